Source: an optimization exercise on an open RTL-to-GDS flow (aim: small area). Production flows keep margins and buffers that such runs may drop. Where RTL was checked, it was by simulation tests only, not by an equivalence proof against the original. Runs are listed by start time; runs that overlapped did not see each other's results, and the first one shown may already differ from the original design. The series may have gaps, and a smaller design here may also do less where the tests do not look. Only the layout flow was run in runs 7 to 9 and 17; the RTL was not checked for function there. The clock port is modelled as an ideal driver, which makes a skipped or thinned clock tree look cheaper than it is; a real chip needs a root buffer or a tree.

--- flow/config.mk ---
export PLATFORM = sky130hd
export DESIGN_NAME = main
export DESIGN_NICKNAME = main
export VERILOG_FILES = /design/flow/design.v
export SDC_FILE = /design/flow/constraint.sdc
export NUM_CORES = 4
export LEC_CHECK = 0
export CAP_MARGIN = 20
export CORE_MARGIN = 2
export CORE_UTILIZATION = 40
export SLEW_MARGIN = 20
--- flow/constraint.sdc ---
create_clock -name core_clock -period 20.0 [get_ports {clk}]
set_input_delay 4.0000 -clock core_clock [delete_from_list [all_inputs] [get_ports {clk}]]
set_output_delay 4.0000 -clock core_clock [all_outputs]
set_load 0.01 [all_outputs]
--- flow/design.v ---
module ADC128S022_DRIVER (input clk_in, start_convert, reset, ADC_SDAT,
								  output reg ADC_SCLK, ADC_CS_N, ADC_SADDR,
								  output reg [15:0] data_out,
								  output reg process_flg
								  );
parameter divider_clk = 16;						 
parameter quantity_clk = 16;
reg [7:0] state;	
reg [7:0] next_state;
localparam IDLE 							= 8'd0;
localparam START							= 8'd1;
localparam START_GENERATE				= 8'd2;
localparam REVERSE_CLK              = 8'd3;
localparam STOP							= 8'd4;
reg [7:0] cnt;
reg [7:0] cnt_quantity_clk;
always @* 	
		case (state)
			IDLE:
				if (start_convert == 1'b1) begin
					next_state <= START;
				end
				else begin
					next_state <= IDLE;
				end
			START:	
				if (cnt == divider_clk) begin
					next_state <= START_GENERATE;
				end
				else begin
					next_state <= START;
				end
			START_GENERATE:
				if (cnt == divider_clk) begin
					next_state <= REVERSE_CLK;
				end
				else begin
					next_state <= START_GENERATE;
				end
			REVERSE_CLK:
				if (cnt == divider_clk && cnt_quantity_clk < quantity_clk) begin
					next_state <= START_GENERATE;
				end
				else if (cnt == divider_clk && cnt_quantity_clk == quantity_clk) begin
					next_state <= STOP;
				end
				else begin
					next_state <= REVERSE_CLK;
				end
			STOP:
				if (state == STOP) begin
					next_state <= IDLE;
				end
				else begin
					next_state <= STOP;
				end
			default:
				next_state <= IDLE;
		endcase
always @(posedge clk_in or negedge reset) begin
	if (!reset) begin
		ADC_SCLK <= 1'b1;
		ADC_CS_N <= 1'b1;
		ADC_SADDR <= 1'b0; 
		process_flg <= 1'b0;
		cnt <= 1'b0;
	end
	else begin
	if (start_convert == 1'b1) begin
		process_flg <= 1'b1;
	end
	if (state == START) begin
		ADC_CS_N <= 1'b0;
		ADC_SADDR <= 1'b0;		
	end
	if (process_flg == 1'b1) begin			
		cnt <= cnt + 1'b1;
	end
	if (cnt == divider_clk) begin
		cnt <= 1'b0;
	end
	if (state == START_GENERATE) begin
		ADC_SCLK <= 1'b0;
	end
	if (state == REVERSE_CLK) begin
		ADC_SCLK <= 1'b1;
	end
	if (state == STOP) begin
		process_flg <= 1'b0;				
		ADC_CS_N <= 1'b1;	
		cnt <= 1'b0;
	end
	end
end	
always @(posedge clk_in or negedge reset) begin		
	if (!reset) begin
		cnt_quantity_clk <= 1'b0;
		data_out <= 1'b0;
	end
	else if (!process_flg) begin														
		cnt_quantity_clk <= 1'b0;
	end
	else if (state == REVERSE_CLK && ADC_SCLK == 1'b0) begin
		cnt_quantity_clk <= cnt_quantity_clk + 1'b1;
		data_out <=  {data_out[14:0], ADC_SDAT};
	end
end
always @(posedge clk_in or negedge reset) begin 
	if(!reset) begin
		state <= IDLE;
	end
	else begin
		state <= next_state;
	end
end		
endmodule
module UART_Tx (input clk_Tx, TX_LAUNCH, reset,							 
					 input [7:0] data_in,
					 output wire UART_clk,		
					 output reg	Tx_out,
					 output reg transmit_flg					 
					 );
parameter Fclk = 50 * 1000000;			
parameter Fuart = 921600;		 
parameter divider	= Fclk / Fuart; 
reg [7:0] state;	
reg [7:0] next_state;
reg [7:0] state_cnt;
assign UART_clk = 1'b0;
localparam IDLE 							= 8'd0;
localparam START_BIT						= 8'd1;
localparam SET_DATA_BIT					= 8'd2;
localparam DEC_BIT_CNT					= 8'd3;
localparam STOP_TRANSMIT				= 8'd4;
reg [24:0] cnt;
reg [7:0] bit_cnt;
always @* 	
		case (state)
			IDLE:
				if (TX_LAUNCH == 1'b0 && transmit_flg == 1'b0) begin
					next_state <= START_BIT;
				end
				else begin
					next_state <= IDLE;
				end
			START_BIT:	
				if (cnt == divider) begin
					next_state <= SET_DATA_BIT;
				end
				else begin
					next_state <= START_BIT;
				end
			SET_DATA_BIT:	
				if (cnt == divider) begin
					next_state <= DEC_BIT_CNT;
				end
				else begin
					next_state <= SET_DATA_BIT;
				end				
			DEC_BIT_CNT:
				if (bit_cnt == 8'd7) begin
					next_state <= STOP_TRANSMIT;
				end
				else begin
					next_state <= SET_DATA_BIT;
				end
			STOP_TRANSMIT:
				if (cnt == divider) begin
					next_state <= IDLE;
				end
				else begin
					next_state <= STOP_TRANSMIT;
				end
			default:
				next_state <= IDLE;
		endcase
always @(posedge clk_Tx or negedge reset) begin
	if (!reset) begin
		transmit_flg <= 1'b0;
		cnt <= 1'b0;
		bit_cnt <= 8'd0;
		Tx_out <= 1'b1;
	end
	else begin
	if (TX_LAUNCH == 1'b0) begin
		transmit_flg <= 1'b1;
	end
	if (transmit_flg == 1'b1) begin
		cnt <= cnt + 1'b1;
	end
	if (cnt == divider) begin
		cnt <= 1'b0;
	end
	if (state == IDLE) begin
		cnt <= 1'b0;
		transmit_flg <= 1'b0;
		bit_cnt <= 1'b0;
		Tx_out <= 1'b1;
	end
	if (state == START_BIT) begin
		Tx_out <= 1'b0;
	end
	if (state == SET_DATA_BIT) begin
		Tx_out <= data_in[bit_cnt];
	end
	if (state == DEC_BIT_CNT) begin
		bit_cnt <= bit_cnt + 1'b1;
	end
	if (state == STOP_TRANSMIT) begin
		Tx_out <= 1'b1;
	end
	end
end	
always @(posedge clk_Tx or negedge reset) begin 
	if(!reset) begin
		state <= IDLE;
	end
	else begin
		state <= next_state;
	end
end		
endmodule
module main
				#(
				  parameter gate_width = 10,
				  parameter MMa_width = 5
				 )
				 (
				  input logic clk, start_read, reset, ADC_SDAT,
				  output logic iv_hold, iv_reset,
				  output logic [gate_width:0] gate, 
				  output logic [MMa_width - 1:0] M, Ma,
				  output logic ADC_SCLK, ADC_CS_N, ADC_SADDR, Tx_out,
				  output logic [7:0] LED
				 );				 
parameter delay_launch_module	= 5;											 
parameter reset_time 			= 100;
parameter accumulation_time 	= 100;
parameter iv_hold_time 			= 10;
parameter iv_reset_time			= 10;
logic [15:0] data_from_ADC;	
logic start_convert; 
logic ADC_process;	
logic TX_LAUNCH;
logic UART_TX_process;
logic [7:0] state;	
logic [7:0] next_state;
localparam IDLE 							= 8'd0;
localparam START_READ					= 8'd1;
localparam ACCUMULATION					= 8'd2;
localparam SELECT_PIXEL					= 8'd3;
localparam IV_HOLD						= 8'd4;
localparam ADC								= 8'd5;
localparam UART_TRANSMIT				= 8'd6;
localparam IV_RESET						= 8'd7;
localparam RESET_SENSOR					= 8'd8;
logic process_flg;
logic [12:0] reset_cnt;
logic [12:0] accum_cnt;
logic [12:0] row_cnt;
logic [12:0] column_cnt;
logic [12:0] iv_hold_cnt;
logic [12:0] iv_reset_cnt;
logic [7:0]  adc_cnt;
logic [7:0]	 uart_cnt;
assign LED[0] = process_flg;
assign LED[1] = ~Tx_out;
assign LED[7:2] = 6'b000000;
always @* 	
		case (state)
			IDLE:	
				if (process_flg == 1'b1) begin
					next_state <= START_READ;
				end
				else begin
					next_state <= IDLE;
				end
			START_READ:
				if (state == START_READ) begin
					next_state <= ACCUMULATION;
				end
				else begin
					next_state <= START_READ;
				end	
			ACCUMULATION:	
				if (state == ACCUMULATION && accum_cnt == accumulation_time) begin
					next_state <= SELECT_PIXEL;
				end
				else begin
					next_state <= ACCUMULATION;
				end
			SELECT_PIXEL:	
				if (state == SELECT_PIXEL) begin
					next_state <= IV_HOLD;
				end
				else begin
					next_state <= SELECT_PIXEL;
				end
			IV_HOLD:
				if (iv_hold_cnt == iv_hold_time) begin
					next_state <= ADC;
				end
				else if (gate == {1'b1, {gate_width{1'b0}}}) begin
					next_state <= RESET_SENSOR;
				end
				else begin
					next_state <= IV_HOLD;
				end				
			ADC:	
				if (adc_cnt >= 7'd5 && ADC_process == 1'b0) begin
					next_state <= UART_TRANSMIT;
				end
				else begin
					next_state <= ADC;
				end
			UART_TRANSMIT:	
				if (uart_cnt >= 7'd5 && UART_TX_process == 1'b0) begin
					next_state <= IV_RESET;
				end
				else begin
					next_state <= UART_TRANSMIT;
				end
			IV_RESET:
				if (iv_reset_cnt == iv_reset_time) begin
					next_state <= SELECT_PIXEL;
				end
				else begin
					next_state <= IV_RESET;
				end	
			RESET_SENSOR:
				if (state == RESET_SENSOR && reset_cnt == reset_time) begin
					next_state <= IDLE;
				end
				else begin
					next_state <= RESET_SENSOR;
				end
			default:
				next_state <= IDLE;
		endcase
always @(posedge clk or negedge reset) begin
	if (!reset) begin
		process_flg <= 1'b0;
		gate <= {gate_width + 1{1'b1}};
		M 	  <= {MMa_width {1'b1}};
		Ma   <= {MMa_width {1'b1}};
		iv_reset 	<= 1'b0;
		iv_hold		<= 1'b1;
		iv_hold_cnt 	<= 1'b0;
		iv_reset_cnt 	<= 1'b0;
		reset_cnt	<= 1'b0;
		accum_cnt 	<= 1'b0;
		row_cnt 		<= 1'b0;
		column_cnt 	<= 1'b0;
		start_convert <= 1'b0;
		TX_LAUNCH	  <= 1'b1;
		adc_cnt 	<= 1'b0;
		uart_cnt 	<= 1'b0;
	end
	else begin
	if (state == IDLE) begin
		start_convert <= 1'b0;
		TX_LAUNCH	  <= 1'b1;
		gate <= {gate_width + 1{1'b1}};		 
		M 	  <= {MMa_width {1'b1}};			 
		Ma   <= {MMa_width {1'b1}};
		iv_reset 	<= 1'b0;
		iv_hold		<= 1'b1;
		iv_hold_cnt 	<= 1'b0;
		iv_reset_cnt 	<= 1'b0;
		accum_cnt 	<= 1'b0;
		reset_cnt 	<= 1'b0;
		row_cnt 		<= 1'b0;
		column_cnt 	<= 1'b0;
	end
	if (start_read == 1'b0) begin
		process_flg <= 1'b1;
	end
	if (state == START_READ) begin
		iv_reset <= 1'b1;
	end
	if (state == ACCUMULATION) begin
		accum_cnt <= accum_cnt + 1'b1;
		gate <= {gate_width + 1{1'b0}};			 
		M 	  <= {MMa_width {1'b0}};				 
		Ma   <= {MMa_width {1'b0}};
	end
	if (accum_cnt == accumulation_time) begin
		accum_cnt <= 1'b0;
	end
	if (state == SELECT_PIXEL) begin
		iv_reset 	<= 1'b1;
		iv_hold		<= 1'b0;
		if (Ma == 1'b0) begin
			Ma <= Ma + 1'b1;
			M <= M + 1'b1;
			gate <= gate + 1'b1;
		end
		if (Ma != 1'b0) begin
			Ma <= Ma << 1;
		end
		if (Ma == {1'b1, {MMa_width - 1{1'b0}}}) begin			
			Ma   <= {{MMa_width - 1{1'b0}}, {1'b1}};														
			M 		<= M 	<< 1;
		end
		if (M == {1'b1, {MMa_width - 1{1'b0}}} && Ma == {1'b1, {MMa_width - 1{1'b0}}}) begin
			M 	  <= {{MMa_width - 1{1'b0}}, {1'b1}};
			gate <= gate << 1;
		end
	end
	if (state == IV_HOLD) begin
		iv_reset 	<= 1'b1;
		iv_hold		<= 1'b0;
		iv_hold_cnt <= iv_hold_cnt + 1'b1;
	end
	if (iv_hold_cnt == iv_hold_time) begin
		iv_hold_cnt <= 1'b0;
	end
	if (state == ADC && adc_cnt < delay_launch_module) begin
		start_convert <= 1'b1;
		adc_cnt <= adc_cnt + 1'b1;
	end
	if (adc_cnt == delay_launch_module) begin
		start_convert <= 1'b0;
	end
	if (state != ADC) begin
		adc_cnt <= 1'b0;
	end
	if (state == UART_TRANSMIT && uart_cnt < delay_launch_module) begin
		iv_reset 	<= 1'b0;
		iv_hold		<= 1'b1;
		uart_cnt <= uart_cnt + 1'b1;
		TX_LAUNCH 	<= 1'b0;
	end	
	if (uart_cnt == delay_launch_module) begin
		TX_LAUNCH 	<= 1'b1;
	end
	if (state != UART_TRANSMIT) begin
		uart_cnt <= 1'b0;
	end
	if (state == IV_RESET) begin
		iv_reset 	<= 1'b0;
		iv_hold		<= 1'b1;
		iv_reset_cnt <= iv_reset_cnt + 1'b1;
	end
	if (iv_reset_cnt == iv_reset_time) begin
		iv_reset_cnt <= 1'b0;
	end
	if (state == RESET_SENSOR) begin
		gate <= {gate_width + 1{1'b1}};			 
		M 	  <= {MMa_width {1'b1}};				 
		Ma   <= {MMa_width {1'b1}};
		iv_reset 	<= 1'b0;
		iv_hold		<= 1'b1;
		reset_cnt <= reset_cnt + 1'b1;
	end
	if (reset_cnt == reset_time) begin
		reset_cnt <= 1'b0;
		process_flg <= 1'b0;
	end
	end
end	
always @(posedge clk or negedge reset) begin 
	if(!reset) begin
		state <= IDLE;
	end
	else begin
		state <= next_state;
	end
end		
ADC128S022_DRIVER ADC1 		(.clk_in(clk), .start_convert(start_convert), .reset(reset), .process_flg(ADC_process),
									 .ADC_SDAT(ADC_SDAT), .ADC_SCLK(ADC_SCLK), .ADC_CS_N(ADC_CS_N), 
									 .ADC_SADDR(ADC_SADDR), .data_out(data_from_ADC));
UART_Tx UART_Tx  				(.clk_Tx(clk), .TX_LAUNCH(TX_LAUNCH), .reset(reset), .data_in(data_from_ADC[11:4]), 
									 .Tx_out(Tx_out), .transmit_flg(UART_TX_process));
endmodule
--- flow/run.sh ---
#!/bin/bash
# synth_recipe.tcl (not shown) runs the flow's synth.tcl, then flattens the netlist and writes it again
# the make line also repeats each setting of config.mk as NAME=value (left out here)
make -C /OpenROAD-flow-scripts/flow DESIGN_CONFIG=/design/flow/config.mk WORK_HOME=/design/flow/orfs CLKGATE_MAP_FILE= SYNTH_SCRIPT=/design/flow/synth_recipe.tcl finish
==> results of run 1 <==
## through the flow
step / cells / util
after global placement: 1358 / 0.429
after detailed placement: 1358 / 0.429
after global routing: 1390 / 0.455
after floorplan: 1054 / -
after CTS: 1390 / 0.455
final: 1390 / 0.455
## placed cells by master (no fill, tap or decap), types with 5 or more instances in the layout
| cell | Yosys | final |
|---|---|---|
| sky130_fd_sc_hd__o21ai_0 | 74 | 74 |
| sky130_fd_sc_hd__o221ai_1 | 6 | 6 |
| sky130_fd_sc_hd__conb_1 | 1 | 7 |
| sky130_fd_sc_hd__inv_1 | 38 | 38 |
| sky130_fd_sc_hd__or3_1 | 11 | 11 |
| sky130_fd_sc_hd__o21ai_1 | 12 | 12 |
| sky130_fd_sc_hd__clkbuf_16 | 0 | 17 |
| sky130_fd_sc_hd__nor2_1 | 124 | 124 |
| sky130_fd_sc_hd__o31ai_1 | 7 | 7 |
| sky130_fd_sc_hd__mux2_2 | 12 | 12 |
| sky130_fd_sc_hd__dfstp_2 | 26 | 26 |
| sky130_fd_sc_hd__a221o_1 | 5 | 5 |
| sky130_fd_sc_hd__a211o_1 | 6 | 6 |
| sky130_fd_sc_hd__a22o_1 | 5 | 5 |
| sky130_fd_sc_hd__or2_2 | 7 | 7 |
| sky130_fd_sc_hd__nor4_1 | 10 | 9 |
| sky130_fd_sc_hd__xnor2_1 | 26 | 26 |
| sky130_fd_sc_hd__dfrtp_1 | 144 | 144 |
| sky130_fd_sc_hd__nor2b_1 | 7 | 7 |
| sky130_fd_sc_hd__or4_1 | 10 | 10 |
| sky130_fd_sc_hd__nor3_1 | 28 | 28 |
| sky130_fd_sc_hd__ha_1 | 27 | 27 |
| sky130_fd_sc_hd__a21oi_1 | 41 | 41 |
| sky130_fd_sc_hd__mux2i_1 | 10 | 10 |
| sky130_fd_sc_hd__nor4b_1 | 5 | 5 |
| sky130_fd_sc_hd__and3_1 | 24 | 24 |
| sky130_fd_sc_hd__clkdlybuf4s50_1 | 0 | 30 |
| sky130_fd_sc_hd__nand3_1 | 44 | 44 |
| sky130_fd_sc_hd__nand4_1 | 33 | 33 |
| sky130_fd_sc_hd__a31oi_1 | 22 | 22 |
| sky130_fd_sc_hd__a211oi_1 | 5 | 5 |
| sky130_fd_sc_hd__xor2_1 | 27 | 27 |
| sky130_fd_sc_hd__buf_4 | 8 | 10 |
| sky130_fd_sc_hd__inv_8 | 0 | 6 |
| sky130_fd_sc_hd__nand2_1 | 113 | 113 |
| sky130_fd_sc_hd__and2_1 | 15 | 15 |
## cells by family after synthesis
family | after synthesis | share of synthesized area
flip-flops | 170 | 0.452
buffers and inverters | 94 | 0.0448
AND/OR/NAND/NOR | 464 | 0.248
AO/OA/AOI/OAI | 215 | 0.140
XOR/XNOR | 53 | 0.0490
other | 1 | 0.000396
multiplexers | 24 | 0.0296
adder cells (fa/ha/maj) | 27 | 0.0357
## worst max-delay path by stage
stage / start / endpoint / slack (ns) / depth (start not counted)
6_report: Ma[4] / Ma[4] / 14.17 / 1
5_1_grt: Ma[4] / Ma[4] / 14.12 / 1
2_1_floorplan: UART_Tx.Tx_out / LED[1] / 15.39 / 1
3_5_place_dp: reset / UART_Tx.cnt[1] / 14.25 / 2
3_3_place_gp: reset / UART_Tx.cnt[3] / 14.24 / 2
4_1_cts: Ma[4] / Ma[4] / 14.15 / 1
## cell type report
cell class | instances | area [um2]
multi-input combinational | 790 | 4790
inverter | 38 | 143
tap | 319 | 399
clock buffer | 17 | 425
sequential | 170 | 4290
clock inverter | 15 | 180
fill | 2264 | 12700
timing repair buffer | 41 | 387
## flip-flops by register name, summed over array words and instances, names as in the netlist, 4 cells and up
| signal | flops |
|---|---|
| UART_Tx.cnt | 25 |
| iv_reset_cnt | 13 |
| ADC1.cnt_quantity_clk | 8 |
| uart_cnt | 8 |
| adc_cnt | 8 |
| accum_cnt | 13 |
| iv_hold_cnt | 13 |
| gate | 11 |
| state | 4 |
| reset_cnt | 13 |
| UART_Tx.bit_cnt | 8 |
| ADC1.data_out | 12 |
| ADC1.cnt | 8 |
| Ma | 5 |
| M | 5 |
## Yosys cell counts, types with 11 or more instances
library cell	number
sky130_fd_sc_hd__and2_1	15
sky130_fd_sc_hd__or3_1	11
sky130_fd_sc_hd__nand2_1	113
sky130_fd_sc_hd__ha_1	27
sky130_fd_sc_hd__xor2_1	27
sky130_fd_sc_hd__a21oi_1	41
sky130_fd_sc_hd__inv_1	38
sky130_fd_sc_hd__nor2_1	124
sky130_fd_sc_hd__nor3_1	28
sky130_fd_sc_hd__xnor2_1	26
sky130_fd_sc_hd__nand3_1	44
sky130_fd_sc_hd__a31oi_1	22
sky130_fd_sc_hd__clkbuf_1	33
sky130_fd_sc_hd__dfrtp_1	144
sky130_fd_sc_hd__mux2_2	12
sky130_fd_sc_hd__nand4_1	33
sky130_fd_sc_hd__and3_1	24
sky130_fd_sc_hd__o21ai_1	12
sky130_fd_sc_hd__dfstp_2	26
sky130_fd_sc_hd__o21ai_0	74
## layer usage
layer | track usage | routed length (um) | vias up
li1 | - | - | 3756
met1 | 0.251 | 10500 | 3674
met2 | 0.278 | 9610 | 137
met3 | 0.0282 | 691 | 17
met4 | 0.0494 | 196 | 0
met5 | 0 | 0 | -
==> results.toml, run 1 <==
[route]
vias = 7584
drc = 0
route.detailed.wl_per_inst_um = 15.1
detail_route.wirelength_um = 21000
drt_first_pass_iters = 5
routed_via_density = 5.46
detail-route-antenna-nets = 0
drtIter0Drc = 499

[setup_path]
critical_path.top_delay_family = "flip-flops"
critical_setup_path_class = "reg -> out"
worstReg2RegStart = "state[0]"
worst-endpoint-arrival_ns = 1.83
cp_data_required_time_ns = 16.00
worstPathCellList = "clkdlybuf4s50_1"
critPathCaptureType = "output port"
timing.critical_path.slowest_stage_cell = "sky130_fd_sc_hd__dfstp_2"
critPathMaxFanout = 21
r2r_cells = 6
cp_num_buf_inv = 1
reg2reg_slack_ns = 17.12
worst_r2r_endpoint = "reset_cnt[4]"
slowest_stage_delay_cp_ns = 0.77
startpoint_type = "register"

[synthesis]
synth_top_flop_cell = "sky130_fd_sc_hd__dfrtp_1"
synth-async-reset-ratio = 1.00
synth_top_area_frac = 0.380
synth-seq-area-share = 0.452
syn-instance-count = 1048
syn-mean-instance-area_um2 = 9.04
yosys_register_bits = 170
synth-edff-count = 0
synth.cell_area_um2 = 9470
warnings_synthesis = 3
cell_types_occupying_the_most_area_after_synthesis = "sky130_fd_sc_hd__dfrtp_1 38%, sky130_fd_sc_hd__dfstp_2 7.2%, sky130_fd_sc_hd__nor2_1 4.9%"
synth_area_leader_cell = "sky130_fd_sc_hd__dfrtp_1"
yosysUniqueCellTypes = 75

[sta]
clock.fmax_mhz = 172
finalSetupViolations = 0
hold-worst-slack_ns = 0.472
timing.final.crit_share = 0.291
final.setup_skew_ns = 0.00931
fin_setup_tns_ns = 0
drv_slew = 0
setup_slack_ns = 14.17
timing.max_slew.rel_slack = 0.368
post-route-min-period_ns = 5.83
timing.final.hold_violations = 0
rsz_0062_raised_after_global_routing = "false"
worstMarginPinSlew_ns = 0.940

[cells_and_area]
design_area_um2 = 10600
finish.net_count = 1089
area_growth_pct = 12.0
antenna-diode-count = 0
layout-drive-gt1-share = 0.0990

[clocking]
clock_tree.buffer_depth = 2
post_cts_hold_buffer_count = 0
ctsResizeCount = 0
htree_levels = 4
clkSinkCount = 170
numCtsBuffers = 17
cts_tree = "built"
post-cts-setup-buffers = 0
cts.reportedPaths.clkPinSlew_ns = 0.07
ctsRootBufferMaster = "sky130_fd_sc_hd__clkbuf_16"
clkLatencyLatePin_ns = 0.43

[floorplanning]
core.rowCount = 56
fp.dieW_um = 158
io_pins = 39
die-area_um2 = 24900
floorplan.initialDensity = 0.406
die_y_um = 158
core_area_um2 = 23300

[placement]
port-buffer-count = 31
gp_congestion = 0.837
dpl_worst_slack_ns = 14.25
postPlaceCellArea_um2 = 10000
post-dp-hpwl_um = 13800

[global_routing]
grt_antenna_before_repair = 0
vias_in_the_first_global_route = 7168
grt_start_max_net_pins = 98
grt_first_pass_wirelength_um = 35900
grt_overflow_total = 0
globalRouteTotalUtil = 0.176

[hold_path]
timing.hold.worst_endpoint = "TX_LAUNCH"
hold_removal_path_class = "reg -> reg"
worst_hold_path.num_cells = 1
worst_hold_startpoint = "uart_cnt[3]"

[job]
drv.max_cap_violation_count = 0

[status]
status = "no timing/DRC/antenna violations"
Power of run 1 is not shown: the default activity estimate is doubtful for this run.
==> inputs of run 2 (changes only) <==
==> flow/design.v (replaced) <==
module main
  #(
    parameter gate_width = 10,
    parameter MMa_width = 5
   )
   (
    input  logic clk, start_read, reset, ADC_SDAT,
    output logic iv_hold, iv_reset,
    output logic [gate_width:0] gate,
    output logic [MMa_width - 1:0] M, Ma,
    output logic ADC_SCLK, ADC_CS_N, ADC_SADDR, Tx_out,
    output logic [7:0] LED
   );
  localparam [5:0] S_G1    = 6'd37;   
  localparam [5:0] S_G2    = 6'd38;   
  localparam [5:0] S_SB    = 6'd39;   
  localparam [5:0] S_POST1 = 6'd48;   
  localparam [5:0] S_POST2 = 6'd49;
  localparam [5:0] S_END1  = 6'd55;   
  localparam [5:0] S_END2  = 6'd56;
  localparam [5:0] S_IDLE  = 6'd57;
  localparam [5:0] S_START = 6'd58;
  localparam [5:0] S_ACC1  = 6'd59;   
  localparam [5:0] S_ACCA  = 6'd60;   
  localparam [5:0] S_ACCB  = 6'd61;
  localparam [5:0] S_PRE   = 6'd62;   
  localparam [5:0] S_ADC0  = 6'd63;   
  logic       busy;
  logic [5:0] seg;
  logic [5:0] cnt;
  logic [3:0] gi;
  logic [2:0] mi, mai;
  logic [7:0] data;
  logic adc_seg;
  assign adc_seg = ~seg[5] | (seg == S_ADC0);
  logic term;
  always_comb begin
    case (seg)
      S_G1, S_G2:                  term = (cnt == 6'd1);
      S_START, S_ACC1:             term = (cnt == 6'd0);
      S_SB, 6'd40:                 term = (cnt == 6'd55);
      6'd41, 6'd42, 6'd43, 6'd44, 6'd45, 6'd46, 6'd47, S_POST1:
                                   term = (cnt == 6'd54);
      S_POST2:                     term = (cnt == 6'd11);
      S_END1, S_END2, S_ACCA:      term = (cnt == 6'd49);
      S_ACCB:                      term = (cnt == 6'd50);
      S_IDLE:                      term = busy;
      S_PRE:                       term = (gi == 4'd10) ? (cnt == 6'd1) : (cnt == 6'd13);
      default:                     term = adc_seg ? (cnt == 6'd16) : 1'b1;
    endcase
  end
  logic [5:0] seg_next;
  always_comb begin
    case (seg)
      6'd31:   seg_next = S_G1;
      S_POST2: seg_next = S_PRE;
      S_PRE:   seg_next = (gi == 4'd10) ? S_END1 : S_ADC0;
      default: seg_next = (adc_seg | seg >= S_G1 && seg <= S_POST2 || seg >= S_END1) ? seg + 6'd1 : S_IDLE;
    endcase
  end
  always_ff @(posedge clk or negedge reset)
    if (!reset) begin
      busy <= 1'b0;
      seg  <= S_IDLE;
    end else begin
      busy <= (busy | ~start_read) & ~(seg == S_END2 && term);
      if (term) seg <= seg_next;
    end
  always_ff @(posedge clk) begin
    cnt <= term ? 6'd0 : cnt + 6'd1;
    if (seg == S_IDLE) begin
      gi <= 4'd0; mi <= 3'd0; mai <= 3'd0;
    end else if (seg == S_POST2 && term) begin
      if (mai == 3'd4) begin
        mai <= 3'd0;
        if (mi == 3'd4) begin
          mi <= 3'd0;
          gi <= gi + 4'd1;
        end else
          mi <= mi + 3'd1;
      end else
        mai <= mai + 3'd1;
    end
    if (~seg[5] && ~seg[0] && (seg[4] ^ seg[3]) && cnt == 6'd16)
      data <= {data[6:0], ADC_SDAT};
  end
  logic ones, zeros;
  assign ones  = (seg >= S_END1 && seg <= S_ACC1);
  assign zeros = (seg == S_ACCA || seg == S_ACCB);
  always_comb begin
    gate = '0; M = '0; Ma = '0;
    if (ones) begin
      gate = '1; M = '1; Ma = '1;
    end else if (!zeros) begin
      gate[gi] = 1'b1; M[mi] = 1'b1; Ma[mai] = 1'b1;
    end
  end
  assign iv_hold   = ~(adc_seg | seg == S_PRE | seg == S_G1);
  assign iv_reset  = adc_seg | seg == S_PRE | seg == S_G1 | seg == S_ACC1 | zeros;
  assign ADC_CS_N  = ~adc_seg;
  assign ADC_SCLK  = seg[5] | seg[0];
  assign ADC_SADDR = 1'b0;
  assign Tx_out    = (seg == S_SB) ? 1'b0 : (seg[5:3] == 3'b101) ? data[seg[2:0]] : 1'b1;
  assign LED       = {6'b000000, ~Tx_out, busy};
endmodule
==> results.toml, run 2 <==
[status]
status = "no timing/DRC/antenna violations"

[clocking]
numCtsBuffers = 5
ctsResizeCount = 0
cts_tree = "built"
post-cts-setup-buffers = 0
clock_tree.buffer_depth = 2
ctsRootBufferMaster = "sky130_fd_sc_hd__clkbuf_8"
cts.reportedPaths.clkPinSlew_ns = 0.07
htree_levels = 2
post_cts_hold_buffer_count = 0
clkLatencyLatePin_ns = 0.28
clkSinkCount = 31

[global_routing]
vias_in_the_first_global_route = 2153
grt_start_max_net_pins = 25
grt_antenna_before_repair = 0
grt_first_pass_wirelength_um = 10400
grt_overflow_total = 0
globalRouteTotalUtil = 0.174

[setup_path]
critPathCaptureType = "output port"
startpoint_type = "register"
critical_path.top_delay_family = "simple AND/OR/NAND/NOR gates"
timing.critical_path.slowest_stage_cell = "sky130_fd_sc_hd__dfstp_2"
cp_num_buf_inv = 1
critical_setup_path_class = "reg -> out"
worst-endpoint-arrival_ns = 2.80
worstPathCellList = "ha_1, xnor2_1, nor2_1, or3_1, o31ai_1, clkdlybuf4s50_1"
cp_data_required_time_ns = 16.00
critPathMaxFanout = 19
slowest_stage_delay_cp_ns = 0.63

[cells_and_area]
area_growth_pct = 14.7
antenna-diode-count = 0
final_cell_mix = "42 x sky130_fd_sc_hd__nand2_1, 35 x sky130_fd_sc_hd__nor2_1, 31 x sky130_fd_sc_hd__clkdlybuf4s50_1"
regArea_um2 = 741
fill_cells = 634
largest_register_ffs = 8
finish.net_count = 379
multi_input_combinational_cell_area_um2 = 1770
layout-drive-gt1-share = 0.0603
largestRegisters = "data: 8 flops, cnt: 6 flops, seg: 6 flops"
leading_cell_type_in_the_layout_fill_and_taps_excluded = "sky130_fd_sc_hd__nand2_1"
max_flop_register = "data"

[sta]
rsz_0062_raised_after_global_routing = "false"
final.setup_skew_ns = 0.00460
finalSetupViolations = 0
timing.max_slew.rel_slack = 0.506
timing.final.crit_share = 0.340
worstMarginPinSlew_ns = 0.732
timing.final.hold_violations = 0
post-route-min-period_ns = 6.80
fin_setup_tns_ns = 0
clock.fmax_mhz = 147
drv_slew = 0
setup_slack_ns = 13.20

[floorplanning]
io_pins = 39
core_area_um2 = 6390
die-area_um2 = 7340
fp.dieW_um = 85.7
die_y_um = 85.7
floorplan.initialDensity = 0.418
core.rowCount = 29

[synthesis]
synth_top_flop_cell = "sky130_fd_sc_hd__dfxtp_1"
most_frequent_cell_after_synthesis = "sky130_fd_sc_hd__nand2_1"
yosys_register_bits = 31
synth_top_area_frac = 0.131
syn-mean-instance-area_um2 = 8.19
cell_types_occupying_the_most_area_after_synthesis = "sky130_fd_sc_hd__ha_1 13%, sky130_fd_sc_hd__dfxtp_1 12%, sky130_fd_sc_hd__edfxtp_1 9.0%"
syn-instance-count = 326
synth_area_leader_cell = "sky130_fd_sc_hd__ha_1"
synth-seq-area-share = 0.278
synth-edff-count = 8
yosysUniqueCellTypes = 60
warnings_synthesis = 1
synth.top_cells.by_count = "42 x sky130_fd_sc_hd__nand2_1, 35 x sky130_fd_sc_hd__nor2_1, 28 x sky130_fd_sc_hd__ha_1"
synth-async-reset-ratio = 0.226
synth.cell_area_um2 = 2670

[placement]
dpl_worst_slack_ns = 13.50
port-buffer-count = 31
gp_congestion = 0.888
post-dp-hpwl_um = 4630

[route]
drc = 0
routed_via_density = 5.54
vias = 2353
detail-route-antenna-nets = 0
drtIter0Drc = 103
drt_first_pass_iters = 4
route.detailed.wl_per_inst_um = 14.5
detail_route.wirelength_um = 6160

[hold_path]
hold_removal_path_class = "reg -> reg"

[job]
drv.max_cap_violation_count = 0
==> run 2: changes by cell type after synthesis, sizes merged, moves of 24 or more <==
cell / change
dfrtp: -141
nor2: -89
o21ai: -73
nand2: -71
nand3: -34
nand4: -30
a21oi: -27
xor2: -24
==> run 2: metal layers <==
metal / track usage / vias to the layer above / wire (um)
met5: 0 / - / 0
met4: 0.0476 / 0 / 70
met2: 0.286 / 84 / 2780
li1: - / 1183 / -
met3: 0.0279 / 8 / 388
met1: 0.238 / 1078 / 2920
==> run 2: cell families after synthesis <==
| kind of cell | after synthesis | share of synthesized area |
|---|---|---|
| AOI/OAI and AO/OA | 61 | 0.166 |
| xor gates and xnor gates | 10 | 0.0328 |
| adders and majority gates | 28 | 0.131 |
| buffers and inverters | 41 | 0.0713 |
| DFF | 31 | 0.278 |
| muxes | 8 | 0.0394 |
| other | 1 | 0.00141 |
| and+or+nand+nor | 146 | 0.280 |
==> run 2: worst paths after layout <==
path                       startpoint      end  slack (ns)  cells after the start
min                           data[4]  data[5]        0.45                      0
max reg2reg                    seg[1]   seg[2]       16.37                     10
max                            seg[0]     M[4]       13.20                      6
min reg2reg                   data[4]  data[5]        0.45                      0
max in group asynchronous       reset   seg[5]       15.73                      1
min in group asynchronous       reset     busy        3.97                      1
==> run 2: layout make-up <==
class                      count  share of cell area
clock inverter                 2             0.00245
clock buffer                   6              0.0237
inverter                      18              0.0221
multi-input combinational    260               0.577
tap                           77              0.0315
sequential                    31               0.242
timing repair buffer          31               0.101
==> run 2: metrics by stage <==
| step | utilization | cell area [um2] | std cells | hold slack, ns |
|---|---|---|---|---|
| floorplan | - | 2690 | 332 | 0.421 |
| global placement | 0.466 | 2980 | 417 | 0.434 |
| detailed placement | 0.466 | 2980 | 417 | 0.439 |
| CTS | 0.478 | 3060 | 425 | 0.460 |
| global route | 0.479 | 3060 | 425 | 0.469 |
| finish | 0.479 | 3060 | 425 | 0.451 |
Power of run 2 is not shown: the default activity estimate is doubtful for this run.
==> inputs of run 3 (changes only) <==
==> flow/design.v (replaced) <==
module main
  #(
    parameter gate_width = 10,
    parameter MMa_width = 5
   )
   (
    input  logic clk, start_read, reset, ADC_SDAT,
    output logic iv_hold, iv_reset,
    output logic [gate_width:0] gate,
    output logic [MMa_width - 1:0] M, Ma,
    output logic ADC_SCLK, ADC_CS_N, ADC_SADDR, Tx_out,
    output logic [7:0] LED
   );
  localparam [5:0] S_IDLE = 6'd25;
  logic       busy;
  logic [5:0] seg;
  logic [5:0] cnt;
  logic [3:0] gi;
  logic [2:0] mi, mai;
  logic [7:0] data;
  wire last  = gi[3] & gi[1];           
  wire pre   = ~seg[5] & seg[4] & seg[2] & seg[1] & ~seg[0];
  wire post2 = ~seg[5] & seg[4] & ~seg[3] & ~seg[2] & seg[0];
  wire idle  = ~seg[5] & seg[4] & seg[3] & ~seg[2] & ~seg[1] & seg[0];
  wire endl  = ~seg[5] & seg[4] & seg[3] & ~seg[2] & ~seg[1] & ~seg[0];
  wire adc   = (seg[4] & seg[3] & seg[2] & seg[1] & seg[0]) | seg[5];
  wire held  = (~seg[4] & ~seg[3] & ~seg[2] & ~seg[1]) | (seg[4] & seg[3] & seg[2] & seg[1]) | seg[5];
  wire ones  = (~seg[5] & seg[4] & seg[3] & ~seg[2] & ~seg[1]) | (~seg[5] & seg[4] & seg[3] & ~seg[2] & ~seg[0]) | (~seg[5] & seg[4] & ~seg[3] & seg[2]);
  wire zeros = (~seg[5] & seg[4] & ~seg[2] & seg[1] & seg[0]) | (~seg[5] & seg[4] & seg[2] & ~seg[1]);
  wire [5:0] k;
  assign k[5] = (~seg[5] & ~seg[4] & seg[3]) | (~seg[5] & ~seg[3] & seg[2] & seg[1] & seg[0]) | (~seg[5] & seg[4] & ~seg[1] & ~seg[0]) | (~seg[5] & seg[3] & seg[2] & ~seg[1]);
  assign k[4] = (seg[2] & seg[1] & seg[0]) | (~seg[4] & seg[3]) | (seg[4] & ~seg[3]) | seg[5] | (seg[4] & ~seg[1] & ~seg[0]) | (seg[3] & seg[1] & seg[0]);
  assign k[3] = 1'b0 | pre & ~last;
  assign k[2] = (~seg[5] & ~seg[4] & seg[2] & seg[1] & seg[0]) | (~seg[5] & ~seg[4] & seg[3]) | pre & ~last;
  assign k[1] = ~seg[5] & ~seg[4] & seg[3];
  assign k[0] = (~seg[5] & seg[3] & ~seg[2] & ~seg[1] & ~seg[0]) | (~seg[5] & seg[4] & ~seg[3] & seg[0]) | (~seg[5] & seg[4] & seg[3] & ~seg[1]) | pre;
  wire term = &(cnt | ~k);
  wire [5:0] inc = seg + {5'd0, term};
  wire [5:0] seg_next = {inc[5:4], inc[3] & ~(pre & last & term) | post2 & term, inc[2] | post2 & term, inc[1:0]};
  always_ff @(posedge clk or negedge reset)
    if (!reset) begin
      busy <= 1'b0;
      seg  <= S_IDLE;
      mi   <= 3'd0;
      mai  <= 3'd0;
    end else begin
      busy <= (busy | ~start_read) & ~(endl & term);
      seg  <= seg_next;
      mai  <= mai ^ {adv & (mai[2] | mai[1] & mai[0]), adv & mai[0], adv & ~mai[2]};
      mi   <= mi ^ {advm & (mi[2] | mi[1] & mi[0]), advm & mi[0], advm & ~mi[2]};
    end
  wire adv  = post2 & term;
  wire advm = adv & mai[2];
  wire advg = advm & mi[2];
  always_ff @(posedge clk) begin
    cnt <= (term | idle & ~busy) ? 6'd0 : cnt + 6'd1;
    gi  <= idle ? 4'd0 : gi + {3'd0, advg};
    if (((seg[5] & ~seg[4] & ~seg[0]) | (seg[5] & ~seg[3] & ~seg[0])) & term)
      data <= {data[6:0], ADC_SDAT};
  end
  wire loop = ~ones & ~zeros;
  genvar j;
  for (j = 0; j <= 10; j++) begin : g_gate
    assign gate[j] = ones | loop & (gi == j);
  end
  for (j = 0; j <= 4; j++) begin : g_m
    assign M[j]  = ones | loop & (mi == j);
    assign Ma[j] = ones | loop & (mai == j);
  end
  assign iv_hold   = ~held;
  assign iv_reset  = (~seg[4] & ~seg[3] & ~seg[2] & ~seg[1]) | seg[5] | (seg[4] & ~seg[2] & seg[1]) | (seg[4] & seg[3] & seg[2]);
  assign ADC_CS_N  = ~adc;
  assign ADC_SCLK  = ~seg[5] | seg[0];
  assign ADC_SADDR = 1'b0;
  assign Tx_out    = ~(~seg[5] & ~seg[4] & ~seg[3] & seg[2]) & (~(~seg[5] & ~seg[4] & seg[3]) | data[seg[2:0]]);
  assign LED       = {6'b000000, ~Tx_out, busy};
endmodule
==> results.toml, run 3 <==
[route]
vias = 1520
drc = 0
drt_first_pass_iters = 4
routed_via_density = 5.22
detail_route.wirelength_um = 3830
detail-route-antenna-nets = 0
route.detailed.wl_per_inst_um = 13.1
drtIter0Drc = 37

[placement]
dpl_worst_slack_ns = 13.51
port-buffer-count = 31
postPlaceCellArea_um2 = 2190
post-dp-hpwl_um = 2710
gp_congestion = 0.782

[global_routing]
grt_start_max_net_pins = 25
grt_first_pass_wirelength_um = 6670
vias_in_the_first_global_route = 1384
globalRouteTotalUtil = 0.163
grt_antenna_before_repair = 0
grt_overflow_total = 0

[cells_and_area]
max_flop_register = "data"
finish.net_count = 245
largest_register_ffs = 8
antenna-diode-count = 0
area_growth_pct = 21.2
design_area_um2 = 2290
layout-drive-gt1-share = 0.101
final_cell_mix = "31 x sky130_fd_sc_hd__clkdlybuf4s50_1, 21 x sky130_fd_sc_hd__nand2_1, 20 x sky130_fd_sc_hd__o21ai_0"
leading_cell_type_in_the_layout_fill_and_taps_excluded = "sky130_fd_sc_hd__clkdlybuf4s50_1"
largestRegisters = "data: 8 flops, cnt: 6 flops, seg: 6 flops"

[clocking]
clkSinkCount = 31
htree_levels = 2
numCtsBuffers = 5
clkLatencyLatePin_ns = 0.29
cts_tree = "built"
post_cts_hold_buffer_count = 0
clock_tree.buffer_depth = 2
cts.reportedPaths.clkPinSlew_ns = 0.07
ctsRootBufferMaster = "sky130_fd_sc_hd__clkbuf_8"
ctsResizeCount = 0
post-cts-setup-buffers = 0

[setup_path]
slowest_stage_delay_cp_ns = 0.81
worstReg2RegStart = "seg[0]"
timing.critical_path.slowest_stage_cell = "sky130_fd_sc_hd__dfrtp_1"
critical_path.top_delay_family = "flip-flops"
cp_data_required_time_ns = 16.00
r2r_cells = 10
startpoint_type = "register"
critPathCaptureType = "output port"
critical_setup_path_class = "reg -> out"
reg2reg_slack_ns = 16.95
worstPathCellList = "mux2_2, nor2_1, or3b_2, o21ai_0, clkdlybuf4s50_1"
worst_r2r_endpoint = "gi[2]"
worst-endpoint-arrival_ns = 2.79
cp_num_buf_inv = 1
critPathMaxFanout = 24

[synthesis]
synth.top_cells.by_count = "21 x sky130_fd_sc_hd__nand2_1, 20 x sky130_fd_sc_hd__o21ai_0, 18 x sky130_fd_sc_hd__nor2_1"
synth-edff-count = 8
synth-seq-area-share = 0.407
warnings_synthesis = 1
synth_top_flop_cell = "sky130_fd_sc_hd__dfxtp_1"
yosysUniqueCellTypes = 46
main_combinational_cell_family_by_area_after_synthesis = "simple AND/OR/NAND/NOR gates"
synth-async-reset-ratio = 0.419
cell_types_occupying_the_most_area_after_synthesis = "sky130_fd_sc_hd__dfrtp_1 13%, sky130_fd_sc_hd__edfxtp_1 13%, sky130_fd_sc_hd__dfxtp_1 11%"
synth_top_area_frac = 0.132
synth.cell_area_um2 = 1890
yosys.area_share.xor_xnor = 0.0595
syn-mean-instance-area_um2 = 8.92
synth_simple_gate_area_share = 0.237
yosys_register_bits = 31
synth_fa_ha_area_frac = 0.0331
synth_area_leader_cell = "sky130_fd_sc_hd__dfrtp_1"
share_of_cell_area_taken_by_muxes_after_synthesis = 0.0417
most_frequent_cell_after_synthesis = "sky130_fd_sc_hd__nand2_1"
syn-instance-count = 212
synth_compound_gate_area_share = 0.147

[sta]
setup_slack_ns = 13.21
final.setup_skew_ns = 0.00673
timing.final.crit_share = 0.339
finalSetupViolations = 0
worstMarginPinSlew_ns = 0.728
timing.final.hold_violations = 0
fin_setup_tns_ns = 0
rsz_0062_raised_after_global_routing = "false"
post-route-min-period_ns = 6.79
drv_slew = 0
clock.fmax_mhz = 147
timing.max_slew.rel_slack = 0.515

[hold_path]
hold_removal_path_class = "reg -> reg"
timing.hold.worst_endpoint = "data[4]"
worst_hold_startpoint = "data[3]"
worst_hold_path.num_cells = 0

[status]
status = "no timing/DRC/antenna violations"

[floorplanning]
core.rowCount = 25
die_y_um = 72.8
fp.dieW_um = 72.8
io_pins = 39
floorplan.initialDensity = 0.409
core_area_um2 = 4630
die-area_um2 = 5300

[job]
drv.max_cap_violation_count = 0
run 3: metrics by stage:
step / hold slack [ns] / utilization / cells
after floorplan: 0.421 / - / 218
after global placement: 0.436 / 0.472 / 283
after detailed placement: 0.433 / 0.472 / 283
after CTS: 0.450 / 0.495 / 291
after global routing: 0.474 / 0.495 / 291
final: 0.450 / 0.495 / 291
run 3: worst register-to-register path, cell delays in order, from the launching register on:
cell and delay (ns):
sky130_fd_sc_hd__dfstp_2 0.72, sky130_fd_sc_hd__inv_1 0.14, sky130_fd_sc_hd__a311oi_2 0.25, sky130_fd_sc_hd__nor4_1 0.08, sky130_fd_sc_hd__or4_1 0.75, sky130_fd_sc_hd__nor3_2 0.30
sky130_fd_sc_hd__and2_1 0.16, sky130_fd_sc_hd__ha_1 0.17, sky130_fd_sc_hd__ha_1 0.17, sky130_fd_sc_hd__xnor2_1 0.12, sky130_fd_sc_hd__a21oi_1 0.05
run 3: how the worst max path moves through the flow:
stage	startpoint	to	slack (ns)	cells after the start
floorplan	seg[0]	Tx_out	14.00	6
global placement	seg[2]	gate[0]	13.54	5
detailed placement	seg[2]	gate[7]	13.51	5
CTS	seg[2]	gate[7]	13.19	5
global route	seg[2]	gate[7]	12.96	5
finish	seg[2]	gate[7]	13.21	5
run 3: kinds of logic after synthesis:
family / after synthesis
flip-flops: 31
XOR/XNOR: 12
AO/OA/AOI/OAI: 47
multiplexers: 5
AND/OR/NAND/NOR: 84
adder cells (fa/ha/maj): 5
buffers and inverters: 27
other: 1
run 3: area by class of cell:
type	instances	area, um2
Clock inverter	3	38.8
Inverter	6	22.5
Sequential cell	31	769
Clock buffer	5	68.8
Multi-Input combinational cell	160	1010
Timing Repair Buffer	32	318
Fill cell	467	2340
Tap cell	54	67.6
run 3: routing by layer:
layer	global-route usage	wire length [um]	up-vias
met1	0.239	1850	688
met3	0.0359	213	10
met4	0.0782	110	0
met2	0.225	1650	43
li1	-	-	779
met5	0	0	-
Power of run 3 is not shown: the default activity estimate is doubtful for this run.
==> inputs of run 4 (changes only) <==
--- a/flow/config.mk
+++ b/flow/config.mk
@@ -8,4 +8,6 @@
 export CAP_MARGIN = 20
 export CORE_MARGIN = 2
 export CORE_UTILIZATION = 40
+export CTS_CLUSTER_DIAMETER = 500
+export CTS_CLUSTER_SIZE = 50
 export SLEW_MARGIN = 20
==> results.toml, run 4 <==
[route]
drt_first_pass_iters = 4
detail-route-antenna-nets = 0
route.detailed.wl_per_inst_um = 13.1
vias = 1520
drtIter0Drc = 37
routed_via_density = 5.22
drc = 0
detail_route.wirelength_um = 3830

[synthesis]
yosys_register_bits = 31
synth_top_area_frac = 0.132
most_frequent_cell_after_synthesis = "sky130_fd_sc_hd__nand2_1"
yosysUniqueCellTypes = 46
synth-edff-count = 8
warnings_synthesis = 1
synth-seq-area-share = 0.407
syn-instance-count = 212
cell_types_occupying_the_most_area_after_synthesis = "sky130_fd_sc_hd__dfrtp_1 13%, sky130_fd_sc_hd__edfxtp_1 13%, sky130_fd_sc_hd__dfxtp_1 11%"
synth.top_cells.by_count = "21 x sky130_fd_sc_hd__nand2_1, 20 x sky130_fd_sc_hd__o21ai_0, 18 x sky130_fd_sc_hd__nor2_1"
synth.cell_area_um2 = 1890
syn-mean-instance-area_um2 = 8.92
synth_top_flop_cell = "sky130_fd_sc_hd__dfxtp_1"
synth-async-reset-ratio = 0.419
synth_area_leader_cell = "sky130_fd_sc_hd__dfrtp_1"

[clocking]
numCtsBuffers = 5
clkLatencyLatePin_ns = 0.29
post-cts-setup-buffers = 0
clock_tree.buffer_depth = 2
clkSinkCount = 31
cts_tree = "built"
ctsResizeCount = 0
cts.reportedPaths.clkPinSlew_ns = 0.07
htree_levels = 2
ctsRootBufferMaster = "sky130_fd_sc_hd__clkbuf_8"
post_cts_hold_buffer_count = 0

[sta]
clock.fmax_mhz = 147
timing.final.crit_share = 0.339
drv_slew = 0
timing.max_slew.rel_slack = 0.515
finalSetupViolations = 0
post-route-min-period_ns = 6.79
timing.final.hold_violations = 0
rsz_0062_raised_after_global_routing = "false"
final.setup_skew_ns = 0.00673
worstMarginPinSlew_ns = 0.728
fin_setup_tns_ns = 0

[setup_path]
reg2reg_slack_ns = 16.95
worst-endpoint-arrival_ns = 2.79
worst_r2r_endpoint = "gi[2]"
cp_data_required_time_ns = 16.00
worstReg2RegStart = "seg[0]"
r2r_cells = 10
critical_setup_path_class = "reg -> out"
startpoint_type = "register"
critPathCaptureType = "output port"
critPathMaxFanout = 24

[placement]
gp_congestion = 0.782
post-dp-hpwl_um = 2710
port-buffer-count = 31

[global_routing]
grt_start_max_net_pins = 25
vias_in_the_first_global_route = 1384
globalRouteTotalUtil = 0.163
grt_antenna_before_repair = 0
grt_first_pass_wirelength_um = 6670
grt_overflow_total = 0

[hold_path]
worst_hold_startpoint = "data[3]"
hold_removal_path_class = "reg -> reg"
worst_hold_path.num_cells = 0
timing.hold.worst_endpoint = "data[4]"

[floorplanning]
core.rowCount = 25
fp.dieW_um = 72.8
floorplan.initialDensity = 0.409
die_y_um = 72.8
io_pins = 39
die-area_um2 = 5300
core_area_um2 = 4630

[cells_and_area]
max_flop_register = "data"
largestRegisters = "data: 8 flops, cnt: 6 flops, seg: 6 flops"
regArea_um2 = 769
area_growth_pct = 21.2
multi_input_combinational_cell_area_um2 = 1010
layout-drive-gt1-share = 0.101
fill_cells = 467
antenna-diode-count = 0
final_cell_mix = "31 x sky130_fd_sc_hd__clkdlybuf4s50_1, 21 x sky130_fd_sc_hd__nand2_1, 20 x sky130_fd_sc_hd__o21ai_0"
leading_cell_type_in_the_layout_fill_and_taps_excluded = "sky130_fd_sc_hd__clkdlybuf4s50_1"
finish.net_count = 245
largest_register_ffs = 8

[status]
status = "no timing/DRC/antenna violations"

[job]
drv.max_cap_violation_count = 0
==> run 4: cell counts in the layout (fill, tap and decap cells not counted) <==
No cell type changed its count.
==> run 4: cells by family after synthesis <==
family,synth area share
adders and majority gates,0.0331
DFF,0.407
and+or+nand+nor,0.237
other,0.00198
xor gates and xnor gates,0.0595
muxes,0.0417
AOI/OAI and AO/OA,0.147
buffers and inverters,0.0721
==> run 4: how the worst max path moves through the flow <==
stage            from      end  slack [ns]  cells after the start
3_5_place_dp   seg[2]  gate[7]       13.51                      5
6_report       seg[2]  gate[7]       13.21                      5
3_3_place_gp   seg[2]  gate[0]       13.54                      5
2_1_floorplan  seg[0]   Tx_out       14.00                      6
5_1_grt        seg[2]  gate[7]       12.96                      5
4_1_cts        seg[2]  gate[7]       13.19                      5
==> run 4: cell type report <==
cell class / instances / area share
multi-input cells: 160 / 0.440
flip-flops and latches: 31 / 0.336
repair buffers: 32 / 0.139
clock buffers: 5 / 0.0300
well taps: 54 / 0.0295
clock inverters: 3 / 0.0169
inverters: 6 / 0.00982
==> run 4: critical path, cell delays in order, from the launching register on <==
cell and delay (ns):
sky130_fd_sc_hd__dfrtp_1 0.81, sky130_fd_sc_hd__mux2_2 0.40, sky130_fd_sc_hd__nor2_1 0.45, sky130_fd_sc_hd__or3b_2 0.25, sky130_fd_sc_hd__o21ai_0 0.09, sky130_fd_sc_hd__clkdlybuf4s50_1 0.49
==> run 4: metrics by stage <==
stage | setup slack (ns) | utilization | cell area, um2 | hold WS, ns | instances
final | 13.21 | 0.495 | 2290 | 0.450 | 291
after global routing | 12.96 | 0.495 | 2290 | 0.474 | 291
after CTS | 13.19 | 0.495 | 2290 | 0.450 | 291
after detailed placement | 13.51 | 0.472 | 2190 | 0.433 | 283
after global placement | 13.54 | 0.472 | 2190 | 0.436 | 283
after floorplan | 14.00 | - | 1910 | 0.421 | 218
==> run 4: routing by layer <==
layer	GRT usage	wire, um	up-vias
met5	0	0	-
met4	0.0782	110	0
met3	0.0359	213	10
met2	0.225	1650	43
met1	0.239	1850	688
li1	-	-	779
Power of run 4 is not shown: the default activity estimate is doubtful for this run.
==> inputs of run 5 (changes only) <==
==> flow/flow/run.sh (new file) <==
#!/bin/bash
# Layout flow: the standard flow with smaller port buffers, a single
# clock buffer level and power recovery (downsizing) after global routing.
bash standard.sh \
  BUFFER_PORTS_ARGS="-buffer_cell sky130_fd_sc_hd__buf_1" \
  RECOVER_POWER=100 \
  CTS_ARGS="-sink_clustering_enable -repair_clock_nets -sink_clustering_size 50 -sink_clustering_max_diameter 500 -dont_use_dummy_load" \
  finish > standard.log 2>&1
==> flow/standard.sh (new file) <==
#!/bin/bash
# synth_recipe.tcl (not shown) runs the flow's synth.tcl, then flattens the netlist and writes it again
# the make line also repeats each setting of config.mk as NAME=value (left out here)
make -C /OpenROAD-flow-scripts/flow DESIGN_CONFIG=/design/flow/config.mk WORK_HOME=/design/flow/orfs CLKGATE_MAP_FILE= SYNTH_SCRIPT=/design/flow/synth_recipe.tcl "${@:-finish}"
--- a/flow/config.mk
+++ b/flow/config.mk
@@ -8,6 +8,4 @@
 export CAP_MARGIN = 20
 export CORE_MARGIN = 2
 export CORE_UTILIZATION = 40
-export CTS_CLUSTER_DIAMETER = 500
-export CTS_CLUSTER_SIZE = 50
 export SLEW_MARGIN = 20
removed: flow/run.sh
==> results.toml, run 5 <==
[clocking]
ctsResizeCount = 0
numCtsBuffers = 5
cts.reportedPaths.clkPinSlew_ns = 0.06
clkLatencyLatePin_ns = 0.28
clkSinkCount = 31
ctsRootBufferMaster = "sky130_fd_sc_hd__clkbuf_8"
post-cts-setup-buffers = 0
clock_tree.buffer_depth = 2
htree_levels = 2
post_cts_hold_buffer_count = 0
cts_tree = "built"

[setup_path]
timing.critical_path.slowest_stage_cell = "sky130_fd_sc_hd__dfstp_1"
critPathMaxFanout = 17
worst-endpoint-arrival_ns = 2.48
cp_data_required_time_ns = 16.00
worst_r2r_endpoint = "gi[2]"
worstReg2RegStart = "seg[0]"
startpoint_type = "register"
slowest_stage_delay_cp_ns = 0.89
reg2reg_slack_ns = 16.65
critPathCaptureType = "output port"
cp_num_buf_inv = 1
r2r_cells = 10
critical_setup_path_class = "reg -> out"
worstPathCellList = "nand2_1, mux2_2, nor2_1, or3b_2, o21ai_0, buf_1"
critical_path.top_delay_family = "flip-flops"

[synthesis]
most_frequent_cell_after_synthesis = "sky130_fd_sc_hd__nand2_1"
share_of_cell_area_taken_by_muxes_after_synthesis = 0.0417
synth.top_cells.by_count = "21 x sky130_fd_sc_hd__nand2_1, 20 x sky130_fd_sc_hd__o21ai_0, 18 x sky130_fd_sc_hd__nor2_1"
synth_simple_gate_area_share = 0.237
synth-edff-count = 8
synth-seq-area-share = 0.407
synth_top_area_frac = 0.132
synth_top_flop_cell = "sky130_fd_sc_hd__dfxtp_1"
synth.cell_area_um2 = 1890
synth_area_leader_cell = "sky130_fd_sc_hd__dfrtp_1"
synth_compound_gate_area_share = 0.147
yosys.area_share.xor_xnor = 0.0595
cell_types_occupying_the_most_area_after_synthesis = "sky130_fd_sc_hd__dfrtp_1 13%, sky130_fd_sc_hd__edfxtp_1 13%, sky130_fd_sc_hd__dfxtp_1 11%"
yosys_register_bits = 31
synth-async-reset-ratio = 0.419
syn-instance-count = 212
main_combinational_cell_family_by_area_after_synthesis = "simple AND/OR/NAND/NOR gates"
synth_fa_ha_area_frac = 0.0331
yosysUniqueCellTypes = 46
syn-mean-instance-area_um2 = 8.92
warnings_synthesis = 1

[hold_path]
timing.hold.worst_endpoint = "data[1]"
worst_hold_path.num_cells = 0
worst_hold_startpoint = "data[0]"
hold_removal_path_class = "reg -> reg"

[sta]
drv_slew = 0
post-route-min-period_ns = 6.48
finalSetupViolations = 0
timing.max_slew.rel_slack = 0.457
timing.final.crit_share = 0.324
final.setup_skew_ns = 0.0146
worstMarginPinSlew_ns = 0.815
rsz_0062_raised_after_global_routing = "false"
fin_setup_tns_ns = 0
hold-worst-slack_ns = 0.450
clock.fmax_mhz = 154
timing.final.hold_violations = 0

[placement]
post-place-cells = 283
postPlaceCellArea_um2 = 1990
port-buffer-count = 31
gp_congestion = 0.773
post-dp-hpwl_um = 2590

[route]
route.detailed.wl_per_inst_um = 12.6
drtIter0Drc = 58
drc = 0
vias = 1486
drt_first_pass_iters = 4
routed_via_density = 5.16
detail-route-antenna-nets = 0
detail_route.wirelength_um = 3630

[cells_and_area]
design_area_um2 = 2030
largestRegisters = "data: 8 flops, cnt: 6 flops, seg: 6 flops"
fill_cells = 504
leading_cell_type_in_the_layout_fill_and_taps_excluded = "sky130_fd_sc_hd__buf_1"
area_growth_pct = 7.14
final_cell_mix = "30 x sky130_fd_sc_hd__buf_1, 21 x sky130_fd_sc_hd__o21ai_0, 21 x sky130_fd_sc_hd__nand2_1"
max_flop_register = "data"
finish.cell_count_without_fillers = 288
antenna-diode-count = 0
layout-drive-gt1-share = 0.0641
finish.net_count = 245
largest_register_ffs = 8

[global_routing]
grt_antenna_before_repair = 0
grt_start_max_net_pins = 25
grt_overflow_total = 0
vias_in_the_first_global_route = 1414
grt_first_pass_wirelength_um = 6250
globalRouteTotalUtil = 0.153

[job]
drv.max_cap_violation_count = 0

[floorplanning]
fp.dieW_um = 72.8
core_area_um2 = 4630
die_y_um = 72.8
die-area_um2 = 5300
io_pins = 39
floorplan.initialDensity = 0.409
core.rowCount = 25

[status]
status = "no timing/DRC/antenna violations"
-- run 5: worst max-delay path by stage --
stage,from,to,slack [ns],depth (start not counted)
finish,seg[0],gate[6],13.52,6
global route,seg[0],gate[4],13.24,6
CTS,seg[2],gate[6],13.58,5
detailed placement,seg[2],gate[6],13.90,5
global placement,seg[2],gate[0],13.93,5
floorplan,seg[0],Tx_out,14.00,6
-- run 5: per-layer routing --
metal	GRT usage	wire length, um	vias to the layer above
met2	0.240	1540	42
met4	0.0638	63	0
met1	0.196	1820	665
li1	-	-	774
met5	0	0	-
met3	0.0483	201	5
-- run 5: area by class of cell --
cell class	instances	area (um2)	area share
clock buffers	5	68.8	0.0340
repair buffers	32	124	0.0611
inverters	6	22.5	0.0111
multi-input cells	160	975	0.481
well taps	54	67.6	0.0333
flip-flops and latches	31	769	0.380
-- run 5: cell families after synthesis --
| family | count (synthesis) |
|---|---|
| AOI/OAI and AO/OA | 47 |
| xor gates and xnor gates | 12 |
| adders and majority gates | 5 |
| buffers and inverters | 27 |
| DFF | 31 |
| muxes | 5 |
| other | 1 |
| and+or+nand+nor | 84 |
-- run 5: worst reg2reg max path: stages, from the launching register on --
cell,delay (ns)
sky130_fd_sc_hd__dfstp_1,0.89
sky130_fd_sc_hd__inv_1,0.17
sky130_fd_sc_hd__a311oi_1,0.31
sky130_fd_sc_hd__nor4_1,0.08
sky130_fd_sc_hd__or4_1,0.72
sky130_fd_sc_hd__nor3_1,0.34
sky130_fd_sc_hd__and2_0,0.19
sky130_fd_sc_hd__ha_1,0.18
sky130_fd_sc_hd__ha_1,0.16
sky130_fd_sc_hd__xnor2_1,0.12
sky130_fd_sc_hd__a21oi_1,0.05
-- run 5: per-stage QoR --
step           utilization  worst slack, ns
6_report             0.438            13.52
5_1_grt              0.438            13.24
4_1_cts              0.445            13.58
3_5_place_dp         0.430            13.90
3_3_place_gp         0.430            13.93
2_1_floorplan            -            14.00
Power of run 5 is not shown: the default activity estimate is doubtful for this run.
==> inputs of run 6 (changes only) <==
==> flow/flow/run.sh (replaced) <==
#!/bin/bash
# Layout flow: the standard flow (standard.sh, unchanged synthesis) with
#  - the smallest buffer (buf_1) on each input and output port,
#  - a clock tree of clkbuf_4 only and no dummy clock loads,
#  - power recovery (downsizing of gates with slack) after global routing.
# The make output goes to standard.log; each tool's log is under orfs/logs.
bash standard.sh \
  BUFFER_PORTS_ARGS="-buffer_cell sky130_fd_sc_hd__buf_1" \
  RECOVER_POWER=100 \
  CTS_ARGS="-sink_clustering_enable -repair_clock_nets -dont_use_dummy_load -buf_list sky130_fd_sc_hd__clkbuf_4" \
  finish > standard.log 2>&1
==> results.toml, run 6 <==
[synthesis]
main_combinational_cell_family_by_area_after_synthesis = "simple AND/OR/NAND/NOR gates"
yosys.area_share.xor_xnor = 0.0595
synth_top_flop_cell = "sky130_fd_sc_hd__dfxtp_1"
yosysUniqueCellTypes = 46
synth_compound_gate_area_share = 0.147
synth-edff-count = 8
synth_fa_ha_area_frac = 0.0331
synth-seq-area-share = 0.407
synth_area_leader_cell = "sky130_fd_sc_hd__dfrtp_1"
synth.top_cells.by_count = "21 x sky130_fd_sc_hd__nand2_1, 20 x sky130_fd_sc_hd__o21ai_0, 18 x sky130_fd_sc_hd__nor2_1"
most_frequent_cell_after_synthesis = "sky130_fd_sc_hd__nand2_1"
synth.cell_area_um2 = 1890
syn-mean-instance-area_um2 = 8.92
yosys_register_bits = 31
synth_simple_gate_area_share = 0.237
cell_types_occupying_the_most_area_after_synthesis = "sky130_fd_sc_hd__dfrtp_1 13%, sky130_fd_sc_hd__edfxtp_1 13%, sky130_fd_sc_hd__dfxtp_1 11%"
synth_top_area_frac = 0.132
warnings_synthesis = 1
synth-async-reset-ratio = 0.419
syn-instance-count = 212
share_of_cell_area_taken_by_muxes_after_synthesis = 0.0417

[cells_and_area]
max_flop_register = "data"
final_cell_mix = "30 x sky130_fd_sc_hd__buf_1, 21 x sky130_fd_sc_hd__o21ai_0, 21 x sky130_fd_sc_hd__nand2_1"
leading_cell_type_in_the_layout_fill_and_taps_excluded = "sky130_fd_sc_hd__buf_1"
largestRegisters = "data: 8 flops, cnt: 6 flops, seg: 6 flops"
finish.net_count = 245
layout-drive-gt1-share = 0.0641
area_growth_pct = 5.49
design_area_um2 = 2000
antenna-diode-count = 0
largest_register_ffs = 8

[route]
met3_wirelength_um = 237
drtIter0Drc = 70
route.detailed.wl_per_inst_um = 12.5
dr.max_layer_used = "met4"
vias = 1490
detail-route-antenna-nets = 0
routed_via_density = 5.17
drt_first_pass_iters = 4
drc = 0
detail_route.wirelength_um = 3610
route.met2.wl_um = 1540
route.layer.met1.wl_um = 1770

[setup_path]
critPathMaxFanout = 17
timing.critical_path.slowest_stage_cell = "sky130_fd_sc_hd__dfstp_1"
r2r_cells = 10
critical_setup_path_class = "reg -> out"
worst_r2r_endpoint = "gi[2]"
startpoint_type = "register"
slowest_stage_delay_cp_ns = 0.90
critPathCaptureType = "output port"
reg2reg_slack_ns = 16.64
cp_data_required_time_ns = 16.00
startpoint = "seg[0]"
worst-endpoint-arrival_ns = 2.54
worstPathCellList = "nand2_1, mux2_2, nor2_1, or3b_2, o21ai_0, buf_1"
worstReg2RegStart = "seg[0]"

[sta]
timing.final.crit_share = 0.327
worstMarginPinSlew_ns = 0.809
post-route-min-period_ns = 6.54
finalSetupViolations = 0
drv_slew = 0
rsz_0062_raised_after_global_routing = "false"
fin_setup_tns_ns = 0
hold-worst-slack_ns = 0.448
timing.final.hold_violations = 0
clock.fmax_mhz = 153
timing.max_slew.rel_slack = 0.460
final.setup_skew_ns = 0.0235

[hold_path]
hold_removal_path_class = "reg -> reg"
worst_hold_startpoint = "data[0]"
worst_hold_path.num_cells = 0
timing.hold.worst_endpoint = "data[1]"

[job]
drv.max_cap_violation_count = 0

[floorplanning]
die_y_um = 72.8
floorplan.initialDensity = 0.409
io_pins = 39
core_area_um2 = 4630
die-area_um2 = 5300
fp.dieW_um = 72.8
core.rowCount = 25

[global_routing]
vias_in_the_first_global_route = 1408
grt_first_pass_wirelength_um = 6240
grt_overflow_total = 0
globalRouteTotalUtil = 0.153
grt_antenna_before_repair = 0
grt_start_max_net_pins = 25

[clocking]
post_cts_hold_buffer_count = 0
ctsRootBufferMaster = "sky130_fd_sc_hd__clkbuf_4"
numCtsBuffers = 5
cts_tree = "built"
htree_levels = 2
cts.reportedPaths.clkPinSlew_ns = 0.09
ctsResizeCount = 0
clock_tree.buffer_depth = 2
clkLatencyLatePin_ns = 0.33
clkSinkCount = 31
post-cts-setup-buffers = 0

[placement]
post-dp-hpwl_um = 2590
port-buffer-count = 31
gp_congestion = 0.773
postPlaceCellArea_um2 = 1990

[status]
status = "no timing/DRC/antenna violations"
==> run 6: cell counts after synthesis <==
No cell type changed its count.
==> run 6: through the flow <==
stage               utilization  worst slack [ns]  cells
finish                    0.431             13.46    288
global route              0.431             13.17    288
CTS                       0.438             13.51    288
detailed placement        0.430             13.90    283
global placement          0.430             13.93    283
floorplan                     -             14.00    218
==> run 6: kinds of logic (layout without fill, tap and decap cells) <==
| logic type | after synthesis | in the layout |
|---|---|---|
| simple gates | 84 | 84 |
| compound gates | 47 | 47 |
| flops | 31 | 31 |
| buf+inv | 27 | 43 |
| xor+xnor | 12 | 12 |
| fa+ha+maj | 5 | 5 |
| mux | 5 | 5 |
| other cells | 1 | 7 |
==> run 6: metal layers <==
| layer | track usage | vias up |
|---|---|---|
| li1 | - | 776 |
| met1 | 0.197 | 658 |
| met2 | 0.240 | 51 |
| met3 | 0.0483 | 5 |
| met4 | 0.0576 | 0 |
| met5 | 0 | - |
==> run 6: critical path: cells and delay by family, from the launching register on <==
family / cells / cell delay [ns]
DFF: 1 / 0.90
AOI/OAI and AO/OA: 1 / 0.08
and+or+nand+nor: 3 / 0.81
buffers and inverters: 1 / 0.14
muxes: 1 / 0.28
==> run 6: layout make-up <==
type | instances | area, um2
Fill cell | 506 | 2630
Multi-Input combinational cell | 160 | 975
Sequential cell | 31 | 769
Timing Repair Buffer | 32 | 124
Tap cell | 54 | 67.6
Clock buffer | 5 | 37.5
Inverter | 6 | 22.5
==> run 6: worst max path at each step <==
stage / endpoint / slack, ns / depth (start not counted)
after CTS: gate[6] / 13.51 / 5
final: gate[6] / 13.46 / 6
after detailed placement: gate[6] / 13.90 / 5
after floorplan: Tx_out / 14.00 / 6
after global routing: gate[4] / 13.17 / 6
after global placement: gate[0] / 13.93 / 5
Power of run 6 is not shown: the default activity estimate is doubtful for this run.
==> inputs of run 7 (changes only) <==
==> flow/design.v (replaced) <==
module main
  #(
    parameter gate_width = 10,
    parameter MMa_width = 5
   )
   (
    input  logic clk, start_read, reset, ADC_SDAT,
    output logic iv_hold, iv_reset,
    output logic [gate_width:0] gate,
    output logic [MMa_width - 1:0] M, Ma,
    output logic ADC_SCLK, ADC_CS_N, ADC_SADDR, Tx_out,
    output logic [7:0] LED
   );
  logic       busy;
  logic [5:0] seg;
  logic [5:0] cnt;
  logic [3:0] gi;                       
  logic [2:0] mi, mai;                  
  logic [7:0] data;
  wire [5:0] s = seg;
  wire [5:0] c = cnt;
  wire term;
  seg_end u_term(.seg(seg), .cnt(cnt), .g3(gi[3]), .g1(gi[1]), .term(term));
  wire h_n, u, q, g1z, x27, ones, y, zeros, zn, idle_n, ib, e_n;
  c_nand2  u_hn  (.A(s[4]), .B(s[3]), .Y(h_n));
  c_nor2   u_u   (.A(s[5]), .B(s[4]), .Y(u));
  c_and4   u_q   (.A(s[4]), .B(s[3]), .C(s[2]), .D(s[1]), .X(q));
  c_nor4   u_g1z (.A(s[4]), .B(s[3]), .C(s[2]), .D(s[1]), .Y(g1z));
  c_nor3   u_hold(.A(s[5]), .B(q), .C(g1z), .Y(iv_hold));
  c_a21o   u_x27 (.A1(s[1]), .A2(s[0]), .B1(s[2]), .X(x27));
  c_a311o  u_rst (.A1(s[4]), .A2(s[3]), .A3(x27), .B1(s[5]), .C1(g1z), .X(iv_reset));
  c_a21oi  u_cs  (.A1(q), .A2(s[0]), .B1(s[5]), .Y(ADC_CS_N));
  c_nand2b u_sclk(.A_N(s[0]), .B(s[5]), .Y(ADC_SCLK));
  c_nor3   u_ones(.A(s[5]), .B(h_n), .C(s[2]), .Y(ones));
  c_nand2b u_y   (.A_N(s[1]), .B(s[2]), .Y(y));
  c_nor3   u_zero(.A(s[5]), .B(h_n), .C(y), .Y(zeros));
  c_inv    u_zn  (.A(zeros), .Y(zn));
  c_nand3b u_idle(.A_N(s[0]), .B(ones), .C(s[1]), .Y(idle_n));
  c_nor2   u_ib  (.A(idle_n), .B(busy), .Y(ib));
  c_nand4b u_en  (.A_N(s[1]), .B(ones), .C(s[0]), .D(term), .Y(e_n));
  wire pre3_n, pre, fin_n, p2a_n, p2;
  c_nand3  u_pr3 (.A(s[4]), .B(s[2]), .C(s[1]), .Y(pre3_n));
  c_nor3   u_pre (.A(s[5]), .B(s[0]), .C(pre3_n), .Y(pre));
  c_nand4  u_fin (.A(pre), .B(gi[3]), .C(gi[1]), .D(term), .Y(fin_n));
  c_nand3  u_p2a (.A(s[4]), .B(s[0]), .C(term), .Y(p2a_n));
  c_nor3   u_p2  (.A(s[5]), .B(s[3]), .C(p2a_n), .Y(p2));
  wire bq, busy_d;
  c_nand2b u_bq  (.A_N(busy), .B(start_read), .Y(bq));
  c_and2   u_bd  (.A(bq), .B(e_n), .X(busy_d));
  wire clr, t2n, t3n, t4n, t5n;
  wire [5:0] xn, cnt_d;
  c_or2    u_clr (.A(term), .B(ib), .X(clr));
  c_nor2   u_cd0 (.A(clr), .B(c[0]), .Y(cnt_d[0]));
  c_xnor2  u_cx1 (.A(c[1]), .B(c[0]), .Y(xn[1]));
  c_nand2  u_t2  (.A(c[1]), .B(c[0]), .Y(t2n));
  c_nand3  u_t3  (.A(c[2]), .B(c[1]), .C(c[0]), .Y(t3n));
  c_nand4  u_t4  (.A(c[3]), .B(c[2]), .C(c[1]), .D(c[0]), .Y(t4n));
  c_nand2b u_t5  (.A_N(t4n), .B(c[4]), .Y(t5n));
  c_xor2   u_cx2 (.A(c[2]), .B(t2n), .X(xn[2]));
  c_xor2   u_cx3 (.A(c[3]), .B(t3n), .X(xn[3]));
  c_xor2   u_cx4 (.A(c[4]), .B(t4n), .X(xn[4]));
  c_xor2   u_cx5 (.A(c[5]), .B(t5n), .X(xn[5]));
  genvar j;
  for (j = 1; j < 6; j++) begin : g_cd
    c_nor2 u_cd(.A(clr), .B(xn[j]), .Y(cnt_d[j]));
  end
  wire [5:0] sum, sc, seg_d;
  c_ha     u_s0  (.A(s[0]), .B(term),  .SUM(sum[0]), .COUT(sc[1]));
  c_ha     u_s1  (.A(s[1]), .B(sc[1]), .SUM(sum[1]), .COUT(sc[2]));
  c_ha     u_s2  (.A(s[2]), .B(sc[2]), .SUM(sum[2]), .COUT(sc[3]));
  c_ha     u_s3  (.A(s[3]), .B(sc[3]), .SUM(sum[3]), .COUT(sc[4]));
  c_ha     u_s4  (.A(s[4]), .B(sc[4]), .SUM(seg_d[4]), .COUT(sc[5]));
  c_xor2   u_s5  (.A(s[5]), .B(sc[5]), .X(seg_d[5]));
  c_and2   u_j0  (.A(sum[0]), .B(fin_n), .X(seg_d[0]));
  c_and2   u_j1  (.A(sum[1]), .B(fin_n), .X(seg_d[1]));
  c_a21o   u_j2  (.A1(sum[2]), .A2(fin_n), .B1(p2), .X(seg_d[2]));
  c_or2    u_j3  (.A(sum[3]), .B(p2), .X(seg_d[3]));
  wire advm, advg;
  wire [2:0] ma_d, m_d;
  wire [3:0] gx, gc, gi_d;
  c_and2   u_avm (.A(p2), .B(mai[2]), .X(advm));
  c_and2   u_avg (.A(advm), .B(mi[2]), .X(advg));
  idx5     u_ima (.q(mai), .adv(p2), .d(ma_d));
  idx5     u_im  (.q(mi), .adv(advm), .d(m_d));
  c_ha     u_g0  (.A(gi[0]), .B(advg),  .SUM(gx[0]), .COUT(gc[1]));
  c_ha     u_g1  (.A(gi[1]), .B(gc[1]), .SUM(gx[1]), .COUT(gc[2]));
  c_ha     u_g2  (.A(gi[2]), .B(gc[2]), .SUM(gx[2]), .COUT(gc[3]));
  c_xor2   u_g3  (.A(gi[3]), .B(gc[3]), .X(gx[3]));
  for (j = 0; j < 4; j++) begin : g_gd
    c_and2 u_gd(.A(gx[j]), .B(idle_n), .X(gi_d[j]));
  end
  wire de;
  c_and4b  u_de  (.A_N(s[0]), .B(s[5]), .C(h_n), .D(term), .X(de));
  always_ff @(posedge clk or negedge reset)
    if (!reset) begin
      busy <= 1'b0;
      seg  <= 6'd26;
      mi   <= 3'd0;
      mai  <= 3'd0;
    end else begin
      busy <= busy_d;
      seg  <= seg_d;
      mi   <= m_d;
      mai  <= ma_d;
    end
  always_ff @(posedge clk) begin
    cnt <= cnt_d;
    gi  <= gi_d;
    if (de) data <= {data[6:0], ADC_SDAT};
  end
  wire g0n, g1n, g2n, w;
  wire [3:0] gpn;
  wire [2:0] gqn;
  c_inv    u_g0n (.A(gi[0]), .Y(g0n));
  c_inv    u_g1n (.A(gi[1]), .Y(g1n));
  c_inv    u_g2n (.A(gi[2]), .Y(g2n));
  c_a21oi  u_gp0 (.A1(g1n), .A2(g0n), .B1(ones), .Y(gpn[0]));
  c_a21oi  u_gp1 (.A1(g1n), .A2(gi[0]), .B1(ones), .Y(gpn[1]));
  c_a21oi  u_gp2 (.A1(gi[1]), .A2(g0n), .B1(ones), .Y(gpn[2]));
  c_a21oi  u_gp3 (.A1(gi[1]), .A2(gi[0]), .B1(ones), .Y(gpn[3]));
  c_nor2   u_w   (.A(zeros), .B(gi[3]), .Y(w));
  c_a21oi  u_gq0 (.A1(w), .A2(g2n), .B1(ones), .Y(gqn[0]));
  c_a21oi  u_gq1 (.A1(w), .A2(gi[2]), .B1(ones), .Y(gqn[1]));
  c_a21oi  u_gq2 (.A1(zn), .A2(gi[3]), .B1(ones), .Y(gqn[2]));
  for (j = 0; j <= 10; j++) begin : g_gate
    c_nor2 u_o(.A(gpn[j % 4]), .B(gqn[j / 4]), .Y(gate[j]));
  end
  sel5 u_selm (.q(mi), .ones(ones), .zeros(zeros), .zn(zn), .o(M));
  sel5 u_selma(.q(mai), .ones(ones), .zeros(zeros), .zn(zn), .o(Ma));
  wire mlo, mhi, mn, inner;
  c_mux4   u_mlo (.A0(data[0]), .A1(data[1]), .A2(data[2]), .A3(data[3]), .S0(s[0]), .S1(s[1]), .X(mlo));
  c_mux4   u_mhi (.A0(data[4]), .A1(data[5]), .A2(data[6]), .A3(data[7]), .S0(s[0]), .S1(s[1]), .X(mhi));
  c_mux2i  u_mn  (.A0(mlo), .A1(mhi), .S(s[2]), .Y(mn));
  c_mux2   u_in  (.A0(s[2]), .A1(mn), .S(s[3]), .X(inner));
  c_nand2  u_tx  (.A(u), .B(inner), .Y(Tx_out));
  c_inv    u_led1(.A(Tx_out), .Y(LED[1]));
  assign ADC_SADDR = 1'b0;
  assign LED[0]    = busy;
  assign LED[7:2]  = 6'b000000;
endmodule
module seg_end(input logic [5:0] seg, input logic [5:0] cnt, input logic g3, g1,
               output logic term);
  wire [5:0] s = seg;
  wire pre = ~s[5] & s[4] & s[2] & s[1] & ~s[0];
  wire first = ~(g3 & g1);              
  wire [5:0] k;
  assign k[5] = (~s[5] & ~s[4] & s[3]) | (~s[5] & ~s[3] & s[2] & s[1] & s[0]) | (~s[5] & s[4] & ~s[1]);
  assign k[4] = (s[2] & s[1] & s[0]) | (~s[4] & s[3]) | (s[3] & ~s[1]) | s[5];
  assign k[3] = pre & first;
  assign k[2] = (~s[5] & ~s[4] & s[3]) | (~s[5] & ~s[3] & s[2] & s[1] & s[0]) | pre & first;
  assign k[1] = (~s[5] & ~s[4] & s[3]) | (~s[5] & s[4] & s[2] & ~s[1] & ~s[0]);
  assign k[0] = (~s[5] & s[3] & ~s[2] & ~s[1] & ~s[0]) | (~s[5] & s[4] & ~s[1] & s[0])
              | (~s[5] & s[4] & s[3] & ~s[2] & ~s[0]) | pre;
  assign term = &(cnt | ~k);
endmodule
module idx5(input logic [2:0] q, input logic adv, output logic [2:0] d);
  wire s0, c1, q10;
  c_ha     u_h  (.A(q[0]), .B(adv), .SUM(s0), .COUT(c1));
  c_nor2b  u_d0 (.A(q[2]), .B_N(s0), .Y(d[0]));
  c_xor2   u_d1 (.A(q[1]), .B(c1), .X(d[1]));
  c_and2   u_10 (.A(q[1]), .B(q[0]), .X(q10));
  c_mux2   u_d2 (.A0(q[2]), .A1(q10), .S(adv), .X(d[2]));
endmodule
module sel5(input logic [2:0] q, input logic ones, zeros, zn, output logic [4:0] o);
  wire q0n, q1n, z2, qn;
  wire [3:0] pn;
  c_inv    u_0n (.A(q[0]), .Y(q0n));
  c_inv    u_1n (.A(q[1]), .Y(q1n));
  c_a21oi  u_p0 (.A1(q1n), .A2(q0n), .B1(ones), .Y(pn[0]));
  c_a21oi  u_p1 (.A1(q1n), .A2(q[0]), .B1(ones), .Y(pn[1]));
  c_a21oi  u_p2 (.A1(q[1]), .A2(q0n), .B1(ones), .Y(pn[2]));
  c_a21oi  u_p3 (.A1(q[1]), .A2(q[0]), .B1(ones), .Y(pn[3]));
  c_nor2   u_z2 (.A(zeros), .B(q[2]), .Y(z2));
  c_nor2   u_qn (.A(ones), .B(z2), .Y(qn));
  genvar j;
  for (j = 0; j < 4; j++) begin : g_o
    c_nor2 u_o(.A(pn[j]), .B(qn), .Y(o[j]));
  end
  c_a21o   u_o4 (.A1(zn), .A2(q[2]), .B1(ones), .X(o[4]));
endmodule
module c_inv   (input logic A, output logic Y); assign Y = ~A; endmodule
module c_nand2 (input logic A, B, output logic Y); assign Y = ~(A & B); endmodule
module c_nor2  (input logic A, B, output logic Y); assign Y = ~(A | B); endmodule
module c_nand3 (input logic A, B, C, output logic Y); assign Y = ~(A & B & C); endmodule
module c_nor3  (input logic A, B, C, output logic Y); assign Y = ~(A | B | C); endmodule
module c_nand4 (input logic A, B, C, D, output logic Y); assign Y = ~(A & B & C & D); endmodule
module c_nor4  (input logic A, B, C, D, output logic Y); assign Y = ~(A | B | C | D); endmodule
module c_and2  (input logic A, B, output logic X); assign X = A & B; endmodule
module c_or2   (input logic A, B, output logic X); assign X = A | B; endmodule
module c_and4  (input logic A, B, C, D, output logic X); assign X = A & B & C & D; endmodule
module c_xor2  (input logic A, B, output logic X); assign X = A ^ B; endmodule
module c_xnor2 (input logic A, B, output logic Y); assign Y = ~(A ^ B); endmodule
module c_ha    (input logic A, B, output logic SUM, COUT); assign SUM = A ^ B; assign COUT = A & B; endmodule
module c_nand2b(input logic A_N, B, output logic Y); assign Y = ~(~A_N & B); endmodule
module c_nor2b (input logic A, B_N, output logic Y); assign Y = ~(A | ~B_N); endmodule
module c_nand3b(input logic A_N, B, C, output logic Y); assign Y = ~(~A_N & B & C); endmodule
module c_nand4b(input logic A_N, B, C, D, output logic Y); assign Y = ~(~A_N & B & C & D); endmodule
module c_and4b (input logic A_N, B, C, D, output logic X); assign X = ~A_N & B & C & D; endmodule
module c_a21o  (input logic A1, A2, B1, output logic X); assign X = (A1 & A2) | B1; endmodule
module c_a21oi (input logic A1, A2, B1, output logic Y); assign Y = ~((A1 & A2) | B1); endmodule
module c_a311o (input logic A1, A2, A3, B1, C1, output logic X); assign X = (A1 & A2 & A3) | B1 | C1; endmodule
module c_mux2  (input logic A0, A1, S, output logic X); assign X = S ? A1 : A0; endmodule
module c_mux2i (input logic A0, A1, S, output logic Y); assign Y = ~(S ? A1 : A0); endmodule
module c_mux4  (input logic A0, A1, A2, A3, S0, S1, output logic X);
  assign X = S1 ? (S0 ? A3 : A2) : (S0 ? A1 : A0);
endmodule
--- a/flow/config.mk
+++ b/flow/config.mk
@@ -9,3 +9,5 @@
 export CORE_MARGIN = 2
 export CORE_UTILIZATION = 40
 export SLEW_MARGIN = 20
+export SYNTH_HIERARCHICAL = 1
+export SYNTH_MINIMUM_KEEP_SIZE = 0
==> results.toml, run 7 <==
[placement]
gp_congestion = 0.688
post-dp-hpwl_um = 2470
port-buffer-count = 31
dpl_worst_slack_ns = 13.76

[synthesis]
most_frequent_cell_after_synthesis = "sky130_fd_sc_hd__nor2_1"
synth_top_area_frac = 0.130
synth-edff-count = 8
warnings_synthesis = 7
yosys_register_bits = 31
syn-instance-count = 189
yosysUniqueCellTypes = 40
synth_area_leader_cell = "sky130_fd_sc_hd__dfrtp_1"
synth.cell_area_um2 = 1920
synth_top_flop_cell = "sky130_fd_sc_hd__dfxtp_1"
synth-seq-area-share = 0.401
cell_types_occupying_the_most_area_after_synthesis = "sky130_fd_sc_hd__dfrtp_1 13%, sky130_fd_sc_hd__edfxtp_1 13%, sky130_fd_sc_hd__dfxtp_1 10%"
synth.top_cells.by_count = "33 x sky130_fd_sc_hd__nor2_1, 16 x sky130_fd_sc_hd__a21oi_2, 12 x sky130_fd_sc_hd__and2_1, 12 x sky130_fd_sc_hd__inv_1"
synth-async-reset-ratio = 0.419
syn-mean-instance-area_um2 = 10.1

[floorplanning]
floorplan.initialDensity = 0.412
fp.dieW_um = 73.2
die_y_um = 73.2
die-area_um2 = 5360
core_area_um2 = 4660
io_pins = 39
core.rowCount = 25

[setup_path]
startpoint = "seg[4]"
critPathMaxFanout = 21
critical_path.top_delay_family = "simple AND/OR/NAND/NOR gates"
cp_data_required_time_ns = 16.00
critical_setup_path_class = "reg -> out"
critPathCaptureType = "output port"
cp_num_buf_inv = 1
timing.critical_path.slowest_stage_cell = "sky130_fd_sc_hd__nor3_1"
slowest_stage_delay_cp_ns = 2.17
startpoint_type = "register"
worstPathCellList = "nand2_1, nor3_1, a21oi_1, nor2_1, buf_1"
worstReg2RegStart = "seg[4]"
worst-endpoint-arrival_ns = 4.20

[hold_path]
hold_removal_path_class = "reg -> reg"
worst_hold_startpoint = "data[3]"

[clocking]
ctsRootBufferMaster = "sky130_fd_sc_hd__clkbuf_4"
clock_tree.buffer_depth = 2
post-cts-setup-buffers = 0
cts_tree = "built"
post_cts_hold_buffer_count = 0
clkLatencyLatePin_ns = 0.34
clkSinkCount = 31
cts.reportedPaths.clkPinSlew_ns = 0.10
htree_levels = 2
ctsResizeCount = 0
numCtsBuffers = 5

[route]
detail-route-antenna-nets = 0
vias = 1389
route.detailed.wl_per_inst_um = 12.7
detail_route.wirelength_um = 3510
routed_via_density = 5.01
drt_first_pass_iters = 4
drtIter0Drc = 27
drc = 0

[sta]
timing.max_slew.rel_slack = -0.888
timing.final.hold_violations = 0
rsz_0062_raised_after_global_routing = "false"
final.setup_skew_ns = 0.0259
setup_slack_ns = 11.80
drv_slew = 22
fin_setup_tns_ns = 0
timing.final.crit_share = 0.410
worstMarginPinSlew_ns = 2.81
post-route-min-period_ns = 8.20
clock.fmax_mhz = 122
finalSetupViolations = 0

[global_routing]
grt_first_pass_wirelength_um = 5860
globalRouteTotalUtil = 0.143
grt_antenna_before_repair = 0
grt_start_max_net_pins = 22
grt_overflow_total = 0
vias_in_the_first_global_route = 1284

[cells_and_area]
leading_cell_type_in_the_layout_fill_and_taps_excluded = "sky130_fd_sc_hd__nor2_1"
layout-drive-gt1-share = 0.126
final_cell_mix = "33 x sky130_fd_sc_hd__nor2_1, 30 x sky130_fd_sc_hd__buf_1, 12 x sky130_fd_sc_hd__inv_1, 12 x sky130_fd_sc_hd__a21oi_2"
finish.net_count = 239
max_flop_register = "data"
area_growth_pct = 6.46
antenna-diode-count = 0
largest_register_ffs = 8
largestRegisters = "data: 8 flops, cnt: 6 flops, seg: 6 flops"
finalCoreUtilization = 0.438

[status]
layout.failed_checks = "capacitance limit, slew limit"
status = "finished with violations"

[job]
drv.max_cap_violation_count = 1
-- run 7: cell count changes in the layout (fill, tap and decap cells not counted), moves of 5 or more --
cell / previous run / this run
sky130_fd_sc_hd__a21oi_2: 0 / 12
sky130_fd_sc_hd__and2_1: 2 / 9
sky130_fd_sc_hd__ha_1: 5 / 10
sky130_fd_sc_hd__inv_1: 6 / 12
sky130_fd_sc_hd__nand2_1: 21 / 6
sky130_fd_sc_hd__nor2_1: 18 / 33
sky130_fd_sc_hd__nor2b_1: 6 / 1
sky130_fd_sc_hd__nor4_1: 6 / 1
sky130_fd_sc_hd__o21ai_0: 21 / 2
sky130_fd_sc_hd__xnor2_1: 6 / 1
-- run 7: final cells by class --
cell class                      count  area [um2]
Fill cell                         465        2620
Multi-Input combinational cell    144        1010
Sequential cell                    31         769
Timing Repair Buffer               31         116
Tap cell                           54        67.6
Inverter                           12        45.0
Clock buffer                        5        37.5
-- run 7: metrics by stage --
stage	hold WS, ns	area (um2)	instances
CTS	0.458	2110	277
finish	0.459	2040	277
global route	0.469	2040	277
floorplan	0.421	1940	195
global placement	0.432	2070	272
detailed placement	0.435	2070	272
-- run 7: routing by layer --
layer	track usage	vias up	share of wire
li1	-	711	-
met1	0.190	654	0.49
met2	0.221	19	0.46
met3	0.0290	5	0.029
met4	0.0679	0	0.014
met5	0	-	0
-- run 7: final timing paths --
check / endpoint / slack [ns] / depth (start not counted)
setup reg to reg: cnt[1] / 15.68 / 6
min in group asynchronous: mai[2] / 3.71 / 1
hold / removal: data[4] / 0.46 / 0
max in group asynchronous: busy / 15.77 / 1
setup / recovery: gate[5] / 11.80 / 5
hold reg to reg: data[4] / 0.46 / 0
-- run 7: worst reg2reg max path: stages (launching register included) --
cell and delay, ns:
sky130_fd_sc_hd__dfstp_1 0.79, sky130_fd_sc_hd__nand2_1 0.18, sky130_fd_sc_hd__nor3_1 2.17, sky130_fd_sc_hd__nand3b_1 0.46, sky130_fd_sc_hd__nor2_1 0.19, sky130_fd_sc_hd__or2_0 0.34
sky130_fd_sc_hd__nor2_1 0.07
-- run 7: cells by family (layout without fill, tap and decap cells) --
logic type,Yosys count,after routing,share of synthesized area
fa+ha+maj,10,10,0.0652
flops,31,31,0.401
xor+xnor,9,9,0.0411
simple gates,82,82,0.247
buf+inv,20,48,0.0548
compound gates,29,29,0.132
other cells,1,7,0.00196
mux,7,7,0.0574
-- run 7: Yosys stat by module (local to each module, per instance), a selection --
module   cell area [um2]  cells inside  flip-flops and latches  copies in the design
seg_end              176            25                       0                     1
c_mux4              22.5             1                       0                     2
c_mux2i             10.0             1                       0                     1
c_and4              8.76             1                       0                     1
c_and2              6.26             1                       0                    11
c_nand3             5.00             1                       0                     3
c_nand2             3.75             1                       0                     3
Power of run 7 is not shown: the default activity estimate is doubtful for this run.
==> inputs of run 8 (changes only) <==
--- a/flow/flow/run.sh
+++ b/flow/flow/run.sh
@@ -7,5 +7,6 @@
 bash standard.sh \
   BUFFER_PORTS_ARGS="-buffer_cell sky130_fd_sc_hd__buf_1" \
   RECOVER_POWER=100 \
+  SKIP_REPAIR_TIE_FANOUT=1 \
   CTS_ARGS="-sink_clustering_enable -repair_clock_nets -dont_use_dummy_load -buf_list sky130_fd_sc_hd__clkbuf_4" \
   finish > standard.log 2>&1
==> results.toml, run 8 <==
[synthesis]
cell_types_occupying_the_most_area_after_synthesis = "sky130_fd_sc_hd__dfrtp_1 13%, sky130_fd_sc_hd__edfxtp_1 13%, sky130_fd_sc_hd__dfxtp_1 10%"
synth_top_area_frac = 0.130
yosysUniqueCellTypes = 40
warnings_synthesis = 7
synth.top_cells.by_count = "33 x sky130_fd_sc_hd__nor2_1, 16 x sky130_fd_sc_hd__a21oi_2, 12 x sky130_fd_sc_hd__and2_1, 12 x sky130_fd_sc_hd__inv_1"
synth-edff-count = 8
synth-async-reset-ratio = 0.419
synth-seq-area-share = 0.401
synth_area_leader_cell = "sky130_fd_sc_hd__dfrtp_1"
syn-instance-count = 189
syn-mean-instance-area_um2 = 10.1
synth_top_flop_cell = "sky130_fd_sc_hd__dfxtp_1"
synth.cell_area_um2 = 1920
yosys_register_bits = 31
most_frequent_cell_after_synthesis = "sky130_fd_sc_hd__nor2_1"

[floorplanning]
floorplan.initialDensity = 0.412
die-area_um2 = 5360
io_pins = 39
core_area_um2 = 4660
die_y_um = 73.2
fp.dieW_um = 73.2
core.rowCount = 25

[sta]
clock.fmax_mhz = 124
post-route-min-period_ns = 8.06
drv_slew = 22
fin_setup_tns_ns = 0
final.setup_skew_ns = 0.0309
finalSetupViolations = 0
rsz_0062_raised_after_global_routing = "false"
timing.final.crit_share = 0.403
worstMarginPinSlew_ns = 2.76
timing.max_slew.rel_slack = -0.856
hold-worst-slack_ns = 0.459
timing.final.hold_violations = 0

[placement]
port-buffer-count = 31
post-dp-hpwl_um = 2500
gp_congestion = 0.705

[route]
detail-route-antenna-nets = 0
vias = 1400
drc = 0
detail_route.wirelength_um = 3500
drt_first_pass_iters = 4
routed_via_density = 5.17
drtIter0Drc = 54
route.detailed.wl_per_inst_um = 12.9

[clocking]
cts.reportedPaths.clkPinSlew_ns = 0.11
ctsResizeCount = 0
ctsRootBufferMaster = "sky130_fd_sc_hd__clkbuf_4"
clkSinkCount = 31
clkLatencyLatePin_ns = 0.33
post_cts_hold_buffer_count = 0
post-cts-setup-buffers = 0
htree_levels = 2
numCtsBuffers = 5
cts_tree = "built"
clock_tree.buffer_depth = 2

[cells_and_area]
layout-drive-gt1-share = 0.129
max_flop_register = "data"
area_growth_pct = 5.15
leading_cell_type_in_the_layout_fill_and_taps_excluded = "sky130_fd_sc_hd__nor2_1"
largestRegisters = "data: 8 flops, cnt: 6 flops, seg: 6 flops"
fill_cells = 478
multi_input_combinational_cell_area_um2 = 981
final_cell_mix = "33 x sky130_fd_sc_hd__nor2_1, 30 x sky130_fd_sc_hd__buf_1, 12 x sky130_fd_sc_hd__inv_1, 12 x sky130_fd_sc_hd__a21oi_2"
finalCoreUtilization = 0.433
finish.net_count = 233
largest_register_ffs = 8
regArea_um2 = 769
antenna-diode-count = 0

[hold_path]
hold_removal_path_class = "reg -> reg"

[status]
layout.failed_checks = "capacitance limit, slew limit"
status = "finished with violations"

[setup_path]
critPathMaxFanout = 21
critPathCaptureType = "output port"
cp_data_required_time_ns = 16.00
startpoint_type = "register"
critical_setup_path_class = "reg -> out"
worst-endpoint-arrival_ns = 4.06

[global_routing]
grt_first_pass_wirelength_um = 5900
grt_start_max_net_pins = 22
grt_overflow_total = 0
vias_in_the_first_global_route = 1281
globalRouteTotalUtil = 0.142
grt_antenna_before_repair = 0

[job]
drv.max_cap_violation_count = 1
## run 8: cell counts after synthesis
Identical to the previous run, type by type.
## run 8: path summary, 6_finish.rpt
kind | cells past startpoint | endpoint | slack (ns) | startpoint
worst max-delay path | 5 | gate[7] | 11.94 | seg[4]
worst min-delay path | 0 | data[4] | 0.46 | data[3]
worst max register to register | 6 | cnt[2] | 15.75 | seg[4]
worst min register to register | 0 | data[4] | 0.46 | data[3]
max in group asynchronous | 1 | seg[5] | 15.78 | reset
min in group asynchronous | 1 | mai[1] | 3.71 | reset
## run 8: logic make-up (layout without fill, tap and decap cells)
group           Yosys count  in the layout  share of synthesized area
simple gates             82             82                      0.247
mux                       7              7                     0.0574
compound gates           29             29                      0.132
flops                    31             31                      0.401
fa+ha+maj                10             10                     0.0652
xor+xnor                  9              9                     0.0411
buf+inv                  20             48                     0.0548
other cells               1              1                    0.00196
## run 8: area by class of cell
| cell class | instances | share of cell area |
|---|---|---|
| timing repair buffer | 31 | 0.0577 |
| tap | 54 | 0.0335 |
| clock buffer | 5 | 0.0186 |
| multi-input combinational | 138 | 0.486 |
| inverter | 12 | 0.0223 |
| sequential | 31 | 0.382 |
## run 8: worst max-delay path: stages (launching register included)
cell and delay [ns]:
sky130_fd_sc_hd__dfstp_1 0.78, sky130_fd_sc_hd__nand2_1 0.17, sky130_fd_sc_hd__nor3_1 2.13, sky130_fd_sc_hd__a21oi_1 0.29, sky130_fd_sc_hd__nor2_1 0.23, sky130_fd_sc_hd__buf_1 0.17
## run 8: per-layer routing
layer | global-route usage | part of all wire | up-vias
met3 | 0.0359 | 0.035 | 7
met4 | 0.0494 | 0.015 | 0
met1 | 0.193 | 0.49 | 663
li1 | - | - | 708
met5 | 0 | 0 | -
met2 | 0.219 | 0.46 | 22
## run 8: per-module statistics from Yosys (local to each module, per instance), a selection
module    times used  area (um2)  cells inside  flops+latches
c_a21o             4        7.51             1              0
c_a21oi           16        8.76             1              0
c_a311o            1        10.0             1              0
c_and2            11        6.26             1              0
c_and4b            1        10.0             1              0
c_ha              10        12.5             1              0
c_inv              9        3.75             1              0
c_mux2             3        15.0             1              0
c_mux4             2        22.5             1              0
c_nand3b           1        7.51             1              0
c_nor2            32        3.75             1              0
c_nor3             5        10.0             1              0
## run 8: metrics by stage
| step | worst slack [ns] | area [um2] | cells |
|---|---|---|---|
| after floorplan | 13.74 | 1920 | 189 |
| after global placement | 13.82 | 2050 | 266 |
| after detailed placement | 13.74 | 2050 | 266 |
| after CTS | 13.38 | 2090 | 271 |
| after global routing | 11.39 | 2020 | 271 |
| final | 11.94 | 2020 | 271 |
Power of run 8 is not shown: the default activity estimate is doubtful for this run.
==> inputs of run 9 (changes only) <==
--- a/flow/flow/run.sh
+++ b/flow/flow/run.sh
@@ -6,7 +6,5 @@
 # The make output goes to standard.log; each tool's log is under orfs/logs.
 bash standard.sh \
   BUFFER_PORTS_ARGS="-buffer_cell sky130_fd_sc_hd__buf_1" \
-  RECOVER_POWER=100 \
-  SKIP_REPAIR_TIE_FANOUT=1 \
   CTS_ARGS="-sink_clustering_enable -repair_clock_nets -dont_use_dummy_load -buf_list sky130_fd_sc_hd__clkbuf_4" \
   finish > standard.log 2>&1
==> results.toml, run 9 <==
[route]
drt_first_pass_iters = 4
drtIter0Drc = 51
drc = 0
routed_via_density = 4.98
vias = 1379
route.detailed.wl_per_inst_um = 12.6
detail-route-antenna-nets = 0
detail_route.wirelength_um = 3480

[global_routing]
grt_antenna_before_repair = 0
vias_in_the_first_global_route = 1284
globalRouteTotalUtil = 0.143
grt_start_max_net_pins = 22
grt_first_pass_wirelength_um = 5860
grt_overflow_total = 0

[synthesis]
synth.top_cells.by_count = "33 x sky130_fd_sc_hd__nor2_1, 16 x sky130_fd_sc_hd__a21oi_2, 12 x sky130_fd_sc_hd__and2_1, 12 x sky130_fd_sc_hd__inv_1"
syn-instance-count = 189
synth-edff-count = 8
synth.cell_area_um2 = 1920
synth_top_area_frac = 0.130
synth-async-reset-ratio = 0.419
warnings_synthesis = 7
syn-mean-instance-area_um2 = 10.1
synth-seq-area-share = 0.401
synth_area_leader_cell = "sky130_fd_sc_hd__dfrtp_1"
yosysUniqueCellTypes = 40
yosys_register_bits = 31
cell_types_occupying_the_most_area_after_synthesis = "sky130_fd_sc_hd__dfrtp_1 13%, sky130_fd_sc_hd__edfxtp_1 13%, sky130_fd_sc_hd__dfxtp_1 10%"
synth_top_flop_cell = "sky130_fd_sc_hd__dfxtp_1"
most_frequent_cell_after_synthesis = "sky130_fd_sc_hd__nor2_1"

[clocking]
cts.reportedPaths.clkPinSlew_ns = 0.10
ctsRootBufferMaster = "sky130_fd_sc_hd__clkbuf_4"
post_cts_hold_buffer_count = 0
post-cts-setup-buffers = 0
numCtsBuffers = 5
clkSinkCount = 31
clkLatencyLatePin_ns = 0.34
clock_tree.buffer_depth = 2
cts_tree = "built"
htree_levels = 2
ctsResizeCount = 0

[setup_path]
critPathCaptureType = "output port"
cp_data_required_time_ns = 16.00
worstPathCellList = "nand2_1, nor3_4, nor2_1, nor2_1, buf_1"
slowest_stage_delay_cp_ns = 0.89
worstReg2RegStart = "seg[1]"
timing.critical_path.slowest_stage_cell = "sky130_fd_sc_hd__nor3_4"
critPathMaxFanout = 21
startpoint = "seg[4]"
most_used_cell_along_the_critical_path = "sky130_fd_sc_hd__nor2_1"
worst-endpoint-arrival_ns = 2.62
critical_setup_path_class = "reg -> out"
startpoint_type = "register"

[hold_path]
hold_removal_path_class = "reg -> reg"
worst_hold_startpoint = "data[3]"

[floorplanning]
core_area_um2 = 4660
floorplan.initialDensity = 0.412
die-area_um2 = 5360
io_pins = 39
fp.dieW_um = 73.2
core.rowCount = 25
die_y_um = 73.2

[job]
drv.max_cap_violation_count = 0

[sta]
drv_slew = 0
timing.final.hold_violations = 0
rsz_0062_raised_after_global_routing = "false"
timing.max_slew.rel_slack = 0.297
final.setup_skew_ns = 0.0262
timing.final.crit_share = 0.331
finalSetupViolations = 0
fin_setup_tns_ns = 0
worstMarginPinSlew_ns = 1.05
post-route-min-period_ns = 6.62
clock.fmax_mhz = 151

[placement]
post-dp-hpwl_um = 2470
port-buffer-count = 31
gp_congestion = 0.688

[cells_and_area]
largest_register_ffs = 8
final_cell_mix = "33 x sky130_fd_sc_hd__nor2_1, 31 x sky130_fd_sc_hd__buf_1, 16 x sky130_fd_sc_hd__a21oi_2"
finish.net_count = 239
fill_cells = 455
largestRegisters = "data: 8 flops, cnt: 6 flops, seg: 6 flops"
multi_input_combinational_cell_area_um2 = 1070
max_flop_register = "data"
regArea_um2 = 769
layout-drive-gt1-share = 0.184
leading_cell_type_in_the_layout_fill_and_taps_excluded = "sky130_fd_sc_hd__nor2_1"
area_growth_pct = 9.92
antenna-diode-count = 0

[status]
status = "no timing/DRC/antenna violations"
-- run 9: cell counts after synthesis --
Identical to the previous run, type by type.
-- run 9: Yosys stat by module, one instance, submodules excluded, excerpt --
module	cells	flip-flops and latches	copies in the design	area [um2]
c_nor2	1	0	32	3.75
c_and2	1	0	11	6.26
c_nor4	1	0	1	12.5
seg_end	25	0	1	176
c_and4	1	0	1	8.76
c_nand2b	1	0	4	6.26
c_inv	1	0	9	3.75
-- run 9: cell type report --
class | instances | share of cell area
well taps | 54 | 0.0320
multi-input cells | 144 | 0.509
inverters | 12 | 0.0214
clock buffers | 5 | 0.0178
repair buffers | 31 | 0.0552
flip-flops and latches | 31 | 0.365
-- run 9: final timing paths --
check | endpoint | slack, ns | cells after the start
hold reg to reg | data[4] | 0.46 | 0
max in group asynchronous | busy | 15.79 | 1
min in group asynchronous | mai[2] | 3.70 | 1
hold / removal | data[4] | 0.46 | 0
setup reg to reg | gi[3] | 16.58 | 13
setup / recovery | M[1] | 13.38 | 5
-- run 9: per-stage QoR --
| step | worst slack, ns | util | hold WS (ns) | area (um2) | cells |
|---|---|---|---|---|---|
| 5_1_grt | 13.15 | 0.452 | 0.469 | 2110 | 277 |
| 4_1_cts | 13.36 | 0.452 | 0.458 | 2110 | 277 |
| 3_5_place_dp | 13.76 | 0.444 | 0.435 | 2070 | 272 |
| 2_1_floorplan | 13.74 | - | 0.421 | 1940 | 195 |
| 3_3_place_gp | 13.83 | 0.444 | 0.432 | 2070 | 272 |
| 6_report | 13.38 | 0.452 | 0.459 | 2110 | 277 |
-- run 9: cells by family (layout without fill, tap and decap cells) --
group                    after synthesis  in the layout  synth area share
adder cells (fa/ha/maj)               10             10            0.0652
other                                  1              7           0.00196
multiplexers                           7              7            0.0574
XOR/XNOR                               9              9            0.0411
buffers and inverters                 20             48            0.0548
AO/OA/AOI/OAI                         29             29             0.132
AND/OR/NAND/NOR                       82             82             0.247
flip-flops                            31             31             0.401
-- run 9: layer usage --
| metal | GRT usage | part of all wire |
|---|---|---|
| met1 | 0.190 | 0.48 |
| met2 | 0.221 | 0.47 |
| met3 | 0.0290 | 0.033 |
| met4 | 0.0679 | 0.021 |
| met5 | 0 | 0 |
-- run 9: critical path, delay by kind of cell (launching register included) --
family | cells | cell delay [ns]
buffers and inverters | 1 | 0.16
DFF | 1 | 0.69
and+or+nand+nor | 4 | 1.42
Power of run 9 is not shown: the default activity estimate is doubtful for this run.
==> inputs of run 10 (changes only) <==
--- a/flow/design.v
+++ b/flow/design.v
@@ -32,6 +32,9 @@
   c_a21oi  u_cs  (.A1(q), .A2(s[0]), .B1(s[5]), .Y(ADC_CS_N));
   c_nand2b u_sclk(.A_N(s[0]), .B(s[5]), .Y(ADC_SCLK));
   c_nor3   u_ones(.A(s[5]), .B(h_n), .C(s[2]), .Y(ones));
+  wire ones_m, ones_a;                  
+  c_nor3   u_onm (.A(s[5]), .B(h_n), .C(s[2]), .Y(ones_m));
+  c_nor3   u_ona (.A(s[5]), .B(h_n), .C(s[2]), .Y(ones_a));
   c_nand2b u_y   (.A_N(s[1]), .B(s[2]), .Y(y));
   c_nor3   u_zero(.A(s[5]), .B(h_n), .C(y), .Y(zeros));
   c_inv    u_zn  (.A(zeros), .Y(zn));
@@ -125,8 +128,8 @@
   for (j = 0; j <= 10; j++) begin : g_gate
     c_nor2 u_o(.A(gpn[j % 4]), .B(gqn[j / 4]), .Y(gate[j]));
   end
-  sel5 u_selm (.q(mi), .ones(ones), .zeros(zeros), .zn(zn), .o(M));
-  sel5 u_selma(.q(mai), .ones(ones), .zeros(zeros), .zn(zn), .o(Ma));
+  sel5 u_selm (.q(mi), .ones(ones_m), .zeros(zeros), .zn(zn), .o(M));
+  sel5 u_selma(.q(mai), .ones(ones_a), .zeros(zeros), .zn(zn), .o(Ma));
   wire mlo, mhi, mn, inner;
   c_mux4   u_mlo (.A0(data[0]), .A1(data[1]), .A2(data[2]), .A3(data[3]), .S0(s[0]), .S1(s[1]), .X(mlo));
   c_mux4   u_mhi (.A0(data[4]), .A1(data[5]), .A2(data[6]), .A3(data[7]), .S0(s[0]), .S1(s[1]), .X(mhi));
--- a/flow/flow/run.sh
+++ b/flow/flow/run.sh
@@ -6,5 +6,6 @@
 # The make output goes to standard.log; each tool's log is under orfs/logs.
 bash standard.sh \
   BUFFER_PORTS_ARGS="-buffer_cell sky130_fd_sc_hd__buf_1" \
+  RECOVER_POWER=100 \
   CTS_ARGS="-sink_clustering_enable -repair_clock_nets -dont_use_dummy_load -buf_list sky130_fd_sc_hd__clkbuf_4" \
   finish > standard.log 2>&1
==> results.toml, run 10 <==
[synthesis]
most_frequent_cell_after_synthesis = "sky130_fd_sc_hd__nor2_1"
yosysUniqueCellTypes = 40
yosys_register_bits = 31
synth_simple_gate_area_share = 0.254
syn-instance-count = 191
synth_top_area_frac = 0.129
main_combinational_cell_family_by_area_after_synthesis = "simple AND/OR/NAND/NOR gates"
synth-seq-area-share = 0.397
synth-async-reset-ratio = 0.419
synth-edff-count = 8
yosys.area_share.xor_xnor = 0.0407
warnings_synthesis = 7
synth_fa_ha_area_frac = 0.0646
synth_area_leader_cell = "sky130_fd_sc_hd__dfrtp_1"
synth_compound_gate_area_share = 0.130
synth_top_flop_cell = "sky130_fd_sc_hd__dfxtp_1"
synth.cell_area_um2 = 1940
synth.top_cells.by_count = "33 x sky130_fd_sc_hd__nor2_1, 16 x sky130_fd_sc_hd__a21oi_2, 12 x sky130_fd_sc_hd__and2_1, 12 x sky130_fd_sc_hd__inv_1"
share_of_cell_area_taken_by_muxes_after_synthesis = 0.0568
cell_types_occupying_the_most_area_after_synthesis = "sky130_fd_sc_hd__dfrtp_1 13%, sky130_fd_sc_hd__edfxtp_1 12%, sky130_fd_sc_hd__dfxtp_1 10%"
syn-mean-instance-area_um2 = 10.1

[clocking]
ctsRootBufferMaster = "sky130_fd_sc_hd__clkbuf_4"
clock_tree.buffer_depth = 2
clkSinkCount = 31
post-cts-setup-buffers = 0
post_cts_hold_buffer_count = 0
cts.reportedPaths.clkPinSlew_ns = 0.09
ctsResizeCount = 0
cts_tree = "built"
numCtsBuffers = 5
htree_levels = 2
clkLatencyLatePin_ns = 0.33

[floorplanning]
core_area_um2 = 4690
fp.dieW_um = 73.6
floorplan.initialDensity = 0.413
die_y_um = 73.6
die-area_um2 = 5420
io_pins = 39
core.rowCount = 25

[setup_path]
cp_data_required_time_ns = 16.00
critical_setup_path_class = "reg -> out"
critPathMaxFanout = 15
worst-endpoint-arrival_ns = 2.54
startpoint_type = "register"
critPathCaptureType = "output port"

[route]
drt_first_pass_iters = 4
detail_route.wirelength_um = 3480
route.detailed.wl_per_inst_um = 12.5
vias = 1410
detail-route-antenna-nets = 0
drtIter0Drc = 70
drc = 0
routed_via_density = 5.05

[global_routing]
grt_antenna_before_repair = 0
grt_first_pass_wirelength_um = 5820
vias_in_the_first_global_route = 1290
grt_start_max_net_pins = 18
grt_overflow_total = 0
globalRouteTotalUtil = 0.142

[cells_and_area]
antenna-diode-count = 0
leading_cell_type_in_the_layout_fill_and_taps_excluded = "sky130_fd_sc_hd__nor2_1"
multi_input_combinational_cell_area_um2 = 1020
largest_register_ffs = 8
finish.net_count = 241
max_flop_register = "data"
area_growth_pct = 6.13
regArea_um2 = 769
largestRegisters = "data: 8 flops, cnt: 6 flops, seg: 6 flops"
fill_cells = 488
layout-drive-gt1-share = 0.129
final_cell_mix = "33 x sky130_fd_sc_hd__nor2_1, 30 x sky130_fd_sc_hd__buf_1, 12 x sky130_fd_sc_hd__inv_1, 12 x sky130_fd_sc_hd__a21oi_2"

[sta]
finalSetupViolations = 0
drv_slew = 0
timing.max_slew.rel_slack = 0.499
clock.fmax_mhz = 153
post-route-min-period_ns = 6.54
rsz_0062_raised_after_global_routing = "false"
worstMarginPinSlew_ns = 0.752
final.setup_skew_ns = 0.0205
timing.final.crit_share = 0.327
timing.final.hold_violations = 0
fin_setup_tns_ns = 0

[placement]
port-buffer-count = 31
post-dp-hpwl_um = 2500
gp_congestion = 0.732

[status]
status = "no timing/DRC/antenna violations"

[job]
drv.max_cap_violation_count = 0

[hold_path]
hold_removal_path_class = "reg -> reg"
-- run 10: worst max-delay path: stages, from the launching register on --
cell                      delay (ns)
sky130_fd_sc_hd__dfstp_1        0.80
sky130_fd_sc_hd__nand2_1        0.25
sky130_fd_sc_hd__nor3_1         0.47
sky130_fd_sc_hd__nor2_1         0.12
sky130_fd_sc_hd__a21oi_1        0.32
sky130_fd_sc_hd__nor2_1         0.10
sky130_fd_sc_hd__buf_1          0.14
-- run 10: kinds of logic after synthesis --
kind of cell / count (synthesis)
AOI/OAI and AO/OA: 29
adders and majority gates: 10
muxes: 7
other: 1
and+or+nand+nor: 84
buffers and inverters: 20
DFF: 31
xor gates and xnor gates: 9
-- run 10: area by class of cell --
cell class              count  share of cell area
well taps                  54              0.0328
multi-input cells         146               0.496
clock buffers               5              0.0182
flip-flops and latches     31               0.374
inverters                  12              0.0219
repair buffers             31              0.0566
-- run 10: layer usage --
metal | GRT usage | vias up | share of wire
met4 | 0.0606 | 0 | 0.014
met2 | 0.227 | 28 | 0.46
met3 | 0.0453 | 5 | 0.039
met5 | 0 | - | 0
met1 | 0.174 | 660 | 0.49
li1 | - | 717 | -
-- run 10: final timing paths --
| path | start | endpoint | slack (ns) | cells after the start |
|---|---|---|---|---|
| setup / recovery | seg[4] | gate[4] | 13.46 | 6 |
| hold reg to reg | data[5] | data[6] | 0.46 | 0 |
| max in group asynchronous | reset | mai[1] | 15.80 | 1 |
| setup reg to reg | seg[1] | gi[3] | 16.03 | 13 |
| min in group asynchronous | reset | mi[0] | 3.71 | 1 |
| hold / removal | data[5] | data[6] | 0.46 | 0 |
-- run 10: stage by stage --
| step | instances | worst slack, ns | util | cell area, um2 | hold WS, ns |
|---|---|---|---|---|---|
| 4_1_cts | 279 | 13.66 | 0.452 | 2120 | 0.463 |
| 3_5_place_dp | 274 | 14.04 | 0.444 | 2080 | 0.444 |
| 2_1_floorplan | 197 | 14.34 | - | 1960 | 0.421 |
| 5_1_grt | 279 | 13.18 | 0.438 | 2060 | 0.474 |
| 6_report | 279 | 13.46 | 0.438 | 2060 | 0.458 |
| 3_3_place_gp | 274 | 14.06 | 0.444 | 2080 | 0.440 |
-- run 10: Yosys stat by module, one instance, submodules excluded, a selection --
module    cell area, um2  copies in the design  cells  flip-flops and latches
c_and4              8.76                     1      1                       0
c_nand4b            8.76                     1      1                       0
c_nor4              12.5                     1      1                       0
c_nand2             3.75                     3      1                       0
c_and2              6.26                    11      1                       0
c_or2               6.26                     2      1                       0
c_nand4             6.26                     2      1                       0
c_a21o              7.51                     4      1                       0
c_nand3             5.00                     3      1                       0
c_nand3b            7.51                     1      1                       0
main                 833                     1     40                      31
c_inv               3.75                     9      1                       0
c_nor3              10.0                     7      1                       0
c_mux2i             10.0                     1      1                       0
c_mux2              15.0                     3      1                       0
Power of run 10 is not shown: the default activity estimate is doubtful for this run.
==> inputs of run 11 (changes only) <==
==> flow/design.v: back to that of run 3 <==
==> flow/flow/run.sh (replaced) <==
#!/bin/bash
# Layout flow: the standard flow (standard.sh, its synthesis unchanged) with
#  - every logic gate swapped for the smallest cell of its footprint after the
#    floorplan (flow/downsize.tcl); placement's repair_design then fixes slew
#    and capacitance,
#  - the smallest buffer (buf_1) on each input and output port,
#  - a clock tree of clkbuf_4 only and no dummy clock loads,
#  - power recovery (downsizing of gates with slack) after global routing.
# Each step's output goes to a log of its own here; the tools' logs are under
# orfs/logs.
set -e
ARGS=(
  BUFFER_PORTS_ARGS="-buffer_cell sky130_fd_sc_hd__buf_1"
  RECOVER_POWER=100
  CTS_ARGS="-sink_clustering_enable -repair_clock_nets -dont_use_dummy_load -buf_list sky130_fd_sc_hd__clkbuf_4"
)
bash standard.sh "${ARGS[@]}" floorplan > standard_floorplan.log 2>&1
openroad -no_init -exit flow/downsize.tcl > downsize.log 2>&1
bash standard.sh "${ARGS[@]}" finish > standard.log 2>&1
==> flow/flow/downsize.tcl (new file) <==
# Swap each logic gate for the smallest cell of the same footprint (same
# function, lowest drive strength); the flow's repair_design fixes slew and
# capacitance afterwards. Flip-flops, buffers and clock cells are left alone.
set res orfs/results/sky130hd/main/base
read_liberty $::env(FLOW_HOME)/platforms/sky130hd/lib/sky130_fd_sc_hd__tt_025C_1v80.lib
read_db $res/2_floorplan.odb
set smaller [dict create \
  sky130_fd_sc_hd__a2111o_2 sky130_fd_sc_hd__a2111o_1 \
  sky130_fd_sc_hd__a2111o_4 sky130_fd_sc_hd__a2111o_1 \
  sky130_fd_sc_hd__a2111oi_1 sky130_fd_sc_hd__a2111oi_0 \
  sky130_fd_sc_hd__a2111oi_2 sky130_fd_sc_hd__a2111oi_0 \
  sky130_fd_sc_hd__a2111oi_4 sky130_fd_sc_hd__a2111oi_0 \
  sky130_fd_sc_hd__a211o_2 sky130_fd_sc_hd__a211o_1 \
  sky130_fd_sc_hd__a211o_4 sky130_fd_sc_hd__a211o_1 \
  sky130_fd_sc_hd__a211oi_2 sky130_fd_sc_hd__a211oi_1 \
  sky130_fd_sc_hd__a211oi_4 sky130_fd_sc_hd__a211oi_1 \
  sky130_fd_sc_hd__a21bo_4 sky130_fd_sc_hd__a21bo_1 \
  sky130_fd_sc_hd__a21boi_2 sky130_fd_sc_hd__a21boi_0 \
  sky130_fd_sc_hd__a21boi_4 sky130_fd_sc_hd__a21boi_0 \
  sky130_fd_sc_hd__a21o_2 sky130_fd_sc_hd__a21o_1 \
  sky130_fd_sc_hd__a21o_4 sky130_fd_sc_hd__a21o_1 \
  sky130_fd_sc_hd__a21oi_2 sky130_fd_sc_hd__a21oi_1 \
  sky130_fd_sc_hd__a21oi_4 sky130_fd_sc_hd__a21oi_1 \
  sky130_fd_sc_hd__a221o_2 sky130_fd_sc_hd__a221o_1 \
  sky130_fd_sc_hd__a221o_4 sky130_fd_sc_hd__a221o_1 \
  sky130_fd_sc_hd__a221oi_2 sky130_fd_sc_hd__a221oi_1 \
  sky130_fd_sc_hd__a221oi_4 sky130_fd_sc_hd__a221oi_1 \
  sky130_fd_sc_hd__a22o_2 sky130_fd_sc_hd__a22o_1 \
  sky130_fd_sc_hd__a22o_4 sky130_fd_sc_hd__a22o_1 \
  sky130_fd_sc_hd__a22oi_2 sky130_fd_sc_hd__a22oi_1 \
  sky130_fd_sc_hd__a22oi_4 sky130_fd_sc_hd__a22oi_1 \
  sky130_fd_sc_hd__a2bb2o_2 sky130_fd_sc_hd__a2bb2o_1 \
  sky130_fd_sc_hd__a2bb2o_4 sky130_fd_sc_hd__a2bb2o_1 \
  sky130_fd_sc_hd__a2bb2oi_2 sky130_fd_sc_hd__a2bb2oi_1 \
  sky130_fd_sc_hd__a2bb2oi_4 sky130_fd_sc_hd__a2bb2oi_1 \
  sky130_fd_sc_hd__a311o_2 sky130_fd_sc_hd__a311o_1 \
  sky130_fd_sc_hd__a311o_4 sky130_fd_sc_hd__a311o_1 \
  sky130_fd_sc_hd__a311oi_2 sky130_fd_sc_hd__a311oi_1 \
  sky130_fd_sc_hd__a311oi_4 sky130_fd_sc_hd__a311oi_1 \
  sky130_fd_sc_hd__a31o_4 sky130_fd_sc_hd__a31o_1 \
  sky130_fd_sc_hd__a31oi_2 sky130_fd_sc_hd__a31oi_1 \
  sky130_fd_sc_hd__a31oi_4 sky130_fd_sc_hd__a31oi_1 \
  sky130_fd_sc_hd__a32o_2 sky130_fd_sc_hd__a32o_1 \
  sky130_fd_sc_hd__a32o_4 sky130_fd_sc_hd__a32o_1 \
  sky130_fd_sc_hd__a32oi_2 sky130_fd_sc_hd__a32oi_1 \
  sky130_fd_sc_hd__a32oi_4 sky130_fd_sc_hd__a32oi_1 \
  sky130_fd_sc_hd__a41o_2 sky130_fd_sc_hd__a41o_1 \
  sky130_fd_sc_hd__a41o_4 sky130_fd_sc_hd__a41o_1 \
  sky130_fd_sc_hd__a41oi_2 sky130_fd_sc_hd__a41oi_1 \
  sky130_fd_sc_hd__a41oi_4 sky130_fd_sc_hd__a41oi_1 \
  sky130_fd_sc_hd__and2_2 sky130_fd_sc_hd__and2_0 \
  sky130_fd_sc_hd__and2_4 sky130_fd_sc_hd__and2_0 \
  sky130_fd_sc_hd__and2b_2 sky130_fd_sc_hd__and2b_1 \
  sky130_fd_sc_hd__and2b_4 sky130_fd_sc_hd__and2b_1 \
  sky130_fd_sc_hd__and3_2 sky130_fd_sc_hd__and3_1 \
  sky130_fd_sc_hd__and3_4 sky130_fd_sc_hd__and3_1 \
  sky130_fd_sc_hd__and3b_2 sky130_fd_sc_hd__and3b_1 \
  sky130_fd_sc_hd__and3b_4 sky130_fd_sc_hd__and3b_1 \
  sky130_fd_sc_hd__and4_2 sky130_fd_sc_hd__and4_1 \
  sky130_fd_sc_hd__and4_4 sky130_fd_sc_hd__and4_1 \
  sky130_fd_sc_hd__and4b_2 sky130_fd_sc_hd__and4b_1 \
  sky130_fd_sc_hd__and4b_4 sky130_fd_sc_hd__and4b_1 \
  sky130_fd_sc_hd__and4bb_4 sky130_fd_sc_hd__and4bb_1 \
  sky130_fd_sc_hd__fa_2 sky130_fd_sc_hd__fa_1 \
  sky130_fd_sc_hd__fa_4 sky130_fd_sc_hd__fa_1 \
  sky130_fd_sc_hd__ha_2 sky130_fd_sc_hd__ha_1 \
  sky130_fd_sc_hd__ha_4 sky130_fd_sc_hd__ha_1 \
  sky130_fd_sc_hd__maj3_2 sky130_fd_sc_hd__maj3_1 \
  sky130_fd_sc_hd__maj3_4 sky130_fd_sc_hd__maj3_1 \
  sky130_fd_sc_hd__mux2_4 sky130_fd_sc_hd__mux2_1 \
  sky130_fd_sc_hd__mux2_8 sky130_fd_sc_hd__mux2_1 \
  sky130_fd_sc_hd__mux2i_2 sky130_fd_sc_hd__mux2i_1 \
  sky130_fd_sc_hd__mux2i_4 sky130_fd_sc_hd__mux2i_1 \
  sky130_fd_sc_hd__mux4_4 sky130_fd_sc_hd__mux4_2 \
  sky130_fd_sc_hd__mux4_1 sky130_fd_sc_hd__mux4_2 \
  sky130_fd_sc_hd__nand2_2 sky130_fd_sc_hd__nand2_1 \
  sky130_fd_sc_hd__nand2_4 sky130_fd_sc_hd__nand2_1 \
  sky130_fd_sc_hd__nand2_8 sky130_fd_sc_hd__nand2_1 \
  sky130_fd_sc_hd__nand2b_2 sky130_fd_sc_hd__nand2b_1 \
  sky130_fd_sc_hd__nand2b_4 sky130_fd_sc_hd__nand2b_1 \
  sky130_fd_sc_hd__nand3_2 sky130_fd_sc_hd__nand3_1 \
  sky130_fd_sc_hd__nand3_4 sky130_fd_sc_hd__nand3_1 \
  sky130_fd_sc_hd__nand3b_2 sky130_fd_sc_hd__nand3b_1 \
  sky130_fd_sc_hd__nand3b_4 sky130_fd_sc_hd__nand3b_1 \
  sky130_fd_sc_hd__nand4_2 sky130_fd_sc_hd__nand4_1 \
  sky130_fd_sc_hd__nand4_4 sky130_fd_sc_hd__nand4_1 \
  sky130_fd_sc_hd__nand4b_2 sky130_fd_sc_hd__nand4b_1 \
  sky130_fd_sc_hd__nand4b_4 sky130_fd_sc_hd__nand4b_1 \
  sky130_fd_sc_hd__nand4bb_2 sky130_fd_sc_hd__nand4bb_1 \
  sky130_fd_sc_hd__nand4bb_4 sky130_fd_sc_hd__nand4bb_1 \
  sky130_fd_sc_hd__nor2_2 sky130_fd_sc_hd__nor2_1 \
  sky130_fd_sc_hd__nor2_4 sky130_fd_sc_hd__nor2_1 \
  sky130_fd_sc_hd__nor2_8 sky130_fd_sc_hd__nor2_1 \
  sky130_fd_sc_hd__nor2b_2 sky130_fd_sc_hd__nor2b_1 \
  sky130_fd_sc_hd__nor2b_4 sky130_fd_sc_hd__nor2b_1 \
  sky130_fd_sc_hd__nor3_2 sky130_fd_sc_hd__nor3_1 \
  sky130_fd_sc_hd__nor3_4 sky130_fd_sc_hd__nor3_1 \
  sky130_fd_sc_hd__nor3b_2 sky130_fd_sc_hd__nor3b_1 \
  sky130_fd_sc_hd__nor3b_4 sky130_fd_sc_hd__nor3b_1 \
  sky130_fd_sc_hd__nor4_2 sky130_fd_sc_hd__nor4_1 \
  sky130_fd_sc_hd__nor4_4 sky130_fd_sc_hd__nor4_1 \
  sky130_fd_sc_hd__nor4b_2 sky130_fd_sc_hd__nor4b_1 \
  sky130_fd_sc_hd__nor4b_4 sky130_fd_sc_hd__nor4b_1 \
  sky130_fd_sc_hd__nor4bb_2 sky130_fd_sc_hd__nor4bb_1 \
  sky130_fd_sc_hd__nor4bb_4 sky130_fd_sc_hd__nor4bb_1 \
  sky130_fd_sc_hd__o2111a_2 sky130_fd_sc_hd__o2111a_1 \
  sky130_fd_sc_hd__o2111a_4 sky130_fd_sc_hd__o2111a_1 \
  sky130_fd_sc_hd__o2111ai_2 sky130_fd_sc_hd__o2111ai_1 \
  sky130_fd_sc_hd__o2111ai_4 sky130_fd_sc_hd__o2111ai_1 \
  sky130_fd_sc_hd__o211a_4 sky130_fd_sc_hd__o211a_1 \
  sky130_fd_sc_hd__o211ai_2 sky130_fd_sc_hd__o211ai_1 \
  sky130_fd_sc_hd__o211ai_4 sky130_fd_sc_hd__o211ai_1 \
  sky130_fd_sc_hd__o21a_2 sky130_fd_sc_hd__o21a_1 \
  sky130_fd_sc_hd__o21a_4 sky130_fd_sc_hd__o21a_1 \
  sky130_fd_sc_hd__o21ai_2 sky130_fd_sc_hd__o21ai_0 \
  sky130_fd_sc_hd__o21ai_4 sky130_fd_sc_hd__o21ai_0 \
  sky130_fd_sc_hd__o21ba_4 sky130_fd_sc_hd__o21ba_1 \
  sky130_fd_sc_hd__o21bai_2 sky130_fd_sc_hd__o21bai_1 \
  sky130_fd_sc_hd__o21bai_4 sky130_fd_sc_hd__o21bai_1 \
  sky130_fd_sc_hd__o221a_4 sky130_fd_sc_hd__o221a_1 \
  sky130_fd_sc_hd__o221ai_2 sky130_fd_sc_hd__o221ai_1 \
  sky130_fd_sc_hd__o221ai_4 sky130_fd_sc_hd__o221ai_1 \
  sky130_fd_sc_hd__o22a_2 sky130_fd_sc_hd__o22a_1 \
  sky130_fd_sc_hd__o22a_4 sky130_fd_sc_hd__o22a_1 \
  sky130_fd_sc_hd__o22ai_2 sky130_fd_sc_hd__o22ai_1 \
  sky130_fd_sc_hd__o22ai_4 sky130_fd_sc_hd__o22ai_1 \
  sky130_fd_sc_hd__o2bb2a_2 sky130_fd_sc_hd__o2bb2a_1 \
  sky130_fd_sc_hd__o2bb2a_4 sky130_fd_sc_hd__o2bb2a_1 \
  sky130_fd_sc_hd__o2bb2ai_2 sky130_fd_sc_hd__o2bb2ai_1 \
  sky130_fd_sc_hd__o2bb2ai_4 sky130_fd_sc_hd__o2bb2ai_1 \
  sky130_fd_sc_hd__o311a_2 sky130_fd_sc_hd__o311a_1 \
  sky130_fd_sc_hd__o311a_4 sky130_fd_sc_hd__o311a_1 \
  sky130_fd_sc_hd__o311ai_2 sky130_fd_sc_hd__o311ai_0 \
  sky130_fd_sc_hd__o311ai_4 sky130_fd_sc_hd__o311ai_0 \
  sky130_fd_sc_hd__o31a_2 sky130_fd_sc_hd__o31a_1 \
  sky130_fd_sc_hd__o31a_4 sky130_fd_sc_hd__o31a_1 \
  sky130_fd_sc_hd__o31ai_2 sky130_fd_sc_hd__o31ai_1 \
  sky130_fd_sc_hd__o31ai_4 sky130_fd_sc_hd__o31ai_1 \
  sky130_fd_sc_hd__o32a_2 sky130_fd_sc_hd__o32a_1 \
  sky130_fd_sc_hd__o32a_4 sky130_fd_sc_hd__o32a_1 \
  sky130_fd_sc_hd__o32ai_2 sky130_fd_sc_hd__o32ai_1 \
  sky130_fd_sc_hd__o32ai_4 sky130_fd_sc_hd__o32ai_1 \
  sky130_fd_sc_hd__o41a_2 sky130_fd_sc_hd__o41a_1 \
  sky130_fd_sc_hd__o41a_4 sky130_fd_sc_hd__o41a_1 \
  sky130_fd_sc_hd__o41ai_2 sky130_fd_sc_hd__o41ai_1 \
  sky130_fd_sc_hd__o41ai_4 sky130_fd_sc_hd__o41ai_1 \
  sky130_fd_sc_hd__or2_4 sky130_fd_sc_hd__or2_0 \
  sky130_fd_sc_hd__or2b_2 sky130_fd_sc_hd__or2b_1 \
  sky130_fd_sc_hd__or2b_4 sky130_fd_sc_hd__or2b_1 \
  sky130_fd_sc_hd__or3_2 sky130_fd_sc_hd__or3_1 \
  sky130_fd_sc_hd__or3_4 sky130_fd_sc_hd__or3_1 \
  sky130_fd_sc_hd__or3b_4 sky130_fd_sc_hd__or3b_1 \
  sky130_fd_sc_hd__or4_2 sky130_fd_sc_hd__or4_1 \
  sky130_fd_sc_hd__or4_4 sky130_fd_sc_hd__or4_1 \
  sky130_fd_sc_hd__or4b_4 sky130_fd_sc_hd__or4b_1 \
  sky130_fd_sc_hd__or4bb_2 sky130_fd_sc_hd__or4bb_1 \
  sky130_fd_sc_hd__or4bb_4 sky130_fd_sc_hd__or4bb_1 \
  sky130_fd_sc_hd__xnor2_2 sky130_fd_sc_hd__xnor2_1 \
  sky130_fd_sc_hd__xnor2_4 sky130_fd_sc_hd__xnor2_1 \
  sky130_fd_sc_hd__xnor3_2 sky130_fd_sc_hd__xnor3_1 \
  sky130_fd_sc_hd__xnor3_4 sky130_fd_sc_hd__xnor3_1 \
  sky130_fd_sc_hd__xor2_2 sky130_fd_sc_hd__xor2_1 \
  sky130_fd_sc_hd__xor2_4 sky130_fd_sc_hd__xor2_1 \
  sky130_fd_sc_hd__xor3_2 sky130_fd_sc_hd__xor3_1 \
  sky130_fd_sc_hd__xor3_4 sky130_fd_sc_hd__xor3_1]
set n 0
foreach inst [get_cells *] {
  set m [get_property $inst ref_name]
  if {[dict exists $smaller $m]} {
    replace_cell $inst [get_lib_cells [dict get $smaller $m]]
    incr n
  }
}
puts "downsized $n cells"
write_db $res/2_floorplan.odb
--- a/flow/config.mk
+++ b/flow/config.mk
@@ -9,5 +9,3 @@
 export CORE_MARGIN = 2
 export CORE_UTILIZATION = 40
 export SLEW_MARGIN = 20
-export SYNTH_HIERARCHICAL = 1
-export SYNTH_MINIMUM_KEEP_SIZE = 0
==> results.toml, run 11 <==
[clocking]
clkSinkCount = 31
cts_tree = "built"
post-cts-setup-buffers = 0
ctsRootBufferMaster = "sky130_fd_sc_hd__clkbuf_4"
htree_levels = 2
cts.reportedPaths.clkPinSlew_ns = 0.10
post_cts_hold_buffer_count = 0
numCtsBuffers = 5
clkLatencyLatePin_ns = 0.33
ctsResizeCount = 0
clock_tree.buffer_depth = 2

[placement]
post-dp-hpwl_um = 2580
port-buffer-count = 31
postPlaceCellArea_um2 = 1950
gp_congestion = 0.764

[setup_path]
slowest_stage_delay_cp_ns = 0.88
startpoint_type = "register"
critPathCaptureType = "output port"
reg2reg_slack_ns = 16.66
cp_num_buf_inv = 1
critical_path.top_delay_family = "flip-flops"
critical_setup_path_class = "reg -> out"
worst-endpoint-arrival_ns = 2.52
worstPathCellList = "nand2_1, mux2_2, nor2_1, or3_1, o21ai_0, buf_1"
cp_data_required_time_ns = 16.00
timing.critical_path.slowest_stage_cell = "sky130_fd_sc_hd__dfstp_1"
critPathMaxFanout = 17

[synthesis]
synth.cell_area_um2 = 1890
share_of_cell_area_taken_by_muxes_after_synthesis = 0.0417
yosysUniqueCellTypes = 46
synth_fa_ha_area_frac = 0.0331
cell_types_occupying_the_most_area_after_synthesis = "sky130_fd_sc_hd__dfrtp_1 13%, sky130_fd_sc_hd__edfxtp_1 13%, sky130_fd_sc_hd__dfxtp_1 11%"
synth.top_cells.by_count = "21 x sky130_fd_sc_hd__nand2_1, 20 x sky130_fd_sc_hd__o21ai_0, 18 x sky130_fd_sc_hd__nor2_1"
yosys_register_bits = 31
warnings_synthesis = 1
synth-edff-count = 8
syn-mean-instance-area_um2 = 8.92
synth_simple_gate_area_share = 0.237
synth-seq-area-share = 0.407
synth_compound_gate_area_share = 0.147
synth-async-reset-ratio = 0.419
synth_top_flop_cell = "sky130_fd_sc_hd__dfxtp_1"
most_frequent_cell_after_synthesis = "sky130_fd_sc_hd__nand2_1"
syn-instance-count = 212
yosys.area_share.xor_xnor = 0.0595
synth_area_leader_cell = "sky130_fd_sc_hd__dfrtp_1"
synth_top_area_frac = 0.132
main_combinational_cell_family_by_area_after_synthesis = "simple AND/OR/NAND/NOR gates"

[sta]
timing.max_slew.rel_slack = 0.474
finalSetupViolations = 0
drv_slew = 0
final.setup_skew_ns = 0.0222
timing.final.hold_violations = 0
timing.final.crit_share = 0.326
post-route-min-period_ns = 6.52
clock.fmax_mhz = 153
rsz_0062_raised_after_global_routing = "false"
worstMarginPinSlew_ns = 0.788
hold-worst-slack_ns = 0.449
fin_setup_tns_ns = 0

[cells_and_area]
layout-drive-gt1-share = 0.0598
leading_cell_type_in_the_layout_fill_and_taps_excluded = "sky130_fd_sc_hd__buf_1"
final_cell_mix = "30 x sky130_fd_sc_hd__buf_1, 21 x sky130_fd_sc_hd__o21ai_0, 21 x sky130_fd_sc_hd__nand2_1"
largestRegisters = "data: 8 flops, cnt: 6 flops, seg: 6 flops"
area_growth_pct = 5.09
largest_register_ffs = 8
regArea_um2 = 769
multi_input_combinational_cell_area_um2 = 967
max_flop_register = "data"
antenna-diode-count = 0
fill_cells = 464
design_area_um2 = 1990
finalCoreUtilization = 0.429
finish.net_count = 245

[global_routing]
globalRouteTotalUtil = 0.151
grt_first_pass_wirelength_um = 6200
grt_start_max_net_pins = 25
grt_antenna_before_repair = 0
vias_in_the_first_global_route = 1383
grt_overflow_total = 0

[route]
drc = 0
detail-route-antenna-nets = 0
drt_first_pass_iters = 4
route.detailed.wl_per_inst_um = 12.4
drtIter0Drc = 32
detail_route.wirelength_um = 3580
vias = 1513
routed_via_density = 5.25

[status]
status = "no timing/DRC/antenna violations"

[floorplanning]
die_y_um = 72.8
die-area_um2 = 5300
core.rowCount = 25
core_area_um2 = 4630
fp.dieW_um = 72.8
io_pins = 39
floorplan.initialDensity = 0.409

[hold_path]
hold_removal_path_class = "reg -> reg"

[job]
drv.max_cap_violation_count = 0
-- run 11: through the flow --
stage | setup slack (ns) | cells
3_5_place_dp | 13.93 | 283
5_1_grt | 13.16 | 288
3_3_place_gp | 13.97 | 283
6_report | 13.48 | 288
4_1_cts | 13.53 | 288
2_1_floorplan | 14.00 | 218
-- run 11: logic make-up after synthesis --
group,after synthesis
and+or+nand+nor,84
AOI/OAI and AO/OA,47
DFF,31
buffers and inverters,27
xor gates and xnor gates,12
adders and majority gates,5
muxes,5
other,1
-- run 11: final timing paths --
path	start	to	depth (start not counted)
max reg2reg	seg[0]	gi[2]	10
min	data[4]	data[5]	0
min reg2reg	data[4]	data[5]	0
max in group asynchronous	reset	mi[2]	1
max	seg[0]	gate[1]	6
min in group asynchronous	reset	seg[2]	1
-- run 11: routing by layer --
layer  GRT usage  routed length, um
met1       0.194               1680
met2       0.237               1570
met3      0.0442                274
met4      0.0617                 61
met5           0                  0
-- run 11: layout make-up --
| class | count | share of cell area |
|---|---|---|
| tap | 54 | 0.0340 |
| multi-input combinational | 160 | 0.486 |
| sequential | 31 | 0.387 |
| clock buffer | 5 | 0.0189 |
| inverter | 6 | 0.0113 |
| timing repair buffer | 32 | 0.0623 |
Power of run 11 is not shown: the default activity estimate is doubtful for this run.
==> inputs of run 12 (changes only) <==
==> flow/design.v: back to that of run 10 <==
--- a/flow/config.mk
+++ b/flow/config.mk
@@ -9,3 +9,5 @@
 export CORE_MARGIN = 2
 export CORE_UTILIZATION = 40
 export SLEW_MARGIN = 20
+export SYNTH_HIERARCHICAL = 1
+export SYNTH_MINIMUM_KEEP_SIZE = 0
==> results.toml, run 12 <==
[status]
status = "no timing/DRC/antenna violations"

[setup_path]
worst_r2r_endpoint = "gi[2]"
critical_setup_path_class = "reg -> out"
worstReg2RegStart = "seg[4]"
worst-endpoint-arrival_ns = 2.52
worstPathCellList = "nand2_1, nor3_1, a21oi_1, nor2_1, buf_1"
r2r_cells = 12
startpoint = "seg[4]"
reg2reg_slack_ns = 16.07
cp_data_required_time_ns = 16.00
slowest_stage_delay_cp_ns = 0.77
startpoint_type = "register"
critPathMaxFanout = 15
timing.critical_path.slowest_stage_cell = "sky130_fd_sc_hd__dfstp_1"
critPathCaptureType = "output port"

[hold_path]
worst_hold_path.num_cells = 0
worst_hold_startpoint = "data[2]"
timing.hold.worst_endpoint = "data[3]"
hold_removal_path_class = "reg -> reg"

[placement]
port-buffer-count = 31
gp_congestion = 0.731
postPlaceCellArea_um2 = 1940
post-dp-hpwl_um = 2440
dpl_worst_slack_ns = 13.97

[sta]
clock.fmax_mhz = 153
finalSetupViolations = 0
hold-worst-slack_ns = 0.455
timing.final.crit_share = 0.326
timing.max_slew.rel_slack = 0.442
worstMarginPinSlew_ns = 0.830
rsz_0062_raised_after_global_routing = "false"
final.setup_skew_ns = 0.0217
timing.final.hold_violations = 0
fin_setup_tns_ns = 0
drv_slew = 0
setup_slack_ns = 13.48
post-route-min-period_ns = 6.52

[clocking]
ctsRootBufferMaster = "sky130_fd_sc_hd__clkbuf_4"
htree_levels = 2
clkSinkCount = 31
numCtsBuffers = 5
ctsResizeCount = 0
clkLatencyLatePin_ns = 0.33
clock_tree.buffer_depth = 2
cts.reportedPaths.clkPinSlew_ns = 0.09
post-cts-setup-buffers = 0
cts_tree = "built"
post_cts_hold_buffer_count = 0

[global_routing]
grt_first_pass_wirelength_um = 5690
vias_in_the_first_global_route = 1242
grt_overflow_total = 0
grt_start_max_net_pins = 18
grt_antenna_before_repair = 0
globalRouteTotalUtil = 0.137

[floorplanning]
floorplan.initialDensity = 0.413
fp.dieW_um = 73.6
io_pins = 39
core_area_um2 = 4690
core.rowCount = 25
die_y_um = 73.6
die-area_um2 = 5420

[synthesis]
cell_types_occupying_the_most_area_after_synthesis = "sky130_fd_sc_hd__dfrtp_1 13%, sky130_fd_sc_hd__edfxtp_1 12%, sky130_fd_sc_hd__dfxtp_1 10%"
warnings_synthesis = 7
synth-edff-count = 8
synth.top_cells.by_count = "33 x sky130_fd_sc_hd__nor2_1, 16 x sky130_fd_sc_hd__a21oi_2, 12 x sky130_fd_sc_hd__and2_1, 12 x sky130_fd_sc_hd__inv_1"
most_frequent_cell_after_synthesis = "sky130_fd_sc_hd__nor2_1"
syn-instance-count = 191
yosysUniqueCellTypes = 40
synth_area_leader_cell = "sky130_fd_sc_hd__dfrtp_1"
synth.cell_area_um2 = 1940
yosys_register_bits = 31
synth-async-reset-ratio = 0.419
synth-seq-area-share = 0.397
synth_top_flop_cell = "sky130_fd_sc_hd__dfxtp_1"
syn-mean-instance-area_um2 = 10.1
synth_top_area_frac = 0.129

[cells_and_area]
fill_cells = 482
leading_cell_type_in_the_layout_fill_and_taps_excluded = "sky130_fd_sc_hd__nor2_1"
largest_register_ffs = 8
max_flop_register = "data"
finish.net_count = 241
antenna-diode-count = 0
multi_input_combinational_cell_area_um2 = 938
design_area_um2 = 1970
largestRegisters = "data: 8 flops, cnt: 6 flops, seg: 6 flops"
layout-drive-gt1-share = 0.0400
regArea_um2 = 769
area_growth_pct = 1.87
final_cell_mix = "33 x sky130_fd_sc_hd__nor2_1, 30 x sky130_fd_sc_hd__buf_1, 17 x sky130_fd_sc_hd__a21oi_1"

[route]
detail_route.wirelength_um = 3380
detail-route-antenna-nets = 0
vias = 1408
route.detailed.wl_per_inst_um = 12.1
drc = 0
drtIter0Drc = 63
routed_via_density = 5.05
drt_first_pass_iters = 4

[job]
drv.max_cap_violation_count = 0
-- run 12: changes by cell type after synthesis, sizes merged, moves of 7 or more --
| cell | delta |
|---|---|
| nor2 | +15 |
| o21ai | -19 |
| buf | -7 |
| a21oi | +8 |
| nand2 | -15 |
| and2 | +8 |
-- run 12: cell type report --
type / instances / share of cell area
flip-flops and latches: 31 / 0.390
clock buffers: 5 / 0.0190
inverters: 12 / 0.0228
well taps: 54 / 0.0342
multi-input cells: 146 / 0.475
repair buffers: 31 / 0.0589
-- run 12: critical path, delay by kind of cell, from the launching register on --
kind / cells / cell delay [ns]
AO/OA/AOI/OAI: 1 / 0.19
buffers and inverters: 1 / 0.17
flip-flops: 1 / 0.77
AND/OR/NAND/NOR: 3 / 1.07
-- run 12: metrics by stage --
stage,util,cells
3_3_place_gp,0.413,274
4_1_cts,0.421,279
6_report,0.421,279
5_1_grt,0.421,279
2_1_floorplan,-,197
3_5_place_dp,0.413,274
-- run 12: worst max-delay path by stage --
stage                   end  slack [ns]
finish              gate[4]       13.48
global route        gate[4]       13.18
CTS                 gate[7]       13.60
detailed placement  gate[7]       13.97
global placement    gate[6]       14.05
floorplan           gate[0]       14.34
-- run 12: per-module statistics from Yosys, one instance, submodules excluded, a selection --
| module | flip-flops and latches | cell area, um2 |
|---|---|---|
| c_nand3 | 0 | 5.00 |
| c_inv | 0 | 3.75 |
| seg_end | 0 | 176 |
| c_xnor2 | 0 | 8.76 |
| c_and2 | 0 | 6.26 |
| c_nand4 | 0 | 6.26 |
| c_nand2 | 0 | 3.75 |
| c_nor2b | 0 | 13.8 |
| c_nand3b | 0 | 7.51 |
| c_nor4 | 0 | 12.5 |
| c_mux4 | 0 | 22.5 |
| c_nor3 | 0 | 10.0 |
| c_a21o | 0 | 7.51 |
| c_nand2b | 0 | 6.26 |
| c_mux2 | 0 | 15.0 |
| c_a311o | 0 | 10.0 |
-- run 12: per-layer routing --
metal  share of wire  wire length (um)  vias up  track usage
met5               0                 0        -            0
met4          0.0080                27        0       0.0424
met3           0.049               165        5       0.0453
met2            0.46              1570       29        0.203
met1            0.48              1620      659        0.188
li1                -                 -      715            -
-- run 12: cells by family after synthesis --
| group | Yosys count | synth area share |
|---|---|---|
| and+or+nand+nor | 84 | 0.254 |
| DFF | 31 | 0.397 |
| AOI/OAI and AO/OA | 29 | 0.130 |
| buffers and inverters | 20 | 0.0542 |
| adders and majority gates | 10 | 0.0646 |
| xor gates and xnor gates | 9 | 0.0407 |
| muxes | 7 | 0.0568 |
| other | 1 | 0.00193 |
Power of run 12 is not shown: the default activity estimate is doubtful for this run.
==> inputs of run 13 (changes only) <==
--- a/flow/flow/run.sh
+++ b/flow/flow/run.sh
@@ -4,6 +4,7 @@
 #    floorplan (flow/downsize.tcl); placement's repair_design then fixes slew
 #    and capacitance,
 #  - the smallest buffer (buf_1) on each input and output port,
+#  - one tie cell for the constant outputs (no tie fanout repair),
 #  - a clock tree of clkbuf_4 only and no dummy clock loads,
 #  - power recovery (downsizing of gates with slack) after global routing.
 # Each step's output goes to a log of its own here; the tools' logs are under
@@ -12,6 +13,7 @@
 ARGS=(
   BUFFER_PORTS_ARGS="-buffer_cell sky130_fd_sc_hd__buf_1"
   RECOVER_POWER=100
+  SKIP_REPAIR_TIE_FANOUT=1
   CTS_ARGS="-sink_clustering_enable -repair_clock_nets -dont_use_dummy_load -buf_list sky130_fd_sc_hd__clkbuf_4"
 )
 bash standard.sh "${ARGS[@]}" floorplan > standard_floorplan.log 2>&1
==> results.toml, run 13 <==
[cells_and_area]
leading_cell_type_in_the_layout_fill_and_taps_excluded = "sky130_fd_sc_hd__nor2_1"
max_flop_register = "data"
largest_register_ffs = 8
layout-drive-gt1-share = 0.0365
final_cell_mix = "33 x sky130_fd_sc_hd__nor2_1, 30 x sky130_fd_sc_hd__buf_1, 17 x sky130_fd_sc_hd__a21oi_1"
regArea_um2 = 769
finish.net_count = 235
multi_input_combinational_cell_area_um2 = 916
largestRegisters = "data: 8 flops, cnt: 6 flops, seg: 6 flops"
fill_cells = 486
area_growth_pct = 0.710
antenna-diode-count = 0

[setup_path]
timing.critical_path.slowest_stage_cell = "sky130_fd_sc_hd__dfstp_1"
r2r_cells = 13
worst_r2r_endpoint = "gi[3]"
startpoint_type = "register"
reg2reg_slack_ns = 16.04
critPathMaxFanout = 15
cp_num_buf_inv = 1
critical_setup_path_class = "reg -> out"
worstReg2RegStart = "seg[1]"
worstPathCellList = "nand2_1, nor3_1, a21oi_1, nor2_1, buf_1"
slowest_stage_delay_cp_ns = 0.78
critical_path.top_delay_family = "simple AND/OR/NAND/NOR gates"
startpoint = "seg[4]"
critPathCaptureType = "output port"
worst-endpoint-arrival_ns = 2.52
cp_data_required_time_ns = 16.00

[floorplanning]
die_y_um = 73.6
core.rowCount = 25
fp.dieW_um = 73.6
core_area_um2 = 4690
floorplan.initialDensity = 0.413
die-area_um2 = 5420
io_pins = 39

[route]
routed_via_density = 4.96
drc = 0
vias = 1355
drtIter0Drc = 90
detail-route-antenna-nets = 0
drt_first_pass_iters = 4
route.detailed.wl_per_inst_um = 11.9
detail_route.wirelength_um = 3250

[clocking]
clkSinkCount = 31
htree_levels = 2
clkLatencyLatePin_ns = 0.34
clock_tree.buffer_depth = 2
cts_tree = "built"
ctsResizeCount = 0
cts.reportedPaths.clkPinSlew_ns = 0.10
ctsRootBufferMaster = "sky130_fd_sc_hd__clkbuf_4"
post_cts_hold_buffer_count = 0
post-cts-setup-buffers = 0
numCtsBuffers = 5

[sta]
final.setup_skew_ns = 0.0233
clock.fmax_mhz = 153
rsz_0062_raised_after_global_routing = "false"
worstMarginPinSlew_ns = 0.821
timing.max_slew.rel_slack = 0.449
post-route-min-period_ns = 6.52
fin_setup_tns_ns = 0
drv_slew = 0
timing.final.hold_violations = 0
timing.final.crit_share = 0.326
finalSetupViolations = 0

[synthesis]
synth_area_leader_cell = "sky130_fd_sc_hd__dfrtp_1"
synth_top_flop_cell = "sky130_fd_sc_hd__dfxtp_1"
yosys_register_bits = 31
yosysUniqueCellTypes = 40
syn-mean-instance-area_um2 = 10.1
synth_top_area_frac = 0.129
syn-instance-count = 191
cell_types_occupying_the_most_area_after_synthesis = "sky130_fd_sc_hd__dfrtp_1 13%, sky130_fd_sc_hd__edfxtp_1 12%, sky130_fd_sc_hd__dfxtp_1 10%"
synth.cell_area_um2 = 1940
synth.top_cells.by_count = "33 x sky130_fd_sc_hd__nor2_1, 16 x sky130_fd_sc_hd__a21oi_2, 12 x sky130_fd_sc_hd__and2_1, 12 x sky130_fd_sc_hd__inv_1"
synth-async-reset-ratio = 0.419
most_frequent_cell_after_synthesis = "sky130_fd_sc_hd__nor2_1"
warnings_synthesis = 7
synth-edff-count = 8
synth-seq-area-share = 0.397

[global_routing]
grt_overflow_total = 0
grt_first_pass_wirelength_um = 5180
grt_antenna_before_repair = 0
grt_start_max_net_pins = 18
globalRouteTotalUtil = 0.127
vias_in_the_first_global_route = 1144

[hold_path]
worst_hold_startpoint = "data[2]"
hold_removal_path_class = "reg -> reg"
worst_hold_path.num_cells = 0
timing.hold.worst_endpoint = "data[3]"

[status]
status = "no timing/DRC/antenna violations"

[job]
drv.max_cap_violation_count = 0

[placement]
gp_congestion = 0.767
post-dp-hpwl_um = 2340
port-buffer-count = 31
-- run 13: cell counts after synthesis --
No cell type changed its count.
-- run 13: cell families after synthesis --
logic type	synth area share
flip-flops	0.397
multiplexers	0.0568
AO/OA/AOI/OAI	0.130
other	0.00193
buffers and inverters	0.0542
AND/OR/NAND/NOR	0.254
adder cells (fa/ha/maj)	0.0646
XOR/XNOR	0.0407
-- run 13: worst max-delay path by stage --
| stage | end | slack [ns] | cells past startpoint |
|---|---|---|---|
| after global routing | gate[6] | 13.19 | 5 |
| after global placement | gate[1] | 14.05 | 5 |
| after detailed placement | gate[5] | 14.00 | 5 |
| after floorplan | gate[0] | 14.34 | 4 |
| final | gate[5] | 13.48 | 5 |
| after CTS | gate[5] | 13.63 | 5 |
-- run 13: routing by layer --
metal / vias to the layer above / share of wire / wire length, um / global-route usage
met3: 8 / 0.040 / 131 / 0.0343
met4: 0 / 0.020 / 66 / 0.0667
met2: 22 / 0.47 / 1510 / 0.180
met5: - / 0 / 0 / 0
li1: 708 / - / - / -
met1: 617 / 0.47 / 1540 / 0.176
-- run 13: stage by stage --
step                std cells  worst slack [ns]  area [um2]  utilization  hold WS [ns]
floorplan                 191             14.34        1940            -         0.421
global placement          268             14.05        1910        0.408         0.430
detailed placement        268             14.00        1910        0.408         0.436
CTS                       273             13.63        1950        0.416         0.462
global route              273             13.19        1950        0.416         0.472
finish                    273             13.48        1950        0.416         0.459
-- run 13: area by class of cell --
class,count,area share
multi-input combinational,140,0.469
timing repair buffer,31,0.0596
clock buffer,5,0.0192
inverter,12,0.0231
tap,54,0.0346
sequential,31,0.394
-- run 13: modules after synthesis (local to each module, per instance), a selection --
module   area [um2]  flops+latches
c_ha           12.5              0
c_inv          3.75              0
main            833             31
c_or2          6.26              0
c_nor2b        13.8              0
c_mux2i        10.0              0
Power of run 13 is not shown: the default activity estimate is doubtful for this run.
==> inputs of run 14 (changes only) <==
--- a/flow/design.v
+++ b/flow/design.v
@@ -11,7 +11,6 @@
     output logic ADC_SCLK, ADC_CS_N, ADC_SADDR, Tx_out,
     output logic [7:0] LED
    );
-  logic       busy;
   logic [5:0] seg;
   logic [5:0] cnt;
   logic [3:0] gi;                       
@@ -21,7 +20,7 @@
   wire [5:0] c = cnt;
   wire term;
   seg_end u_term(.seg(seg), .cnt(cnt), .g3(gi[3]), .g1(gi[1]), .term(term));
-  wire h_n, u, q, g1z, x27, ones, y, zeros, zn, idle_n, ib, e_n;
+  wire h_n, u, q, g1z, x27, ones, y, zeros, zn, idle_n;
   c_nand2  u_hn  (.A(s[4]), .B(s[3]), .Y(h_n));
   c_nor2   u_u   (.A(s[5]), .B(s[4]), .Y(u));
   c_and4   u_q   (.A(s[4]), .B(s[3]), .C(s[2]), .D(s[1]), .X(q));
@@ -39,20 +38,17 @@
   c_nor3   u_zero(.A(s[5]), .B(h_n), .C(y), .Y(zeros));
   c_inv    u_zn  (.A(zeros), .Y(zn));
   c_nand3b u_idle(.A_N(s[0]), .B(ones), .C(s[1]), .Y(idle_n));
-  c_nor2   u_ib  (.A(idle_n), .B(busy), .Y(ib));
-  c_nand4b u_en  (.A_N(s[1]), .B(ones), .C(s[0]), .D(term), .Y(e_n));
   wire pre3_n, pre, fin_n, p2a_n, p2;
   c_nand3  u_pr3 (.A(s[4]), .B(s[2]), .C(s[1]), .Y(pre3_n));
   c_nor3   u_pre (.A(s[5]), .B(s[0]), .C(pre3_n), .Y(pre));
   c_nand4  u_fin (.A(pre), .B(gi[3]), .C(gi[1]), .D(term), .Y(fin_n));
   c_nand3  u_p2a (.A(s[4]), .B(s[0]), .C(term), .Y(p2a_n));
   c_nor3   u_p2  (.A(s[5]), .B(s[3]), .C(p2a_n), .Y(p2));
-  wire bq, busy_d;
-  c_nand2b u_bq  (.A_N(busy), .B(start_read), .Y(bq));
-  c_and2   u_bd  (.A(bq), .B(e_n), .X(busy_d));
-  wire clr, t2n, t3n, t4n, t5n;
+  wire clr, wait0, t2n, t3n, t4n, t5n;
   wire [5:0] xn, cnt_d;
-  c_or2    u_clr (.A(term), .B(ib), .X(clr));
+  c_nor3   u_w0  (.A(idle_n), .B(c[0]), .C(c[1]), .Y(wait0));
+  c_a21o   u_clr (.A1(wait0), .A2(start_read), .B1(term), .X(clr));
+  c_or3    u_led0(.A(idle_n), .B(c[0]), .C(c[1]), .X(LED[0]));
   c_nor2   u_cd0 (.A(clr), .B(c[0]), .Y(cnt_d[0]));
   c_xnor2  u_cx1 (.A(c[1]), .B(c[0]), .Y(xn[1]));
   c_nand2  u_t2  (.A(c[1]), .B(c[0]), .Y(t2n));
@@ -96,18 +92,18 @@
   c_and4b  u_de  (.A_N(s[0]), .B(s[5]), .C(h_n), .D(term), .X(de));
   always_ff @(posedge clk or negedge reset)
     if (!reset) begin
-      busy <= 1'b0;
+      cnt[1:0] <= 2'd0;
       seg  <= 6'd26;
       mi   <= 3'd0;
       mai  <= 3'd0;
     end else begin
-      busy <= busy_d;
+      cnt[1:0] <= cnt_d[1:0];
       seg  <= seg_d;
       mi   <= m_d;
       mai  <= ma_d;
     end
   always_ff @(posedge clk) begin
-    cnt <= cnt_d;
+    cnt[5:2] <= cnt_d[5:2];
     gi  <= gi_d;
     if (de) data <= {data[6:0], ADC_SDAT};
   end
@@ -138,7 +134,6 @@
   c_nand2  u_tx  (.A(u), .B(inner), .Y(Tx_out));
   c_inv    u_led1(.A(Tx_out), .Y(LED[1]));
   assign ADC_SADDR = 1'b0;
-  assign LED[0]    = busy;
   assign LED[7:2]  = 6'b000000;
 endmodule
 module seg_end(input logic [5:0] seg, input logic [5:0] cnt, input logic g3, g1,
@@ -151,9 +146,9 @@
   assign k[4] = (s[2] & s[1] & s[0]) | (~s[4] & s[3]) | (s[3] & ~s[1]) | s[5];
   assign k[3] = pre & first;
   assign k[2] = (~s[5] & ~s[4] & s[3]) | (~s[5] & ~s[3] & s[2] & s[1] & s[0]) | pre & first;
-  assign k[1] = (~s[5] & ~s[4] & s[3]) | (~s[5] & s[4] & s[2] & ~s[1] & ~s[0]);
-  assign k[0] = (~s[5] & s[3] & ~s[2] & ~s[1] & ~s[0]) | (~s[5] & s[4] & ~s[1] & s[0])
-              | (~s[5] & s[4] & s[3] & ~s[2] & ~s[0]) | pre;
+  assign k[1] = (~s[5] & ~s[4] & s[3]) | (~s[5] & s[3] & ~s[2] & s[1] & ~s[0])
+              | (~s[5] & s[4] & s[2] & ~s[1] & ~s[0]);
+  assign k[0] = (~s[5] & s[3] & ~s[2] & ~s[1] & ~s[0]) | (~s[5] & s[4] & ~s[1] & s[0]) | pre;
   assign term = &(cnt | ~k);
 endmodule
 module idx5(input logic [2:0] q, input logic adv, output logic [2:0] d);
@@ -190,6 +185,7 @@
 module c_nor4  (input logic A, B, C, D, output logic Y); assign Y = ~(A | B | C | D); endmodule
 module c_and2  (input logic A, B, output logic X); assign X = A & B; endmodule
 module c_or2   (input logic A, B, output logic X); assign X = A | B; endmodule
+module c_or3   (input logic A, B, C, output logic X); assign X = A | B | C; endmodule
 module c_and4  (input logic A, B, C, D, output logic X); assign X = A & B & C & D; endmodule
 module c_xor2  (input logic A, B, output logic X); assign X = A ^ B; endmodule
 module c_xnor2 (input logic A, B, output logic Y); assign Y = ~(A ^ B); endmodule
==> results.toml, run 14 <==
[clocking]
post-cts-setup-buffers = 0
clock_tree.buffer_depth = 2
cts.reportedPaths.clkPinSlew_ns = 0.08
ctsResizeCount = 0
clkSinkCount = 30
htree_levels = 2
ctsRootBufferMaster = "sky130_fd_sc_hd__clkbuf_4"
clkLatencyLatePin_ns = 0.31
numCtsBuffers = 5
post_cts_hold_buffer_count = 0
cts_tree = "built"

[placement]
port-buffer-count = 31
gp_congestion = 0.716
post-dp-hpwl_um = 2400

[sta]
worstMarginPinSlew_ns = 0.796
timing.max_slew.rel_slack = 0.469
drv_slew = 0
timing.final.crit_share = 0.337
post-route-min-period_ns = 6.74
rsz_0062_raised_after_global_routing = "false"
finalSetupViolations = 0
fin_setup_tns_ns = 0
clock.fmax_mhz = 148
final.setup_skew_ns = 0.00756
timing.final.hold_violations = 0

[global_routing]
vias_in_the_first_global_route = 1232
grt_start_max_net_pins = 19
grt_antenna_before_repair = 0
grt_overflow_total = 0
grt_first_pass_wirelength_um = 5730
globalRouteTotalUtil = 0.141

[setup_path]
timing.critical_path.slowest_stage_cell = "sky130_fd_sc_hd__dfstp_1"
worst_r2r_endpoint = "gi[2]"
setup.worst_path.end = "LED[0]"
reg2reg_slack_ns = 16.51
worstReg2RegStart = "seg[1]"
critical_setup_path_class = "reg -> out"
critPathMaxFanout = 14
slowest_stage_delay_cp_ns = 0.75
cp_data_required_time_ns = 16.00
critPathCaptureType = "output port"
startpoint_type = "register"
startpoint = "seg[4]"
worst-endpoint-arrival_ns = 2.74
worstPathCellList = "nand2_1, nor3_1, nand3b_1, or3_1, buf_1"
r2r_cells = 12

[route]
detail-route-antenna-nets = 0
routed_via_density = 5.17
route.detailed.wl_per_inst_um = 12.6
detail_route.wirelength_um = 3310
drc = 0
vias = 1360
drt_first_pass_iters = 4
drtIter0Drc = 148

[floorplanning]
floorplan.initialDensity = 0.423
die-area_um2 = 5270
core_area_um2 = 4440
fp.dieW_um = 72.6
core.rowCount = 24
io_pins = 39
die_y_um = 72.6

[cells_and_area]
final_cell_mix = "31 x sky130_fd_sc_hd__nor2_1, 30 x sky130_fd_sc_hd__buf_1, 17 x sky130_fd_sc_hd__a21oi_1"
area_growth_pct = 1.80
finish.net_count = 227
largestRegisters = "data: 8 flops, cnt: 6 flops, seg: 6 flops"
layout-drive-gt1-share = 0.0379
max_flop_register = "data"
antenna-diode-count = 0
leading_cell_type_in_the_layout_fill_and_taps_excluded = "sky130_fd_sc_hd__nor2_1"
largest_register_ffs = 8

[synthesis]
syn-mean-instance-area_um2 = 10.3
synth_area_leader_cell = "sky130_fd_sc_hd__dfrtp_1"
synth-edff-count = 8
synth_top_flop_cell = "sky130_fd_sc_hd__dfrtp_1"
synth-seq-area-share = 0.401
synth.top_cells.by_count = "31 x sky130_fd_sc_hd__nor2_1, 16 x sky130_fd_sc_hd__a21oi_2, 11 x sky130_fd_sc_hd__dfrtp_1"
yosysUniqueCellTypes = 44
synth_top_area_frac = 0.146
synth-async-reset-ratio = 0.467
warnings_synthesis = 7
synth.cell_area_um2 = 1880
most_frequent_cell_after_synthesis = "sky130_fd_sc_hd__nor2_1"
cell_types_occupying_the_most_area_after_synthesis = "sky130_fd_sc_hd__dfrtp_1 15%, sky130_fd_sc_hd__edfxtp_1 13%, sky130_fd_sc_hd__dfxtp_1 8.5%"
yosys_register_bits = 30
syn-instance-count = 182

[job]
drv.max_cap_violation_count = 0

[status]
status = "no timing/DRC/antenna violations"

[hold_path]
hold_removal_path_class = "reg -> reg"
-- run 14: cell count changes after synthesis, moves of 2 or more --
cell	delta
sky130_fd_sc_hd__a31oi_1	+3
sky130_fd_sc_hd__nand2_1	-3
sky130_fd_sc_hd__and2_1	-2
sky130_fd_sc_hd__dfxtp_1	-2
sky130_fd_sc_hd__inv_1	-2
sky130_fd_sc_hd__nand2b_1	-2
sky130_fd_sc_hd__nor2_1	-2
-- run 14: cell families (layout without fill, tap and decap cells) --
family | after synthesis | count (layout) | synth area share
other cells | 1 | 1 | 0.00199
compound gates | 32 | 32 | 0.136
flops | 30 | 30 | 0.401
xor+xnor | 9 | 9 | 0.0419
fa+ha+maj | 10 | 10 | 0.0665
buf+inv | 17 | 46 | 0.0479
simple gates | 77 | 77 | 0.252
mux | 6 | 6 | 0.0532
-- run 14: worst max-delay path, delay by kind of cell (launching register included) --
family / cells / cell delay [ns]
buffers and inverters: 1 / 0.13
DFF: 1 / 0.75
and+or+nand+nor: 4 / 1.55
-- run 14: worst min path at each step --
stage | startpoint | to | slack, ns | cells past startpoint
after floorplan | data[2] | data[3] | 0.42 | 0
after global placement | data[2] | data[3] | 0.43 | 0
after detailed placement | data[3] | data[4] | 0.44 | 0
after CTS | data[6] | data[7] | 0.45 | 0
after global routing | data[6] | data[7] | 0.46 | 0
final | data[6] | data[7] | 0.45 | 0
-- run 14: layout make-up --
class	count	area, um2
tap	52	65.1
multi-input combinational	135	903
inverter	10	37.5
timing repair buffer	31	116
sequential	30	754
clock buffer	5	37.5
fill	444	2530
-- run 14: modules after synthesis, one instance, submodules excluded, a selection --
module,area (um2),times used,flops+latches
c_nor2b,13.8,2,0
c_nor3,10.0,8,0
main,811,1,30
c_mux4,22.5,2,0
c_nor2,3.75,31,0
c_nand3,5.00,3,0
c_ha,12.5,10,0
c_and2,6.26,10,0
c_nand2b,6.26,3,0
c_mux2,15.0,3,0
c_mux2i,10.0,1,0
c_a21o,7.51,5,0
-- run 14: stage by stage --
stage               setup WS, ns  utilization  hold slack (ns)  std cells  instance area [um2]
finish                     13.26        0.431            0.447        263                 1910
global route               12.96        0.431            0.457        263                 1910
CTS                        13.40        0.431            0.448        263                 1910
detailed placement         13.76        0.422            0.436        258                 1880
global placement           13.79        0.422            0.430        258                 1880
floorplan                  14.01            -            0.421        182                 1880
-- run 14: layer usage --
| metal | GRT usage | wire length (um) |
|---|---|---|
| met1 | 0.187 | 1540 |
| met2 | 0.214 | 1570 |
| met3 | 0.0403 | 174 |
| met4 | 0.0576 | 21 |
| met5 | 0 | 0 |
Power of run 14 is not shown: the default activity estimate is doubtful for this run.
==> inputs of run 15 (changes only) <==
--- a/flow/design.v
+++ b/flow/design.v
@@ -31,9 +31,8 @@
   c_a21oi  u_cs  (.A1(q), .A2(s[0]), .B1(s[5]), .Y(ADC_CS_N));
   c_nand2b u_sclk(.A_N(s[0]), .B(s[5]), .Y(ADC_SCLK));
   c_nor3   u_ones(.A(s[5]), .B(h_n), .C(s[2]), .Y(ones));
-  wire ones_m, ones_a;                  
+  wire ones_m;                          
   c_nor3   u_onm (.A(s[5]), .B(h_n), .C(s[2]), .Y(ones_m));
-  c_nor3   u_ona (.A(s[5]), .B(h_n), .C(s[2]), .Y(ones_a));
   c_nand2b u_y   (.A_N(s[1]), .B(s[2]), .Y(y));
   c_nor3   u_zero(.A(s[5]), .B(h_n), .C(y), .Y(zeros));
   c_inv    u_zn  (.A(zeros), .Y(zn));
@@ -77,8 +76,8 @@
   wire advm, advg;
   wire [2:0] ma_d, m_d;
   wire [3:0] gx, gc, gi_d;
-  c_and2   u_avm (.A(p2), .B(mai[2]), .X(advm));
-  c_and2   u_avg (.A(advm), .B(mi[2]), .X(advg));
+  c_and3b  u_avm (.A_N(mai[0]), .B(p2), .C(mai[2]), .X(advm));
+  c_and3b  u_avg (.A_N(mi[0]), .B(advm), .C(mi[2]), .X(advg));
   idx5     u_ima (.q(mai), .adv(p2), .d(ma_d));
   idx5     u_im  (.q(mi), .adv(advm), .d(m_d));
   c_ha     u_g0  (.A(gi[0]), .B(advg),  .SUM(gx[0]), .COUT(gc[1]));
@@ -125,7 +124,7 @@
     c_nor2 u_o(.A(gpn[j % 4]), .B(gqn[j / 4]), .Y(gate[j]));
   end
   sel5 u_selm (.q(mi), .ones(ones_m), .zeros(zeros), .zn(zn), .o(M));
-  sel5 u_selma(.q(mai), .ones(ones_a), .zeros(zeros), .zn(zn), .o(Ma));
+  sel5 u_selma(.q(mai), .ones(ones_m), .zeros(zeros), .zn(zn), .o(Ma));
   wire mlo, mhi, mn, inner;
   c_mux4   u_mlo (.A0(data[0]), .A1(data[1]), .A2(data[2]), .A3(data[3]), .S0(s[0]), .S1(s[1]), .X(mlo));
   c_mux4   u_mhi (.A0(data[4]), .A1(data[5]), .A2(data[6]), .A3(data[7]), .S0(s[0]), .S1(s[1]), .X(mhi));
@@ -152,29 +151,23 @@
   assign term = &(cnt | ~k);
 endmodule
 module idx5(input logic [2:0] q, input logic adv, output logic [2:0] d);
-  wire s0, c1, q10;
-  c_ha     u_h  (.A(q[0]), .B(adv), .SUM(s0), .COUT(c1));
-  c_nor2b  u_d0 (.A(q[2]), .B_N(s0), .Y(d[0]));
-  c_xor2   u_d1 (.A(q[1]), .B(c1), .X(d[1]));
+  wire q2n, q10;
+  c_inv    u_2n (.A(q[2]), .Y(q2n));
   c_and2   u_10 (.A(q[1]), .B(q[0]), .X(q10));
+  c_mux2   u_d0 (.A0(q[0]), .A1(q2n), .S(adv), .X(d[0]));
+  c_mux2   u_d1 (.A0(q[1]), .A1(q[0]), .S(adv), .X(d[1]));
   c_mux2   u_d2 (.A0(q[2]), .A1(q10), .S(adv), .X(d[2]));
 endmodule
 module sel5(input logic [2:0] q, input logic ones, zeros, zn, output logic [4:0] o);
-  wire q0n, q1n, z2, qn;
-  wire [3:0] pn;
+  wire q0n, q1n, q2n;
   c_inv    u_0n (.A(q[0]), .Y(q0n));
   c_inv    u_1n (.A(q[1]), .Y(q1n));
-  c_a21oi  u_p0 (.A1(q1n), .A2(q0n), .B1(ones), .Y(pn[0]));
-  c_a21oi  u_p1 (.A1(q1n), .A2(q[0]), .B1(ones), .Y(pn[1]));
-  c_a21oi  u_p2 (.A1(q[1]), .A2(q0n), .B1(ones), .Y(pn[2]));
-  c_a21oi  u_p3 (.A1(q[1]), .A2(q[0]), .B1(ones), .Y(pn[3]));
-  c_nor2   u_z2 (.A(zeros), .B(q[2]), .Y(z2));
-  c_nor2   u_qn (.A(ones), .B(z2), .Y(qn));
-  genvar j;
-  for (j = 0; j < 4; j++) begin : g_o
-    c_nor2 u_o(.A(pn[j]), .B(qn), .Y(o[j]));
-  end
-  c_a21o   u_o4 (.A1(zn), .A2(q[2]), .B1(ones), .X(o[4]));
+  c_inv    u_2n (.A(q[2]), .Y(q2n));
+  c_a31o   u_o0 (.A1(zn), .A2(q2n), .A3(q0n), .B1(ones), .X(o[0]));
+  c_a31o   u_o1 (.A1(zn), .A2(q[0]), .A3(q1n), .B1(ones), .X(o[1]));
+  c_a31o   u_o2 (.A1(zn), .A2(q[1]), .A3(q2n), .B1(ones), .X(o[2]));
+  c_a31o   u_o3 (.A1(zn), .A2(q[2]), .A3(q[0]), .B1(ones), .X(o[3]));
+  c_a31o   u_o4 (.A1(zn), .A2(q[2]), .A3(q0n), .B1(ones), .X(o[4]));
 endmodule
 module c_inv   (input logic A, output logic Y); assign Y = ~A; endmodule
 module c_nand2 (input logic A, B, output logic Y); assign Y = ~(A & B); endmodule
@@ -195,6 +188,8 @@
 module c_nand3b(input logic A_N, B, C, output logic Y); assign Y = ~(~A_N & B & C); endmodule
 module c_nand4b(input logic A_N, B, C, D, output logic Y); assign Y = ~(~A_N & B & C & D); endmodule
 module c_and4b (input logic A_N, B, C, D, output logic X); assign X = ~A_N & B & C & D; endmodule
+module c_a31o  (input logic A1, A2, A3, B1, output logic X); assign X = (A1 & A2 & A3) | B1; endmodule
+module c_and3b (input logic A_N, B, C, output logic X); assign X = ~A_N & B & C; endmodule
 module c_a21o  (input logic A1, A2, B1, output logic X); assign X = (A1 & A2) | B1; endmodule
 module c_a21oi (input logic A1, A2, B1, output logic Y); assign Y = ~((A1 & A2) | B1); endmodule
 module c_a311o (input logic A1, A2, A3, B1, C1, output logic X); assign X = (A1 & A2 & A3) | B1 | C1; endmodule
==> results.toml, run 15 <==
[route]
routed_via_density = 5.31
drtIter0Drc = 19
detail_route.wirelength_um = 3220
drc = 0
detail-route-antenna-nets = 0
vias = 1338
drt_first_pass_iters = 4
route.detailed.wl_per_inst_um = 12.8

[synthesis]
warnings_synthesis = 7
synth_top_area_frac = 0.150
synth_area_leader_cell = "sky130_fd_sc_hd__dfrtp_1"
synth.cell_area_um2 = 1840
synth_top_flop_cell = "sky130_fd_sc_hd__dfrtp_1"
synth-async-reset-ratio = 0.467
syn-mean-instance-area_um2 = 10.7
synth-seq-area-share = 0.410
synth.top_cells.by_count = "19 x sky130_fd_sc_hd__nor2_1, 14 x sky130_fd_sc_hd__inv_1, 11 x sky130_fd_sc_hd__dfrtp_1"
syn-instance-count = 171
cell_types_occupying_the_most_area_after_synthesis = "sky130_fd_sc_hd__dfrtp_1 15%, sky130_fd_sc_hd__edfxtp_1 13%, sky130_fd_sc_hd__dfxtp_1 8.7%"
yosysUniqueCellTypes = 45
synth-edff-count = 8
yosys_register_bits = 30
most_frequent_cell_after_synthesis = "sky130_fd_sc_hd__nor2_1"

[cells_and_area]
largestRegisters = "data: 8 flops, cnt: 6 flops, seg: 6 flops"
fill_cells = 448
leading_cell_type_in_the_layout_fill_and_taps_excluded = "sky130_fd_sc_hd__buf_1"
design_area_um2 = 1910
layout-drive-gt1-share = 0.0400
final_cell_mix = "30 x sky130_fd_sc_hd__buf_1, 19 x sky130_fd_sc_hd__nor2_1, 14 x sky130_fd_sc_hd__inv_1"
finalCoreUtilization = 0.435
largest_register_ffs = 8
finish.net_count = 214
area_growth_pct = 3.74
max_flop_register = "data"
antenna-diode-count = 0

[job]
drv.max_cap_violation_count = 0

[setup_path]
worstReg2RegStart = "seg[1]"
r2r_cells = 12
startpoint = "seg[4]"
critPathMaxFanout = 14
startpoint_type = "register"
critPathCaptureType = "output port"
cp_data_required_time_ns = 16.00
worst-endpoint-arrival_ns = 2.70
critical_setup_path_class = "reg -> out"

[sta]
worstMarginPinSlew_ns = 0.979
clock.fmax_mhz = 149
hold-worst-slack_ns = 0.459
fin_setup_tns_ns = 0
drv_slew = 0
finalSetupViolations = 0
rsz_0062_raised_after_global_routing = "false"
timing.final.hold_violations = 0
post-route-min-period_ns = 6.70
timing.max_slew.rel_slack = 0.342
final.setup_skew_ns = 0.0272
timing.final.crit_share = 0.335

[global_routing]
globalRouteTotalUtil = 0.137
grt_start_max_net_pins = 19
vias_in_the_first_global_route = 1220
grt_first_pass_wirelength_um = 5460
grt_antenna_before_repair = 0
grt_overflow_total = 0

[clocking]
clkLatencyLatePin_ns = 0.32
cts.reportedPaths.clkPinSlew_ns = 0.10
ctsResizeCount = 0
clkSinkCount = 30
post_cts_hold_buffer_count = 0
htree_levels = 2
post-cts-setup-buffers = 0
ctsRootBufferMaster = "sky130_fd_sc_hd__clkbuf_4"
clock_tree.buffer_depth = 2
numCtsBuffers = 5
cts_tree = "built"

[floorplanning]
io_pins = 39
floorplan.initialDensity = 0.419
fp.dieW_um = 71.8
die-area_um2 = 5150
core.rowCount = 24
die_y_um = 71.8
core_area_um2 = 4380

[placement]
post-dp-hpwl_um = 2290
port-buffer-count = 31
gp_congestion = 0.694
postPlaceCellArea_um2 = 1870

[hold_path]
worst_hold_path.num_cells = 0
worst_hold_startpoint = "data[2]"
hold_removal_path_class = "reg -> reg"

[status]
status = "no timing/DRC/antenna violations"
[run 15: cells by family after synthesis]
logic type	Yosys count	synth area share
buffers and inverters	21	0.0572
muxes	10	0.0871
and+or+nand+nor	62	0.215
AOI/OAI and AO/OA	32	0.140
other	1	0.00204
adders and majority gates	8	0.0545
DFF	30	0.410
xor gates and xnor gates	7	0.0334
[run 15: Yosys stat by module, one instance, submodules excluded, a selection]
module / cells inside / flip-flops and latches / area (um2) / times used
c_a21o: 1 / 0 / 7.51 / 3
c_mux2i: 1 / 0 / 10.0 / 1
c_nand3: 1 / 0 / 5.00 / 3
c_ha: 1 / 0 / 12.5 / 8
c_nor4: 1 / 0 / 12.5 / 1
c_nand4: 1 / 0 / 6.26 / 2
c_a311o: 1 / 0 / 10.0 / 1
seg_end: 20 / 0 / 149 / 1
c_and4b: 1 / 0 / 10.0 / 1
[run 15: per-layer routing]
| layer | GRT usage | share of wire | vias to the layer above |
|---|---|---|---|
| met4 | 0.0587 | 0.017 | 0 |
| met1 | 0.172 | 0.49 | 639 |
| met5 | 0 | 0 | - |
| met2 | 0.216 | 0.45 | 19 |
| li1 | - | - | 675 |
| met3 | 0.0464 | 0.041 | 5 |
[run 15: worst paths after layout]
check / end / slack (ns)
max: LED[0] / 13.30
min: data[3] / 0.46
max reg2reg: gi[2] / 16.28
min reg2reg: data[3] / 0.46
max in group asynchronous: seg[5] / 15.74
min in group asynchronous: mai[1] / 3.73
[run 15: layout make-up]
type,instances,area (um2),share of cell area
clock buffer,5,37.5,0.0197
inverter,14,52.6,0.0276
multi-input combinational,120,881,0.462
sequential,30,754,0.396
tap,52,65.1,0.0341
timing repair buffer,31,116,0.0610
[run 15: critical path: stages, from the launching register on]
cell	delay, ns
sky130_fd_sc_hd__dfstp_1	0.76
sky130_fd_sc_hd__nand2_1	0.17
sky130_fd_sc_hd__nor3_1	0.65
sky130_fd_sc_hd__nand3b_1	0.29
sky130_fd_sc_hd__or3_1	0.40
sky130_fd_sc_hd__buf_1	0.13
[run 15: through the flow]
step / std cells / setup slack [ns]
final: 252 / 13.30
after CTS: 252 / 13.42
after detailed placement: 247 / 13.78
after global placement: 247 / 13.85
after floorplan: 171 / 14.04
after global routing: 252 / 12.95
Power of run 15 is not shown: the default activity estimate is doubtful for this run.
==> inputs of run 16 (changes only) <==
--- a/flow/design.v
+++ b/flow/design.v
@@ -78,8 +78,11 @@
   wire [3:0] gx, gc, gi_d;
   c_and3b  u_avm (.A_N(mai[0]), .B(p2), .C(mai[2]), .X(advm));
   c_and3b  u_avg (.A_N(mi[0]), .B(advm), .C(mi[2]), .X(advg));
-  idx5     u_ima (.q(mai), .adv(p2), .d(ma_d));
-  idx5     u_im  (.q(mi), .adv(advm), .d(m_d));
+  wire ma2n, m2n;
+  c_inv    u_ma2n(.A(mai[2]), .Y(ma2n));
+  c_inv    u_m2n (.A(mi[2]), .Y(m2n));
+  idx5     u_ima (.q(mai), .q2n(ma2n), .adv(p2), .d(ma_d));
+  idx5     u_im  (.q(mi), .q2n(m2n), .adv(advm), .d(m_d));
   c_ha     u_g0  (.A(gi[0]), .B(advg),  .SUM(gx[0]), .COUT(gc[1]));
   c_ha     u_g1  (.A(gi[1]), .B(gc[1]), .SUM(gx[1]), .COUT(gc[2]));
   c_ha     u_g2  (.A(gi[2]), .B(gc[2]), .SUM(gx[2]), .COUT(gc[3]));
@@ -123,8 +126,8 @@
   for (j = 0; j <= 10; j++) begin : g_gate
     c_nor2 u_o(.A(gpn[j % 4]), .B(gqn[j / 4]), .Y(gate[j]));
   end
-  sel5 u_selm (.q(mi), .ones(ones_m), .zeros(zeros), .zn(zn), .o(M));
-  sel5 u_selma(.q(mai), .ones(ones_m), .zeros(zeros), .zn(zn), .o(Ma));
+  sel5 u_selm (.q(mi), .q2n(m2n), .ones(ones_m), .zn(zn), .o(M));
+  sel5 u_selma(.q(mai), .q2n(ma2n), .ones(ones_m), .zn(zn), .o(Ma));
   wire mlo, mhi, mn, inner;
   c_mux4   u_mlo (.A0(data[0]), .A1(data[1]), .A2(data[2]), .A3(data[3]), .S0(s[0]), .S1(s[1]), .X(mlo));
   c_mux4   u_mhi (.A0(data[4]), .A1(data[5]), .A2(data[6]), .A3(data[7]), .S0(s[0]), .S1(s[1]), .X(mhi));
@@ -150,19 +153,17 @@
   assign k[0] = (~s[5] & s[3] & ~s[2] & ~s[1] & ~s[0]) | (~s[5] & s[4] & ~s[1] & s[0]) | pre;
   assign term = &(cnt | ~k);
 endmodule
-module idx5(input logic [2:0] q, input logic adv, output logic [2:0] d);
-  wire q2n, q10;
-  c_inv    u_2n (.A(q[2]), .Y(q2n));
+module idx5(input logic [2:0] q, input logic q2n, adv, output logic [2:0] d);
+  wire q10;
   c_and2   u_10 (.A(q[1]), .B(q[0]), .X(q10));
   c_mux2   u_d0 (.A0(q[0]), .A1(q2n), .S(adv), .X(d[0]));
   c_mux2   u_d1 (.A0(q[1]), .A1(q[0]), .S(adv), .X(d[1]));
   c_mux2   u_d2 (.A0(q[2]), .A1(q10), .S(adv), .X(d[2]));
 endmodule
-module sel5(input logic [2:0] q, input logic ones, zeros, zn, output logic [4:0] o);
-  wire q0n, q1n, q2n;
+module sel5(input logic [2:0] q, input logic q2n, ones, zn, output logic [4:0] o);
+  wire q0n, q1n;
   c_inv    u_0n (.A(q[0]), .Y(q0n));
   c_inv    u_1n (.A(q[1]), .Y(q1n));
-  c_inv    u_2n (.A(q[2]), .Y(q2n));
   c_a31o   u_o0 (.A1(zn), .A2(q2n), .A3(q0n), .B1(ones), .X(o[0]));
   c_a31o   u_o1 (.A1(zn), .A2(q[0]), .A3(q1n), .B1(ones), .X(o[1]));
   c_a31o   u_o2 (.A1(zn), .A2(q[1]), .A3(q2n), .B1(ones), .X(o[2]));
==> results.toml, run 16 <==
[synthesis]
synth_top_flop_cell = "sky130_fd_sc_hd__dfrtp_1"
synth-seq-area-share = 0.412
cell_types_occupying_the_most_area_after_synthesis = "sky130_fd_sc_hd__dfrtp_1 15%, sky130_fd_sc_hd__edfxtp_1 13%, sky130_fd_sc_hd__dfxtp_1 8.7%"
synth-async-reset-ratio = 0.467
syn-mean-instance-area_um2 = 10.8
yosys.area_share.xor_xnor = 0.0335
warnings_synthesis = 7
synth_area_leader_cell = "sky130_fd_sc_hd__dfrtp_1"
synth.cell_area_um2 = 1830
synth-edff-count = 8
most_frequent_cell_after_synthesis = "sky130_fd_sc_hd__nor2_1"
share_of_cell_area_taken_by_muxes_after_synthesis = 0.0875
synth_simple_gate_area_share = 0.216
syn-instance-count = 169
synth.top_cells.by_count = "19 x sky130_fd_sc_hd__nor2_1, 12 x sky130_fd_sc_hd__inv_1, 11 x sky130_fd_sc_hd__dfrtp_1"
yosys_register_bits = 30
main_combinational_cell_family_by_area_after_synthesis = "simple AND/OR/NAND/NOR gates"
yosysUniqueCellTypes = 45
synth_compound_gate_area_share = 0.141
synth_top_area_frac = 0.150
synth_fa_ha_area_frac = 0.0547

[placement]
post-dp-hpwl_um = 2350
port-buffer-count = 31
gp_congestion = 0.720
postPlaceCellArea_um2 = 1860
post-place-cells = 245

[setup_path]
worst-endpoint-arrival_ns = 2.70
critPathMaxFanout = 14
reg2reg_slack_ns = 16.27
worstReg2RegStart = "seg[1]"
cp_num_buf_inv = 1
critical_setup_path_class = "reg -> out"
critPathCaptureType = "output port"
worstPathCellList = "nand2_1, nor3_1, nand3b_1, or3_1, buf_1"
slowest_stage_delay_cp_ns = 0.77
cp_data_required_time_ns = 16.00
r2r_cells = 13
timing.critical_path.slowest_stage_cell = "sky130_fd_sc_hd__dfstp_1"
critical_path.top_delay_family = "simple AND/OR/NAND/NOR gates"
worst_r2r_endpoint = "gi[3]"
startpoint_type = "register"

[floorplanning]
io_pins = 39
die-area_um2 = 5130
core_area_um2 = 4380
floorplan.initialDensity = 0.418
die_y_um = 71.7
fp.dieW_um = 71.7
core.rowCount = 24

[cells_and_area]
finish.cell_count_without_fillers = 250
finish.net_count = 212
largest_register_ffs = 8
largestRegisters = "data: 8 flops, cnt: 6 flops, seg: 6 flops"
area_growth_pct = 3.76
design_area_um2 = 1900
final_cell_mix = "30 x sky130_fd_sc_hd__buf_1, 19 x sky130_fd_sc_hd__nor2_1, 12 x sky130_fd_sc_hd__inv_1"
antenna-diode-count = 0
layout-drive-gt1-share = 0.0404
max_flop_register = "data"
leading_cell_type_in_the_layout_fill_and_taps_excluded = "sky130_fd_sc_hd__buf_1"

[global_routing]
grt_first_pass_wirelength_um = 5420
vias_in_the_first_global_route = 1184
grt_start_max_net_pins = 19
grt_overflow_total = 0
grt_antenna_before_repair = 0
globalRouteTotalUtil = 0.137

[hold_path]
timing.hold.worst_endpoint = "data[4]"
worst_hold_startpoint = "data[3]"
hold_removal_path_class = "reg -> reg"
worst_hold_path.num_cells = 0

[status]
status = "no timing/DRC/antenna violations"

[sta]
timing.max_slew.rel_slack = 0.356
timing.final.crit_share = 0.335
post-route-min-period_ns = 6.70
finalSetupViolations = 0
worstMarginPinSlew_ns = 0.959
rsz_0062_raised_after_global_routing = "false"
clock.fmax_mhz = 149
final.setup_skew_ns = 0.0222
drv_slew = 0
fin_setup_tns_ns = 0
timing.final.hold_violations = 0

[route]
route.detailed.wl_per_inst_um = 13.1
drtIter0Drc = 38
routed_via_density = 5.25
detail-route-antenna-nets = 0
drt_first_pass_iters = 4
detail_route.wirelength_um = 3270
vias = 1313
drc = 0

[clocking]
clkSinkCount = 30
numCtsBuffers = 5
post_cts_hold_buffer_count = 0
clkLatencyLatePin_ns = 0.32
htree_levels = 2
clock_tree.buffer_depth = 2
ctsRootBufferMaster = "sky130_fd_sc_hd__clkbuf_4"
cts.reportedPaths.clkPinSlew_ns = 0.10
post-cts-setup-buffers = 0
ctsResizeCount = 0
cts_tree = "built"

[job]
drv.max_cap_violation_count = 0
## run 16: changes by cell type in the layout (fill, tap and decap cells not counted), sizes merged
cell	previous run	this run
inv	14	12
## run 16: Yosys stat by module, one instance, submodules excluded, a selection
module | cells | copies in the design | flops+latches | area (um2)
c_mux4 | 1 | 2 | 0 | 22.5
c_nand4 | 1 | 2 | 0 | 6.26
c_nor4 | 1 | 1 | 0 | 12.5
c_or2 | 1 | 1 | 0 | 6.26
c_or3 | 1 | 1 | 0 | 6.26
c_and4 | 1 | 1 | 0 | 8.76
## run 16: area by class of cell
type                       instances  area (um2)
fill                             454        2480
multi-input combinational        120         881
timing repair buffer              31         116
sequential                        30         754
clock buffer                       5        37.5
tap                               52        65.1
inverter                          12        45.0
## run 16: logic make-up after synthesis
family                   count (synthesis)
AND/OR/NAND/NOR                         62
AO/OA/AOI/OAI                           32
flip-flops                              30
buffers and inverters                   19
multiplexers                            10
adder cells (fa/ha/maj)                  8
XOR/XNOR                                 7
other                                    1
## run 16: metal layers
metal  up-vias  GRT usage  share of wire
met1       610      0.179           0.50
li1        672          -              -
met5         -          0              0
met4         0     0.0440          0.012
met3         5     0.0520          0.045
met2        26      0.209           0.44
## run 16: how the worst max path moves through the flow
stage | depth (start not counted) | from | slack (ns) | endpoint
floorplan | 4 | seg[3] | 14.04 | LED[0]
global placement | 5 | seg[4] | 13.85 | LED[0]
detailed placement | 5 | seg[4] | 13.79 | LED[0]
CTS | 5 | seg[4] | 13.41 | LED[0]
global route | 5 | seg[4] | 12.97 | LED[0]
finish | 5 | seg[4] | 13.30 | LED[0]
## run 16: through the flow
stage	setup WS (ns)	util	hold WS [ns]
3_3_place_gp	13.85	0.425	0.429
4_1_cts	13.41	0.433	0.456
6_report	13.30	0.433	0.454
2_1_floorplan	14.04	-	0.421
5_1_grt	12.97	0.433	0.467
3_5_place_dp	13.79	0.425	0.432
Power of run 16 is not shown: the default activity estimate is doubtful for this run.
==> inputs of run 17 (changes only) <==
--- a/flow/design.v
+++ b/flow/design.v
@@ -148,9 +148,8 @@
   assign k[4] = (s[2] & s[1] & s[0]) | (~s[4] & s[3]) | (s[3] & ~s[1]) | s[5];
   assign k[3] = pre & first;
   assign k[2] = (~s[5] & ~s[4] & s[3]) | (~s[5] & ~s[3] & s[2] & s[1] & s[0]) | pre & first;
-  assign k[1] = (~s[5] & ~s[4] & s[3]) | (~s[5] & s[3] & ~s[2] & s[1] & ~s[0])
-              | (~s[5] & s[4] & s[2] & ~s[1] & ~s[0]);
-  assign k[0] = (~s[5] & s[3] & ~s[2] & ~s[1] & ~s[0]) | (~s[5] & s[4] & ~s[1] & s[0]) | pre;
+  assign k[1] = (~s[5] & ~s[4] & s[3]) | (~s[5] & s[3] & ~s[2] & ~s[0]) | (~s[5] & s[4] & s[2] & ~s[1] & s[0]);
+  assign k[0] = (~s[5] & ~s[4] & s[3] & ~s[2] & ~s[1] & ~s[0]) | (~s[5] & s[4] & ~s[3] & ~s[0]) | (~s[5] & s[4] & s[2] & ~s[1] & ~s[0]) | pre;
   assign term = &(cnt | ~k);
 endmodule
 module idx5(input logic [2:0] q, input logic q2n, adv, output logic [2:0] d);
==> results.toml, run 17 <==
[sta]
timing.final.hold_violations = 0
finalSetupViolations = 0
drv_slew = 0
final.setup_skew_ns = 0.0146
fin_setup_tns_ns = 0
clock.fmax_mhz = 148
rsz_0062_raised_after_global_routing = "false"
timing.max_slew.rel_slack = 0.264
post-route-min-period_ns = 6.75
hold-worst-slack_ns = 0.447
worstMarginPinSlew_ns = 1.10
timing.final.crit_share = 0.338

[global_routing]
grt_antenna_before_repair = 0
global_routing_usage_on_met3 = 0.0366
grt_start_max_net_pins = 18
globalRouteTotalUtil = 0.139
grtUsageMet2 = 0.214
grt.met1_usage = 0.184
grt_overflow_total = 0
grt_first_pass_wirelength_um = 5610
globalRoute.busiestLayer = "met2"
vias_in_the_first_global_route = 1195

[setup_path]
worst-endpoint-arrival_ns = 2.75
worstReg2RegStart = "seg[3]"
critPathMaxFanout = 12
startpoint = "seg[3]"
critical_setup_path_class = "reg -> out"
startpoint_type = "register"
critPathCaptureType = "output port"
cp_data_required_time_ns = 16.00

[synthesis]
warnings_synthesis = 7
synth-async-reset-ratio = 0.467
synth.top_cells.by_count = "22 x sky130_fd_sc_hd__nor2_1, 13 x sky130_fd_sc_hd__inv_1, 11 x sky130_fd_sc_hd__dfrtp_1"
synth.cell_area_um2 = 1830
cell_types_occupying_the_most_area_after_synthesis = "sky130_fd_sc_hd__dfrtp_1 15%, sky130_fd_sc_hd__edfxtp_1 13%, sky130_fd_sc_hd__dfxtp_1 8.7%"
synth_top_area_frac = 0.150
synth_area_leader_cell = "sky130_fd_sc_hd__dfrtp_1"
syn-mean-instance-area_um2 = 10.6
synth_top_flop_cell = "sky130_fd_sc_hd__dfrtp_1"
syn-instance-count = 173
yosysUniqueCellTypes = 44
synth-seq-area-share = 0.412
yosys_register_bits = 30
most_frequent_cell_after_synthesis = "sky130_fd_sc_hd__nor2_1"
synth-edff-count = 8

[cells_and_area]
finish.cell_count_without_fillers = 254
largestRegisters = "data: 8 flops, cnt: 6 flops, seg: 6 flops"
final_cell_mix = "30 x sky130_fd_sc_hd__buf_1, 22 x sky130_fd_sc_hd__nor2_1, 13 x sky130_fd_sc_hd__inv_1"
area_growth_pct = 3.69
finish.net_count = 216
max_flop_register = "data"
leading_cell_type_in_the_layout_fill_and_taps_excluded = "sky130_fd_sc_hd__buf_1"
layout-drive-gt1-share = 0.0495
antenna-diode-count = 0
fill_cells = 431
largest_register_ffs = 8

[route]
vias = 1321
detail_route.wirelength_um = 3340
routed_via_density = 5.20
drt_first_pass_iters = 4
detail-route-antenna-nets = 0
route.detailed.wl_per_inst_um = 13.1
drc = 0
drtIter0Drc = 114

[status]
status = "no timing/DRC/antenna violations"

[floorplanning]
core.rowCount = 24
core_area_um2 = 4380
io_pins = 39
floorplan.initialDensity = 0.418
die_y_um = 71.7
die-area_um2 = 5140
fp.dieW_um = 71.7

[clocking]
post-cts-setup-buffers = 0
ctsRootBufferMaster = "sky130_fd_sc_hd__clkbuf_4"
cts_tree = "built"
ctsResizeCount = 0
clkSinkCount = 30
htree_levels = 2
post_cts_hold_buffer_count = 0
numCtsBuffers = 5
cts.reportedPaths.clkPinSlew_ns = 0.09
clkLatencyLatePin_ns = 0.32
clock_tree.buffer_depth = 2

[placement]
post-place-cells = 249
post-dp-hpwl_um = 2350
port-buffer-count = 31
gp_congestion = 0.766

[hold_path]
hold_removal_path_class = "reg -> reg"
worst_hold_startpoint = "data[3]"

[job]
drv.max_cap_violation_count = 0
-- run 17: cell count changes after synthesis, moves of 2 or more --
| cell | before | now |
|---|---|---|
| sky130_fd_sc_hd__nor2_1 | 19 | 22 |
| sky130_fd_sc_hd__a31oi_1 | 3 | 1 |
| sky130_fd_sc_hd__nand2_1 | 3 | 5 |
| sky130_fd_sc_hd__nand4b_1 | 2 | 0 |
-- run 17: final timing paths --
kind	slack (ns)	depth (start not counted)	end
min	0.45	0	data[4]
max reg2reg	16.25	13	gi[3]
max	13.25	5	LED[0]
max in group asynchronous	15.78	1	cnt[0]
min in group asynchronous	3.72	1	mi[1]
min reg2reg	0.45	0	data[4]
-- run 17: critical path, cell delays in order, from the launching register on --
cell and delay (ns):
sky130_fd_sc_hd__dfstp_1 0.73, sky130_fd_sc_hd__nand2_1 0.17, sky130_fd_sc_hd__nor3_1 0.70, sky130_fd_sc_hd__nand3b_1 0.29, sky130_fd_sc_hd__or3_1 0.40, sky130_fd_sc_hd__buf_1 0.13
-- run 17: per-stage QoR --
stage                util  cell area, um2  worst slack (ns)
floorplan               -            1830             14.03
global placement    0.425            1860             13.84
detailed placement  0.425            1860             13.72
CTS                 0.433            1900             13.33
global route        0.433            1900             12.96
finish              0.433            1900             13.25
-- run 17: area by class of cell --
cell class / count / area (um2) / share of cell area
tap: 52 / 65.1 / 0.0343
timing repair buffer: 31 / 116 / 0.0613
sequential: 30 / 754 / 0.397
multi-input combinational: 123 / 877 / 0.462
clock buffer: 5 / 37.5 / 0.0198
inverter: 13 / 48.8 / 0.0257
-- run 17: layer usage --
metal | share of wire | wire, um
met5 | 0 | 0
met4 | 0.017 | 57
met3 | 0.057 | 191
met1 | 0.48 | 1610
met2 | 0.44 | 1480
-- run 17: modules after synthesis (local to each module, per instance), a selection --
module	cell area [um2]	cells
c_and2	6.26	1
c_and4	8.76	1
c_mux4	22.5	1
c_nand2	3.75	1
c_nor3	10.0	1
c_or2	6.26	1
c_xor2	8.76	1
-- run 17: logic make-up after synthesis --
| kind of cell | after synthesis | share of synthesized area |
|---|---|---|
| and+or+nand+nor | 65 | 0.207 |
| xor gates and xnor gates | 7 | 0.0335 |
| buffers and inverters | 20 | 0.0553 |
| muxes | 11 | 0.0936 |
| other | 1 | 0.00205 |
| DFF | 30 | 0.412 |
| AOI/OAI and AO/OA | 31 | 0.142 |
| adders and majority gates | 8 | 0.0546 |
Power of run 17 is not shown: the default activity estimate is doubtful for this run.
==> inputs of run 18 (changes only) <==
--- a/flow/design.v
+++ b/flow/design.v
@@ -18,8 +18,7 @@
   logic [7:0] data;
   wire [5:0] s = seg;
   wire [5:0] c = cnt;
-  wire term;
-  seg_end u_term(.seg(seg), .cnt(cnt), .g3(gi[3]), .g1(gi[1]), .term(term));
+  wire term;                            
   wire h_n, u, q, g1z, x27, ones, y, zeros, zn, idle_n;
   c_nand2  u_hn  (.A(s[4]), .B(s[3]), .Y(h_n));
   c_nor2   u_u   (.A(s[5]), .B(s[4]), .Y(u));
@@ -43,6 +42,8 @@
   c_nand4  u_fin (.A(pre), .B(gi[3]), .C(gi[1]), .D(term), .Y(fin_n));
   c_nand3  u_p2a (.A(s[4]), .B(s[0]), .C(term), .Y(p2a_n));
   c_nor3   u_p2  (.A(s[5]), .B(s[3]), .C(p2a_n), .Y(p2));
+  seg_end u_term(.seg(seg), .cnt(cnt), .g3(gi[3]), .g1(gi[1]), .pre(pre), .u(u), .ones(ones),
+                 .zeros(zeros), .term(term));
   wire clr, wait0, t2n, t3n, t4n, t5n;
   wire [5:0] xn, cnt_d;
   c_nor3   u_w0  (.A(idle_n), .B(c[0]), .C(c[1]), .Y(wait0));
@@ -139,17 +140,18 @@
   assign LED[7:2]  = 6'b000000;
 endmodule
 module seg_end(input logic [5:0] seg, input logic [5:0] cnt, input logic g3, g1,
-               output logic term);
+               input logic pre, u, ones, zeros, output logic term);
   wire [5:0] s = seg;
-  wire pre = ~s[5] & s[4] & s[2] & s[1] & ~s[0];
   wire first = ~(g3 & g1);              
+  wire d = u & s[3];                    
+  wire s7 = ~s[5] & ~s[3] & s[2] & s[1] & s[0];    
   wire [5:0] k;
-  assign k[5] = (~s[5] & ~s[4] & s[3]) | (~s[5] & ~s[3] & s[2] & s[1] & s[0]) | (~s[5] & s[4] & ~s[1]);
+  assign k[5] = d | s7 | (~s[5] & s[4] & ~s[1]);
   assign k[4] = (s[2] & s[1] & s[0]) | (~s[4] & s[3]) | (s[3] & ~s[1]) | s[5];
   assign k[3] = pre & first;
-  assign k[2] = (~s[5] & ~s[4] & s[3]) | (~s[5] & ~s[3] & s[2] & s[1] & s[0]) | pre & first;
-  assign k[1] = (~s[5] & ~s[4] & s[3]) | (~s[5] & s[3] & ~s[2] & ~s[0]) | (~s[5] & s[4] & s[2] & ~s[1] & s[0]);
-  assign k[0] = (~s[5] & ~s[4] & s[3] & ~s[2] & ~s[1] & ~s[0]) | (~s[5] & s[4] & ~s[3] & ~s[0]) | (~s[5] & s[4] & s[2] & ~s[1] & ~s[0]) | pre;
+  assign k[2] = d | s7 | pre & first;
+  assign k[1] = d | (ones & ~s[0]) | (zeros & s[0]);
+  assign k[0] = (d & ~s[2] & ~s[1] & ~s[0]) | (~s[5] & s[4] & ~s[3] & ~s[0]) | (zeros & ~s[0]) | pre;
   assign term = &(cnt | ~k);
 endmodule
 module idx5(input logic [2:0] q, input logic q2n, adv, output logic [2:0] d);
==> results.toml, run 18 <==
[synthesis]
most_frequent_cell_after_synthesis = "sky130_fd_sc_hd__nor2_1"
syn-mean-instance-area_um2 = 10.8
synth-edff-count = 8
synth.top_cells.by_count = "21 x sky130_fd_sc_hd__nor2_1, 11 x sky130_fd_sc_hd__dfrtp_1, 11 x sky130_fd_sc_hd__inv_1"
synth.cell_area_um2 = 1800
syn-instance-count = 166
synth_top_flop_cell = "sky130_fd_sc_hd__dfrtp_1"
synth-async-reset-ratio = 0.467
cell_types_occupying_the_most_area_after_synthesis = "sky130_fd_sc_hd__dfrtp_1 15%, sky130_fd_sc_hd__edfxtp_1 13%, sky130_fd_sc_hd__dfxtp_1 8.9%"
warnings_synthesis = 7
synth_top_area_frac = 0.153
yosysUniqueCellTypes = 41
synth-seq-area-share = 0.420
synth_area_leader_cell = "sky130_fd_sc_hd__dfrtp_1"
yosys_register_bits = 30

[clocking]
ctsRootBufferMaster = "sky130_fd_sc_hd__clkbuf_4"
htree_levels = 2
clkLatencyLatePin_ns = 0.33
post-cts-setup-buffers = 0
cts.reportedPaths.clkPinSlew_ns = 0.10
ctsResizeCount = 0
numCtsBuffers = 5
clkSinkCount = 30
post_cts_hold_buffer_count = 0
clock_tree.buffer_depth = 2
cts_tree = "built"

[sta]
timing.final.hold_violations = 0
fin_setup_tns_ns = 0
final.setup_skew_ns = 0.0234
timing.max_slew.rel_slack = 0.352
clock.fmax_mhz = 148
worstMarginPinSlew_ns = 0.964
post-route-min-period_ns = 6.77
drv_slew = 0
hold-worst-slack_ns = 0.463
rsz_0062_raised_after_global_routing = "false"
finalSetupViolations = 0
timing.final.crit_share = 0.338

[setup_path]
critPathCaptureType = "output port"
critPathMaxFanout = 11
worst-endpoint-arrival_ns = 2.77
worstReg2RegStart = "seg[4]"
r2r_cells = 15
critical_setup_path_class = "reg -> out"
worst_r2r_endpoint = "gi[3]"
startpoint_type = "register"
cp_data_required_time_ns = 16.00
reg2reg_slack_ns = 16.09

[route]
route.detailed.wl_per_inst_um = 13.5
drtIter0Drc = 44
detail-route-antenna-nets = 0
routed_via_density = 5.22
drt_first_pass_iters = 4
vias = 1289
drc = 0
detail_route.wirelength_um = 3340

[cells_and_area]
finish.cell_count_without_fillers = 247
antenna-diode-count = 0
finalCoreUtilization = 0.428
final_cell_mix = "30 x sky130_fd_sc_hd__buf_1, 21 x sky130_fd_sc_hd__nor2_1, 11 x sky130_fd_sc_hd__inv_1, 11 x sky130_fd_sc_hd__dfrtp_1, 10 x sky130_fd_sc_hd__a31o_1"
area_growth_pct = 3.83
leading_cell_type_in_the_layout_fill_and_taps_excluded = "sky130_fd_sc_hd__buf_1"
finish.net_count = 209
max_flop_register = "data"
layout-drive-gt1-share = 0.0410
largest_register_ffs = 8
largestRegisters = "data: 8 flops, cnt: 6 flops, seg: 6 flops"

[floorplanning]
fp.dieW_um = 71.0
core.rowCount = 24
io_pins = 39
die_y_um = 71.0
floorplan.initialDensity = 0.413
core_area_um2 = 4350
die-area_um2 = 5040

[hold_path]
worst_hold_startpoint = "data[2]"
worst_hold_path.num_cells = 0
hold_removal_path_class = "reg -> reg"
timing.hold.worst_endpoint = "data[3]"

[placement]
port-buffer-count = 31
post-place-cells = 242
post-dp-hpwl_um = 2390
gp_congestion = 0.751

[global_routing]
grt_start_max_net_pins = 16
globalRouteTotalUtil = 0.145
vias_in_the_first_global_route = 1183
grt_antenna_before_repair = 0
grt_first_pass_wirelength_um = 5660
grt_overflow_total = 0

[job]
drv.max_cap_violation_count = 0

[status]
status = "no timing/DRC/antenna violations"
==> run 18: through the flow <==
stage | area, um2 | worst slack (ns)
4_1_cts | 1870 | 13.34
2_1_floorplan | 1800 | 14.02
5_1_grt | 1870 | 12.98
3_5_place_dp | 1830 | 13.71
6_report | 1870 | 13.23
3_3_place_gp | 1830 | 13.80
==> run 18: how the worst max path moves through the flow <==
| stage | slack (ns) | to | cells past startpoint | start |
|---|---|---|---|---|
| floorplan | 14.02 | LED[0] | 4 | seg[3] |
| global placement | 13.80 | LED[0] | 5 | seg[4] |
| detailed placement | 13.71 | LED[0] | 5 | seg[4] |
| CTS | 13.34 | LED[0] | 5 | seg[4] |
| global route | 12.98 | LED[0] | 5 | seg[4] |
| finish | 13.23 | LED[0] | 5 | seg[4] |
==> run 18: cell families (layout without fill, tap and decap cells) <==
family / after synthesis / after routing / synth area share
multiplexers: 11 / 11 / 0.0947
AO/OA/AOI/OAI: 30 / 30 / 0.140
flip-flops: 30 / 30 / 0.420
buffers and inverters: 18 / 47 / 0.0522
other: 1 / 1 / 0.00209
adder cells (fa/ha/maj): 8 / 8 / 0.0557
AND/OR/NAND/NOR: 61 / 61 / 0.201
XOR/XNOR: 7 / 7 / 0.0341
==> run 18: final cells by class <==
| class | count | area, um2 |
|---|---|---|
| Fill cell | 439 | 2490 |
| Inverter | 11 | 41.3 |
| Clock buffer | 5 | 37.5 |
| Tap cell | 52 | 65.1 |
| Sequential cell | 30 | 754 |
| Multi-Input combinational cell | 118 | 851 |
| Timing Repair Buffer | 31 | 116 |
==> run 18: critical path: stages (launching register included) <==
cell and delay [ns]:
sky130_fd_sc_hd__dfstp_1 0.71, sky130_fd_sc_hd__nand2_1 0.16, sky130_fd_sc_hd__nor3_1 0.75, sky130_fd_sc_hd__nand3b_1 0.29, sky130_fd_sc_hd__or3_1 0.41, sky130_fd_sc_hd__buf_1 0.13
==> run 18: Yosys stat by module (local to each module, per instance), a selection <==
module	cells inside	area, um2	flops+latches	copies in the design
c_mux2	1	15.0	0	7
c_ha	1	12.5	0	8
c_a31o	1	8.76	0	10
c_xor2	1	8.76	0	6
c_a21oi	1	8.76	0	8
c_or2	1	6.26	0	1
==> run 18: layer usage <==
metal / up-vias / routed length [um] / global-route usage
li1: 653 / - / -
met1: 599 / 1640 / 0.198
met2: 30 / 1470 / 0.211
met3: 7 / 158 / 0.0427
met4: 0 / 68 / 0.0713
met5: - / 0 / 0
Power of run 18 is not shown: the default activity estimate is doubtful for this run.
==> inputs of run 19 (changes only) <==
--- a/flow/design.v
+++ b/flow/design.v
@@ -48,7 +48,7 @@
   wire [5:0] xn, cnt_d;
   c_nor3   u_w0  (.A(idle_n), .B(c[0]), .C(c[1]), .Y(wait0));
   c_a21o   u_clr (.A1(wait0), .A2(start_read), .B1(term), .X(clr));
-  c_or3    u_led0(.A(idle_n), .B(c[0]), .C(c[1]), .X(LED[0]));
+  c_inv    u_led0(.A(wait0), .Y(LED[0]));
   c_nor2   u_cd0 (.A(clr), .B(c[0]), .Y(cnt_d[0]));
   c_xnor2  u_cx1 (.A(c[1]), .B(c[0]), .Y(xn[1]));
   c_nand2  u_t2  (.A(c[1]), .B(c[0]), .Y(t2n));
==> results.toml, run 19 <==
[clocking]
post-cts-setup-buffers = 0
ctsRootBufferMaster = "sky130_fd_sc_hd__clkbuf_4"
clkSinkCount = 30
htree_levels = 2
numCtsBuffers = 5
cts_tree = "built"
clkLatencyLatePin_ns = 0.33
clock_tree.buffer_depth = 2
post_cts_hold_buffer_count = 0
ctsResizeCount = 0
cts.reportedPaths.clkPinSlew_ns = 0.10

[synthesis]
synth-edff-count = 8
synth_top_area_frac = 0.153
syn-mean-instance-area_um2 = 10.8
synth.cell_area_um2 = 1790
yosysUniqueCellTypes = 40
syn-instance-count = 166
synth_top_flop_cell = "sky130_fd_sc_hd__dfrtp_1"
cell_types_occupying_the_most_area_after_synthesis = "sky130_fd_sc_hd__dfrtp_1 15%, sky130_fd_sc_hd__edfxtp_1 13%, sky130_fd_sc_hd__dfxtp_1 8.9%"
yosys_register_bits = 30
synth.top_cells.by_count = "21 x sky130_fd_sc_hd__nor2_1, 12 x sky130_fd_sc_hd__inv_1, 11 x sky130_fd_sc_hd__dfrtp_1"
most_frequent_cell_after_synthesis = "sky130_fd_sc_hd__nor2_1"
synth-seq-area-share = 0.421
synth-async-reset-ratio = 0.467
synth_area_leader_cell = "sky130_fd_sc_hd__dfrtp_1"
warnings_synthesis = 7

[status]
status = "no timing/DRC/antenna violations"

[route]
routed_via_density = 5.28
route.detailed.wl_per_inst_um = 13.0
drc = 0
detail-route-antenna-nets = 0
drtIter0Drc = 28
detail_route.wirelength_um = 3210
vias = 1305
drt_first_pass_iters = 4

[setup_path]
critPathMaxFanout = 10
cp_data_required_time_ns = 16.00
critical_setup_path_class = "reg -> out"
worst-endpoint-arrival_ns = 2.70
startpoint_type = "register"
critPathCaptureType = "output port"

[floorplanning]
core_area_um2 = 4320
die_y_um = 71.0
io_pins = 39
floorplan.initialDensity = 0.415
core.rowCount = 24
fp.dieW_um = 71.0
die-area_um2 = 5040

[cells_and_area]
layout-drive-gt1-share = 0.0410
fill_cells = 453
finalCoreUtilization = 0.431
largest_register_ffs = 8
design_area_um2 = 1860
largestRegisters = "data: 8 flops, cnt: 6 flops, seg: 6 flops"
antenna-diode-count = 0
final_cell_mix = "30 x sky130_fd_sc_hd__buf_1, 21 x sky130_fd_sc_hd__nor2_1, 12 x sky130_fd_sc_hd__inv_1"
finish.net_count = 209
max_flop_register = "data"
area_growth_pct = 3.84
leading_cell_type_in_the_layout_fill_and_taps_excluded = "sky130_fd_sc_hd__buf_1"

[job]
drv.max_cap_violation_count = 0

[sta]
timing.final.crit_share = 0.335
drv_slew = 0
finalSetupViolations = 0
clock.fmax_mhz = 149
timing.max_slew.rel_slack = 0.335
timing.final.hold_violations = 0
rsz_0062_raised_after_global_routing = "false"
worstMarginPinSlew_ns = 0.990
final.setup_skew_ns = 0.0279
post-route-min-period_ns = 6.70
fin_setup_tns_ns = 0

[global_routing]
grt_antenna_before_repair = 0
grt_start_max_net_pins = 16
grt_overflow_total = 0
globalRouteTotalUtil = 0.143
vias_in_the_first_global_route = 1203
grt_first_pass_wirelength_um = 5640

[placement]
gp_congestion = 0.769
port-buffer-count = 31
postPlaceCellArea_um2 = 1830
post-dp-hpwl_um = 2320

[hold_path]
hold_removal_path_class = "reg -> reg"
## run 19: cell types whose count changed after synthesis
cell / before / now
sky130_fd_sc_hd__inv_1: 11 / 12
sky130_fd_sc_hd__or3_1: 1 / 0
## run 19: layout make-up
class | count | area (um2) | area share
clock buffers | 5 | 37.5 | 0.0201
multi-input cells | 117 | 845 | 0.453
repair buffers | 31 | 116 | 0.0625
well taps | 52 | 65.1 | 0.0349
inverters | 12 | 45.0 | 0.0242
flip-flops and latches | 30 | 754 | 0.405
## run 19: stage by stage
stage | worst slack [ns] | hold WS, ns | cells
global placement | 13.89 | 0.432 | 242
global route | 12.96 | 0.463 | 247
floorplan | 14.17 | 0.421 | 166
CTS | 13.41 | 0.455 | 247
finish | 13.30 | 0.451 | 247
detailed placement | 13.78 | 0.429 | 242
## run 19: metal layers
layer | share of wire | track usage | routed length, um | up-vias
li1 | - | - | - | 653
met1 | 0.48 | 0.188 | 1540 | 616
met2 | 0.45 | 0.218 | 1450 | 32
met3 | 0.056 | 0.0470 | 181 | 4
met4 | 0.010 | 0.0566 | 32 | 0
met5 | 0 | 0 | 0 | -
## run 19: final timing paths
kind                              start  endpoint  slack, ns  cells past startpoint
worst min-delay path            data[6]   data[7]       0.45                      0
worst min register to register  data[6]   data[7]       0.45                      0
min in group asynchronous         reset    mai[1]       3.73                      1
worst max register to register   seg[3]     gi[3]      16.14                     15
worst max-delay path             seg[3]    LED[0]      13.30                      6
max in group asynchronous         reset    cnt[1]      15.74                      1
## run 19: per-module statistics from Yosys, one instance, submodules excluded, excerpt
| module | cells | copies in the design |
|---|---|---|
| main | 38 | 1 |
| c_xor2 | 1 | 6 |
| c_nor3 | 1 | 7 |
| c_mux2 | 1 | 7 |
| c_and4b | 1 | 1 |
| c_or2 | 1 | 1 |
| c_mux2i | 1 | 1 |
## run 19: cells by family after synthesis
logic type                 Yosys count  share of synthesized area
AOI/OAI and AO/OA                   30                      0.140
xor gates and xnor gates             7                     0.0342
adders and majority gates            8                     0.0558
buffers and inverters               19                     0.0544
DFF                                 30                      0.421
muxes                               11                     0.0948
other                                1                    0.00209
and+or+nand+nor                     60                      0.198
## run 19: critical path: stages (launching register included)
cell	delay (ns)
sky130_fd_sc_hd__dfstp_1	0.71
sky130_fd_sc_hd__nand2_1	0.16
sky130_fd_sc_hd__nor3_1	0.72
sky130_fd_sc_hd__nand3b_1	0.28
sky130_fd_sc_hd__nor3_1	0.31
sky130_fd_sc_hd__inv_1	0.06
sky130_fd_sc_hd__buf_1	0.13
Power of run 19 is not shown: the default activity estimate is doubtful for this run.
==> inputs of run 20 (changes only) <==
--- a/flow/flow/run.sh
+++ b/flow/flow/run.sh
@@ -5,7 +5,8 @@
 #    and capacitance,
 #  - the smallest buffer (buf_1) on each input and output port,
 #  - one tie cell for the constant outputs (no tie fanout repair),
-#  - a clock tree of clkbuf_4 only and no dummy clock loads,
+#  - a single clkbuf_16 driving every flip-flop (flow/collapse.tcl, after
+#    clock tree synthesis),
 #  - power recovery (downsizing of gates with slack) after global routing.
 # Each step's output goes to a log of its own here; the tools' logs are under
 # orfs/logs.
@@ -14,6 +15,7 @@
   BUFFER_PORTS_ARGS="-buffer_cell sky130_fd_sc_hd__buf_1"
   RECOVER_POWER=100
   SKIP_REPAIR_TIE_FANOUT=1
+  POST_CTS_TCL="$PWD/flow/collapse.tcl"
   CTS_ARGS="-sink_clustering_enable -repair_clock_nets -dont_use_dummy_load -buf_list sky130_fd_sc_hd__clkbuf_4"
 )
 bash standard.sh "${ARGS[@]}" floorplan > standard_floorplan.log 2>&1
==> flow/flow/collapse.tcl (new file) <==
# After clock tree synthesis: one clock buffer drives every flip-flop. The
# leaf buffers of the tree are removed, their loads moved to the root
# buffer's net, and the root buffer is sized up to drive them.
set block [ord::get_db_block]
set root [$block findInst clkbuf_0_clk]
set rootnet [[$root findITerm X] getNet]
set nleaf 0
foreach inst [$block getInsts] {
  if {![string match "clkbuf_*__f_clk" [$inst getName]]} { continue }
  set leafnet [[$inst findITerm X] getNet]
  foreach it [$leafnet getITerms] {
    if {[$it getInst] == $inst} { continue }
    $it disconnect
    $it connect $rootnet
  }
  [$inst findITerm A] disconnect
  [$inst findITerm X] disconnect
  odb::dbInst_destroy $inst
  odb::dbNet_destroy $leafnet
  incr nleaf
}
replace_cell clkbuf_0_clk [get_lib_cells sky130_fd_sc_hd__clkbuf_16]
puts "clock tree collapsed: $nleaf leaf buffers removed"
detailed_placement
estimate_parasitics -placement
report_clock_skew
==> results.toml, run 20 <==
[placement]
gp_congestion = 0.769
post-dp-hpwl_um = 2320
port-buffer-count = 31

[cells_and_area]
leading_cell_type_in_the_layout_fill_and_taps_excluded = "sky130_fd_sc_hd__buf_1"
max_flop_register = "data"
area_growth_pct = 3.14
layout-drive-gt1-share = 0.0209
final_cell_mix = "30 x sky130_fd_sc_hd__buf_1, 21 x sky130_fd_sc_hd__nor2_1, 12 x sky130_fd_sc_hd__inv_1"
antenna-diode-count = 0
largestRegisters = "data: 8 flops, cnt: 6 flops, seg: 6 flops"
finish.net_count = 205
largest_register_ffs = 8

[route]
detail_route.wirelength_um = 3270
vias = 1312
drt_first_pass_iters = 5
drtIter0Drc = 95
route.detailed.wl_per_inst_um = 13.5
drc = 0
detail-route-antenna-nets = 0
routed_via_density = 5.40

[sta]
finalSetupViolations = 0
drv_slew = 0
rsz_0062_raised_after_global_routing = "false"
clock.fmax_mhz = 153
fin_setup_tns_ns = 0
post-route-min-period_ns = 6.55
timing.final.crit_share = 0.327
timing.final.hold_violations = 0
worstMarginPinSlew_ns = 1.00
final.setup_skew_ns = 0.00884
timing.max_slew.rel_slack = 0.326

[synthesis]
synth-async-reset-ratio = 0.467
synth_top_area_frac = 0.153
synth.cell_area_um2 = 1790
synth-seq-area-share = 0.421
warnings_synthesis = 7
yosys_register_bits = 30
synth_top_flop_cell = "sky130_fd_sc_hd__dfrtp_1"
syn-mean-instance-area_um2 = 10.8
cell_types_occupying_the_most_area_after_synthesis = "sky130_fd_sc_hd__dfrtp_1 15%, sky130_fd_sc_hd__edfxtp_1 13%, sky130_fd_sc_hd__dfxtp_1 8.9%"
synth.top_cells.by_count = "21 x sky130_fd_sc_hd__nor2_1, 12 x sky130_fd_sc_hd__inv_1, 11 x sky130_fd_sc_hd__dfrtp_1"
syn-instance-count = 166
synth-edff-count = 8
synth_area_leader_cell = "sky130_fd_sc_hd__dfrtp_1"
yosysUniqueCellTypes = 40
most_frequent_cell_after_synthesis = "sky130_fd_sc_hd__nor2_1"

[setup_path]
worstPathCellList = "nand2_1, nor3_1, nand3b_1, nor3_1, inv_1, buf_1"
critical_path.top_delay_family = "simple AND/OR/NAND/NOR gates"
critPathCaptureType = "output port"
worst-endpoint-arrival_ns = 2.55
reg2reg_slack_ns = 16.17
slowest_stage_delay_cp_ns = 0.72
cp_data_required_time_ns = 16.00
critPathMaxFanout = 11
startpoint_type = "register"
timing.critical_path.slowest_stage_cell = "sky130_fd_sc_hd__dfstp_1"
most_used_cell_along_the_critical_path = "sky130_fd_sc_hd__nor3_1"
critical_setup_path_class = "reg -> out"
cp_num_buf_inv = 2

[job]
drv.max_cap_violation_count = 0

[global_routing]
globalRouteTotalUtil = 0.157
grt_overflow_total = 0
grt_first_pass_wirelength_um = 5630
grt_start_max_net_pins = 31
vias_in_the_first_global_route = 1193
grt_antenna_before_repair = 0

[floorplanning]
fp.dieW_um = 71.0
die_y_um = 71.0
core.rowCount = 24
core_area_um2 = 4320
die-area_um2 = 5040
io_pins = 39
floorplan.initialDensity = 0.415

[clocking]
clkSinkCount = 30
cts.reportedPaths.clkPinSlew_ns = 0.11
clkLatencyLatePin_ns = 0.17

[status]
status = "no timing/DRC/antenna violations"

[hold_path]
hold_removal_path_class = "reg -> reg"
[run 20: cell counts after synthesis]
No cell type changed its count.
[run 20: per-stage QoR]
step / instance area (um2) / instances / worst slack (ns) / hold WS, ns / utilization
global route: 1850 / 243 / 13.12 / 0.465 / 0.428
global placement: 1830 / 242 / 13.89 / 0.432 / 0.422
floorplan: 1790 / 166 / 14.17 / 0.421 / -
detailed placement: 1830 / 242 / 13.78 / 0.429 / 0.422
finish: 1850 / 243 / 13.45 / 0.456 / 0.428
[run 20: worst register-to-register path, stage by stage (launching register included)]
cell and delay [ns]:
sky130_fd_sc_hd__dfstp_1 0.72, sky130_fd_sc_hd__nand2_1 0.16, sky130_fd_sc_hd__nor3_1 0.72, sky130_fd_sc_hd__mux2i_1 0.16
sky130_fd_sc_hd__a21oi_1 0.18, sky130_fd_sc_hd__nor4_1 0.06, sky130_fd_sc_hd__o311a_1 0.19, sky130_fd_sc_hd__nand3_1 0.12
sky130_fd_sc_hd__nor3_1 0.12, sky130_fd_sc_hd__and3b_1 0.27, sky130_fd_sc_hd__and3b_1 0.20, sky130_fd_sc_hd__ha_1 0.18
sky130_fd_sc_hd__ha_1 0.18, sky130_fd_sc_hd__ha_1 0.18, sky130_fd_sc_hd__xor2_1 0.15, sky130_fd_sc_hd__and2_0 0.15
[run 20: final timing paths]
kind / from / end / cells past startpoint
worst max-delay path: seg[4] / LED[0] / 6
min in group asynchronous: reset / seg[0] / 1
worst max register to register: seg[4] / gi[3] / 15
worst min-delay path: data[3] / data[4] / 0
max in group asynchronous: reset / cnt[1] / 1
worst min register to register: data[3] / data[4] / 0
[run 20: cell type report]
class,instances,area [um2]
inverters,12,45.0
flip-flops and latches,30,754
multi-input cells,117,845
repair buffers,31,116
well taps,52,65.1
fillers,451,2470
clock buffers,1,25.0
[run 20: per-module statistics from Yosys, one instance, submodules excluded, excerpt]
module / area, um2 / copies in the design / cells inside / flip-flops and latches
c_a21o: 7.51 / 3 / 1 / 0
c_a311o: 10.0 / 1 / 1 / 0
c_a31o: 8.76 / 10 / 1 / 0
c_and2: 6.26 / 8 / 1 / 0
c_and3b: 8.76 / 2 / 1 / 0
c_and4: 8.76 / 1 / 1 / 0
c_and4b: 10.0 / 1 / 1 / 0
c_inv: 3.75 / 12 / 1 / 0
c_mux2: 15.0 / 7 / 1 / 0
c_mux2i: 10.0 / 1 / 1 / 0
c_nand2b: 6.26 / 3 / 1 / 0
c_nand3: 5.00 / 3 / 1 / 0
c_nand3b: 7.51 / 1 / 1 / 0
c_nand4: 6.26 / 2 / 1 / 0
c_nor3: 10.0 / 7 / 1 / 0
seg_end: 115 / 1 / 17 / 0
[run 20: logic make-up after synthesis]
kind of cell               count (synthesis)  synth area share
and+or+nand+nor                           60             0.198
AOI/OAI and AO/OA                         30             0.140
DFF                                       30             0.421
buffers and inverters                     19            0.0544
muxes                                     11            0.0948
adders and majority gates                  8            0.0558
xor gates and xnor gates                   7            0.0342
other                                      1           0.00209
[run 20: layer usage]
metal / vias up / global-route usage / part of all wire
li1: 643 / - / -
met1: 624 / 0.224 / 0.47
met2: 43 / 0.262 / 0.46
met3: 2 / 0.0214 / 0.060
met4: 0 / 0.0252 / 0.0064
met5: - / 0 / 0
Power of run 20 is not shown: the default activity estimate is doubtful for this run.

-- separate check: timing with driven ports --
Ports are ideal in the flow. The routed layouts listed here were re-timed in OpenROAD.
Step 1 (the two cells are an assumption about what drives the block):
set clk [get_ports {clk}]
set_driving_cell -lib_cell sky130_fd_sc_hd__clkbuf_16 $clk
set_driving_cell -lib_cell sky130_fd_sc_hd__buf_2 [delete_from_list [all_inputs] $clk]
Step 2 times the ports against the registers' clock, not the clock port: input delays grow and output delays shrink by t, the midpoint of the rising clock arrivals with the driver on.
a / b / c = ideal ports / drivers / drivers and shift; a / b = the first two.
run	shift t [ns]	setup slack, ns	worst setup path after step 2
run 1	0.473	14.174 / 14.126 / 14.382	input, reset recovery
run 2	0.305	13.197 / 13.170 / 13.476	register to output
run 3	0.307	13.211 / 13.185 / 13.492	register to output
run 4	0.307	13.211 / 13.185 / 13.492	register to output
run 5	0.297	13.517 / 13.490 / 13.788	register to output
run 6	0.341	13.458 / 13.435 / 13.776	register to output
run 7	0.346	11.800 / 11.778 / 12.124	register to output
run 8	0.339	11.935 / 11.911 / 12.250	register to output
run 9	0.351	13.379 / 13.356 / 13.707	register to output
run 10	0.342	13.464 / 13.439 / 13.780	register to output
run 11	0.343	13.484 / 13.461 / 13.804	register to output
run 12	0.343	13.479 / 13.456 / 13.799	register to output
run 13	0.347	13.481 / 13.457 / 13.804	register to output
run 14	0.333	13.255 / 13.231 / 13.564	register to output
run 15	0.337	13.302 / 13.275 / 13.612	register to output
run 16	0.331	13.301 / 13.277 / 13.608	register to output
run 17	0.340	13.245 / 13.222 / 13.561	register to output
run 18	0.344	13.235 / 13.209 / 13.553	register to output
run 19	0.340	13.302 / 13.278 / 13.618	register to output
run 20	0.200	13.452 / 13.421 / 13.620	register to output
Setup slack includes reset recovery checks.
